Context: an optimization exercise on an open-source flow, tuned for small area. The choices shown serve that exercise and are no tape-out recipe. Where RTL was checked, it was by simulation tests only, not by an equivalence proof against the original. Runs are listed by start time; runs that overlapped did not see each other's results, and the first one shown may already differ from the original design. Not every run is shown, and edits may drop behaviour that the tests do not exercise. No functional check of the RTL was part of runs 15, 16 and 23. Power and IR drop assume default switching activity.

`flow/design.v`:
```
module mtm_Alu_deserializer (
    input wire clk,
    input wire rst,
    input wire sin,
    output reg [31:0] A,
	output reg [31:0] B,
	output reg [7:0] CTL
) ;
	reg [3:0] CRC;
	reg [3:0]bit_counter;
	reg [10:0]data_a;
	reg [10:0]data_b;
	reg [10:0]data_ctl;
	reg [3:0] packet_counter;
	reg [1:0] error_data;
	reg [1:0] error;
	reg [1:0] stop;
	reg [31:0] A_nxt;
	reg [31:0] B_nxt;
	always @ (posedge clk) begin
		if (!rst) begin
			bit_counter = 11;
			packet_counter =0;
			error_data = 0;
			error = 0;
			stop = 0;
			data_a = 11'b11111111111;
			data_b = 11'b11111111111;
			data_ctl = 11'b11111111111;
			A_nxt= 32'b11111111111111111111111111111111;
			B_nxt = 32'b11111111111111111111111111111111;
			CTL <= 8'b11111111;
		end 
		else begin
		if((!sin) || (bit_counter < 11)) begin
			if(bit_counter == 11) begin
				bit_counter = 0;
			end
			if (error == 1) begin
				if(bit_counter >0) begin
					bit_counter = bit_counter -1;
				end
				else begin
          				CTL <= 8'b11111111;
					error = 0;
					bit_counter = 11;
					packet_counter = 0;
				end
			end
			else if(stop == 1) begin
				if(bit_counter >0) begin
					bit_counter = bit_counter -1;
				end
				else begin
					CTL <= 8'b11111111;
					stop = 0;
					bit_counter = 11;
					packet_counter = 0;
					data_a = 11'b11111111111;
					data_b = 11'b11111111111;
					data_ctl = 11'b11111111111;
					A_nxt= 32'b11111111111111111111111111111111;
					B_nxt = 32'b11111111111111111111111111111111;
					CTL <= 8'b11111111;
					A<= 32'b11111111111111111111111111111111;
					B <= 32'b11111111111111111111111111111111;
				end
			end
			else if(bit_counter == 0 && sin ==1) begin
				error_data=1;
			end
			else if(bit_counter ==1 && packet_counter <8 && sin == 1) begin
				error_data =1;
			end
			else if(bit_counter ==1 && packet_counter ==8 && sin == 0) begin
				error_data =1;
			end
			else if(bit_counter ==10 && sin != 1) begin
				error_data =1;
			end
			else if(packet_counter <4) begin
				data_a[11-1-bit_counter] = sin;			
				bit_counter = bit_counter + 1;
				if (bit_counter == 11) begin
					packet_counter = packet_counter+1;
					A_nxt= {A_nxt,data_a[8:1]};
				end
			end
			else if( packet_counter<8) begin
				data_b[11-1-bit_counter] = sin;			
				bit_counter = bit_counter + 1;
				if (bit_counter == 11) begin
					packet_counter = packet_counter+1;
					B_nxt= {B_nxt,data_b[8:1]};
				end
			end
			else if(packet_counter == 8) begin
				data_ctl[11-1-bit_counter] = sin;			
				bit_counter = bit_counter + 1;
				if (bit_counter == 11) begin
					CTL <= data_ctl[8:1];
					CRC = nextCRC4_D68({A_nxt[31:0],B_nxt[31:0],1'b1,data_ctl[7:5]}, 4'b0000);
					packet_counter = 0;
					if(CRC == data_ctl[4:1]) begin
						A <= A_nxt;
						B <= B_nxt;
						CTL <= data_ctl[8:1];
						stop = 1;
						bit_counter =1;
					end
					else begin
						CTL <= 8'b10100101;
						error =1;
						bit_counter = 9;
					end
				end
			end
			if ( error_data == 1) begin
				bit_counter =9;
				CTL <= 8'b11001001;
				error= 1;
				error_data =0;
			end
		end
		end
end
function [3:0] nextCRC4_D68;
    input [67:0] Data;
    input [3:0] crc;
    reg [67:0] d;
    reg [3:0] c;
    reg [3:0] newcrc;
  begin
    d = Data;
    c = crc;
    newcrc[0] = d[60] ^ d[56] ^ d[55] ^ d[54] ^ d[53] ^ d[51] ^ d[49] ^ d[48] ^ d[45] ^ d[41] ^ d[40] ^ d[39] ^ d[38] ^ d[36] ^ d[33] ^ d[32] ^ d[31] ^ d[30] ^ d[26] ^ d[25] ^ d[24] ^ d[23] ^ d[21] ^ d[19] ^ d[18] ^ d[15] ^ d[11] ^ d[10] ^ d[9] ^ d[8] ^ d[6] ^ d[4] ^ d[3] ^ d[0] ^ c[0] ^ c[2];
    newcrc[1] = d[60] ^ d[57] ^ d[53] ^ d[52] ^ d[51] ^ d[50] ^ d[48] ^ d[46] ^ d[45] ^ d[42] ^ d[38] ^ d[37] ^ d[36] ^ d[34] ^ d[30] ^ d[29] ^ d[27] ^ d[23] ^ d[22] ^ d[21] ^ d[20] ^ d[18] ^ d[16] ^ d[15] ^ d[12] ^ d[8] ^ d[7] ^ d[6] ^ d[5] ^ d[3] ^ d[1] ^ d[0] ^ c[1] ^ c[2] ^ c[3];
    newcrc[2] = d[58] ^ d[54] ^ d[53] ^ d[52] ^ d[51] ^ d[49] ^ d[47] ^ d[46] ^ d[43] ^ d[39] ^ d[38] ^ d[37] ^ d[36] ^ d[35] ^ d[31] ^ d[30] ^ d[29] ^ d[28] ^ d[24] ^ d[23] ^ d[22] ^ d[21] ^ d[19] ^ d[17] ^ d[16] ^ d[13] ^ d[9] ^ d[8] ^ d[7] ^ d[6] ^ d[4] ^ d[2] ^ d[1] ^ c[0] ^ c[2] ^ c[3];
    newcrc[3] = d[59] ^ d[55] ^ d[54] ^ d[53] ^ d[52] ^ d[50] ^ d[48] ^ d[47] ^ d[44] ^ d[40] ^ d[39] ^ d[38] ^ d[37] ^ d[32] ^ d[31] ^ d[30] ^ d[29] ^ d[25] ^ d[24] ^ d[23] ^ d[22] ^ d[20] ^ d[18] ^ d[17] ^ d[14] ^ d[10] ^ d[9] ^ d[8] ^ d[7] ^ d[5] ^ d[3] ^ d[2] ^ c[1] ^ c[3];
    nextCRC4_D68 = newcrc;
  end
  endfunction
endmodule
module mtm_Alu_core (
    input wire clk,
    input wire rst_n,
    input wire [31:0] A,
    input wire [31:0] B,
    input wire [7:0] CTL_in,
    output reg [31:0] C,
    output reg [7:0] CTL_out
) ;
wire [2:0] OP;
wire [3:0] CRC;
assign OP = CTL_in[6:4];
assign CRC = CTL_in[3:0];
reg [31:0] C_t;
reg [7:0] CTL_out_t;
reg Carry,
	Overflow, 
	Zero, 
	Negative;
localparam 	AND = 3'b000,
			OR = 3'b001,
			ADD = 3'b100,
			SUB = 3'b101;
always @(posedge clk) begin
	C_t = C;
	CTL_out_t = CTL_out;
	if (!rst_n) begin
		Carry = 0; 
		Overflow = 0; 
		Zero = 0; 
		Negative = 0;
		CTL_out_t = 8'b11111111;
		C_t = 0;
	end
	else begin
		if(CTL_in[7] == 0) begin
			case(OP)
				AND: begin						 
					C_t = A & B;					 
					Carry = 0; 
					Overflow = 0; 
					Zero = 0; 
					Negative = 0;
					CTL_out_t = {1'b0,Carry,Overflow,Zero,Negative,nextCRC3_D36({C_t,1'b0,Carry,Overflow,Zero,Negative}, 3'b000)};				 
				end							
				OR: begin
					C_t = A | B;
					Carry = 0; 
					Overflow = 0; 
					Zero = 0; 
					Negative = 0;
					CTL_out_t = {1'b0,Carry,Overflow,Zero,Negative,nextCRC3_D36({C_t,1'b0,Carry,Overflow,Zero,Negative}, 3'b000)};
				end
				ADD: begin
					{Carry,C_t} = A+B;
					Zero = ~(|C_t);
					Overflow = ({Carry,C_t[31]} == 2'b01);
					Negative = (C_t[31] == 1);
					CTL_out_t = {1'b0,Carry,Overflow,Zero,Negative,nextCRC3_D36({C_t,1'b0,Carry,Overflow,Zero,Negative}, 3'b000)};
				end
				SUB: begin
					{Carry,C_t} = A-B;
					Zero = ~(|C_t);
					Overflow = ({Carry,C_t[31]} == 2'b01);
					Negative = (A < B);
					CTL_out_t = {1'b0,Carry,Overflow,Zero,Negative,nextCRC3_D36({C_t,1'b0,Carry,Overflow,Zero,Negative}, 3'b000)};
				end
				default: begin
					CTL_out_t = 8'b10010011;
				end
			endcase
		end
		else if(CTL_in == 8'b10100101 || CTL_in == 8'b11001001) begin
			CTL_out_t = CTL_in;
		end
		else begin
			Carry = 0;
			Overflow =0;
			Zero = 0;
			Negative = 0;
			CTL_out_t = 8'b11111111;
		end
	end
	C <= C_t;
	CTL_out <= CTL_out_t;
end
    function [2:0] nextCRC3_D36;  
        input [35:0] Data;
        input [2:0] crc;
        reg [35:0] d;
        reg [2:0] c;
        reg [2:0] newcrc;
    begin
        d = Data;
        c = crc;
    newcrc[0] = d[35] ^ d[32] ^ d[31] ^ d[30] ^ d[28] ^ d[25] ^ d[24] ^ d[23] ^ d[21] ^ d[18] ^ d[17] ^ d[16] ^ d[14] ^ d[11] ^ d[10] ^ d[9] ^ d[7] ^ d[4] ^ d[3] ^ d[2] ^ d[0] ^ c[2];
    newcrc[1] = d[35] ^ d[33] ^ d[30] ^ d[29] ^ d[28] ^ d[26] ^ d[23] ^ d[22] ^ d[21] ^ d[19] ^ d[16] ^ d[15] ^ d[14] ^ d[12] ^ d[9] ^ d[8] ^ d[7] ^ d[5] ^ d[2] ^ d[1] ^ d[0] ^ c[0] ^ c[2];
    newcrc[2] = d[34] ^ d[31] ^ d[30] ^ d[29] ^ d[27] ^ d[24] ^ d[23] ^ d[22] ^ d[20] ^ d[17] ^ d[16] ^ d[15] ^ d[13] ^ d[10] ^ d[9] ^ d[8] ^ d[6] ^ d[3] ^ d[2] ^ d[1] ^ c[1];
    nextCRC3_D36 = newcrc;
  end
  endfunction
endmodule
module mtm_Alu_serializer(
  input  wire clk,   
  input  wire rst_n,
  input wire [31:0] C,
  input wire [7:0] CTL_out,
  output reg sout
  );
  localparam 	IDLE = 3'b000,  
  	 	TRANSFER_DATA = 3'b001,
	  	TRANSFER_CTL = 3'b010,
  		FIRST_BIT = 3'b011, 
		TRANSFER_OPT = 3'b100, 
  		END = 3'b101;   
  reg [7:0] bit_counter;
  reg [4:0] packet_counter;
  reg [2:0] state;
  reg [31:0] C_nxt;
  reg [7:0] CTL_nxt;
always @(posedge clk) begin
    if (!rst_n) begin
      state = IDLE;
      bit_counter = 0;
      packet_counter = 0;
      CTL_nxt = 0;
      C_nxt = 0;
      sout <= 1;
    end
    else begin
      case(state)
        IDLE: begin
	  if (CTL_out[7] == 0) begin
            C_nxt = C;
            CTL_nxt = CTL_out;
            packet_counter = 0;
            bit_counter = 31;
	    state = FIRST_BIT;
          end
          else if (CTL_out[7:0] == 8'b11001001 || CTL_out[7:0] == 8'b10010011 || CTL_out[7:0] == 8'b10100101) begin
            state = FIRST_BIT;
            C_nxt = C;
            CTL_nxt = CTL_out;
            packet_counter = 4;
          end
          else begin
            sout <= 1;
          end
        end
        FIRST_BIT: begin
          sout <= 0;
	  state = TRANSFER_OPT;
          end
	TRANSFER_OPT: begin  
		if (packet_counter < 4) begin
            sout <= 0;
            state = TRANSFER_DATA;
          end
          else begin
            sout <= 1;
            state = TRANSFER_CTL;
            bit_counter = 7;
          end
        end
        TRANSFER_DATA: begin
          if ((bit_counter+1)% 8 == 1) begin
            sout <= C_nxt[bit_counter];
            state = END;
            packet_counter = packet_counter + 1;
            bit_counter = bit_counter - 1;
          end
          else begin
            sout <= C_nxt[bit_counter];
            bit_counter = bit_counter - 1;
          end
        end
        TRANSFER_CTL: begin
          if (bit_counter == 0) begin
            sout <= CTL_nxt[bit_counter];
            packet_counter = packet_counter + 1;
	    state = END;
          end
          else begin
            sout <= CTL_nxt[bit_counter];
            bit_counter = bit_counter - 1;
          end
        end
        END: begin
          sout <= 1;
	  if (packet_counter == 5) begin
            	state = IDLE;
          end
          else
          	state = FIRST_BIT;
          end
      endcase
    end
  end
endmodule
module mtm_Alu (
    input  wire clk,    
    input  wire rst_n,  
    input  wire sin,    
    output wire sout    
);
wire [31:0] A;
wire [31:0] B;
wire [31:0]	C;
wire [7:0] CTL_in;
wire [7:0] CTL_out;
mtm_Alu_deserializer u_mtm_Alu_deserializer(
	.clk(clk),
	.rst(rst_n),
	.sin(sin),
	.A(A),
	.B(B),
	.CTL(CTL_in)
);
mtm_Alu_core u_mtm_Alu_core(
	.clk(clk),
	.rst_n(rst_n),
	.A(A),
	.B(B),
	.CTL_in(CTL_in),
	.C(C),
	.CTL_out(CTL_out)
);
mtm_Alu_serializer u_mtm_Alu_serializer(
	.clk(clk),
	.rst_n(rst_n),
	.C(C),
	.CTL_out(CTL_out),
	.sout(sout)
);
endmodule
```
`flow/run.sh`:
```
#!/bin/bash
# synth_recipe.tcl (not shown) runs the flow's synth.tcl, then flattens the netlist and writes it again
# the make line also repeats each setting of config.mk as NAME=value (left out here)
make -C /OpenROAD-flow-scripts/flow DESIGN_CONFIG=/design/flow/config.mk WORK_HOME=/design/flow/orfs CLKGATE_MAP_FILE= SYNTH_SCRIPT=/design/flow/synth_recipe.tcl finish
```
`flow/config.mk`:
```
export PLATFORM = sky130hd
export DESIGN_NAME = mtm_Alu
export DESIGN_NICKNAME = mtm_Alu
export VERILOG_FILES = /design/flow/design.v
export SDC_FILE = /design/flow/constraint.sdc
export NUM_CORES = 4
export LEC_CHECK = 0
export CAP_MARGIN = 20
export CORE_MARGIN = 2
export CORE_UTILIZATION = 40
export SLEW_MARGIN = 20
```
`flow/constraint.sdc`:
```
create_clock -name core_clock -period 8.0 [get_ports {clk}]
set_input_delay 1.6000 -clock core_clock [delete_from_list [all_inputs] [get_ports {clk}]]
set_output_delay 1.6000 -clock core_clock [all_outputs]
set_load 0.01 [all_outputs]
```
==> results of run 1 <==
==> worst max path at each step <==
stage,startpoint,end,slack [ns]
floorplan,u_mtm_Alu_deserializer.bit_counter[1]$_SDFFE_PN1N_,u_mtm_Alu_deserializer.A[0]$_SDFFCE_PP1P_,0.86
global placement,u_mtm_Alu_deserializer.bit_counter[0]$_SDFFE_PN1N_,u_mtm_Alu_deserializer.A[12]$_SDFFCE_PP1P_,1.95
detailed placement,u_mtm_Alu_deserializer.bit_counter[0]$_SDFFE_PN1N_,u_mtm_Alu_deserializer.B[9]$_SDFFCE_PP1P_,1.91
CTS,u_mtm_Alu_deserializer.bit_counter[0]$_SDFFE_PN1N_,u_mtm_Alu_deserializer.A[26]$_SDFFCE_PP1P_,1.86
global route,u_mtm_Alu_deserializer.bit_counter[0]$_SDFFE_PN1N_,u_mtm_Alu_deserializer.A[28]$_SDFFCE_PP1P_,1.36
finish,u_mtm_Alu_deserializer.bit_counter[0]$_SDFFE_PN1N_,u_mtm_Alu_deserializer.A[9]$_SDFFCE_PP1P_,1.80
==> synthesized netlist by cell type (4+ instances only) <==
| cell type | number |
|---|---|
| o21ai_1 | 6 |
| a22oi_1 | 6 |
| or3_1 | 12 |
| o22ai_1 | 15 |
| o31ai_1 | 21 |
| buf_2 | 19 |
| nor2b_1 | 15 |
| o21ai_0 | 93 |
| a21o_1 | 18 |
| o21a_1 | 11 |
| nand3_1 | 86 |
| nor4_1 | 10 |
| xor2_1 | 36 |
| nor2_1 | 157 |
| a21oi_1 | 188 |
| a221oi_1 | 8 |
| clkbuf_1 | 93 |
| dfxtp_1 | 205 |
| mux2_2 | 4 |
| inv_1 | 137 |
| and2_1 | 12 |
| nand3b_1 | 7 |
| a211oi_1 | 43 |
| nand4_1 | 24 |
| o211ai_1 | 17 |
| mux2i_1 | 11 |
| xnor2_1 | 208 |
| o2111ai_1 | 4 |
| nand2b_1 | 21 |
| edfxtp_1 | 64 |
| nor3b_1 | 7 |
| or2_2 | 73 |
| a2111oi_0 | 5 |
| ha_1 | 115 |
| mux4_2 | 33 |
| a211o_1 | 8 |
| buf_6 | 6 |
| buf_1 | 7 |
| o21bai_1 | 6 |
| xnor3_1 | 7 |
| nor3_1 | 38 |
| and3_1 | 15 |
| nand2_1 | 342 |
| nor4b_1 | 5 |
| a31oi_1 | 21 |
==> placed cells by master (no fill, tap or decap), types with 36 or more instances in the layout <==
| master | count |
|---|---|
| a211oi_1 | 42 |
| a21oi_1 | 187 |
| dfxtp_1 | 202 |
| edfxtp_1 | 64 |
| ha_1 | 115 |
| inv_1 | 136 |
| nand2_1 | 342 |
| nand3_1 | 86 |
| nor2_1 | 154 |
| nor3_1 | 38 |
| o21ai_0 | 92 |
| or2_2 | 73 |
| xnor2_1 | 208 |
| xor2_1 | 36 |
==> routing by layer <==
| metal | routed length (um) | track usage (%) |
|---|---|---|
| met5 | 0 | 0 |
| met2 | 27800 | 39.0 |
| met4 | 2430 | 8.49 |
| met3 | 3410 | 2.63 |
| met1 | 28400 | 34.1 |
==> metrics by stage <==
step | area [um2] | hold slack [ns]
global placement | 19600 | 0.435
floorplan | 19300 | 0.424
finish | 20700 | 0.445
global route | 20700 | 0.464
detailed placement | 19600 | 0.446
CTS | 20700 | 0.448
==> worst max-delay path: cells and delay by family, from the launching register on <==
kind,cells,cell delay (ns)
DFF,1,0.55
and+or+nand+nor,10,2.32
adders and majority gates,3,0.93
buffers and inverters,2,0.87
xor gates and xnor gates,2,0.25
AOI/OAI and AO/OA,4,0.85
==> cell families after synthesis <==
family / Yosys count / synth area share (%)
compound gates: 524 / 17.5
xor+xnor: 254 / 12.2
fa+ha+maj: 117 / 7.68
buf+inv: 267 / 5.60
flops: 269 / 31.3
mux: 49 / 4.74
simple gates: 849 / 20.9
==> power breakdown <==
group          switching, uW  internal [uW]  total (uW)
registers                109           1450        1560
logic                    775            468        1240
clock network            568            837        1410
==> flip-flops by register name (all words and copies together) (netlist names) <==
signal / flops
u_mtm_Alu_deserializer.stop: 1
u_mtm_Alu_serializer.packet_counter: 5
u_mtm_Alu_deserializer.CTL: 8
u_mtm_Alu_deserializer.error_data: 2
u_mtm_Alu_serializer.C_nxt: 32
u_mtm_Alu_deserializer.B_nxt: 32
u_mtm_Alu_deserializer.error: 1
u_mtm_Alu_serializer.bit_counter: 8
u_mtm_Alu_deserializer.data_ctl: 8
u_mtm_Alu_core.CTL_out: 8
u_mtm_Alu_deserializer.B: 32
u_mtm_Alu_serializer.CTL_nxt: 8
u_mtm_Alu_serializer.state: 3
u_mtm_Alu_serializer.sout: 1
u_mtm_Alu_deserializer.bit_counter: 4
u_mtm_Alu_deserializer.packet_counter: 4
u_mtm_Alu_deserializer.A_nxt: 32
u_mtm_Alu_deserializer.data_a: 8
u_mtm_Alu_deserializer.A: 32
u_mtm_Alu_deserializer.data_b: 8
u_mtm_Alu_core.C: 32
==> final cells by class <==
type / count / area (um2)
multi-input combinational: 1793 / 12200
antenna: 1 / 2.50
fill: 4725 / 27000
inverter: 140 / 526
timing repair buffer: 17 / 133
clock buffer: 43 / 891
tap: 615 / 769
clock inverter: 13 / 123
sequential: 269 / 6030
==> results_dict.tcl, run 1 <==
set metrics [dict create \
    final_max_slew_viol_count 0 \
    fin_skew_ns 0.0329 \
    netlist_top_cells_area "dfxtp_1 21%, edfxtp_1 10%, xnor2_1 9.5%" \
    placementRows 80 \
    io_pins 4 \
    synth.largest_area_cell "dfxtp_1" \
    crit_slowest_cell "buf_4" \
    syn_area_per_cell_um2 8.27 \
    numPlacedInstances 2834 \
    rr_startpoint "u_mtm_Alu_deserializer.bit_counter[0]$_SDFFE_PN1N_" \
    fin_util_pct 43.4 \
    cts_buffer_depth 3 \
    end_kind "flop" \
    min_to "u_mtm_Alu_serializer.C_nxt[13]$_SDFFE_PN0P_" \
    overflow 0 \
    worst_pin_slew_ns 1.02 \
    dpl.hpwl_um 47900 \
    cts_root_buffer "clkbuf_16" \
    total_power_uw 4210 \
    chipHeight_um 223 \
    nets 2371 \
    synth_cells 2329 \
    synthesis.nets 2449 \
    drive_gt1_share_pct 9.67 \
    drv_cap 0 \
    setup.worst_path.class "reg -> reg" \
    cts_max_level 1 \
    dieArea_um2 49900 \
    max_freq_mhz 161 \
    final_cell_count_no_fill 2891 \
    antenna_found_initial 0 \
    period_needed_ns 6.20 \
    p_leak_uw 0.00780 \
    drc 0 \
    crit_top_cell "ha_1" \
    synthFlopType "dfxtp_1" \
    synth_top_area_share_pct 21.3 \
    gp_congestion 0.993 \
    seq_area_frac_synth_pct 31.3 \
    p_per_area_nw_per_um2 204 \
    grt_start_max_net_pins 94 \
    synth_cell_type_count 100 \
    clk_latency_ns 0.57 \
    drt-total-wl_um 62100 \
    synthesis.area_um2 19300 \
    ant_nets 0 \
    fin_ws_ns 1.80 \
    grt.total_usage_pct 24.3 \
    yosys_warnings 3 \
    maxSlewHeadroom_pct 32.1 \
    synth_seq_cells 269 \
    fin_crit_sh_pct 77.5 \
    status "finished clean" \
    drtIter0Drc 1790 \
    rsz0062_at_grt "no" \
    hp-class "reg -> reg" \
    arrival_ns 6.40 \
    ys_async_sr_fraction_pct 0 \
    dr.pass1.iters 5 \
    grt_pass1_vias 15800 \
    max_stage_delay_ns 0.65 \
    r2r_setup_slack_ns 1.80 \
    grt_pass1_wl_um 94700 \
    post_drt_via_cell_ratio 5.78 \
    dp_slack_ns 1.91 \
    cts_made_buffers 30 \
    hold_viol_final 0 \
    wl_per_cell_um 21.5 \
    min_from "u_mtm_Alu_core.C[13]$_SDFFE_PN0P_" \
    start_util_pct 40.4 \
    crit_required_ns 8.20 \
    clkTransAtPathRegs_ns 0.06 \
    die_w_um 223 \
    setup_viol 0 \
    ir_drop_uv 145 \
    port_buffers 3 \
    cts-resized-gates 0 \
    critPathLaunchType "flop" \
    synthToLayoutAreaGrowth_pct 7.27 \
    synth_edf_count 64 \
    path_max_fanout 64 \
    worst_r2r_endpoint "u_mtm_Alu_deserializer.A[9]$_SDFFCE_PP1P_" \
    core_um2 47600 \
    cts_sinks 269 \
    tns_ns 0 \
    vias 16718 \
    cts_tree "done" \
    holdPathStages 2 \
    rr_worst_depth 21 \
    crit_chain "ha_1 > nand3b_1 > nand2_1 > inv_1 > ha_1 > or2_1 > o22ai_1 > and3_1 > nand2_1 > ha_1 > nand3b_1 > nor3_1 > and4_1 > a21o_1 > xnor2_1 > xnor2_1 > or3_1 > a22oi_4 > nand2_2 > a211oi_4 > buf_4" \
    postCtsSetupRepairBufs 0 \
    holdBufCountCts 0 \
]
==> run 2: changes to the inputs <==
==> flow/design.v (replaced) <==
module mtm_Alu (
    input  wire clk,    
    input  wire rst_n,  
    input  wire sin,    
    output reg  sout    
);
reg  [3:0]  bc;       
reg  [3:0]  pc;       
reg         err;      
reg         stp;      
reg         etype;    
reg         err_d, stp_d;
reg  [3:0]  lf;       
reg  [7:0]  cmd;      
reg  [31:0] X;
reg  [31:0] H;        
wire act     = !sin || (bc != 4'd11);
wire [3:0] b = (bc == 4'd11) ? 4'd0 : bc;
wire busy    = err || stp;
wire ferr    = (b == 4'd1 && pc != 4'd8 && sin) || (b == 4'd1 && pc == 4'd8 && !sin) ||
               (b == 4'd10 && !sin);
wire rx      = act && !busy && !ferr;            
wire pay     = rx && b >= 4'd2 && b <= 4'd9;    
wire last    = rx && b == 4'd10;                 
wire cmdstop = act && !busy && pc == 4'd8 && b == 4'd10;
wire        arith = cmd[6];
wire        sub   = cmd[4];
wire [32:0] sum   = {1'b0, X} + {1'b0, H ^ {32{sub}}} + {32'd0, sub};
wire [31:0] R     = arith ? sum[31:0] : (sub ? (X | H) : (X & H));
wire        cyr   = sum[32] ^ sub;
reg        sact;
reg  [2:0] spc;
reg  [3:0] sbc;
reg  [1:0] smode;     
reg  [2:0] oc;        
reg        z;
reg        fC, fR;
wire echoA5 = (cmd == 8'hA5);
wire echoC9 = (cmd == 8'hC9);
wire [2:0] code = err_d ? (etype ? 3'd6 : 3'd7) :
                  stp_d ? (!cmd[7] ? (cmd[5] ? 3'd5 : 3'd4) :
                           echoA5 ? 3'd6 : echoC9 ? 3'd7 : 3'd0) : 3'd0;
wire sdata = sact && spc != 3'd4 && sbc >= 4'd2 && sbc <= 4'd9;
reg  [7:0] cbyte;
always @* begin
    case (smode)
        2'd0: cbyte = {1'b0, fC, !fC && fR, z && arith, sub ? fC : fR, oc[2], oc[2], oc[2]};
        2'd1: cbyte = 8'h93;
        2'd2: cbyte = 8'hA5;
        default: cbyte = 8'hC9;
    endcase
end
wire cbit = cbyte[4'd9 - sbc];
reg  obit;
always @* begin
    if (sbc == 4'd0) obit = 1'b0;
    else if (sbc == 4'd1) obit = (spc == 3'd4);
    else if (sbc == 4'd10) obit = 1'b1;
    else if (spc != 3'd4) obit = H[31];
    else obit = cbit;
end
always @(posedge clk) begin
    if (!rst_n) begin
        bc <= 4'd11; pc <= 4'd0; err <= 1'b0; stp <= 1'b0;
        err_d <= 1'b0; stp_d <= 1'b0;
        sact <= 1'b0; sout <= 1'b1;
    end else begin
        err_d <= err;
        stp_d <= stp;
        if (act) begin
            if (busy) begin
                if (b != 4'd0) bc <= b - 4'd1;
                else begin
                    err <= 1'b0; stp <= 1'b0; bc <= 4'd11; pc <= 4'd0;
                end
            end else if (ferr) begin
                bc <= 4'd9; err <= 1'b1; etype <= 1'b0;
            end else if (b == 4'd10) begin
                bc <= 4'd11;
                if (pc != 4'd8) pc <= pc + 4'd1;
                else begin
                    pc <= 4'd0;
                    if (lf == 4'd0) begin stp <= 1'b1; bc <= 4'd1; end
                    else begin err <= 1'b1; bc <= 4'd9; etype <= 1'b1; end
                end
            end else bc <= b + 4'd1;
        end
        if (!sact) begin
            sout <= 1'b1;
            if (code != 3'd0) begin
                sact <= 1'b1;
                sbc <= 4'd0;
                spc <= (code == 3'd4) ? 3'd0 : 3'd4;
                smode <= code[1:0];
            end
        end else begin
            sout <= obit;
            if (sbc == 4'd10) begin
                sbc <= 4'd0;
                if (spc == 3'd4) sact <= 1'b0;
                else spc <= spc + 3'd1;
            end else sbc <= sbc + 4'd1;
        end
    end
end
always @(posedge clk) begin
    if (pc == 4'd0 && bc < 4'd9)
        lf <= 4'd0;
    else if (pay) begin
        lf <= {lf[2:0], 1'b0} ^ (lf[3] ? 4'b0011 : 4'b0000) ^
              (((pc == 4'd8 && b == 4'd2) || sin) ? ((pc == 4'd4 && b <= 4'd8) ? 4'b1111 : 4'b0011) : 4'b0000);
    end
    if (pay && pc == 4'd8) cmd <= {cmd[6:0], sin};
    if (pay && pc < 4'd4) X <= {X[30:0], sin};
    if (cmdstop) H <= R;
    else if ((pay && pc >= 4'd4 && pc < 4'd8) || sdata) H <= {H[30:0], sin};
    if (cmdstop) begin
        fC <= arith && cyr;
        fR <= arith && R[31];
    end
    if (!sact || (spc == 3'd0 && sbc <= 4'd2)) oc <= 3'd0;
    else if (sdata || (spc == 3'd4 && sbc >= 4'd2 && sbc <= 4'd6))
        oc <= {oc[1:0], 1'b0} ^ ((oc[2] ^ obit) ? 3'b011 : 3'b000);
    else if (spc == 3'd4 && sbc >= 4'd7 && sbc <= 4'd9)
        oc <= {oc[1:0], 1'b0};
    if (!sact) z <= 1'b1;
    else if (sdata) z <= z && !H[31];
end
endmodule
==> results_dict.tcl, run 2 <==
set metrics [dict create \
    status "finished clean" \
    path_max_fanout 32 \
    chipHeight_um 139 \
    drt-total-wl_um 14800 \
    cts_made_buffers 9 \
    setup.worst_path.class "in -> reg" \
    hp-class "reg -> reg" \
    netlist_top_cells_area "edfxtp_1 34%, ha_1 8.0%, a21oi_1 7.5%" \
    tns_ns 0 \
    min_from "cmd[0]$_DFFE_PP_" \
    synth_cell_type_count 71 \
    synthToLayoutAreaGrowth_pct 7.05 \
    holdPathStages 0 \
    start_util_pct 40.8 \
    drtIter0Drc 331 \
    rr_worst_depth 12 \
    antenna_found_initial 0 \
    dr.pass1.iters 5 \
    synth_top_area_share_pct 34.4 \
    synth_edf_count 84 \
    drive_gt1_share_pct 5.30 \
    period_needed_ns 4.10 \
    final_common_cell "a21oi_1" \
    port_buffers 3 \
    gp_congestion 0.840 \
    arrival_ns 4.10 \
    synthTopCellsByCount "110 x a21oi_1, 96 x nand2_1, 84 x edfxtp_1" \
    critPathLaunchType "input pin" \
    rsz0062_at_grt "no" \
    cts_tree "done" \
    core_um2 18000 \
    drv_cap 0 \
    overflow 0 \
    whs_ns 0.456 \
    final_cell_mix "110 x a21oi_1, 96 x nand2_1, 84 x edfxtp_1, 77 x o21ai_0, 64 x nor2_1" \
    maxSlewHeadroom_pct 46.2 \
    io_pins 4 \
    fin_ws_ns 3.90 \
    grt.total_usage_pct 15.6 \
    dp_slack_ns 3.55 \
    vias 5724 \
    fin_crit_sh_pct 51.3 \
    postCtsSetupRepairBufs 0 \
    p_per_area_nw_per_um2 314 \
    cts_max_level 3 \
    synth_cells 825 \
    met1_length_um 7560 \
    worst_pin_slew_ns 0.804 \
    synthesis.area_um2 7330 \
    ys_async_sr_fraction_pct 0 \
    drc 0 \
    end_kind "flop" \
    final_max_slew_viol_count 0 \
    syn_area_per_cell_um2 8.88 \
    synthFlopType "edfxtp_1" \
    crit_required_ns 8.00 \
    met2WireLength_um 6570 \
    post-synth-top-count-cell "a21oi_1" \
    numPlacedInstances 1025 \
    min_to "cmd[1]$_DFFE_PP_" \
    synthMuxAreaShare_pct 1.18 \
    fillers 1726 \
    final_cell_count_no_fill 1041 \
    seq_area_frac_synth_pct 40.4 \
    dieArea_um2 19400 \
    setup_viol 0 \
    dpl.hpwl_um 10100 \
    grt_pass1_wl_um 25400 \
    hold_viol_final 0 \
    worst_r2r_endpoint "H[27]$_DFFE_PP_" \
    seq_area_um2 2960 \
    cts_sinks 106 \
    r2r_setup_slack_ns 4.37 \
    grt_pass1_vias 5293 \
    die_w_um 139 \
    synthSimpleGateAreaFrac_pct 16.1 \
    max_freq_mhz 244 \
    reg_top3 "H x32, X x32, cmd x8" \
    cts_buffer_depth 2 \
    synth_compound_area_share_pct 22.3 \
    yosys_warnings 1 \
    cts-resized-gates 0 \
    grt_start_max_net_pins 70 \
    nets 858 \
    synth_seq_cells 106 \
    clk_latency_ns 0.35 \
    met3_length_um 452 \
    ant_nets 0 \
    clkTransAtPathRegs_ns 0.07 \
    post_drt_via_cell_ratio 5.50 \
    synth.largest_area_cell "edfxtp_1" \
    topRoutingLayerUsed "met4" \
    placementRows 49 \
    synth_top_family_by_area "compound AO/OA/AOI/OAI gates" \
    p_leak_uw 0.00304 \
    holdBufCountCts 0 \
    multiInputGateArea_um2 4120 \
    wl_per_cell_um 14.2 \
    rr_startpoint "cmd[4]$_DFFE_PP_" \
    synth-adder-area-share_pct 8.57 \
    n_antenna_cell 0 \
    synthesis.nets 876 \
    ir_drop_uv 191 \
    cts_root_buffer "clkbuf_16" \
    synth_xor_xnor_area_share_pct 7.89 \
    fin_skew_ns 0.00687 \
]
-- run 2: cell families after synthesis --
kind of cell             count (synthesis)
adder cells (fa/ha/maj)                 50
buffers and inverters                   67
AND/OR/NAND/NOR                        255
XOR/XNOR                                66
multiplexers                             8
flip-flops                             106
AO/OA/AOI/OAI                          273
-- run 2: layer usage --
layer	GRT usage (%)	vias to the layer above
li1	-	2961
met1	22.4	2653
met2	24.4	100
met3	2.48	10
met4	4.63	0
met5	0	-
-- run 2: how the worst max path moves through the flow --
stage                     cells past startpoint  slack [ns]  from               to
after floorplan                               6        1.07   sin   H[0]$_DFFE_PP_
after global placement                        7        3.61   sin  H[15]$_DFFE_PP_
after detailed placement                      7        3.55   sin  H[12]$_DFFE_PP_
after CTS                                     7        3.91   sin  H[16]$_DFFE_PP_
after global routing                          7        3.72   sin  H[22]$_DFFE_PP_
final                                         7        3.90   sin  H[15]$_DFFE_PP_
-- run 2: area by class of cell --
class / count / share of cell area, %
multi-input combinational: 652 / 52.5
sequential: 106 / 37.8
tap: 229 / 3.65
clock buffer: 11 / 3.22
inverter: 29 / 1.39
timing repair buffer: 9 / 0.957
clock inverter: 5 / 0.479
-- run 2: metrics by stage --
step / utilization, % / area, um2 / total power [uW]
after CTS: 43.7 / 7840 / 2480
after floorplan: - / 7330 / 1780
after detailed placement: 42.0 / 7550 / 2040
after global placement: 42.0 / 7550 / 2040
after global routing: 43.7 / 7840 / 2670
final: 43.7 / 7840 / 2470
-- run 2: worst max-delay path: stages --
cell	delay (ns)
clkdlybuf4s50_1	0.59
xnor2_1	0.22
and3_1	0.22
nor2_2	0.28
nand3_1	0.39
o311ai_2	0.33
buf_4	0.46
-- run 2: power by group --
group	internal [uW]	leakage [uW]	total [uW]	switching [uW]
logic	443	0.00192	1130	685
registers	788	0.000971	908	120
clock network	230	0.000146	429	200
==> run 3: changes to the inputs <==
==> flow/design.v (replaced) <==
module mtm_Alu (
    input  wire clk,    
    input  wire rst_n,  
    input  wire sin,    
    output reg  sout    
);
reg  [3:0]  bc;
reg  [3:0]  pc;
reg  [1:0]  cd;       
reg  [3:0]  lf;       
reg  [3:0]  M;        
reg         e;        
reg  [31:0] X;
reg  [31:0] H;        
wire busy  = pc[3] & pc[2];
wire pc8   = pc[3] & !pc[2];
wire bc10  = (bc == 4'd10);
wire ferr  = !busy && ((bc == 4'd1 && (pc8 ? !sin : sin)) || (bc10 && !sin));
wire pay   = !busy && bc >= 4'd2 && bc <= 4'd9;
wire ldr   = !busy && pc8 && bc10;               
wire        arith = M[2];
wire        sub   = M[0];
wire [31:0] yb    = H ^ {32{sub}};
wire [32:0] cc;
wire [31:0] sum;
assign cc[0] = sub;
genvar gi;
generate for (gi = 0; gi < 32; gi = gi + 1) begin : rca
    assign sum[gi]  = X[gi] ^ yb[gi] ^ cc[gi];
    assign cc[gi+1] = (X[gi] & yb[gi]) | (X[gi] & cc[gi]) | (yb[gi] & cc[gi]);
end endgenerate
wire [31:0] R     = arith ? sum : (sub ? (X | H) : (X & H));
wire        cyr   = cc[32] ^ sub;
reg  [2:0] spc;
reg  [3:0] sbc;
reg  [2:0] oc;        
reg        z;
reg        fC, fR;
wire sidle = spc[2] & (spc[1] | spc[0]);
wire spc4  = spc[2] & !spc[1] & !spc[0];
wire sdata = !sidle && !spc4 && sbc >= 4'd2 && sbc <= 4'd9;
wire go    = sidle && (cd[1] || (cd[0] && (!M[3] || e)));
reg cbit;
always @* begin
    if (!M[3]) begin
        case (sbc)
            4'd2: cbit = 1'b0;
            4'd3: cbit = fC;
            4'd4: cbit = !fC && fR;
            4'd5: cbit = z;
            4'd6: cbit = sub ? fC : fR;
            default: cbit = oc[2];
        endcase
    end else begin
        case (sbc)
            4'd2: cbit = M[3];
            4'd3: cbit = M[2];
            4'd4: cbit = M[1];
            4'd5: cbit = M[0];
            4'd6: cbit = M[2];
            4'd7: cbit = M[1];
            4'd8: cbit = M[0];
            default: cbit = 1'b1;
        endcase
    end
end
reg  obit;
always @* begin
    if (sbc == 4'd0) obit = 1'b0;
    else if (sbc == 4'd1) obit = spc4;
    else if (sbc == 4'd10) obit = 1'b1;
    else if (!spc4) obit = H[31];
    else obit = cbit;
end
always @(posedge clk) begin
    if (!rst_n) begin
        bc <= 4'd0; pc <= 4'd0; cd <= 2'd0;
        spc <= 3'd7; sout <= 1'b1;
    end else begin
        cd <= busy ? pc[1:0] : 2'd0;
        if (bc != 4'd0 || !sin) begin
            if (ferr) begin
                bc <= 4'd1; pc <= 4'd14;
            end else if (bc10) begin
                bc <= 4'd0;
                if (busy) pc <= 4'd0;
                else if (!pc8) pc <= pc + 4'd1;
                else if (lf == 4'd0) begin pc <= 4'd13; bc <= 4'd9; end
                else begin pc <= 4'd15; bc <= 4'd1; end
            end else bc <= bc + 4'd1;
        end
        if (sidle) begin
            sout <= 1'b1;
            if (go) begin
                sbc <= 4'd0;
                spc <= (cd[1] || M[3] || M[1]) ? 3'd4 : 3'd0;
            end
        end else begin
            sout <= obit;
            if (sbc == 4'd10) begin
                sbc <= 4'd0;
                spc <= spc + 3'd1;
            end else sbc <= sbc + 4'd1;
        end
    end
end
always @(posedge clk) begin
    if (pc == 4'd0 && bc < 4'd9)
        lf <= 4'd0;
    else if (pay) begin
        lf <= {lf[2:0], 1'b0} ^ (lf[3] ? 4'b0011 : 4'b0000) ^
              (((pc8 && bc == 4'd2) || sin) ? ((pc == 4'd4 && bc <= 4'd8) ? 4'b1111 : 4'b0011) : 4'b0000);
    end
    if (go && cd[1]) M <= {1'b1, !cd[0], cd[0], 1'b0};
    else if (go && !M[3] && M[1]) M <= 4'b1001;
    else if (pay && pc8 && bc <= 4'd5) M <= {M[2:0], sin};
    if (pay && pc8) begin
        if (bc == 4'd6) e <= M[3] && (M[2:0] == 3'b010 || M[2:0] == 3'b100) && (sin == M[2]);
        else if (bc == 4'd7) e <= e && (sin == M[1]);
        else if (bc == 4'd8) e <= e && !sin;
        else if (bc == 4'd9) e <= e && sin;
    end
    if (pay && pc[3:2] == 2'b00) X <= {X[30:0], sin};
    if (ldr) H <= R;
    else if ((pay && pc[3:2] == 2'b01) || sdata) H <= {H[30:0], sin};
    if (ldr) begin
        fC <= arith && cyr;
        fR <= arith && R[31];
    end
    if (spc == 3'd0 && sbc == 4'd2) begin
        oc <= 3'd0;
        z <= arith && !H[31];
    end else begin
        if (sdata || (spc4 && sbc >= 4'd2 && sbc <= 4'd6))
            oc <= {oc[1:0], 1'b0} ^ ((oc[2] ^ obit) ? 3'b011 : 3'b000);
        else if (spc4 && sbc >= 4'd7 && sbc <= 4'd9)
            oc <= {oc[1:0], 1'b0};
        if (sdata) z <= z && !H[31];
    end
end
endmodule
==> results_dict.tcl, run 3 <==
set metrics [dict create \
    final_cell_mix "82 x a21oi_1, 74 x edfxtp_1, 73 x inv_1, 64 x nor2_1, 56 x nand2_1" \
    drv_cap 0 \
    nets 713 \
    arrival_ns 11.98 \
    fin_crit_sh_pct 149 \
    grt.total_usage_pct 16.3 \
    drtIter0Drc 308 \
    holdPathStages 2 \
    synth_seq_cells 97 \
    critPathLaunchType "flop" \
    period_needed_ns 11.90 \
    synth_top_area_share_pct 36.1 \
    final_cell_count_no_fill 864 \
    synth_cells 661 \
    p_per_area_nw_per_um2 253 \
    maxSlewHeadroom_pct 53.7 \
    synthesis.nets 703 \
    grt_pass1_vias 4499 \
    clk_latency_ns 0.35 \
    placementRows 45 \
    fin_ws_ns -3.90 \
    min_to "oc[2]$_SDFFE_PP0P_" \
    dr.pass1.iters 4 \
    gp_congestion 0.851 \
    cts_root_buffer "clkbuf_16" \
    synthesis.area_um2 6150 \
    ir_drop_uv 129 \
    wl_per_cell_um 14.5 \
    synthToLayoutAreaGrowth_pct 12.2 \
    die_w_um 128 \
    antenna_found_initial 0 \
    ant_nets 0 \
    grt_pass1_wl_um 21500 \
    worst_r2r_endpoint "H[31]$_DFFE_PP_" \
    rsz0062_at_grt "yes" \
    synthTopCellsByCount "82 x a21oi_1, 74 x edfxtp_1, 74 x inv_1" \
    drive_gt1_share_pct 13.8 \
    rr_worst_depth 36 \
    crit_top_cell "fa_2" \
    end_kind "flop" \
    clkTransAtPathRegs_ns 0.07 \
    min_from "oc[2]$_SDFFE_PP0P_" \
    grt_start_max_net_pins 70 \
    ys_async_sr_fraction_pct 0 \
    setup_viol 14 \
    seq_area_frac_synth_pct 43.6 \
    cts_max_level 3 \
    overflow 0 \
    cts_sinks 97 \
    core_um2 15100 \
    vias 4552 \
    rr_startpoint "H[0]$_DFFE_PP_" \
    yosys_warnings 1 \
    holdBufCountCts 0 \
    path_max_fanout 4 \
    fin_skew_ns 0.00587 \
    chipHeight_um 128 \
    p_leak_uw 0.00265 \
    crit_required_ns 8.08 \
    post-synth-top-count-cell "a21oi_1" \
    final_common_cell "a21oi_1" \
    worst_pin_slew_ns 0.694 \
    reg_top3 "H x32, X x32" \
    r2r_setup_slack_ns -3.90 \
    hold_viol_final 0 \
    syn_area_per_cell_um2 9.31 \
    final_max_slew_viol_count 0 \
    violations "setup timing" \
    crit_slowest_cell "fa_2" \
    synthFlopType "edfxtp_1" \
    post_drt_via_cell_ratio 5.27 \
    max_freq_mhz 84.0 \
    cts_buffer_depth 2 \
    n_antenna_cell 0 \
    fillers 1379 \
    drc 0 \
    start_util_pct 40.6 \
    synth_cell_type_count 58 \
    numPlacedInstances 847 \
    status "finished with violations" \
    synth.largest_area_cell "edfxtp_1" \
    max_stage_delay_ns 0.53 \
    setup.worst_path.class "reg -> reg" \
    cts_made_buffers 9 \
    path_delay_family "adder cells" \
    synth_edf_count 74 \
    dpl.hpwl_um 8350 \
    io_pins 4 \
    fin_util_pct 45.6 \
    path_buf_inv 1 \
    netlist_top_cells_area "edfxtp_1 36%, fa_1 10%, dfxtp_1 7.5%" \
    cts_tree "done" \
    hp-class "reg -> reg" \
    dieArea_um2 16400 \
    port_buffers 3 \
    drt-total-wl_um 12500 \
    tns_ns -31.04 \
]
-- run 3: cell types whose count changed in the layout (fill, tap and decap cells not counted), moves of 10 or more --
cell and delta:
xnor2_1 +21, nor3_1 +25, fa_2 +31, o21ai_0 -35, ha_1 -39, inv_1 +44, nand2_1 -40, edfxtp_1 -10
a21o_1 -18, buf_4 +24, xor2_1 -45, nand3_1 -16, a21oi_1 -28
-- run 3: timing repair --
item	CTS	global route
resized for setup	7	0
setup buffers	1	0
hold endpoints to repair	0	0
setup endpoints to repair	14	14
pin swaps	3	1
-- run 3: worst max-delay path by stage --
stage                      startpoint               to  slack, ns  cells after the start
floorplan           M[0]$_SDFFE_PP0P_  H[31]$_DFFE_PP_      -3.75                     39
global placement       H[0]$_DFFE_PP_  H[31]$_DFFE_PP_      -3.78                     36
detailed placement     H[0]$_DFFE_PP_  H[31]$_DFFE_PP_      -3.99                     36
CTS                 M[0]$_SDFFE_PP0P_  H[31]$_DFFE_PP_      -3.92                     37
global route           H[0]$_DFFE_PP_  H[31]$_DFFE_PP_      -4.18                     36
finish                 H[0]$_DFFE_PP_  H[31]$_DFFE_PP_      -3.90                     36
-- run 3: report_power, final --
group / switching (uW) / total (uW) / internal, uW
logic: 391 / 717 / 326
clock network: 194 / 408 / 214
registers: 38.2 / 623 / 585
total: 624 / 1750 / 1120
-- run 3: routing by layer --
| metal | track usage [%] | part of all wire, % | up-vias |
|---|---|---|---|
| met5 | 0 | 0 | - |
| met4 | 6.46 | 1.8 | 0 |
| met3 | 2.55 | 2.4 | 19 |
| met2 | 26.8 | 48 | 48 |
| met1 | 21.8 | 48 | 2199 |
| li1 | - | - | 2286 |
-- run 3: area by class of cell --
| cell class | count | area, um2 | area share [%] |
|---|---|---|---|
| flip-flops and latches | 97 | 2680 | 38.9 |
| clock buffers | 11 | 233 | 3.37 |
| clock inverters | 5 | 41.3 | 0.598 |
| well taps | 188 | 235 | 3.41 |
| inverters | 75 | 282 | 4.08 |
| repair buffers | 34 | 267 | 3.86 |
| multi-input cells | 454 | 3160 | 45.8 |
-- run 3: tightest hold or removal path, cell delays in order (launching register included) --
cell and delay, ns:
dfxtp_1 0.32, nand2_1 0.05, a21oi_1 0.06
-- run 3: kinds of logic (layout without fill, tap and decap cells) --
family                   count (synthesis)  after routing  synth area share, %
AND/OR/NAND/NOR                        202            202                 15.1
AO/OA/AOI/OAI                          164            164                 15.7
buffers and inverters                  110            125                 6.85
flip-flops                              97             97                 43.6
XOR/XNOR                                44             44                 6.26
adder cells (fa/ha/maj)                 39             39                 11.7
multiplexers                             5              5                0.813
-- run 3: per-stage QoR --
stage                     hold slack, ns  setup WS [ns]  power (uW)  cell area (um2)
after floorplan                    0.436          -3.75        1200             6270
after global placement             0.450          -3.78        1310             6600
after detailed placement           0.460          -3.99        1340             6600
after CTS                          0.469          -3.92        1770             6900
after global routing               0.492          -4.18        1890             6900
final                              0.470          -3.90        1750             6900
==> run 4: changes to the inputs <==
--- a/flow/design.v
+++ b/flow/design.v
@@ -20,17 +20,20 @@
 wire ldr   = !busy && pc8 && bc10;               
 wire        arith = M[2];
 wire        sub   = M[0];
+reg         c16;
 wire [31:0] yb    = H ^ {32{sub}};
 wire [32:0] cc;
 wire [31:0] sum;
-assign cc[0] = sub;
+assign cc[0]  = sub;
 genvar gi;
 generate for (gi = 0; gi < 32; gi = gi + 1) begin : rca
-    assign sum[gi]  = X[gi] ^ yb[gi] ^ cc[gi];
-    assign cc[gi+1] = (X[gi] & yb[gi]) | (X[gi] & cc[gi]) | (yb[gi] & cc[gi]);
+    wire ci = (gi == 16) ? c16 : cc[gi];
+    assign sum[gi]  = X[gi] ^ yb[gi] ^ ci;
+    assign cc[gi+1] = (X[gi] & yb[gi]) | (X[gi] & ci) | (yb[gi] & ci);
 end endgenerate
 wire [31:0] R     = arith ? sum : (sub ? (X | H) : (X & H));
 wire        cyr   = cc[32] ^ sub;
+wire        ldh   = (pc == 4'd13) && bc[0];      
 reg  [2:0] spc;
 reg  [3:0] sbc;
 reg  [2:0] oc;        
@@ -121,9 +124,12 @@
         else if (bc == 4'd9) e <= e && sin;
     end
     if (pay && pc[3:2] == 2'b00) X <= {X[30:0], sin};
-    if (ldr) H <= R;
+    if (ldr) begin
+        H[15:0] <= R[15:0];
+        c16 <= cc[16];
+    end else if (ldh) H[31:16] <= R[31:16];
     else if ((pay && pc[3:2] == 2'b01) || sdata) H <= {H[30:0], sin};
-    if (ldr) begin
+    if (ldh) begin
         fC <= arith && cyr;
         fR <= arith && R[31];
     end
==> results_dict.tcl, run 4 <==
set metrics [dict create \
    status "finished clean" \
    fin_skew_ns 0.00935 \
    setup_viol 0 \
    gp_congestion 0.858 \
    synthesis.nets 653 \
    synthFlopType "edfxtp_1" \
    wl_per_cell_um 14.9 \
    grt_start_max_net_pins 59 \
    drtIter0Drc 242 \
    path_max_fanout 4 \
    nets 642 \
    p_sw_share_pct 33.1 \
    arrival_ns 7.51 \
    synth-adder-area-share_pct 16.4 \
    pwr-share-seq_pct 37.9 \
    yosys_warnings 1 \
    overflow 0 \
    cts_tree "done" \
    dpl.hpwl_um 7840 \
    port_buffers 3 \
    tns_ns 0 \
    synthToLayoutAreaGrowth_pct 7.88 \
    synthTopCellsByCount "75 x edfxtp_1, 63 x nor2_1, 56 x nand2_1" \
    drt-total-wl_um 11800 \
    drv_cap 0 \
    vias 4205 \
    synthSimpleGateAreaFrac_pct 13.2 \
    final_cell_mix "75 x edfxtp_1, 63 x nor2_1, 56 x nand2_1, 51 x a21oi_1, 45 x inv_1" \
    p_per_area_nw_per_um2 251 \
    final_common_cell "edfxtp_1" \
    dieArea_um2 16300 \
    synthesis.area_um2 6120 \
    drc 0 \
    rsz0062_at_grt "no" \
    chipHeight_um 128 \
    hold_viol_final 0 \
    core_um2 15100 \
    fin_util_pct 43.7 \
    cts_sinks 98 \
    reg_top3 "H x32, X x32" \
    rr_worst_depth 21 \
    total_power_uw 1660 \
    critPathLaunchType "flop" \
    synth_top_family_by_area "adder cells" \
    post-synth-top-count-cell "edfxtp_1" \
    combPwrFrac_pct 35.9 \
    synth_compound_area_share_pct 13.2 \
    placementRows 45 \
    max_freq_mhz 135 \
    n_antenna_cell 0 \
    post_drt_via_cell_ratio 5.31 \
    end_kind "flop" \
    postCtsSetupRepairBufs 0 \
    cts_max_level 3 \
    synthMuxAreaShare_pct 1.43 \
    setup.worst_path.class "reg -> reg" \
    seq_area_frac_synth_pct 44.4 \
    grt_pass1_vias 4218 \
    clk_latency_ns 0.35 \
    drive_gt1_share_pct 4.80 \
    clkTransAtPathRegs_ns 0.06 \
    crit_required_ns 8.08 \
    p_switching_uw 548 \
    fin_crit_sh_pct 92.9 \
    ant_nets 0 \
    synth_cell_type_count 58 \
    synth_cells 610 \
    ys_async_sr_fraction_pct 0 \
    antenna_found_initial 0 \
    holdBufCountCts 0 \
    period_needed_ns 7.43 \
    synth_edf_count 75 \
    grt_pass1_wl_um 20300 \
    netlist_top_cells_area "edfxtp_1 37%, fa_1 10%, dfxtp_1 7.5%" \
    p_int_uw 1110 \
    grt.total_usage_pct 15.6 \
    cts_buffer_depth 2 \
    die_w_um 128 \
    hp-class "reg -> reg" \
    worst_pin_slew_ns 0.646 \
    synth_xor_xnor_area_share_pct 6.30 \
    syn_area_per_cell_um2 10.0 \
    final_max_slew_viol_count 0 \
    cts_root_buffer "clkbuf_16" \
    p_leak_uw 0.00243 \
    cts-resized-gates 0 \
    synth_top_area_share_pct 36.8 \
    ir_drop_uv 129 \
    synth.largest_area_cell "edfxtp_1" \
    start_util_pct 40.5 \
    holdPathStages 1 \
    synth_seq_cells 98 \
    pwr-share-clk_pct 26.2 \
    io_pins 4 \
    dr.pass1.iters 5 \
    cts_made_buffers 9 \
    maxSlewHeadroom_pct 56.9 \
]
==> run 4: cell count changes after synthesis, moves of 3 or more <==
cell,before,now
nand3_1,4,10
a21boi_0,0,3
clkbuf_1,26,22
maj3_1,0,27
a21oi_1,82,51
inv_1,74,46
nor3_1,40,14
==> run 4: power by group through the flow <==
| stage | Clock (uW) | Sequential, uW | Combinational (uW) |
|---|---|---|---|
| final | 434 | 628 | 594 |
| after global routing | 463 | 633 | 697 |
| after CTS | 447 | 628 | 602 |
| after detailed placement | 0 | 638 | 594 |
| after global placement | 0 | 637 | 574 |
| after floorplan | 0 | 615 | 503 |
==> run 4: worst paths after layout <==
| check | start | end | slack (ns) |
|---|---|---|---|
| min reg2reg | oc[0]$_SDFFE_PP0P_ | oc[0]$_SDFFE_PP0P_ | 0.48 |
| max reg2reg | H[16]$_DFFE_PP_ | H[31]$_DFFE_PP_ | 0.57 |
| max | H[16]$_DFFE_PP_ | H[31]$_DFFE_PP_ | 0.57 |
| min | oc[0]$_SDFFE_PP0P_ | oc[0]$_SDFFE_PP0P_ | 0.48 |
==> run 4: through the flow <==
stage	instance area, um2	std cells	hold WS [ns]	worst slack (ns)
3_3_place_gp	6310	776	0.463	0.688
2_1_floorplan	6120	610	0.449	0.586
3_5_place_dp	6310	776	0.470	0.651
6_report	6600	792	0.483	0.568
4_1_cts	6600	792	0.486	0.587
5_1_grt	6600	792	0.504	0.226
==> run 4: layout make-up <==
type	instances	area, um2
Fill cell	1432	8490
Multi-Input combinational cell	433	3090
Sequential cell	98	2710
Clock buffer	14	254
Tap cell	188	235
Inverter	46	173
Timing Repair Buffer	11	90.1
Clock inverter	2	37.5
==> run 4: cells by family (layout without fill, tap and decap cells) <==
family / Yosys count / count (layout)
simple gates: 178 / 178
compound gates: 136 / 136
flops: 98 / 98
buf+inv: 79 / 73
fa+ha+maj: 67 / 67
xor+xnor: 44 / 44
mux: 8 / 8
==> run 4: worst max-delay path: stages, from the launching register on <==
cell      delay [ns]
edfxtp_1        0.43
xor2_1          0.20
fa_1            0.20
inv_1           0.05
fa_1            0.39
fa_1            0.39
fa_1            0.40
fa_1            0.41
fa_1            0.41
fa_1            0.41
fa_1            0.39
fa_1            0.40
fa_1            0.40
fa_1            0.39
fa_1            0.39
fa_1            0.39
fa_1            0.39
fa_1            0.38
fa_1            0.49
nor2_1          0.05
nor2_1          0.12
o21ai_0         0.09
==> run 4: layer usage <==
| layer | track usage [%] | up-vias | share of wire (%) |
|---|---|---|---|
| met2 | 24.6 | 57 | 46 |
| met3 | 2.55 | 14 | 2.4 |
| met1 | 21.4 | 2044 | 49 |
| met4 | 6.85 | 0 | 2.0 |
| met5 | 0 | - | 0 |
| li1 | - | 2090 | - |
==> run 5: changes to the inputs <==
--- a/flow/config.mk
+++ b/flow/config.mk
@@ -8,4 +8,5 @@
 export CAP_MARGIN = 20
 export CORE_MARGIN = 2
 export CORE_UTILIZATION = 40
+export CTS_BUF_LIST = sky130_fd_sc_hd__clkbuf_8
 export SLEW_MARGIN = 20
==> results_dict.tcl, run 5 <==
set metrics [dict create \
    status "finished clean" \
    p_int_uw 1010 \
    antenna_found_initial 0 \
    cts_root_buffer "clkbuf_8" \
    tns_ns 0 \
    drv_cap 0 \
    vias 4255 \
    n_antenna_cell 0 \
    max_stage_delay_ns 0.49 \
    fin_crit_sh_pct 92.9 \
    cts_buffer_depth 2 \
    p_leak_uw 0.00240 \
    nets 642 \
    min_from "oc[0]$_SDFFE_PP0P_" \
    clk_latency_ns 0.38 \
    io_pins 4 \
    final_cell_mix "75 x edfxtp_1, 63 x nor2_1, 56 x nand2_1, 51 x a21oi_1, 49 x inv_1" \
    cts-resized-gates 0 \
    ys_async_sr_fraction_pct 0 \
    setup_viol 0 \
    ant_nets 0 \
    gp_congestion 0.858 \
    cts_made_buffers 9 \
    rr_worst_depth 21 \
    p_sw_share_pct 34.9 \
    synth_edf_count 75 \
    fin_skew_ns 0.0128 \
    grt.total_usage_pct 15.6 \
    cts_tree "done" \
    grt_pass1_wl_um 20300 \
    path_max_fanout 4 \
    period_needed_ns 7.44 \
    netlist_top_cells_area "edfxtp_1 37%, fa_1 10%, dfxtp_1 7.5%" \
    syn_area_per_cell_um2 10.0 \
    rsz0062_at_grt "no" \
    drt-total-wl_um 11900 \
    rr_startpoint "H[16]$_DFFE_PP_" \
    critPathLaunchType "flop" \
    cts_sinks 98 \
    min_to "oc[0]$_SDFFE_PP0P_" \
    synth_cell_type_count 58 \
    core_um2 15100 \
    grt_start_max_net_pins 59 \
    synthesis.nets 653 \
    synthTopCellsByCount "75 x edfxtp_1, 63 x nor2_1, 56 x nand2_1" \
    post_drt_via_cell_ratio 5.37 \
    placementRows 45 \
    synth.largest_area_cell "edfxtp_1" \
    die_w_um 128 \
    ir_drop_uv 123 \
    drtIter0Drc 274 \
    chipHeight_um 128 \
    hp-class "reg -> reg" \
    dieArea_um2 16300 \
    synth_cells 610 \
    synth_top_area_share_pct 36.8 \
    synthesis.area_um2 6120 \
    postCtsSetupRepairBufs 0 \
    final_cell_count_no_fill 792 \
    grt_pass1_vias 4191 \
    post-synth-top-count-cell "edfxtp_1" \
    yosys_warnings 1 \
    crit_slowest_cell "fa_1" \
    seq_area_frac_synth_pct 44.4 \
    p_switching_uw 538 \
    final_common_cell "edfxtp_1" \
    p_per_area_nw_per_um2 238 \
    r2r_setup_slack_ns 0.56 \
    holdBufCountCts 0 \
    synth_seq_cells 98 \
    port_buffers 3 \
    pwr-share-seq_pct 40.6 \
    holdPathStages 1 \
    worst_pin_slew_ns 0.644 \
    numPlacedInstances 776 \
    combPwrFrac_pct 38.6 \
    arrival_ns 7.56 \
    setup.worst_path.class "reg -> reg" \
    maxSlewHeadroom_pct 57.1 \
    crit_required_ns 8.12 \
    fin_util_pct 43.1 \
    dpl.hpwl_um 7840 \
    synthToLayoutAreaGrowth_pct 6.22 \
    pwr-share-clk_pct 20.8 \
    worst_r2r_endpoint "H[31]$_DFFE_PP_" \
    cts_max_level 3 \
    crit_top_cell "fa_1" \
    max_freq_mhz 134 \
    fillers 1444 \
    clkTransAtPathRegs_ns 0.09 \
    reg_top3 "H x32, X x32" \
    end_kind "flop" \
    synthFlopType "edfxtp_1" \
    hold_viol_final 0 \
    start_util_pct 40.5 \
    crit_chain "xor2_1 > fa_1 > inv_1 > fa_1 > fa_1 > fa_1 > fa_1 > fa_1 > fa_1 > fa_1 > fa_1 > fa_1 > fa_1 > fa_1 > fa_1 > fa_1 > fa_1 > fa_1 > nor2_1 > nor2_1 > o21ai_0" \
    wl_per_cell_um 15.0 \
    final_max_slew_viol_count 0 \
    drive_gt1_share_pct 4.80 \
    drc 0 \
    overflow 0 \
    dr.pass1.iters 6 \
]
==> run 5: cell types whose count changed in the layout (fill, tap and decap cells not counted) <==
cell	change
clkbuf_8	+9
clkbuf_1	-4
inv_1	+4
clkbuf_16	-9
==> run 5: cell type report <==
class	count	area, um2	share of cell area [%]
Multi-Input combinational cell	433	3090	47.6
Timing Repair Buffer	11	90.1	1.39
Clock buffer	10	138	2.12
Tap cell	188	235	3.62
Inverter	46	173	2.66
Sequential cell	98	2710	41.8
Clock inverter	6	52.6	0.809
==> run 5: stage by stage <==
stage / total power, uW / instance area (um2) / worst slack (ns) / hold slack, ns
after detailed placement: 1230 / 6310 / 0.651 / 0.470
final: 1540 / 6500 / 0.565 / 0.489
after global routing: 1680 / 6500 / 0.224 / 0.511
after floorplan: 1120 / 6120 / 0.586 / 0.449
after global placement: 1210 / 6310 / 0.688 / 0.463
after CTS: 1570 / 6500 / 0.590 / 0.492
==> run 5: routing by layer <==
| layer | part of all wire, % | vias to the layer above | wire [um] | global-route usage, % |
|---|---|---|---|---|
| li1 | - | 2087 | - | - |
| met1 | 48 | 2077 | 5730 | 21.7 |
| met2 | 46 | 77 | 5510 | 24.3 |
| met3 | 3.4 | 14 | 403 | 3.17 |
| met4 | 1.7 | 0 | 204 | 5.88 |
| met5 | 0 | - | 0 | 0 |
==> run 5: worst max-delay path by stage <==
stage                       from               to
6_report         H[16]$_DFFE_PP_  H[31]$_DFFE_PP_
4_1_cts          H[16]$_DFFE_PP_  H[31]$_DFFE_PP_
3_5_place_dp     H[16]$_DFFE_PP_  H[31]$_DFFE_PP_
5_1_grt          H[16]$_DFFE_PP_  H[31]$_DFFE_PP_
2_1_floorplan  M[0]$_SDFFE_PP0P_  H[31]$_DFFE_PP_
3_3_place_gp     H[16]$_DFFE_PP_  H[31]$_DFFE_PP_
==> run 5: worst max-delay path, delay by kind of cell (launching register included) <==
family                     cells  cell delay [ns]
AOI/OAI and AO/OA              1             0.09
xor gates and xnor gates       1             0.20
adders and majority gates     16             6.25
buffers and inverters          1             0.05
DFF                            1             0.44
and+or+nand+nor                2             0.17
==> run 5: kinds of logic (layout without fill, tap and decap cells) <==
logic type,after synthesis,in the layout,share of synthesized area [%]
flops,98,98,44.4
xor+xnor,44,44,6.30
buf+inv,79,73,5.13
fa+ha+maj,67,67,16.4
mux,8,8,1.43
compound gates,136,136,13.2
simple gates,178,178,13.2
==> run 5: power by group through the flow <==
| stage | registers, uW | logic [uW] | clock network (uW) |
|---|---|---|---|
| 2_1_floorplan | 615 | 503 | 0 |
| 3_3_place_gp | 637 | 574 | 0 |
| 3_5_place_dp | 638 | 594 | 0 |
| 4_1_cts | 627 | 603 | 336 |
| 5_1_grt | 633 | 698 | 350 |
| 6_report | 627 | 596 | 320 |
==> run 6: changes to the inputs <==
--- a/flow/config.mk
+++ b/flow/config.mk
@@ -8,5 +8,5 @@
 export CAP_MARGIN = 20
 export CORE_MARGIN = 2
 export CORE_UTILIZATION = 40
-export CTS_BUF_LIST = sky130_fd_sc_hd__clkbuf_8
+export CTS_BUF_LIST = sky130_fd_sc_hd__clkbuf_8 sky130_fd_sc_hd__clkbuf_4
 export SLEW_MARGIN = 20
==> results_dict.tcl, run 6 <==
set metrics [dict create \
    ant_nets 0 \
    grt_start_max_net_pins 59 \
    setup_viol 0 \
    cts_sinks 98 \
    p_per_area_nw_per_um2 240 \
    dieArea_um2 16300 \
    tns_ns 0 \
    n_antenna_cell 0 \
    synthTopCellsByCount "75 x edfxtp_1, 63 x nor2_1, 56 x nand2_1" \
    cts-resized-gates 0 \
    cts_made_buffers 9 \
    dr.pass1.iters 5 \
    final_max_slew_viol_count 0 \
    post_drt_via_cell_ratio 5.34 \
    cts_buffer_depth 2 \
    synth.largest_area_cell "edfxtp_1" \
    period_needed_ns 7.44 \
    synth_cells 610 \
    dpl.hpwl_um 7840 \
    total_power_uw 1560 \
    status "finished clean" \
    yosys_warnings 1 \
    end_kind "flop" \
    fin_ws_ns 0.564 \
    maxSlewHeadroom_pct 57.8 \
    chipHeight_um 128 \
    syn_area_per_cell_um2 10.0 \
    die_w_um 128 \
    drv_cap 0 \
    synth_seq_cells 98 \
    fin_skew_ns 0.0160 \
    ys_async_sr_fraction_pct 0 \
    crit_top_cell "fa_1" \
    numPlacedInstances 776 \
    drtIter0Drc 252 \
    worst_pin_slew_ns 0.633 \
    grt.total_usage_pct 15.6 \
    final_cell_count_no_fill 792 \
    synth_edf_count 75 \
    gp_congestion 0.858 \
    synthesis.nets 653 \
    hold_viol_final 0 \
    dp_slack_ns 0.651 \
    max_stage_delay_ns 0.49 \
    synthToLayoutAreaGrowth_pct 6.46 \
    grt_pass1_wl_um 20300 \
    postCtsSetupRepairBufs 0 \
    netlist_top_cells_area "edfxtp_1 37%, fa_1 10%, dfxtp_1 7.5%" \
    cts_tree "done" \
    wl_per_cell_um 15.0 \
    fillers 1444 \
    clk_latency_ns 0.39 \
    max_freq_mhz 134 \
    post-synth-top-count-cell "edfxtp_1" \
    final_common_cell "edfxtp_1" \
    reg_top3 "H x32, X x32" \
    drt-total-wl_um 11900 \
    arrival_ns 7.56 \
    synthesis.area_um2 6120 \
    critPathLaunchType "flop" \
    fin_crit_sh_pct 92.9 \
    holdBufCountCts 0 \
    nets 642 \
    synthFlopType "edfxtp_1" \
    ir_drop_uv 123 \
    final_cell_mix "75 x edfxtp_1, 63 x nor2_1, 56 x nand2_1, 51 x a21oi_1, 45 x inv_1" \
    synth_top_area_share_pct 36.8 \
    crit_slowest_cell "fa_1" \
    cts_root_buffer "clkbuf_8" \
    clkTransAtPathRegs_ns 0.09 \
    port_buffers 3 \
    crit_chain "xor2_1 > fa_1 > inv_1 > fa_1 > fa_1 > fa_1 > fa_1 > fa_1 > fa_1 > fa_1 > fa_1 > fa_1 > fa_1 > fa_1 > fa_1 > fa_1 > fa_1 > fa_1 > nor2_1 > nor2_1 > o21ai_0" \
    grt_pass1_vias 4210 \
    hp-class "reg -> reg" \
    path_max_fanout 4 \
    seq_area_frac_synth_pct 44.4 \
    placementRows 45 \
    start_util_pct 40.5 \
    cts_max_level 3 \
    overflow 0 \
    setup.worst_path.class "reg -> reg" \
    synth_cell_type_count 58 \
    drc 0 \
    antenna_found_initial 0 \
    p_leak_uw 0.00240 \
    drive_gt1_share_pct 5.46 \
    io_pins 4 \
    vias 4232 \
    crit_required_ns 8.12 \
    rsz0062_at_grt "no" \
    core_um2 15100 \
]
run 6: stage by stage:
stage	utilization [%]	hold WS [ns]	cell area [um2]
after global routing	43.2	0.511	6510
final	43.2	0.489	6510
after floorplan	-	0.449	6120
after global placement	41.8	0.463	6310
after detailed placement	41.8	0.470	6310
after CTS	43.2	0.492	6510
run 6: where the power goes:
part	total (uW)	internal, uW	leakage (uW)	switching (uW)
clock	339	168	0.000105	172
combinational	595	268	0.00143	327
sequential	627	588	0.000869	39.1
total	1560	1020	0.00240	538
run 6: kinds of logic after synthesis:
family	Yosys count	synth area share (%)
AND/OR/NAND/NOR	178	13.2
AO/OA/AOI/OAI	136	13.2
flip-flops	98	44.4
buffers and inverters	79	5.13
adder cells (fa/ha/maj)	67	16.4
XOR/XNOR	44	6.30
multiplexers	8	1.43
run 6: critical path, delay by kind of cell, from the launching register on:
family	cells	cell delay (ns)
AOI/OAI and AO/OA	1	0.09
xor gates and xnor gates	1	0.20
adders and majority gates	16	6.25
buffers and inverters	1	0.05
DFF	1	0.44
and+or+nand+nor	2	0.18
run 6: cell type report:
type | instances | area, um2 | area share (%)
Clock buffer | 14 | 168 | 2.57
Clock inverter | 2 | 37.5 | 0.576
Inverter | 46 | 173 | 2.65
Multi-Input combinational cell | 433 | 3090 | 47.5
Sequential cell | 98 | 2710 | 41.7
Tap cell | 188 | 235 | 3.61
Timing Repair Buffer | 11 | 90.1 | 1.38
run 6: per-layer routing:
| layer | GRT usage (%) | up-vias | share of wire, % |
|---|---|---|---|
| met5 | 0 | - | 0 |
| met4 | 5.88 | 0 | 1.7 |
| met3 | 3.17 | 14 | 3.2 |
| met2 | 24.6 | 75 | 47 |
| met1 | 21.5 | 2054 | 48 |
| li1 | - | 2089 | - |
run 6: path summary, 6_finish.rpt:
kind                            from            endpoint  slack (ns)  cells after the start
setup reg to reg     H[16]$_DFFE_PP_     H[31]$_DFFE_PP_        0.56                     21
setup / recovery     H[16]$_DFFE_PP_     H[31]$_DFFE_PP_        0.56                     21
hold / removal    oc[0]$_SDFFE_PP0P_  oc[0]$_SDFFE_PP0P_        0.49                      1
hold reg to reg   oc[0]$_SDFFE_PP0P_  oc[0]$_SDFFE_PP0P_        0.49                      1
==> run 7: changes to the inputs <==
==> flow/design.v (replaced) <==
module mtm_Alu (
    input  wire clk,    
    input  wire rst_n,  
    input  wire sin,    
    output wire sout    
);
reg  [3:0]  bc;
reg  [3:0]  pc;
reg  [1:0]  cd;       
reg  [3:0]  lf;       
reg  [3:0]  M;
reg  [31:0] X;
reg  [31:0] H;        
wire busy  = pc[3] & pc[2];
wire pc8   = pc[3] & !pc[2];
wire bc10  = (bc == 4'd10);
wire ferr  = !busy && ((bc == 4'd1 && (pc8 ? !sin : sin)) || (bc10 && !sin));
wire pay   = !busy && bc >= 4'd2 && bc <= 4'd9;
wire ldr   = !busy && pc8 && bc10;               
wire ldh   = (pc == 4'd13) && bc[0];             
reg         c16;
wire        arith = M[2];
wire        sub   = M[0];
wire [31:0] yb    = H ^ {32{sub}};
wire [32:0] cc;
wire [31:0] sum;
assign cc[0]  = sub;
genvar gi;
generate for (gi = 0; gi < 32; gi = gi + 1) begin : rca
    wire ci = (gi == 16) ? c16 : cc[gi];
    assign sum[gi]  = X[gi] ^ yb[gi] ^ ci;
    assign cc[gi+1] = (X[gi] & yb[gi]) | (X[gi] & ci) | (yb[gi] & ci);
end endgenerate
wire [31:0] R     = arith ? sum : (sub ? (X | H) : (X & H));
reg  [2:0] spc;
reg  [3:0] sbc;
reg  [2:0] oc;        
reg        z;        
wire spc4  = spc[2];
wire sidle = spc4 && bc10s;
wire bc10s = (sbc == 4'd10);
wire spay  = sbc >= 4'd2 && sbc <= 4'd9;
wire sdata = !spc4 && spay;
wire go    = sidle && (cd[1] || (cd[0] && (!M[3] || M == 4'b1010 || M == 4'b1100)));
wire cy    = c16 ^ sub;
reg  obit;
always @* begin
    if (sbc == 4'd0) obit = 1'b0;
    else if (sbc == 4'd1) obit = spc4;
    else if (!spay) obit = 1'b1;
    else if (!spc4) obit = H[31];
    else if (sbc <= 4'd6) obit = M[3];
    else obit = oc[2];
end
assign sout = obit;
always @(posedge clk) begin
    if (!rst_n) begin
        bc <= 4'd0; pc <= 4'd0; cd <= 2'd0;
        spc <= 3'd4; sbc <= 4'd10;
    end else begin
        cd <= busy ? pc[1:0] : 2'd0;
        if (bc != 4'd0 || !sin) begin
            if (ferr) begin
                bc <= 4'd1; pc <= 4'd14;
            end else if (bc10) begin
                bc <= 4'd0;
                if (busy) pc <= 4'd0;
                else if (!pc8) pc <= pc + 4'd1;
                else if (lf == 4'd0) begin pc <= 4'd13; bc <= 4'd9; end
                else begin pc <= 4'd15; bc <= 4'd1; end
            end else bc <= bc + 4'd1;
        end
        if (go) begin
            sbc <= 4'd15;
            spc <= (cd[1] || M[3] || M[1]) ? 3'd4 : 3'd0;
        end else if (!sidle) begin
            if (bc10s) begin
                sbc <= 4'd0;
                spc <= spc + 3'd1;
            end else sbc <= sbc + 4'd1;
        end
    end
end
always @(posedge clk) begin
    if (pc == 4'd0 && bc < 4'd9)
        lf <= 4'd0;
    else if (pay) begin
        lf <= {lf[2:0], 1'b0} ^ (lf[3] ? 4'b0011 : 4'b0000) ^
              (((pc8 && bc == 4'd2) || sin) ? ((pc == 4'd4 && bc <= 4'd8) ? 4'b1111 : 4'b0011) : 4'b0000);
    end
    if (go) begin
        if (cd[1]) begin                                       
            M <= cd[0] ? 4'b1010 : 4'b1100;
            z <= !cd[0];
            oc <= cd[0] ? 3'b111 : 3'b101;
        end else if (M[3]) begin                               
            z <= M[2];
            oc <= M[2] ? 3'b101 : 3'b111;
        end else if (M[1]) begin                               
            M <= 4'b1001;
            z <= 1'b0;
            oc <= 3'b110;
        end else begin                                         
            M <= {1'b0, arith && cy, arith && !cy && H[31], arith};
            z <= arith && (sub ? cy : H[31]);
        end
    end else begin
        if (pay && pc8) begin
            if (bc <= 4'd5) M <= {M[2:0], sin};
            else if (M[3] && (sin != (bc == 4'd6 ? M[2] : bc == 4'd7 ? M[1] : bc == 4'd9)))
                M <= 4'b1000;
        end else if (spc4 && spay) M <= {M[2:0], z};
        else if (sdata) M[0] <= M[0] && !H[31];
        if (spc == 3'd0 && sbc == 4'd2) oc <= 3'd0;
        else if (spay) oc <= {oc[1:0], 1'b0} ^ ((oc[2] ^ obit) ? 3'b011 : 3'b000);
    end
    if (pay && pc[3:2] == 2'b00) X <= {X[30:0], sin};
    if (ldr) begin
        H[15:0] <= R[15:0];
        c16 <= cc[16];
    end else if (ldh) begin
        H[31:16] <= R[31:16];
        c16 <= cc[32];
    end else if ((pay && pc[3:2] == 2'b01) || sdata) H <= {H[30:0], sin};
end
endmodule
--- a/flow/config.mk
+++ b/flow/config.mk
@@ -8,5 +8,5 @@
 export CAP_MARGIN = 20
 export CORE_MARGIN = 2
 export CORE_UTILIZATION = 40
-export CTS_BUF_LIST = sky130_fd_sc_hd__clkbuf_8 sky130_fd_sc_hd__clkbuf_4
+export CTS_BUF_LIST = sky130_fd_sc_hd__clkbuf_8
 export SLEW_MARGIN = 20
==> results_dict.tcl, run 7 <==
set metrics [dict create \
    crit_slowest_cell "edfxtp_1" \
    drive_gt1_share_pct 5.82 \
    path_buf_inv 2 \
    tns_ns 0 \
    dr.pass1.iters 5 \
    syn_area_per_cell_um2 10.0 \
    p_per_area_nw_per_um2 253 \
    cts_root_buffer "clkbuf_8" \
    path_max_fanout 30 \
    path_delay_family "adder cells" \
    cts_max_level 3 \
    grt_pass1_wl_um 19300 \
    cts-resized-gates 0 \
    crit_chain "buf_4 > xnor2_1 > fa_1 > fa_1 > fa_1 > fa_1 > fa_1 > fa_1 > fa_1 > fa_1 > fa_1 > fa_1 > fa_1 > fa_1 > fa_1 > inv_1 > fa_1 > a21oi_1 > o21ai_0" \
    vias 4085 \
    setup_viol 0 \
    clkTransAtPathRegs_ns 0.10 \
    rsz0062_at_grt "no" \
    holdBufCountCts 0 \
    period_needed_ns 7.32 \
    yosys_warnings 1 \
    fin_skew_ns 0.0125 \
    synthToLayoutAreaGrowth_pct 6.47 \
    cts_sinks 94 \
    worst_pin_slew_ns 0.839 \
    met2WireLength_um 5190 \
    chipHeight_um 126 \
    ys_async_sr_fraction_pct 0 \
    seq_area_frac_synth_pct 44.0 \
    overflow 0 \
    n_antenna_cell 0 \
    met3_length_um 436 \
    cp.depth 19 \
    nets 619 \
    cts_buffer_depth 2 \
    grt.total_usage_pct 14.8 \
    synthesis.area_um2 5940 \
    ir_drop_uv 140 \
    worst_r2r_endpoint "H[15]$_DFFE_PP_" \
    synth_top_area_share_pct 36.9 \
    antenna_found_initial 0 \
    synth_edf_count 73 \
    r2r_setup_slack_ns 0.68 \
    dpl.hpwl_um 7530 \
    met1_length_um 5410 \
    seq_area_um2 2610 \
    maxSlewHeadroom_pct 44.0 \
    core_um2 14500 \
    reg_top3 "H x32, X x32" \
    final_common_cell "edfxtp_1" \
    ant_nets 0 \
    hp-class "reg -> reg" \
    final_max_slew_viol_count 0 \
    synthesis.nets 633 \
    synth_seq_cells 94 \
    crit_required_ns 8.10 \
    post_drt_via_cell_ratio 5.32 \
    max_freq_mhz 137 \
    dieArea_um2 15800 \
    postCtsSetupRepairBufs 0 \
    netlist_top_cells_area "edfxtp_1 37%, fa_1 10%, dfxtp_1 7.1%" \
    synth.largest_area_cell "edfxtp_1" \
    gp_congestion 0.811 \
    multiInputGateArea_um2 3010 \
    final_cell_mix "73 x edfxtp_1, 60 x nand2_1, 53 x nor2_1, 46 x inv_1" \
    crit_top_cell "fa_1" \
    synthFlopType "edfxtp_1" \
    start_util_pct 40.9 \
    cts_made_buffers 9 \
    placementRows 44 \
    drv_cap 0 \
    drt-total-wl_um 11200 \
    hold_viol_final 0 \
    port_buffers 3 \
    cts_tree "done" \
    rr_startpoint "M[0]$_DFFE_PP_" \
    fin_crit_sh_pct 91.5 \
    fillers 1411 \
    max_stage_delay_ns 0.52 \
    rr_worst_depth 19 \
    min_to "X[7]$_DFFE_PP_" \
    end_kind "flop" \
    total_power_uw 1600 \
    synth_cells 593 \
    min_from "X[6]$_DFFE_PP_" \
    critPathLaunchType "flop" \
    drtIter0Drc 298 \
    io_pins 4 \
    grt_start_max_net_pins 54 \
    post-synth-top-count-cell "edfxtp_1" \
    synth_cell_type_count 59 \
    clk_latency_ns 0.38 \
    topRoutingLayerUsed "met4" \
    grt_pass1_vias 4047 \
    wl_per_cell_um 14.6 \
    holdPathStages 0 \
    arrival_ns 7.42 \
    p_leak_uw 0.00239 \
    drc 0 \
    synthTopCellsByCount "73 x edfxtp_1, 61 x nand2_1, 53 x nor2_1" \
    die_w_um 126 \
    status "finished clean" \
    setup.worst_path.class "reg -> reg" \
]
run 7: changes by cell type after synthesis, sizes merged, moves of 4 or more:
cell,before,now
nor2,63,53
nand2b,8,3
nand2,56,61
a21oi,53,45
mux2i,5,9
nand3,10,6
a21o,1,5
run 7: kinds of logic after synthesis:
| group | count (synthesis) | share of synthesized area [%] |
|---|---|---|
| AND/OR/NAND/NOR | 168 | 13.0 |
| AO/OA/AOI/OAI | 135 | 13.6 |
| flip-flops | 94 | 44.0 |
| buffers and inverters | 81 | 5.43 |
| adder cells (fa/ha/maj) | 63 | 16.1 |
| XOR/XNOR | 41 | 6.04 |
| multiplexers | 11 | 1.90 |
run 7: how the worst max path moves through the flow:
stage                   startpoint              end  slack, ns
finish              M[0]$_DFFE_PP_  H[15]$_DFFE_PP_       0.68
global placement    M[0]$_DFFE_PP_  H[31]$_DFFE_PP_       0.84
floorplan           M[0]$_DFFE_PP_  H[31]$_DFFE_PP_       0.68
detailed placement  M[0]$_DFFE_PP_  H[15]$_DFFE_PP_       0.72
CTS                 M[0]$_DFFE_PP_  H[15]$_DFFE_PP_       0.69
global route        M[0]$_DFFE_PP_  H[31]$_DFFE_PP_       0.30
run 7: area by class of cell:
cell class / count / share of cell area (%)
inverters: 46 / 2.73
clock buffers: 9 / 1.96
flip-flops and latches: 94 / 41.3
multi-input cells: 418 / 47.6
well taps: 184 / 3.64
clock inverters: 7 / 1.42
repair buffers: 10 / 1.31
run 7: where the power goes:
part	total (uW)	switching, uW	internal (uW)
logic	593	331	262
clock network	345	171	174
registers	660	70.7	589
total	1600	573	1030
run 7: metrics by stage:
| stage | area (um2) | hold slack [ns] | worst slack, ns | util [%] | instances |
|---|---|---|---|---|---|
| finish | 6320 | 0.491 | 0.677 | 43.5 | 768 |
| global route | 6320 | 0.508 | 0.301 | 43.5 | 768 |
| CTS | 6320 | 0.496 | 0.687 | 43.5 | 768 |
| detailed placement | 6110 | 0.475 | 0.718 | 42.0 | 752 |
| global placement | 6110 | 0.476 | 0.840 | 42.0 | 752 |
| floorplan | 5940 | 0.457 | 0.682 | - | 593 |
run 7: routing by layer:
metal / vias to the layer above / GRT usage, %
met5: - / 0
met4: 0 / 4.40
met3: 13 / 4.08
met2: 89 / 23.7
met1: 1964 / 19.9
li1: 2019 / -
==> run 8: changes to the inputs <==
--- a/flow/design.v
+++ b/flow/design.v
@@ -16,22 +16,30 @@
 wire bc10  = (bc == 4'd10);
 wire ferr  = !busy && ((bc == 4'd1 && (pc8 ? !sin : sin)) || (bc10 && !sin));
 wire pay   = !busy && bc >= 4'd2 && bc <= 4'd9;
-wire ldr   = !busy && pc8 && bc10;               
-wire ldh   = (pc == 4'd13) && bc[0];             
-reg         c16;
+reg         c8;
 wire        arith = M[2];
 wire        sub   = M[0];
-wire [31:0] yb    = H ^ {32{sub}};
-wire [32:0] cc;
-wire [31:0] sum;
-assign cc[0]  = sub;
+wire [1:0]  ck    = {bc[3], bc[0]};                  
+wire        ldc   = pay && pc8 && bc >= 4'd6;
+reg  [7:0]  xa, ha;
+always @* begin
+    case (ck)
+        2'd0: begin xa = X[7:0];   ha = H[7:0];   end
+        2'd1: begin xa = X[15:8];  ha = H[15:8];  end
+        2'd2: begin xa = X[23:16]; ha = H[23:16]; end
+        default: begin xa = X[31:24]; ha = H[31:24]; end
+    endcase
+end
+wire [7:0]  yb    = ha ^ {8{sub}};
+wire [8:0]  cc;
+wire [7:0]  sum;
+assign cc[0] = (ck == 2'd0) ? sub : c8;
 genvar gi;
-generate for (gi = 0; gi < 32; gi = gi + 1) begin : rca
-    wire ci = (gi == 16) ? c16 : cc[gi];
-    assign sum[gi]  = X[gi] ^ yb[gi] ^ ci;
-    assign cc[gi+1] = (X[gi] & yb[gi]) | (X[gi] & ci) | (yb[gi] & ci);
+generate for (gi = 0; gi < 8; gi = gi + 1) begin : rca
+    assign sum[gi]  = xa[gi] ^ yb[gi] ^ cc[gi];
+    assign cc[gi+1] = (xa[gi] & yb[gi]) | (xa[gi] & cc[gi]) | (yb[gi] & cc[gi]);
 end endgenerate
-wire [31:0] R     = arith ? sum : (sub ? (X | H) : (X & H));
+wire [7:0]  R     = arith ? sum : (sub ? (xa | ha) : (xa & ha));
 reg  [2:0] spc;
 reg  [3:0] sbc;
 reg  [2:0] oc;        
@@ -42,7 +50,7 @@
 wire spay  = sbc >= 4'd2 && sbc <= 4'd9;
 wire sdata = !spc4 && spay;
 wire go    = sidle && (cd[1] || (cd[0] && (!M[3] || M == 4'b1010 || M == 4'b1100)));
-wire cy    = c16 ^ sub;
+wire cy    = c8 ^ sub;
 reg  obit;
 always @* begin
     if (sbc == 4'd0) obit = 1'b0;
@@ -115,12 +123,14 @@
         else if (spay) oc <= {oc[1:0], 1'b0} ^ ((oc[2] ^ obit) ? 3'b011 : 3'b000);
     end
     if (pay && pc[3:2] == 2'b00) X <= {X[30:0], sin};
-    if (ldr) begin
-        H[15:0] <= R[15:0];
-        c16 <= cc[16];
-    end else if (ldh) begin
-        H[31:16] <= R[31:16];
-        c16 <= cc[32];
+    if (ldc) begin
+        case (ck)
+            2'd0: H[7:0]   <= R;
+            2'd1: H[15:8]  <= R;
+            2'd2: H[23:16] <= R;
+            default: H[31:24] <= R;
+        endcase
+        c8 <= cc[8];
     end else if ((pay && pc[3:2] == 2'b01) || sdata) H <= {H[30:0], sin};
 end
 endmodule
==> results_dict.tcl, run 8 <==
set metrics [dict create \
    rr_startpoint "bc[0]$_SDFFE_PN0P_" \
    drt-total-wl_um 10500 \
    clk_latency_ns 0.38 \
    dr.pass1.iters 5 \
    hp-class "reg -> reg" \
    synth_cells 469 \
    drc 0 \
    worst_pin_slew_ns 1.02 \
    ir_drop_uv 80.6 \
    rsz0062_at_grt "no" \
    critPathLaunchType "flop" \
    hold_viol_final 0 \
    cts_buffer_depth 2 \
    crit_top_cell "fa_1" \
    antenna_found_initial 0 \
    seq_area_frac_synth_pct 50.4 \
    rr_worst_depth 14 \
    status "finished clean" \
    max_stage_delay_ns 0.94 \
    grt_start_max_net_pins 43 \
    clkTransAtPathRegs_ns 0.10 \
    p_per_area_nw_per_um2 220 \
    tns_ns 0 \
    ant_nets 0 \
    crit_slowest_cell "dfxtp_2" \
    synth_cell_type_count 69 \
    synth_seq_cells 94 \
    synth.largest_area_cell "edfxtp_1" \
    synth_top_area_share_pct 42.3 \
    grt.total_usage_pct 15.8 \
    port_buffers 3 \
    core_um2 12600 \
    synthFlopType "edfxtp_1" \
    period_needed_ns 5.68 \
    holdBufCountCts 0 \
    ys_async_sr_fraction_pct 0 \
    path_max_fanout 32 \
    worst_r2r_endpoint "H[15]$_DFFE_PP_" \
    final_max_slew_viol_count 0 \
    post_drt_via_cell_ratio 5.50 \
    cts_tree "done" \
    drive_gt1_share_pct 13.8 \
    gp_congestion 0.807 \
    final_common_cell "nand2_1" \
    drv_cap 0 \
    vias 3501 \
    yosys_warnings 1 \
    dpl.hpwl_um 7140 \
    crit_chain "mux4_1 > xnor2_1 > fa_1 > fa_1 > fa_1 > fa_1 > fa_1 > fa_1 > fa_1 > fa_1 > inv_1 > a21oi_1 > o21ai_2 > nand2_1" \
    p_leak_uw 0.00201 \
    netlist_top_cells_area "edfxtp_1 42%, dfxtp_1 8.1%, mux4_2 6.1%" \
    place_area_um2 5330 \
    startpoint "bc[0]$_SDFFE_PN0P_" \
    nets 475 \
    cts_made_buffers 9 \
    postCtsSetupRepairBufs 0 \
    whs_ns 0.454 \
    max_freq_mhz 176 \
    cts-resized-gates 0 \
    numPlacedInstances 621 \
    post-synth-top-count-cell "nand2_1" \
    fin_crit_sh_pct 71.0 \
    crit_required_ns 8.13 \
    n_antenna_cell 0 \
    final_cell_count_no_fill 637 \
    setup_viol 0 \
    start_util_pct 41.1 \
    r2r_setup_slack_ns 2.32 \
    cts_sinks 94 \
    synthTopCellsByCount "82 x nand2_1, 73 x edfxtp_1, 25 x nor2_1" \
    wl_per_cell_um 16.5 \
    crit_end "H[15]$_DFFE_PP_" \
    synthesis.area_um2 5190 \
    reg_top3 "H x32, X x32" \
    synth_edf_count 73 \
    die_w_um 118 \
    placementRows 41 \
    arrival_ns 5.81 \
    overflow 0 \
    final_cell_mix "82 x nand2_1, 73 x edfxtp_1, 25 x nor2_1, 24 x inv_1, 24 x a21oi_1" \
    fin_ws_ns 2.32 \
    cts_max_level 3 \
    stdcell_area_um2 5510 \
    dp_slack_ns 2.35 \
    synthToLayoutAreaGrowth_pct 6.13 \
    maxSlewHeadroom_pct 31.4 \
    dieArea_um2 13900 \
    chipHeight_um 118 \
    fin_skew_ns 0.0123 \
    grt_pass1_vias 3374 \
    drtIter0Drc 310 \
    io_pins 4 \
    grt_pass1_wl_um 17500 \
    cts_root_buffer "clkbuf_8" \
    synthesis.nets 484 \
    end_kind "flop" \
    setup.worst_path.class "reg -> reg" \
    syn_area_per_cell_um2 11.1 \
]
## run 8: worst min path at each step
stage	start	end	slack [ns]	cells after the start
after CTS	X[28]$_DFFE_PP_	X[29]$_DFFE_PP_	0.46	0
final	X[28]$_DFFE_PP_	X[29]$_DFFE_PP_	0.45	0
after global placement	X[29]$_DFFE_PP_	X[30]$_DFFE_PP_	0.43	0
after floorplan	X[11]$_DFFE_PP_	X[12]$_DFFE_PP_	0.42	0
after global routing	X[28]$_DFFE_PP_	X[29]$_DFFE_PP_	0.46	0
after detailed placement	X[28]$_DFFE_PP_	X[29]$_DFFE_PP_	0.43	0
## run 8: layer usage
layer	GRT usage, %	share of wire (%)	vias to the layer above
li1	-	-	1700
met1	22.8	49	1720
met2	23.5	46	63
met3	3.39	3.6	18
met4	5.50	2.0	0
met5	0	0	-
## run 8: kinds of logic (layout without fill, tap and decap cells)
kind of cell	after synthesis	after routing	share of synthesized area, %
multiplexers	22	22	8.30
XOR/XNOR	17	17	2.87
flip-flops	94	94	50.4
buffers and inverters	55	51	5.09
adder cells (fa/ha/maj)	20	20	5.76
AND/OR/NAND/NOR	162	162	14.6
AO/OA/AOI/OAI	99	99	13.0
## run 8: per-stage QoR
| stage | utilization, % | power, uW |
|---|---|---|
| 2_1_floorplan | - | 865 |
| 3_3_place_gp | 42.2 | 912 |
| 3_5_place_dp | 42.2 | 916 |
| 4_1_cts | 43.6 | 1220 |
| 5_1_grt | 43.6 | 1280 |
| 6_report | 43.6 | 1210 |
## run 8: cell type report
type	instances	area (um2)
fill	1189	7110
sequential	94	2610
multi-input combinational	320	2320
tap	172	215
clock buffer	9	124
inverter	26	97.6
timing repair buffer	9	75.1
clock inverter	7	56.3
## run 8: worst max-delay path, delay by kind of cell, from the launching register on
kind,cells,cell delay (ns)
AO/OA/AOI/OAI,2,0.21
XOR/XNOR,1,0.17
adder cells (fa/ha/maj),8,3.28
buffers and inverters,1,0.06
flip-flops,1,0.94
multiplexers,1,0.70
AND/OR/NAND/NOR,1,0.08
## run 8: where the power goes
group	leakage, uW	internal (uW)	switching [uW]
clock network	0.0000953	118	183
logic	0.00108	124	145
registers	0.000833	572	67.1
==> run 9: changes to the inputs <==
--- a/flow/design.v
+++ b/flow/design.v
@@ -111,6 +111,7 @@
         end else begin                                         
             M <= {1'b0, arith && cy, arith && !cy && H[31], arith};
             z <= arith && (sub ? cy : H[31]);
+            oc <= {H[31], 2'b00};
         end
     end else begin
         if (pay && pc8) begin
@@ -119,8 +120,7 @@
                 M <= 4'b1000;
         end else if (spc4 && spay) M <= {M[2:0], z};
         else if (sdata) M[0] <= M[0] && !H[31];
-        if (spc == 3'd0 && sbc == 4'd2) oc <= 3'd0;
-        else if (spay) oc <= {oc[1:0], 1'b0} ^ ((oc[2] ^ obit) ? 3'b011 : 3'b000);
+        if (spay) oc <= {oc[1:0], 1'b0} ^ ((oc[2] ^ obit) ? 3'b011 : 3'b000);
     end
     if (pay && pc[3:2] == 2'b00) X <= {X[30:0], sin};
     if (ldc) begin
==> flow/flow/run.sh (new file) <==
#!/bin/bash
set -euo pipefail
cd "$(dirname "$0")/.."
rm -rf scripts_area
cp -r "$FLOW_HOME/scripts" scripts_area
cp flow/abc_area.script scripts_area/abc_area.script
export SCRIPTS_DIR="$PWD/scripts_area"
bash standard.sh > standard_flow.log 2>&1
==> flow/flow/abc_area.script (new file) <==
strash
&get -n
&deepsyn -T 30
&put
dch -f
amap
==> flow/standard.sh (new file) <==
#!/bin/bash
# synth_recipe.tcl (not shown) runs the flow's synth.tcl, then flattens the netlist and writes it again
# the make line also repeats each setting of config.mk as NAME=value (left out here)
make -C /OpenROAD-flow-scripts/flow DESIGN_CONFIG=/design/flow/config.mk WORK_HOME=/design/flow/orfs CLKGATE_MAP_FILE= SYNTH_SCRIPT=/design/flow/synth_recipe.tcl "${@:-finish}"
--- a/flow/config.mk
+++ b/flow/config.mk
@@ -5,6 +5,7 @@
 export SDC_FILE = /design/flow/constraint.sdc
 export NUM_CORES = 4
 export LEC_CHECK = 0
+export ABC_AREA = 1
 export CAP_MARGIN = 20
 export CORE_MARGIN = 2
 export CORE_UTILIZATION = 40
removed: flow/run.sh
==> results_dict.tcl, run 9 <==
set metrics [dict create \
    grt.total_usage_pct 19.4 \
    setup_viol 0 \
    dieArea_um2 12100 \
    cts_root_buffer "clkbuf_8" \
    ir_drop_uv 105 \
    period_needed_ns 6.47 \
    io_pins 4 \
    cts_made_buffers 9 \
    post_drt_via_cell_ratio 5.81 \
    wl_per_cell_um 18.1 \
    max_freq_mhz 154 \
    syn_area_per_cell_um2 10.4 \
    path_max_fanout 13 \
    chipHeight_um 110 \
    antenna_found_initial 0 \
    cts-resized-gates 0 \
    post-synth-top-count-cell "edfxtp_1" \
    synthesis.area_um2 4490 \
    synth_cells 432 \
    end_kind "flop" \
    synthesis.nets 446 \
    topRoutingLayerUsed "met4" \
    drtIter0Drc 443 \
    final_cell_mix "73 x edfxtp_1, 69 x clkinv_1, 64 x nor2_1, 56 x o21ai_0, 27 x o22ai_1" \
    netlist_top_cells_area "edfxtp_1 49%, dfxtp_1 9.4%, o21ai_0 6.4%" \
    clkTransAtPathRegs_ns 0.11 \
    setup.worst_path.class "reg -> reg" \
    start_util_pct 41.2 \
    hp-class "reg -> reg" \
    p_per_area_nw_per_um2 224 \
    final_common_cell "edfxtp_1" \
    n_antenna_cell 0 \
    reg_top3 "H x32, X x32" \
    holdBufCountCts 0 \
    seq_area_um2 2610 \
    ant_nets 0 \
    multiInputGateArea_um2 1620 \
    clk_latency_ns 0.38 \
    synthFlopType "edfxtp_1" \
    maxSlewHeadroom_pct 34.0 \
    p_leak_uw 0.00158 \
    overflow 0 \
    rsz0062_at_grt "no" \
    synth.largest_area_cell "edfxtp_1" \
    placementRows 38 \
    seq_area_frac_synth_pct 58.2 \
    synth_edf_count 73 \
    cts_buffer_depth 2 \
    tns_ns 0 \
    core_um2 10900 \
    synthTopCellsByCount "73 x edfxtp_1, 69 x clkinv_1, 65 x nor2_1" \
    worst_pin_slew_ns 0.984 \
    met3_length_um 720 \
    crit_required_ns 8.11 \
    grt_pass1_wl_um 17300 \
    met2WireLength_um 4900 \
    ys_async_sr_fraction_pct 0 \
    total_power_uw 1110 \
    synthToLayoutAreaGrowth_pct 10.7 \
    die_w_um 110 \
    critPathLaunchType "flop" \
    vias 3474 \
    gp_congestion 0.925 \
    drv_cap 0 \
    met1_length_um 4940 \
    drt-total-wl_um 10800 \
    fin_skew_ns 0.0134 \
    grt_pass1_vias 3280 \
    drc 0 \
    yosys_warnings 1 \
    grt_start_max_net_pins 46 \
    postCtsSetupRepairBufs 0 \
    port_buffers 3 \
    synth_seq_cells 94 \
    final_max_slew_viol_count 0 \
    drive_gt1_share_pct 5.46 \
    fillers 1006 \
    fin_crit_sh_pct 80.9 \
    arrival_ns 6.59 \
    cts_sinks 94 \
    dpl.hpwl_um 7720 \
    hold_viol_final 0 \
    cts_max_level 3 \
    nets 467 \
    status "finished clean" \
    synth_cell_type_count 32 \
    synth_top_area_share_pct 48.9 \
    dr.pass1.iters 5 \
    cts_tree "done" \
]
run 9: changes by cell type in the layout (fill, tap and decap cells not counted), sizes merged, moves of 8 or more:
cell,delta
nand2,-68
maj3,-8
xnor2,-11
mux4,-16
a21oi,-14
o22ai,+26
clkinv,+71
o21ai,+31
nor2,+39
inv,-28
run 9: metrics by stage:
stage | cell area, um2 | hold WS, ns | worst slack (ns) | instances | util, %
floorplan | 4490 | 0.427 | 2.54 | 432 | -
global placement | 4750 | 0.441 | 1.97 | 582 | 43.6
detailed placement | 4750 | 0.440 | 1.68 | 582 | 43.6
CTS | 4970 | 0.468 | 1.65 | 598 | 45.6
global route | 4970 | 0.469 | 1.26 | 598 | 45.6
finish | 4970 | 0.465 | 1.53 | 598 | 45.6
run 9: cell type report:
| class | instances | area share [%] |
|---|---|---|
| Tap cell | 140 | 3.53 |
| Timing Repair Buffer | 10 | 1.66 |
| Clock inverter | 7 | 1.86 |
| Inverter | 69 | 5.21 |
| Clock buffer | 9 | 2.49 |
| Multi-Input combinational cell | 269 | 32.7 |
| Sequential cell | 94 | 52.6 |
run 9: critical path, cell delays in order (launching register included):
cell,delay (ns)
dfxtp_1,0.57
clkinv_1,0.19
nor2_1,0.66
clkinv_1,0.59
o22ai_1,0.32
nor2_1,0.12
fa_1,0.48
fa_1,0.40
fa_1,0.40
fa_1,0.40
fa_1,0.40
fa_1,0.42
fa_1,0.41
fa_1,0.45
a31oi_1,0.29
o21ai_0,0.14
run 9: final timing paths:
check	start	slack (ns)	cells past startpoint	to
worst max-delay path	bc[3]$_SDFFE_PN0P_	1.53	15	H[31]$_DFFE_PP_
worst min-delay path	X[27]$_DFFE_PP_	0.46	0	X[28]$_DFFE_PP_
worst max register to register	bc[3]$_SDFFE_PN0P_	1.53	15	H[31]$_DFFE_PP_
worst min register to register	X[27]$_DFFE_PP_	0.46	0	X[28]$_DFFE_PP_
run 9: cell families after synthesis:
kind of cell / count (synthesis) / synth area share, %
adder cells (fa/ha/maj): 11 / 4.41
buffers and inverters: 69 / 5.77
AND/OR/NAND/NOR: 110 / 10.4
flip-flops: 94 / 58.2
AO/OA/AOI/OAI: 148 / 21.2
run 9: power breakdown:
group          switching, uW  internal, uW
clock network            190           152
registers               28.3           572
logic                    109          60.6
total                    327           785
run 9: per-layer routing:
metal  vias up  GRT usage [%]
met2       154           28.7
met5         -              0
met1      1643           27.7
li1       1657              -
met3        20           3.14
met4         0           9.13
==> run 10: changes to the inputs <==
--- a/flow/flow/run.sh
+++ b/flow/flow/run.sh
@@ -5,4 +5,5 @@
 cp -r "$FLOW_HOME/scripts" scripts_area
 cp flow/abc_area.script scripts_area/abc_area.script
 export SCRIPTS_DIR="$PWD/scripts_area"
+export CTS_ARGS="-sink_clustering_enable -repair_clock_nets -buf_list sky130_fd_sc_hd__clkbuf_8 -dont_use_dummy_load"
 bash standard.sh > standard_flow.log 2>&1
==> results_dict.tcl, run 10 <==
set metrics [dict create \
    clkTransAtPathRegs_ns 0.11 \
    final_common_cell "edfxtp_1" \
    dpl.hpwl_um 7720 \
    p_leak_uw 0.00154 \
    crit_slowest_cell "nor2_1" \
    hp-class "reg -> reg" \
    final_max_slew_viol_count 0 \
    seq_area_frac_synth_pct 58.2 \
    synthToLayoutAreaGrowth_pct 8.67 \
    maxSlewHeadroom_pct 34.8 \
    crit_top_cell "fa_1" \
    hold_viol_final 0 \
    rr_startpoint "bc[3]$_SDFFE_PN0P_" \
    final_cell_mix "73 x edfxtp_1, 69 x clkinv_1, 64 x nor2_1, 56 x o21ai_0, 27 x o22ai_1" \
    synthesis.area_um2 4490 \
    placementRows 38 \
    holdPathStages 0 \
    crit_chain "clkinv_1 > nor2_1 > clkinv_1 > o22ai_1 > nor2_1 > fa_1 > fa_1 > fa_1 > fa_1 > fa_1 > fa_1 > fa_1 > fa_1 > a31oi_1 > o21ai_0" \
    antenna_found_initial 0 \
    synthesis.nets 446 \
    end_kind "flop" \
    fin_skew_ns 0.0453 \
    cts_tree "done" \
    cp.depth 15 \
    path_max_fanout 13 \
    wl_per_cell_um 18.3 \
    busiest_layer "met2" \
    synth_cells 432 \
    cts_made_buffers 9 \
    drv_cap 0 \
    dp_slack_ns 1.68 \
    synth.largest_area_cell "edfxtp_1" \
    path_buf_inv 2 \
    met2_usage_pct 28.7 \
    nets 467 \
    ir_drop_uv 90.4 \
    holdBufCountCts 0 \
    cts_max_level 3 \
    status "finished clean" \
    port_buffers 3 \
    critPathLaunchType "flop" \
    pwr-share-seq_pct 58.8 \
    synth_edf_count 73 \
    grt_pass1_wl_um 17200 \
    arrival_ns 6.58 \
    ys_async_sr_fraction_pct 0 \
    setup.worst_path.class "reg -> reg" \
    gp_congestion 0.925 \
    dieArea_um2 12100 \
    syn_area_per_cell_um2 10.4 \
    post-synth-top-count-cell "edfxtp_1" \
    cts_sinks 94 \
    p_per_area_nw_per_um2 210 \
    grt.total_usage_pct 19.4 \
    overflow 0 \
    use_met1_pct 27.7 \
    cts_buffer_depth 2 \
    setup_viol 0 \
    max_stage_delay_ns 0.69 \
    fin_ws_ns 1.50 \
    max_freq_mhz 154 \
    synth_top_area_share_pct 48.9 \
    vias 3468 \
    io_pins 4 \
    p_int_uw 734 \
    pwr-share-clk_pct 24.6 \
    fin_crit_sh_pct 81.3 \
    reg_top3 "H x32, X x32" \
    dr.pass1.iters 5 \
    chipHeight_um 110 \
    start_util_pct 41.2 \
    grtUsageMet3_pct 3.85 \
    drive_gt1_share_pct 3.99 \
    clk_latency_ns 0.38 \
    netlist_top_cells_area "edfxtp_1 49%, dfxtp_1 9.4%, o21ai_0 6.4%" \
    post_drt_via_cell_ratio 5.87 \
    grt_start_max_net_pins 46 \
    die_w_um 110 \
    synthFlopType "edfxtp_1" \
    rsz0062_at_grt "no" \
    path_delay_family "adder cells" \
    synthTopCellsByCount "73 x edfxtp_1, 69 x clkinv_1, 65 x nor2_1" \
    startpoint "bc[3]$_SDFFE_PN0P_" \
    postCtsSetupRepairBufs 0 \
    yosys_warnings 1 \
    drt-total-wl_um 10800 \
    drtIter0Drc 437 \
    drc 0 \
    synth_cell_type_count 32 \
    synth_seq_cells 94 \
    core_um2 10900 \
    ant_nets 0 \
    crit_required_ns 8.07 \
    cts-resized-gates 0 \
    grt_pass1_vias 3294 \
    p_sw_share_pct 28.2 \
    combPwrFrac_pct 16.6 \
    period_needed_ns 6.50 \
    cts_root_buffer "clkbuf_8" \
    n_antenna_cell 0 \
    worst_pin_slew_ns 0.971 \
    tns_ns 0 \
    min_from "X[27]$_DFFE_PP_" \
    p_switching_uw 289 \
    rr_worst_depth 15 \
]
==> run 10: cell count changes in the layout (fill, tap and decap cells not counted), sizes merged <==
cell,before,now
clkinv,73,69
inv,2,0
bufinv,1,0
==> run 10: worst paths after layout <==
check,endpoint,slack [ns]
max,H[31]$_DFFE_PP_,1.50
min,X[28]$_DFFE_PP_,0.44
max reg2reg,H[31]$_DFFE_PP_,1.50
min reg2reg,X[28]$_DFFE_PP_,0.44
==> run 10: through the flow <==
| step | instance area [um2] | util [%] | total power, uW | hold slack (ns) | cells |
|---|---|---|---|---|---|
| floorplan | 4490 | - | 721 | 0.427 | 432 |
| global placement | 4750 | 43.6 | 773 | 0.441 | 582 |
| detailed placement | 4750 | 43.6 | 779 | 0.440 | 582 |
| CTS | 4880 | 44.8 | 1030 | 0.447 | 591 |
| global route | 4880 | 44.8 | 1070 | 0.446 | 591 |
| finish | 4880 | 44.8 | 1020 | 0.439 | 591 |
==> run 10: logic make-up (layout without fill, tap and decap cells) <==
family                   after synthesis  after routing  synth area share, %
AND/OR/NAND/NOR                      110            110                 10.4
AO/OA/AOI/OAI                        148            148                 21.2
adder cells (fa/ha/maj)               11             11                 4.41
flip-flops                            94             94                 58.2
buffers and inverters                 69             88                 5.77
==> run 10: layout make-up <==
cell class / count / area [um2]
inverter: 69 / 259
clock buffer: 9 / 124
fill: 1019 / 6010
sequential: 94 / 2610
multi-input combinational: 269 / 1620
timing repair buffer: 10 / 82.6
tap: 140 / 175
==> run 10: per-layer routing <==
metal  wire [um]  up-vias
met5           0        -
met4         211        0
met3         858       14
met2        4850      155
met1        4910     1646
li1            -     1653
==> run 10: power groups by stage <==
stage	logic (uW)	clock network [uW]	registers, uW
after floorplan	120	0	601
after global placement	161	0	612
after detailed placement	168	0	611
after CTS	168	258	601
after global routing	190	276	606
final	170	252	601
==> run 11: changes to the inputs <==
==> flow/flow/run.sh (replaced) <==
#!/bin/bash
set -euo pipefail
cd "$(dirname "$0")/.."
rm -rf scripts_area
cp -r "$FLOW_HOME/scripts" scripts_area
cp flow/abc_area.script scripts_area/abc_area.script
export SCRIPTS_DIR="$PWD/scripts_area"
export CTS_ARGS="-sink_clustering_enable -repair_clock_nets -root_buf sky130_fd_sc_hd__clkbuf_8 -buf_list sky130_fd_sc_hd__clkbuf_4 -dont_use_dummy_load"
bash standard.sh > standard_flow.log 2>&1
==> results_dict.tcl, run 11 <==
set metrics [dict create \
    status "finished clean" \
    synth.largest_area_cell "edfxtp_1" \
    placementRows 38 \
    drive_gt1_share_pct 3.99 \
    end_kind "flop" \
    place_area_um2 4750 \
    crit_top_cell "fa_1" \
    nets 467 \
    drt-total-wl_um 10800 \
    arrival_ns 6.58 \
    max_freq_mhz 154 \
    cts_root_buffer "clkbuf_8" \
    antenna_found_initial 0 \
    critPathLaunchType "flop" \
    fillers 1019 \
    synthFlopType "edfxtp_1" \
    clk_latency_ns 0.38 \
    setup_viol 0 \
    fin_crit_sh_pct 81.3 \
    seq_area_frac_synth_pct 58.2 \
    synthesis.area_um2 4490 \
    final_cell_mix "73 x edfxtp_1, 69 x clkinv_1, 64 x nor2_1, 56 x o21ai_0, 27 x o22ai_1" \
    worst_pin_slew_ns 0.971 \
    grt_pass1_wl_um 17200 \
    cts_made_buffers 9 \
    overflow 0 \
    final_max_slew_viol_count 0 \
    n_antenna_cell 0 \
    cts_sinks 94 \
    hp-class "reg -> reg" \
    hold_viol_final 0 \
    vias 3468 \
    startpoint "bc[3]$_SDFFE_PN0P_" \
    tns_ns 0 \
    wl_per_cell_um 18.3 \
    die_w_um 110 \
    crit_required_ns 8.07 \
    post_drt_via_cell_ratio 5.87 \
    synth_seq_cells 94 \
    synthTopCellsByCount "73 x edfxtp_1, 69 x clkinv_1, 65 x nor2_1" \
    netlist_top_cells_area "edfxtp_1 49%, dfxtp_1 9.4%, o21ai_0 6.4%" \
    io_pins 4 \
    min_from "X[27]$_DFFE_PP_" \
    setup.worst_path.class "reg -> reg" \
    yosys_warnings 1 \
    period_needed_ns 6.50 \
    ir_drop_uv 90.4 \
    synth_cells 432 \
    p_leak_uw 0.00154 \
    max_stage_delay_ns 0.69 \
    crit_slowest_cell "nor2_1" \
    path_delay_family "adder cells" \
    start_util_pct 41.2 \
    gp_congestion 0.925 \
    ys_async_sr_fraction_pct 0 \
    post-synth-top-count-cell "edfxtp_1" \
    port_buffers 3 \
    cts_max_level 3 \
    synthesis.nets 446 \
    path_max_fanout 13 \
    seq_area_um2 2610 \
    clkTransAtPathRegs_ns 0.11 \
    cts_buffer_depth 2 \
    dieArea_um2 12100 \
    rr_startpoint "bc[3]$_SDFFE_PN0P_" \
    grt_start_max_net_pins 46 \
    synthToLayoutAreaGrowth_pct 8.67 \
    fin_skew_ns 0.0453 \
    path_buf_inv 2 \
    syn_area_per_cell_um2 10.4 \
    dpl.hpwl_um 7720 \
    synth_cell_type_count 32 \
    drc 0 \
    maxSlewHeadroom_pct 34.8 \
    grt.total_usage_pct 19.4 \
    holdBufCountCts 0 \
    drtIter0Drc 437 \
    ant_nets 0 \
    cts_tree "done" \
    core_um2 10900 \
    crit_chain "clkinv_1 > nor2_1 > clkinv_1 > o22ai_1 > nor2_1 > fa_1 > fa_1 > fa_1 > fa_1 > fa_1 > fa_1 > fa_1 > fa_1 > a31oi_1 > o21ai_0" \
    reg_top3 "H x32, X x32" \
    cts-resized-gates 0 \
    multiInputGateArea_um2 1620 \
    chipHeight_um 110 \
    synth_edf_count 73 \
    p_per_area_nw_per_um2 210 \
    final_common_cell "edfxtp_1" \
    grt_pass1_vias 3294 \
    stdcell_area_um2 4880 \
    drv_cap 0 \
    rsz0062_at_grt "no" \
    synth_top_area_share_pct 48.9 \
    postCtsSetupRepairBufs 0 \
    dr.pass1.iters 5 \
]
run 11: cell counts in the layout (fill, tap and decap cells not counted):
No cell type changed its count.
run 11: worst reg2reg max path, stage by stage (launching register included):
cell      delay (ns)
dfxtp_1         0.56
clkinv_1        0.19
nor2_1          0.69
clkinv_1        0.59
o22ai_1         0.33
nor2_1          0.12
fa_1            0.47
fa_1            0.40
fa_1            0.40
fa_1            0.40
fa_1            0.39
fa_1            0.42
fa_1            0.41
fa_1            0.44
a31oi_1         0.29
o21ai_0         0.14
run 11: layout make-up:
class	instances	area share [%]
clock buffer	9	2.54
timing repair buffer	10	1.69
tap	140	3.59
inverter	69	5.31
sequential	94	53.6
multi-input combinational	269	33.3
run 11: cell families after synthesis:
group / after synthesis / synth area share, %
fa+ha+maj: 11 / 4.41
simple gates: 110 / 10.4
flops: 94 / 58.2
compound gates: 148 / 21.2
buf+inv: 69 / 5.77
run 11: per-stage QoR:
step                utilization, %  setup slack, ns  hold WS (ns)  total power (uW)  std cells
floorplan                        -             2.54         0.427               721        432
global placement              43.6             1.97         0.441               773        582
finish                        44.8             1.50         0.439              1020        591
detailed placement            43.6             1.68         0.440               779        582
global route                  44.8             1.25         0.446              1070        591
CTS                           44.8             1.63         0.447              1030        591
run 11: worst paths after layout:
path / endpoint / slack (ns) / cells past startpoint
max: H[31]$_DFFE_PP_ / 1.50 / 15
max reg2reg: H[31]$_DFFE_PP_ / 1.50 / 15
min: X[28]$_DFFE_PP_ / 0.44 / 0
min reg2reg: X[28]$_DFFE_PP_ / 0.44 / 0
run 11: layer usage:
metal / vias up / GRT usage, % / wire (um)
met2: 155 / 28.7 / 4850
met3: 14 / 3.85 / 858
met1: 1646 / 27.7 / 4910
li1: 1653 / - / -
met4: 0 / 7.96 / 211
met5: - / 0 / 0
run 11: report_power, final:
group          leakage (uW)  switching [uW]  internal [uW]
Sequential         0.000838            28.5            572
Clock             0.0000647             151            101
Combinational      0.000638             110           60.5
==> run 12: changes to the inputs <==
==> flow/flow/run.sh (replaced) <==
#!/bin/bash
set -euo pipefail
cd "$(dirname "$0")/.."
rm -rf scripts_area
cp -r "$FLOW_HOME/scripts" scripts_area
cp flow/abc_area.script scripts_area/abc_area.script
export SCRIPTS_DIR="$PWD/scripts_area"
export CTS_ARGS="-sink_clustering_enable -repair_clock_nets -buf_list sky130_fd_sc_hd__clkbuf_8 -dont_use_dummy_load"
export BUFFER_PORTS_ARGS="-buffer_cell sky130_fd_sc_hd__buf_1"
bash standard.sh > standard_flow.log 2>&1
--- a/flow/config.mk
+++ b/flow/config.mk
@@ -6,8 +6,8 @@
 export NUM_CORES = 4
 export LEC_CHECK = 0
 export ABC_AREA = 1
-export CAP_MARGIN = 20
+export CAP_MARGIN = 0
 export CORE_MARGIN = 2
 export CORE_UTILIZATION = 40
 export CTS_BUF_LIST = sky130_fd_sc_hd__clkbuf_8
-export SLEW_MARGIN = 20
+export SLEW_MARGIN = 0
==> results_dict.tcl, run 12 <==
set metrics [dict create \
    gp_congestion 0.864 \
    setup_viol 0 \
    p_leak_uw 0.00153 \
    arrival_ns 6.61 \
    cts_made_buffers 9 \
    grt_start_max_net_pins 46 \
    port_buffers 3 \
    dieArea_um2 12100 \
    drt-total-wl_um 10700 \
    maxSlewHeadroom_pct 35.2 \
    grt_pass1_wl_um 17300 \
    cts_sinks 94 \
    clkTransAtPathRegs_ns 0.09 \
    rsz0062_at_grt "no" \
    postCtsSetupRepairBufs 0 \
    ys_async_sr_fraction_pct 0 \
    critPathLaunchType "flop" \
    reg_top3 "H x32, X x32" \
    final_cell_mix "73 x edfxtp_1, 69 x clkinv_1, 64 x nor2_1, 55 x o21ai_0, 27 x o22ai_1" \
    p_per_area_nw_per_um2 209 \
    vias 3462 \
    synth_seq_cells 94 \
    grtUsageMet3_pct 5.16 \
    drive_gt1_share_pct 3.78 \
    synthToLayoutAreaGrowth_pct 8.09 \
    holdBufCountCts 0 \
    max_stage_delay_ns 0.73 \
    synthesis.nets 446 \
    whs_ns 0.449 \
    ir_drop_uv 120 \
    end_kind "flop" \
    synthFlopType "edfxtp_1" \
    synth_cell_type_count 32 \
    crit_required_ns 8.10 \
    fin_skew_ns 0.0170 \
    post_drt_via_cell_ratio 5.87 \
    start_util_pct 41.2 \
    final_common_cell "edfxtp_1" \
    antenna_found_initial 0 \
    path_buf_inv 2 \
    drv_cap 0 \
    fin_crit_sh_pct 81.4 \
    syn_area_per_cell_um2 10.4 \
    cts_max_level 3 \
    path_delay_family "adder cells" \
    seq_area_frac_synth_pct 58.2 \
    core_um2 10900 \
    met2_usage_pct 28.4 \
    overflow 0 \
    n_antenna_cell 0 \
    crit_top_cell "fa_1" \
    fin_util_pct 44.5 \
    synth_edf_count 73 \
    r2r_setup_slack_ns 1.49 \
    worst_pin_slew_ns 0.966 \
    cts_root_buffer "clkbuf_8" \
    period_needed_ns 6.51 \
    crit_slowest_cell "nor2_1" \
    chipHeight_um 110 \
    synth_top_area_share_pct 48.9 \
    dr.pass1.iters 5 \
    max_freq_mhz 154 \
    synthTopCellsByCount "73 x edfxtp_1, 69 x clkinv_1, 65 x nor2_1" \
    worst_r2r_endpoint "H[31]$_DFFE_PP_" \
    wl_per_cell_um 18.2 \
    startpoint "bc[3]$_SDFFE_PN0P_" \
    nets 466 \
    placementRows 38 \
    rr_startpoint "bc[3]$_SDFFE_PN0P_" \
    clk_latency_ns 0.37 \
    synth_cells 432 \
    final_max_slew_viol_count 0 \
    dpl.hpwl_um 7760 \
    tns_ns 0 \
    cts_tree "done" \
    grt_pass1_vias 3298 \
    grt.total_usage_pct 19.4 \
    use_met1_pct 28.0 \
    ant_nets 0 \
    drc 0 \
    crit_chain "clkinv_1 > nor2_1 > clkinv_1 > o22ai_1 > nor2_1 > fa_1 > fa_1 > fa_1 > fa_1 > fa_1 > fa_1 > fa_1 > fa_1 > a31oi_1 > o21ai_0" \
    drtIter0Drc 307 \
    setup.worst_path.class "reg -> reg" \
    cts_buffer_depth 2 \
    status "finished clean" \
    yosys_warnings 1 \
    path_max_fanout 13 \
    io_pins 4 \
    synth.largest_area_cell "edfxtp_1" \
    crit_end "H[31]$_DFFE_PP_" \
    cts-resized-gates 0 \
    rr_worst_depth 15 \
    busiest_layer "met2" \
    synthesis.area_um2 4490 \
    die_w_um 110 \
    netlist_top_cells_area "edfxtp_1 49%, dfxtp_1 9.4%, o21ai_0 6.4%" \
    hold_viol_final 0 \
    cp.depth 15 \
    hp-class "reg -> reg" \
    post-synth-top-count-cell "edfxtp_1" \
]
-- run 12: cell counts after synthesis --
No cell type changed its count.
-- run 12: logic make-up (layout without fill, tap and decap cells) --
group / after synthesis / count (layout) / synth area share (%)
flops: 94 / 94 / 58.2
buf+inv: 69 / 87 / 5.77
simple gates: 110 / 110 / 10.4
fa+ha+maj: 11 / 11 / 4.41
compound gates: 148 / 148 / 21.2
-- run 12: layout make-up --
class | count | area [um2]
flip-flops and latches | 94 | 2610
repair buffers | 9 | 56.3
well taps | 140 | 175
inverters | 69 | 259
multi-input cells | 269 | 1620
clock buffers | 9 | 124
fillers | 1033 | 6040
-- run 12: worst min-delay path by stage --
stage	start	end	slack, ns	cells past startpoint
6_report	X[30]$_DFFE_PP_	X[31]$_DFFE_PP_	0.45	0
5_1_grt	X[30]$_DFFE_PP_	X[31]$_DFFE_PP_	0.46	0
4_1_cts	X[30]$_DFFE_PP_	X[31]$_DFFE_PP_	0.45	0
3_5_place_dp	X[26]$_DFFE_PP_	X[27]$_DFFE_PP_	0.44	0
3_3_place_gp	X[26]$_DFFE_PP_	X[27]$_DFFE_PP_	0.44	0
2_1_floorplan	X[0]$_DFFE_PP_	X[1]$_DFFE_PP_	0.43	0
-- run 12: worst reg2reg max path, cell delays in order, from the launching register on --
cell and delay, ns:
dfxtp_1 0.57, clkinv_1 0.18, nor2_1 0.73, clkinv_1 0.62
o22ai_1 0.32, nor2_1 0.12, fa_1 0.47, fa_1 0.40
fa_1 0.42, fa_1 0.40, fa_1 0.39, fa_1 0.39
fa_1 0.40, fa_1 0.44, a31oi_1 0.28, o21ai_0 0.14
-- run 12: per-stage QoR --
step / power, uW / instances / cell area [um2] / setup WS (ns)
2_1_floorplan: 721 / 432 / 4490 / 2.54
3_3_place_gp: 773 / 581 / 4730 / 1.84
3_5_place_dp: 776 / 581 / 4730 / 1.63
4_1_cts: 1020 / 590 / 4850 / 1.57
5_1_grt: 1070 / 590 / 4850 / 1.16
6_report: 1020 / 590 / 4850 / 1.49
-- run 12: power breakdown --
part	switching [uW]	leakage, uW	internal [uW]	total [uW]
Clock	149	0.0000647	101	250
Combinational	108	0.000623	58.1	166
Sequential	27.9	0.000838	572	600
-- run 12: layer usage --
layer | part of all wire, % | vias to the layer above
li1 | - | 1645
met1 | 48 | 1697
met2 | 45 | 109
met3 | 6.5 | 11
met4 | 1.1 | 0
met5 | 0 | -
==> run 13: changes to the inputs <==
--- a/flow/config.mk
+++ b/flow/config.mk
@@ -6,8 +6,8 @@
 export NUM_CORES = 4
 export LEC_CHECK = 0
 export ABC_AREA = 1
-export CAP_MARGIN = 0
+export CAP_MARGIN = 20
 export CORE_MARGIN = 2
 export CORE_UTILIZATION = 40
 export CTS_BUF_LIST = sky130_fd_sc_hd__clkbuf_8
-export SLEW_MARGIN = 0
+export SLEW_MARGIN = 20
==> results_dict.tcl, run 13 <==
set metrics [dict create \
    status "finished clean" \
    synth_cells 432 \
    cts_max_level 3 \
    rsz0062_at_grt "no" \
    synthToLayoutAreaGrowth_pct 8.09 \
    maxSlewHeadroom_pct 35.2 \
    fin_skew_ns 0.0170 \
    clk_latency_ns 0.37 \
    final_common_cell "edfxtp_1" \
    overflow 0 \
    cts_tree "done" \
    synth.largest_area_cell "edfxtp_1" \
    worst_r2r_endpoint "H[31]$_DFFE_PP_" \
    fillers 1033 \
    placementRows 38 \
    synthesis.area_um2 4490 \
    stdcell_area_um2 4850 \
    gp_congestion 0.864 \
    final_cell_mix "73 x edfxtp_1, 69 x clkinv_1, 64 x nor2_1, 55 x o21ai_0, 27 x o22ai_1" \
    arrival_ns 6.61 \
    vias 3462 \
    final_max_slew_viol_count 0 \
    ir_drop_uv 120 \
    path_max_fanout 13 \
    reg_top3 "H x32, X x32" \
    p_switching_uw 284 \
    post_drt_via_cell_ratio 5.87 \
    syn_area_per_cell_um2 10.4 \
    max_freq_mhz 154 \
    place_area_um2 4730 \
    n_antenna_cell 0 \
    max_stage_delay_ns 0.73 \
    total_power_uw 1020 \
    grt_start_max_net_pins 46 \
    numPlacedInstances 581 \
    start_util_pct 41.2 \
    fin_crit_sh_pct 81.4 \
    worst_pin_slew_ns 0.966 \
    final_cell_count_no_fill 590 \
    cts_made_buffers 9 \
    synthesis.nets 446 \
    setup.worst_path.class "reg -> reg" \
    drt-total-wl_um 10700 \
    ant_nets 0 \
    rr_worst_depth 15 \
    hp-class "reg -> reg" \
    crit_slowest_cell "nor2_1" \
    postCtsSetupRepairBufs 0 \
    nets 466 \
    synth_edf_count 73 \
    drc 0 \
    r2r_setup_slack_ns 1.49 \
    chipHeight_um 110 \
    grt.total_usage_pct 19.4 \
    synthTopCellsByCount "73 x edfxtp_1, 69 x clkinv_1, 65 x nor2_1" \
    synthFlopType "edfxtp_1" \
    cts-resized-gates 0 \
    holdBufCountCts 0 \
    critPathLaunchType "flop" \
    p_leak_uw 0.00153 \
    crit_required_ns 8.10 \
    die_w_um 110 \
    cts_buffer_depth 2 \
    combPwrFrac_pct 16.3 \
    period_needed_ns 6.51 \
    seq_area_frac_synth_pct 58.2 \
    end_kind "flop" \
    port_buffers 3 \
    holdPathStages 0 \
    yosys_warnings 1 \
    post-synth-top-count-cell "edfxtp_1" \
    dieArea_um2 12100 \
    pwr-share-clk_pct 24.6 \
    drv_cap 0 \
    tns_ns 0 \
    min_from "X[30]$_DFFE_PP_" \
    whs_ns 0.449 \
    drtIter0Drc 307 \
    grt_pass1_wl_um 17300 \
    io_pins 4 \
    pwr-share-seq_pct 59.1 \
    rr_startpoint "bc[3]$_SDFFE_PN0P_" \
    min_to "X[31]$_DFFE_PP_" \
    dpl.hpwl_um 7760 \
    crit_top_cell "fa_1" \
    wl_per_cell_um 18.2 \
    setup_viol 0 \
    ys_async_sr_fraction_pct 0 \
    grt_pass1_vias 3298 \
    dr.pass1.iters 5 \
    hold_viol_final 0 \
    cts_root_buffer "clkbuf_8" \
    p_int_uw 731 \
    synth_top_area_share_pct 48.9 \
    p_per_area_nw_per_um2 209 \
    cts_sinks 94 \
    clkTransAtPathRegs_ns 0.09 \
    synth_cell_type_count 32 \
    p_sw_share_pct 28.0 \
    core_um2 10900 \
    synth_seq_cells 94 \
    antenna_found_initial 0 \
    netlist_top_cells_area "edfxtp_1 49%, dfxtp_1 9.4%, o21ai_0 6.4%" \
    drive_gt1_share_pct 3.78 \
    crit_chain "clkinv_1 > nor2_1 > clkinv_1 > o22ai_1 > nor2_1 > fa_1 > fa_1 > fa_1 > fa_1 > fa_1 > fa_1 > fa_1 > fa_1 > a31oi_1 > o21ai_0" \
]
run 13: cell counts in the layout (fill, tap and decap cells not counted):
Identical to the previous run, type by type.
run 13: per-stage QoR:
stage | utilization (%) | setup WS, ns
final | 44.5 | 1.49
after global routing | 44.5 | 1.16
after CTS | 44.5 | 1.57
after detailed placement | 43.4 | 1.63
after global placement | 43.4 | 1.84
after floorplan | - | 2.54
run 13: critical path: cells and delay by family, from the launching register on:
kind | cells | cell delay, ns
adder cells (fa/ha/maj) | 8 | 3.30
AO/OA/AOI/OAI | 3 | 0.74
buffers and inverters | 2 | 0.80
flip-flops | 1 | 0.57
AND/OR/NAND/NOR | 2 | 0.85
run 13: worst max path at each step:
stage | from | to | depth (start not counted)
6_report | bc[3]$_SDFFE_PN0P_ | H[31]$_DFFE_PP_ | 15
5_1_grt | bc[3]$_SDFFE_PN0P_ | H[31]$_DFFE_PP_ | 15
2_1_floorplan | bc[0]$_SDFFE_PN0P_ | H[15]$_DFFE_PP_ | 17
3_5_place_dp | bc[3]$_SDFFE_PN0P_ | H[31]$_DFFE_PP_ | 15
3_3_place_gp | bc[3]$_SDFFE_PN0P_ | H[15]$_DFFE_PP_ | 15
4_1_cts | bc[3]$_SDFFE_PN0P_ | H[31]$_DFFE_PP_ | 15
run 13: per-layer routing:
| metal | up-vias | part of all wire, % | routed length [um] | GRT usage (%) |
|---|---|---|---|---|
| met4 | 0 | 1.1 | 116 | 5.79 |
| met2 | 109 | 45 | 4790 | 28.4 |
| li1 | 1645 | - | - | - |
| met1 | 1697 | 48 | 5110 | 28.0 |
| met5 | - | 0 | 0 | 0 |
| met3 | 11 | 6.5 | 699 | 5.16 |
run 13: power by group through the flow:
stage          registers [uW]  clock network [uW]  logic, uW
3_5_place_dp              611                   0        165
5_1_grt                   605                 273        189
4_1_cts                   601                 254        166
3_3_place_gp              611                   0        162
6_report                  600                 250        166
2_1_floorplan             601                   0        120
run 13: layout make-up:
class / count / area (um2) / share of cell area [%]
clock buffer: 9 / 124 / 2.55
multi-input combinational: 269 / 1620 / 33.5
inverter: 69 / 259 / 5.34
sequential: 94 / 2610 / 53.9
tap: 140 / 175 / 3.61
timing repair buffer: 9 / 56.3 / 1.16
run 13: cell families after synthesis:
| kind of cell | after synthesis | synth area share (%) |
|---|---|---|
| fa+ha+maj | 11 | 4.41 |
| compound gates | 148 | 21.2 |
| simple gates | 110 | 10.4 |
| flops | 94 | 58.2 |
| buf+inv | 69 | 5.77 |
==> run 14: changes to the inputs <==
--- a/flow/design.v
+++ b/flow/design.v
@@ -21,15 +21,16 @@
 wire        sub   = M[0];
 wire [1:0]  ck    = {bc[3], bc[0]};                  
 wire        ldc   = pay && pc8 && bc >= 4'd6;
-reg  [7:0]  xa, ha;
+reg  [7:0]  xa;
 always @* begin
     case (ck)
-        2'd0: begin xa = X[7:0];   ha = H[7:0];   end
-        2'd1: begin xa = X[15:8];  ha = H[15:8];  end
-        2'd2: begin xa = X[23:16]; ha = H[23:16]; end
-        default: begin xa = X[31:24]; ha = H[31:24]; end
+        2'd0: xa = X[7:0];
+        2'd1: xa = X[15:8];
+        2'd2: xa = X[23:16];
+        default: xa = X[31:24];
     endcase
 end
+wire [7:0]  ha    = H[7:0];
 wire [7:0]  yb    = ha ^ {8{sub}};
 wire [8:0]  cc;
 wire [7:0]  sum;
@@ -124,12 +125,7 @@
     end
     if (pay && pc[3:2] == 2'b00) X <= {X[30:0], sin};
     if (ldc) begin
-        case (ck)
-            2'd0: H[7:0]   <= R;
-            2'd1: H[15:8]  <= R;
-            2'd2: H[23:16] <= R;
-            default: H[31:24] <= R;
-        endcase
+        H <= {R, H[31:8]};
         c8 <= cc[8];
     end else if ((pay && pc[3:2] == 2'b01) || sdata) H <= {H[30:0], sin};
 end
--- a/flow/flow/run.sh
+++ b/flow/flow/run.sh
@@ -1,4 +1,7 @@
 #!/bin/bash
+# The standard layout (standard.sh), with these changes:
+#  - clock tree synthesis adds no dummy loads;
+#  - the ports are buffered with buf_1.
 set -euo pipefail
 cd "$(dirname "$0")/.."
 rm -rf scripts_area
==> results_dict.tcl, run 14 <==
set metrics [dict create \
    synth_top_area_share_pct 50.2 \
    p_per_area_nw_per_um2 210 \
    cts_sinks 94 \
    arrival_ns 5.58 \
    grt_start_max_net_pins 42 \
    die_w_um 108 \
    holdBufCountCts 0 \
    critPathLaunchType "flop" \
    max_stage_delay_ns 0.51 \
    wl_per_cell_um 16.3 \
    cts_buffer_depth 2 \
    grt_pass1_vias 2976 \
    cts_tree "done" \
    tns_ns 0 \
    rsz0062_at_grt "no" \
    ir_drop_uv 120 \
    stdcell_area_um2 4730 \
    synth_cell_type_count 32 \
    postCtsSetupRepairBufs 0 \
    max_freq_mhz 184 \
    overflow 0 \
    cts_max_level 3 \
    final_max_slew_viol_count 0 \
    hold_viol_final 0 \
    path_delay_family "adder cells" \
    clkTransAtPathRegs_ns 0.11 \
    cts-resized-gates 0 \
    period_needed_ns 5.43 \
    grt.total_usage_pct 17.5 \
    crit_slowest_cell "edfxtp_1" \
    grt_pass1_wl_um 15400 \
    synthToLayoutAreaGrowth_pct 8.35 \
    dpl.hpwl_um 6620 \
    cts_root_buffer "clkbuf_8" \
    drv_cap 0 \
    drtIter0Drc 248 \
    cts_made_buffers 9 \
    p_leak_uw 0.00151 \
    worst_pin_slew_ns 0.657 \
    crit_required_ns 8.16 \
    drt-total-wl_um 9290 \
    yosys_warnings 1 \
    setup_viol 0 \
    clk_latency_ns 0.38 \
    post-synth-top-count-cell "nor2_1" \
    crit_top_cell "fa_1" \
    setup.worst_path.class "reg -> reg" \
    synthesis.area_um2 4360 \
    ant_nets 0 \
    io_pins 4 \
    synth_seq_cells 94 \
    reg_top3 "H x32, X x32" \
    seq_area_frac_synth_pct 59.9 \
    netlist_top_cells_area "edfxtp_1 50%, dfxtp_1 9.6%, nor2_1 6.7%" \
    chipHeight_um 108 \
    post_drt_via_cell_ratio 5.57 \
    antenna_found_initial 0 \
    n_antenna_cell 0 \
    syn_area_per_cell_um2 10.6 \
    drive_gt1_share_pct 3.73 \
    synth_edf_count 73 \
    synthTopCellsByCount "78 x nor2_1, 73 x edfxtp_1, 53 x clkinv_1" \
    path_max_fanout 22 \
    hp-class "reg -> reg" \
    crit_chain "clkinv_1 > nor2_1 > a21oi_1 > nor2_1 > nor2_1 > a21oi_1 > and2_0 > nor2_1 > fa_1 > fa_1 > fa_1 > fa_1 > fa_1 > fa_1 > clkinv_1 > fa_1 > a222oi_1" \
    place_area_um2 4600 \
    dr.pass1.iters 5 \
    nets 444 \
    maxSlewHeadroom_pct 56.1 \
    start_util_pct 40.6 \
    placementRows 38 \
    final_common_cell "nor2_1" \
    synth.largest_area_cell "edfxtp_1" \
    final_cell_mix "78 x nor2_1, 73 x edfxtp_1, 52 x clkinv_1, 43 x a21oi_1, 23 x o22ai_1" \
    core_um2 10700 \
    dieArea_um2 11800 \
    synthesis.nets 426 \
    gp_congestion 0.910 \
    drc 0 \
    port_buffers 3 \
    synthFlopType "edfxtp_1" \
    vias 3171 \
    end_kind "flop" \
    fin_skew_ns 0.0336 \
    status "finished clean" \
    path_buf_inv 2 \
    fin_crit_sh_pct 67.8 \
    ys_async_sr_fraction_pct 0 \
    synth_cells 413 \
]
run 14: changes by cell type after synthesis, moves of 5 or more:
cell      before  now
o22a_1         0   15
a222oi_1       0    5
nor2_1        65   78
o21ai_0       57   15
a221o_1        5    0
nor2b_1        7    1
a221oi_1       8    2
a21oi_1       10   43
a32o_1         6    1
clkinv_1      69   53
run 14: path summary, 6_finish.rpt:
check                  startpoint               to  slack (ns)  cells past startpoint
setup reg to reg   M[0]$_DFFE_PP_  H[31]$_DFFE_PP_        2.57                     17
hold reg to reg   X[28]$_DFFE_PP_  X[29]$_DFFE_PP_        0.45                      0
hold / removal    X[28]$_DFFE_PP_  X[29]$_DFFE_PP_        0.45                      0
setup / recovery   M[0]$_DFFE_PP_  H[31]$_DFFE_PP_        2.57                     17
run 14: worst register-to-register path, cell delays in order, from the launching register on:
cell and delay [ns]:
edfxtp_1 0.51, clkinv_1 0.51, nor2_1 0.29, a21oi_1 0.10, nor2_1 0.18, nor2_1 0.05, a21oi_1 0.21, and2_0 0.19
nor2_1 0.06, fa_1 0.38, fa_1 0.40, fa_1 0.39, fa_1 0.39, fa_1 0.39, fa_1 0.37, clkinv_1 0.06
fa_1 0.40, a222oi_1 0.34
run 14: stage by stage:
stage               util, %  total power [uW]  hold WS, ns  setup slack (ns)  instances
CTS                    44.0              1010        0.459              2.54        569
floorplan                 -               709        0.421              3.07        413
finish                 44.0               994        0.451              2.57        569
global placement       42.8               751        0.433              2.74        560
detailed placement     42.8               755        0.437              2.54        560
global route           44.0              1050        0.469              2.19        569
run 14: report_power, final:
group / switching, uW / internal (uW) / leakage (uW)
Combinational: 97.0 / 51.6 / 0.000606
Clock: 149 / 101 / 0.0000647
Sequential: 26.2 / 569 / 0.000836
Total: 272 / 722 / 0.00151
run 14: area by class of cell:
cell class | instances | area, um2
timing repair buffer | 7 | 41.3
sequential | 94 | 2610
tap | 140 | 175
inverter | 53 | 199
clock buffer | 9 | 124
fill | 1059 | 6020
multi-input combinational | 266 | 1580
run 14: routing by layer:
| layer | global-route usage, % | vias up | wire, um |
|---|---|---|---|
| met1 | 24.3 | 1512 | 4280 |
| met4 | 5.77 | 0 | 206 |
| li1 | - | 1567 | - |
| met5 | 0 | - | 0 |
| met2 | 25.9 | 75 | 4310 |
| met3 | 5.61 | 17 | 496 |
run 14: logic make-up after synthesis:
group	count (synthesis)	share of synthesized area, %
AO/OA/AOI/OAI	133	19.8
adder cells (fa/ha/maj)	10	4.07
buffers and inverters	53	4.56
flip-flops	94	59.9
AND/OR/NAND/NOR	123	11.7
==> run 15: changes to the inputs <==
--- a/flow/design.v
+++ b/flow/design.v
@@ -75,7 +75,7 @@
                 bc <= 4'd0;
                 if (busy) pc <= 4'd0;
                 else if (!pc8) pc <= pc + 4'd1;
-                else if (lf == 4'd0) begin pc <= 4'd13; bc <= 4'd9; end
+                else if (lf == {{3{!M[3]}}, 1'b0}) begin pc <= 4'd13; bc <= 4'd9; end
                 else begin pc <= 4'd15; bc <= 4'd1; end
             end else bc <= bc + 4'd1;
         end
@@ -95,7 +95,7 @@
         lf <= 4'd0;
     else if (pay) begin
         lf <= {lf[2:0], 1'b0} ^ (lf[3] ? 4'b0011 : 4'b0000) ^
-              (((pc8 && bc == 4'd2) || sin) ? ((pc == 4'd4 && bc <= 4'd8) ? 4'b1111 : 4'b0011) : 4'b0000);
+              (sin ? ((pc == 4'd4 && bc <= 4'd8) ? 4'b1111 : 4'b0011) : 4'b0000);
     end
     if (go) begin
         if (cd[1]) begin                                       
--- a/flow/flow/run.sh
+++ b/flow/flow/run.sh
@@ -8,6 +8,6 @@
 cp -r "$FLOW_HOME/scripts" scripts_area
 cp flow/abc_area.script scripts_area/abc_area.script
 export SCRIPTS_DIR="$PWD/scripts_area"
-export CTS_ARGS="-sink_clustering_enable -repair_clock_nets -buf_list sky130_fd_sc_hd__clkbuf_8 -dont_use_dummy_load"
+export CTS_ARGS="-sink_clustering_enable -repair_clock_nets -buf_list sky130_fd_sc_hd__clkbuf_8 -dont_use_dummy_load -sink_clustering_size 24 -sink_clustering_max_diameter 80"
 export BUFFER_PORTS_ARGS="-buffer_cell sky130_fd_sc_hd__buf_1"
 bash standard.sh > standard_flow.log 2>&1
==> results_dict.tcl, run 15 <==
set metrics [dict create \
    status "finished clean" \
    fin_crit_sh_pct 61.4 \
    ant_nets 0 \
    core_um2 10700 \
    crit_top_cell "fa_1" \
    syn_area_per_cell_um2 11.0 \
    postCtsSetupRepairBufs 0 \
    synthFlopType "edfxtp_1" \
    stdcell_area_um2 4740 \
    clkTransAtPathRegs_ns 0.09 \
    arrival_ns 5.15 \
    ys_async_sr_fraction_pct 0 \
    drv_cap 0 \
    synthTopCellsByCount "73 x edfxtp_1, 60 x nor2_1, 54 x clkinv_1" \
    nets 426 \
    hold_viol_final 0 \
    path_max_fanout 7 \
    hp-class "reg -> reg" \
    place_area_um2 4590 \
    tns_ns 0 \
    synthToLayoutAreaGrowth_pct 8.88 \
    yosys_warnings 1 \
    antenna_found_initial 0 \
    wl_per_cell_um 16.9 \
    synth_seq_cells 94 \
    cts_buffer_depth 2 \
    cts_sinks 94 \
    cts_max_level 3 \
    path_buf_inv 3 \
    crit_chain "clkinv_1 > nor2_1 > clkinv_1 > o22ai_1 > nor2_1 > fa_1 > fa_1 > fa_1 > fa_1 > fa_1 > fa_1 > clkinv_1 > fa_1 > nor3_1 > a221o_1" \
    final_cell_count_no_fill 551 \
    p_per_area_nw_per_um2 220 \
    post-synth-top-count-cell "edfxtp_1" \
    dp_slack_ns 3.14 \
    max_stage_delay_ns 0.46 \
    maxSlewHeadroom_pct 48.6 \
    dr.pass1.iters 7 \
    rsz0062_at_grt "no" \
    final_common_cell "edfxtp_1" \
    synth.largest_area_cell "edfxtp_1" \
    path_delay_family "adder cells" \
    grt_start_max_net_pins 48 \
    reg_top3 "H x32, X x32" \
    setup_viol 0 \
    grt_pass1_wl_um 15500 \
    synthesis.nets 409 \
    cts_made_buffers 9 \
    clk_latency_ns 0.37 \
    critPathLaunchType "flop" \
    drive_gt1_share_pct 3.65 \
    netlist_top_cells_area "edfxtp_1 50%, dfxtp_1 9.7%, nor2_1 5.2%" \
    ir_drop_uv 129 \
    dieArea_um2 11700 \
    setup.worst_path.class "reg -> reg" \
    crit_slowest_cell "dfxtp_1" \
    grt_pass1_vias 3034 \
    synth-adder-area-share_pct 4.08 \
    synthesis.area_um2 4350 \
    start_util_pct 40.5 \
    worst_pin_slew_ns 0.768 \
    seq_area_frac_synth_pct 60.0 \
    synth_top_area_share_pct 50.3 \
    fin_util_pct 44.1 \
    drtIter0Drc 276 \
    synth_xor_xnor_area_share_pct 0 \
    port_buffers 3 \
    chipHeight_um 108 \
    holdBufCountCts 0 \
    cts-resized-gates 0 \
    synthMuxAreaShare_pct 0 \
    grt.total_usage_pct 17.5 \
    synth_top_family_by_area "compound AO/OA/AOI/OAI gates" \
    drt-total-wl_um 9320 \
    synth_compound_area_share_pct 21.1 \
    vias 3156 \
    synthSimpleGateAreaFrac_pct 10.2 \
    cts_tree "done" \
    numPlacedInstances 541 \
    final_cell_mix "73 x edfxtp_1, 60 x nor2_1, 54 x clkinv_1, 30 x a21oi_1, 23 x o21ai_0" \
    synth_edf_count 73 \
    n_antenna_cell 0 \
    p_leak_uw 0.00151 \
    period_needed_ns 4.91 \
    final_max_slew_viol_count 0 \
    cts_root_buffer "clkbuf_8" \
    max_freq_mhz 204 \
    fin_skew_ns 0.0240 \
    dpl.hpwl_um 6710 \
    io_pins 4 \
    drc 0 \
    end_kind "flop" \
    synth_cell_type_count 38 \
    synth_cells 396 \
    fin_ws_ns 3.09 \
    crit_required_ns 8.24 \
    gp_congestion 0.823 \
    die_w_um 108 \
    placementRows 38 \
    post_drt_via_cell_ratio 5.73 \
    overflow 0 \
]
-- run 15: cell count changes after synthesis, moves of 4 or more --
| cell | change |
|---|---|
| a21oi_1 | -13 |
| o21ai_0 | +9 |
| nor2_1 | -18 |
| o22ai_1 | -9 |
| a22o_1 | +5 |
| a222oi_1 | +4 |
| a31oi_1 | -6 |
| a221o_1 | +5 |
-- run 15: kinds of logic (layout without fill, tap and decap cells) --
group / Yosys count / in the layout
AO/OA/AOI/OAI: 132 / 132
AND/OR/NAND/NOR: 106 / 106
flip-flops: 94 / 94
buffers and inverters: 54 / 69
adder cells (fa/ha/maj): 10 / 10
-- run 15: worst reg2reg max path, cell delays in order (launching register included) --
cell,delay (ns)
dfxtp_1,0.46
clkinv_1,0.23
nor2_1,0.42
clkinv_1,0.28
o22ai_1,0.17
nor2_1,0.10
fa_1,0.46
fa_1,0.40
fa_1,0.39
fa_1,0.39
fa_1,0.38
fa_1,0.38
clkinv_1,0.07
fa_1,0.40
nor3_1,0.14
a221o_1,0.13
-- run 15: final timing paths --
check	slack [ns]	end	startpoint	cells after the start
max reg2reg	3.09	H[31]$_DFFE_PP_	bc[3]$_SDFFE_PN0P_	15
min	0.46	X[20]$_DFFE_PP_	X[19]$_DFFE_PP_	0
min reg2reg	0.46	X[20]$_DFFE_PP_	X[19]$_DFFE_PP_	0
max	3.09	H[31]$_DFFE_PP_	bc[3]$_SDFFE_PN0P_	15
-- run 15: layout make-up --
type,count,area (um2)
repair buffers,6,53.8
flip-flops and latches,94,2610
multi-input cells,248,1570
inverters,54,203
fillers,1038,6000
well taps,140,175
clock buffers,9,124
-- run 15: metal layers --
metal | vias to the layer above | global-route usage, % | wire length [um]
li1 | 1529 | - | -
met1 | 1530 | 24.1 | 4420
met2 | 84 | 27.3 | 4330
met3 | 13 | 4.10 | 415
met4 | 0 | 5.59 | 156
met5 | - | 0 | 0
-- run 15: per-stage QoR --
step / hold WS, ns / total power, uW
final: 0.461 / 1040
after global routing: 0.474 / 1100
after CTS: 0.462 / 1050
after detailed placement: 0.438 / 806
after global placement: 0.441 / 800
after floorplan: 0.425 / 751
-- run 15: report_power, final --
group	switching, uW	total [uW]	internal (uW)	leakage (uW)
combinational	114	182	68.2	0.000609
clock	145	246	101	0.0000647
sequential	33.9	616	582	0.000838
total	293	1040	751	0.00151
==> run 16: changes to the inputs <==
==> flow/flow/run.sh (replaced) <==
#!/bin/bash
# The standard layout (standard.sh), with these changes:
#  - clock tree synthesis adds no dummy loads;
#  - the ports are buffered with buf_1.
set -euo pipefail
cd "$(dirname "$0")/.."
rm -rf scripts_area
cp -r "$FLOW_HOME/scripts" scripts_area
cp flow/abc_area.script scripts_area/abc_area.script
export SCRIPTS_DIR="$PWD/scripts_area"
export CTS_ARGS="-sink_clustering_enable -repair_clock_nets -buf_list sky130_fd_sc_hd__clkbuf_8 -dont_use_dummy_load -sink_clustering_size 32 -sink_clustering_max_diameter 150"
export BUFFER_PORTS_ARGS="-buffer_cell sky130_fd_sc_hd__buf_1"
bash standard.sh > standard_flow.log 2>&1
==> results_dict.tcl, run 16 <==
set metrics [dict create \
    synthFlopType "edfxtp_1" \
    core_um2 10700 \
    rr_worst_depth 15 \
    holdBufCountCts 0 \
    crit_required_ns 8.24 \
    io_pins 4 \
    dpl.hpwl_um 6710 \
    synthesis.nets 409 \
    tns_ns 0 \
    grt.total_usage_pct 17.5 \
    fillers 1038 \
    grt_pass1_wl_um 15500 \
    ir_drop_uv 129 \
    synth-adder-area-share_pct 4.08 \
    cts_made_buffers 9 \
    critPathLaunchType "flop" \
    cts_tree "done" \
    path_max_fanout 7 \
    synth_xor_xnor_area_share_pct 0 \
    clk_latency_ns 0.37 \
    period_needed_ns 4.91 \
    post-synth-top-count-cell "edfxtp_1" \
    end_kind "flop" \
    status "finished clean" \
    n_antenna_cell 0 \
    fin_skew_ns 0.0240 \
    hp-class "reg -> reg" \
    max_freq_mhz 204 \
    maxSlewHeadroom_pct 48.6 \
    total_power_uw 1040 \
    drtIter0Drc 276 \
    start_util_pct 40.5 \
    cts_root_buffer "clkbuf_8" \
    ys_async_sr_fraction_pct 0 \
    grt_pass1_vias 3034 \
    final_cell_mix "73 x edfxtp_1, 60 x nor2_1, 54 x clkinv_1, 30 x a21oi_1, 23 x o21ai_0" \
    gp_congestion 0.823 \
    seq_area_frac_synth_pct 60.0 \
    cts_buffer_depth 2 \
    chipHeight_um 108 \
    yosys_warnings 1 \
    synth_top_family_by_area "compound AO/OA/AOI/OAI gates" \
    cts_max_level 3 \
    worst_r2r_endpoint "H[31]$_DFFE_PP_" \
    final_common_cell "edfxtp_1" \
    hold_viol_final 0 \
    dr.pass1.iters 7 \
    vias 3156 \
    clkTransAtPathRegs_ns 0.09 \
    synth_cells 396 \
    wl_per_cell_um 16.9 \
    synthToLayoutAreaGrowth_pct 8.88 \
    drive_gt1_share_pct 3.65 \
    ant_nets 0 \
    synth.largest_area_cell "edfxtp_1" \
    postCtsSetupRepairBufs 0 \
    rr_startpoint "bc[3]$_SDFFE_PN0P_" \
    fin_crit_sh_pct 61.4 \
    final_cell_count_no_fill 551 \
    placementRows 38 \
    drt-total-wl_um 9320 \
    cts-resized-gates 0 \
    setup_viol 0 \
    synthTopCellsByCount "73 x edfxtp_1, 60 x nor2_1, 54 x clkinv_1" \
    p_per_area_nw_per_um2 220 \
    numPlacedInstances 541 \
    antenna_found_initial 0 \
    reg_top3 "H x32, X x32" \
    die_w_um 108 \
    drc 0 \
    netlist_top_cells_area "edfxtp_1 50%, dfxtp_1 9.7%, nor2_1 5.2%" \
    synth_compound_area_share_pct 21.1 \
    arrival_ns 5.15 \
    dieArea_um2 11700 \
    cts_sinks 94 \
    synth_top_area_share_pct 50.3 \
    startpoint "bc[3]$_SDFFE_PN0P_" \
    r2r_setup_slack_ns 3.09 \
    synth_cell_type_count 38 \
    synth_edf_count 73 \
    setup.worst_path.class "reg -> reg" \
    fin_util_pct 44.1 \
    crit_end "H[31]$_DFFE_PP_" \
    drv_cap 0 \
    overflow 0 \
    grt_start_max_net_pins 48 \
    worst_pin_slew_ns 0.768 \
    final_max_slew_viol_count 0 \
    port_buffers 3 \
    post_drt_via_cell_ratio 5.73 \
    synthSimpleGateAreaFrac_pct 10.2 \
    synthMuxAreaShare_pct 0 \
    synth_seq_cells 94 \
    rsz0062_at_grt "no" \
    synthesis.area_um2 4350 \
    p_leak_uw 0.00151 \
    whs_ns 0.461 \
    nets 426 \
    syn_area_per_cell_um2 11.0 \
]
run 16: cell counts after synthesis:
Identical to the previous run, type by type.
run 16: worst min path at each step:
stage                          from              end  slack (ns)  cells past startpoint
floorplan            X[8]$_DFFE_PP_   X[9]$_DFFE_PP_        0.43                      0
global placement     X[5]$_DFFE_PP_   X[6]$_DFFE_PP_        0.44                      0
detailed placement   X[7]$_DFFE_PP_   X[8]$_DFFE_PP_        0.44                      0
CTS                  X[3]$_DFFE_PP_   X[4]$_DFFE_PP_        0.46                      0
global route         X[3]$_DFFE_PP_   X[4]$_DFFE_PP_        0.47                      0
finish              X[19]$_DFFE_PP_  X[20]$_DFFE_PP_        0.46                      0
run 16: kinds of logic after synthesis:
logic type / Yosys count
compound gates: 132
simple gates: 106
flops: 94
buf+inv: 54
fa+ha+maj: 10
run 16: where the power goes:
part           switching, uW  internal, uW
combinational            114          68.2
clock                    145           101
sequential              33.9           582
total                    293           751
run 16: per-layer routing:
| metal | global-route usage [%] | part of all wire [%] |
|---|---|---|
| met2 | 27.3 | 46 |
| met4 | 5.59 | 1.7 |
| met3 | 4.10 | 4.5 |
| met1 | 24.1 | 47 |
| met5 | 0 | 0 |
run 16: layout make-up:
| cell class | instances | area, um2 | area share, % |
|---|---|---|---|
| Clock buffer | 9 | 124 | 2.61 |
| Inverter | 54 | 203 | 4.28 |
| Multi-Input combinational cell | 248 | 1570 | 33.2 |
| Sequential cell | 94 | 2610 | 55.1 |
| Tap cell | 140 | 175 | 3.69 |
| Timing Repair Buffer | 6 | 53.8 | 1.13 |
run 16: critical path: stages (launching register included):
cell and delay (ns):
dfxtp_1 0.46, clkinv_1 0.23, nor2_1 0.42, clkinv_1 0.28, o22ai_1 0.17, nor2_1 0.10
fa_1 0.46, fa_1 0.40, fa_1 0.39, fa_1 0.39, fa_1 0.38, fa_1 0.38
clkinv_1 0.07, fa_1 0.40, nor3_1 0.14, a221o_1 0.13
run 16: per-stage QoR:
step	area [um2]	setup slack, ns
floorplan	4350	2.23
global placement	4590	3.29
detailed placement	4590	3.14
CTS	4710	3.13
global route	4740	2.75
finish	4740	3.09
==> run 17: changes to the inputs <==
--- a/flow/design.v
+++ b/flow/design.v
@@ -90,6 +90,9 @@
         end
     end
 end
+wire        hsh = !ldc && ((pay && pc[3:2] == 2'b01) || sdata);
+wire        hkp = !ldc && !hsh;
+wire [31:0] Hn  = ({32{ldc}} & {R, H[31:8]}) | ({32{hsh}} & {H[30:0], sin}) | ({32{hkp}} & H);
 always @(posedge clk) begin
     if (pc == 4'd0 && bc < 4'd9)
         lf <= 4'd0;
@@ -124,9 +127,7 @@
         if (spay) oc <= {oc[1:0], 1'b0} ^ ((oc[2] ^ obit) ? 3'b011 : 3'b000);
     end
     if (pay && pc[3:2] == 2'b00) X <= {X[30:0], sin};
-    if (ldc) begin
-        H <= {R, H[31:8]};
-        c8 <= cc[8];
-    end else if ((pay && pc[3:2] == 2'b01) || sdata) H <= {H[30:0], sin};
+    if (ldc) c8 <= cc[8];
+    H <= Hn;
 end
 endmodule
==> flow/flow/run.sh (replaced) <==
#!/bin/bash
# The standard layout (standard.sh), with these changes:
#  - clock tree synthesis adds no dummy loads;
#  - the ports are buffered with buf_1.
set -euo pipefail
cd "$(dirname "$0")/.."
rm -rf scripts_area
cp -r "$FLOW_HOME/scripts" scripts_area
cp flow/abc_area.script scripts_area/abc_area.script
export SCRIPTS_DIR="$PWD/scripts_area"
export CTS_ARGS="-sink_clustering_enable -repair_clock_nets -buf_list sky130_fd_sc_hd__clkbuf_8 -dont_use_dummy_load"
export BUFFER_PORTS_ARGS="-buffer_cell sky130_fd_sc_hd__buf_1"
bash standard.sh > standard_flow.log 2>&1
==> results_dict.tcl, run 17 <==
set metrics [dict create \
    status "finished clean" \
    tns_ns 0 \
    crit_slowest_cell "edfxtp_1" \
    combPwrFrac_pct 24.7 \
    p_switching_uw 414 \
    yosys_warnings 1 \
    synth_compound_area_share_pct 24.1 \
    synthMuxAreaShare_pct 0 \
    arrival_ns 5.18 \
    die_w_um 106 \
    p_sw_share_pct 32.7 \
    fin_crit_sh_pct 61.8 \
    chipHeight_um 106 \
    dr.pass1.iters 6 \
    synth_edf_count 41 \
    start_util_pct 40.7 \
    reg_top3 "H x32, X x32" \
    holdBufCountCts 0 \
    synth-adder-area-share_pct 4.57 \
    port_buffers 3 \
    crit_end "H[31]$_DFF_P_" \
    cts_tree "done" \
    synthesis.nets 434 \
    n_antenna_cell 0 \
    busiest_layer "met1" \
    max_stage_delay_ns 0.73 \
    setup.worst_path.class "reg -> reg" \
    vias 3305 \
    path_max_fanout 21 \
    ant_nets 0 \
    p_per_area_nw_per_um2 282 \
    overflow 0 \
    nets 451 \
    cp.depth 14 \
    grt_pass1_vias 3064 \
    worst_pin_slew_ns 0.879 \
    clkTransAtPathRegs_ns 0.08 \
    setup_viol 0 \
    drc 0 \
    post-synth-top-count-cell "clkinv_1" \
    antenna_found_initial 0 \
    path_delay_family "adder cells" \
    p_leak_uw 0.00149 \
    synth_seq_cells 94 \
    maxSlewHeadroom_pct 41.2 \
    cts_root_buffer "clkbuf_8" \
    cts_buffer_depth 2 \
    max_freq_mhz 202 \
    period_needed_ns 4.94 \
    dpl.hpwl_um 6800 \
    startpoint "M[0]$_DFFE_PP_" \
    synth_cells 420 \
    final_common_cell "clkinv_1" \
    synth_top_area_share_pct 29.6 \
    grt_start_max_net_pins 33 \
    synth.largest_area_cell "edfxtp_1" \
    grtUsageMet3_pct 3.43 \
    path_buf_inv 2 \
    drtIter0Drc 327 \
    end_kind "flop" \
    final_cell_mix "67 x clkinv_1, 59 x nor2_1, 53 x dfxtp_1, 41 x edfxtp_1, 41 x o22ai_1" \
    hold_viol_final 0 \
    ys_async_sr_fraction_pct 0 \
    pwr-share-clk_pct 19.7 \
    final_max_slew_viol_count 0 \
    pwr-share-seq_pct 55.7 \
    rr_worst_depth 14 \
    hp-class "reg -> reg" \
    r2r_setup_slack_ns 3.06 \
    seq_area_frac_synth_pct 55.1 \
    crit_chain "clkinv_1 > a21oi_1 > ha_1 > nor2_1 > fa_1 > fa_1 > fa_1 > fa_1 > fa_1 > fa_1 > clkinv_1 > fa_1 > o22ai_1 > a211oi_1" \
    clk_latency_ns 0.37 \
    use_met1_pct 26.7 \
    synthTopCellsByCount "67 x clkinv_1, 59 x nor2_1, 53 x dfxtp_1" \
    synthSimpleGateAreaFrac_pct 10.2 \
    cts_made_buffers 9 \
    fin_skew_ns 0.0208 \
    grt_pass1_wl_um 15900 \
    synthFlopType "dfxtp_1" \
    cts-resized-gates 0 \
    dieArea_um2 11200 \
    netlist_top_cells_area "edfxtp_1 30%, dfxtp_1 26%, o22ai_1 6.2%" \
    cts_sinks 94 \
    met2_usage_pct 26.4 \
    post_drt_via_cell_ratio 5.79 \
    crit_required_ns 8.24 \
    synth_xor_xnor_area_share_pct 0 \
    synth_top_family_by_area "compound AO/OA/AOI/OAI gates" \
    worst_r2r_endpoint "H[31]$_DFF_P_" \
    p_int_uw 852 \
    critPathLaunchType "flop" \
    drv_cap 0 \
    cts_max_level 3 \
    grt.total_usage_pct 18.1 \
    rsz0062_at_grt "no" \
    rr_startpoint "M[0]$_DFFE_PP_" \
    syn_area_per_cell_um2 9.90 \
    drt-total-wl_um 9490 \
    drive_gt1_share_pct 2.99 \
    io_pins 4 \
    crit_top_cell "fa_1" \
    placementRows 37 \
    ir_drop_uv 108 \
    fillers 998 \
    wl_per_cell_um 16.6 \
    whs_ns 0.458 \
    synth_cell_type_count 32 \
    synthToLayoutAreaGrowth_pct 8.00 \
    synthesis.area_um2 4160 \
    gp_congestion 0.876 \
    core_um2 10200 \
    postCtsSetupRepairBufs 0 \
]
## run 17: cell count changes after synthesis, sizes merged, moves of 5 or more
cell    delta
a211oi     +5
a21oi     -12
a221oi     +7
clkinv    +13
dfxtp     +32
edfxtp    -32
o221ai     +7
o22a      -16
o22ai     +27
## run 17: worst min path at each step
stage	start	end	cells past startpoint
after floorplan	X[19]$_DFFE_PP_	X[20]$_DFFE_PP_	0
after global placement	X[5]$_DFFE_PP_	X[6]$_DFFE_PP_	0
after detailed placement	X[30]$_DFFE_PP_	X[31]$_DFFE_PP_	0
after CTS	X[30]$_DFFE_PP_	X[31]$_DFFE_PP_	0
after global routing	X[28]$_DFFE_PP_	X[29]$_DFFE_PP_	0
final	X[13]$_DFFE_PP_	X[14]$_DFFE_PP_	0
## run 17: power groups by stage
stage | registers [uW] | logic [uW] | clock network, uW
6_report | 705 | 312 | 249
5_1_grt | 720 | 358 | 273
4_1_cts | 705 | 314 | 254
3_5_place_dp | 716 | 312 | 0
3_3_place_gp | 716 | 307 | 0
2_1_floorplan | 688 | 242 | 0
## run 17: stage by stage
stage               instances  total power, uW  utilization (%)  setup slack [ns]  instance area, um2
global placement          562             1020             42.7              3.22                4370
global route              571             1350             43.9              2.67                4490
detailed placement        562             1030             42.7              3.09                4370
floorplan                 420              930                -              3.48                4160
finish                    571             1270             43.9              3.06                4490
CTS                       571             1270             43.9              3.07                4490
## run 17: cell families (layout without fill, tap and decap cells)
group | count (synthesis) | in the layout
flip-flops | 94 | 94
AND/OR/NAND/NOR | 104 | 104
adder cells (fa/ha/maj) | 11 | 11
AO/OA/AOI/OAI | 144 | 144
buffers and inverters | 67 | 82
## run 17: metal layers
metal	vias up	part of all wire, %
met5	-	0
met4	0	2.0
met3	12	5.1
met2	88	45
met1	1588	48
li1	1617	-
## run 17: area by class of cell
cell class / count / area, um2 / area share (%)
flip-flops and latches: 94 / 2290 / 51.0
well taps: 136 / 170 / 3.79
multi-input cells: 259 / 1620 / 36.1
inverters: 67 / 251 / 5.60
clock buffers: 9 / 124 / 2.76
repair buffers: 6 / 33.8 / 0.752
==> run 18: changes to the inputs <==
--- a/flow/design.v
+++ b/flow/design.v
@@ -93,6 +93,40 @@
 wire        hsh = !ldc && ((pay && pc[3:2] == 2'b01) || sdata);
 wire        hkp = !ldc && !hsh;
 wire [31:0] Hn  = ({32{ldc}} & {R, H[31:8]}) | ({32{hsh}} & {H[30:0], sin}) | ({32{hkp}} & H);
+reg  [3:0] Mg;        
+reg        zg;
+reg  [2:0] ocg;
+always @* begin
+    if (cd[1]) begin                                       
+        Mg = cd[0] ? 4'b1010 : 4'b1100;
+        zg = !cd[0];
+        ocg = cd[0] ? 3'b111 : 3'b101;
+    end else if (M[3]) begin                               
+        Mg = M;
+        zg = M[2];
+        ocg = M[2] ? 3'b101 : 3'b111;
+    end else if (M[1]) begin                               
+        Mg = 4'b1001;
+        zg = 1'b0;
+        ocg = 3'b110;
+    end else begin                                         
+        Mg = {1'b0, arith && cy, arith && !cy && H[31], arith};
+        zg = arith && (sub ? cy : H[31]);
+        ocg = {H[31], 2'b00};
+    end
+end
+wire       mrx  = !go && pay && pc8;
+wire       mef  = mrx && !(!bc[3] && !(bc[2] && bc[1])) && M[3] &&
+                  (sin != (bc == 4'd6 ? M[2] : bc == 4'd7 ? M[1] : bc == 4'd9));
+wire       msh  = !go && ((mrx && bc <= 4'd5) || (!(pay && pc8) && spc4 && spay));
+wire       mza  = !go && !(pay && pc8) && !(spc4 && spay) && sdata;
+wire       mkp  = !go && !msh && !mef && !mza;
+wire [3:0] Mn   = ({4{go}} & Mg) | ({4{msh}} & {M[2:0], mrx ? sin : z}) | {mef, 3'b000} |
+                  ({4{mza}} & {M[3:1], M[0] && !H[31]}) | ({4{mkp}} & M);
+wire       zn   = go ? zg : z;
+wire       ocs  = !go && spay;
+wire [2:0] ocn  = ({3{go}} & ocg) | ({3{ocs}} & ({oc[1:0], 1'b0} ^ ((oc[2] ^ obit) ? 3'b011 : 3'b000))) |
+                  ({3{!go && !ocs}} & oc);
 always @(posedge clk) begin
     if (pc == 4'd0 && bc < 4'd9)
         lf <= 4'd0;
@@ -100,32 +134,9 @@
         lf <= {lf[2:0], 1'b0} ^ (lf[3] ? 4'b0011 : 4'b0000) ^
               (sin ? ((pc == 4'd4 && bc <= 4'd8) ? 4'b1111 : 4'b0011) : 4'b0000);
     end
-    if (go) begin
-        if (cd[1]) begin                                       
-            M <= cd[0] ? 4'b1010 : 4'b1100;
-            z <= !cd[0];
-            oc <= cd[0] ? 3'b111 : 3'b101;
-        end else if (M[3]) begin                               
-            z <= M[2];
-            oc <= M[2] ? 3'b101 : 3'b111;
-        end else if (M[1]) begin                               
-            M <= 4'b1001;
-            z <= 1'b0;
-            oc <= 3'b110;
-        end else begin                                         
-            M <= {1'b0, arith && cy, arith && !cy && H[31], arith};
-            z <= arith && (sub ? cy : H[31]);
-            oc <= {H[31], 2'b00};
-        end
-    end else begin
-        if (pay && pc8) begin
-            if (bc <= 4'd5) M <= {M[2:0], sin};
-            else if (M[3] && (sin != (bc == 4'd6 ? M[2] : bc == 4'd7 ? M[1] : bc == 4'd9)))
-                M <= 4'b1000;
-        end else if (spc4 && spay) M <= {M[2:0], z};
-        else if (sdata) M[0] <= M[0] && !H[31];
-        if (spay) oc <= {oc[1:0], 1'b0} ^ ((oc[2] ^ obit) ? 3'b011 : 3'b000);
-    end
+    M <= Mn;
+    z <= zn;
+    oc <= ocn;
     if (pay && pc[3:2] == 2'b00) X <= {X[30:0], sin};
     if (ldc) c8 <= cc[8];
     H <= Hn;
==> results_dict.tcl, run 18 <==
set metrics [dict create \
    status "finished clean" \
    synthesis.area_um2 4140 \
    nets 452 \
    p_per_area_nw_per_um2 315 \
    antenna_found_initial 0 \
    setup.worst_path.class "reg -> reg" \
    cts_tree "done" \
    fillers 1012 \
    synth_cells 421 \
    holdBufCountCts 0 \
    fin_crit_sh_pct 64.2 \
    grt_pass1_vias 3073 \
    ant_nets 0 \
    drc 0 \
    post-synth-top-count-cell "clkinv_1" \
    cts_sinks 94 \
    cts_made_buffers 9 \
    hold_viol_final 0 \
    drive_gt1_share_pct 2.98 \
    vias 3342 \
    clkTransAtPathRegs_ns 0.10 \
    reg_top3 "H x32, X x32" \
    fin_skew_ns 0.0343 \
    path_buf_inv 2 \
    chipHeight_um 106 \
    grt_pass1_wl_um 15500 \
    postCtsSetupRepairBufs 0 \
    io_pins 4 \
    seq_area_frac_synth_pct 53.7 \
    die_w_um 106 \
    drtIter0Drc 341 \
    whs_ns 0.435 \
    crit_top_cell "fa_1" \
    dr.pass1.iters 6 \
    wl_per_cell_um 16.5 \
    ir_drop_uv 98.0 \
    core_um2 10200 \
    overflow 0 \
    p_leak_uw 0.00147 \
    crit_slowest_cell "dfxtp_1" \
    rsz0062_at_grt "no" \
    drv_cap 0 \
    worst_pin_slew_ns 0.774 \
    synth_seq_cells 94 \
    grt.total_usage_pct 17.7 \
    max_stage_delay_ns 0.76 \
    path_delay_family "adder cells" \
    cts_buffer_depth 2 \
    synth_edf_count 34 \
    synthToLayoutAreaGrowth_pct 8.04 \
    ys_async_sr_fraction_pct 0 \
    synth_top_area_share_pct 29.0 \
    path_max_fanout 21 \
    rr_worst_depth 14 \
    period_needed_ns 5.14 \
    drt-total-wl_um 9420 \
    numPlacedInstances 563 \
    tns_ns 0 \
    synthesis.nets 435 \
    dieArea_um2 11200 \
    arrival_ns 5.38 \
    clk_latency_ns 0.38 \
    synthTopCellsByCount "83 x clkinv_1, 60 x dfxtp_1, 50 x nor2_1" \
    start_util_pct 40.6 \
    post_drt_via_cell_ratio 5.84 \
    synth_cell_type_count 34 \
    grt_start_max_net_pins 33 \
    end_kind "flop" \
    port_buffers 3 \
    cts_root_buffer "clkbuf_8" \
    setup_viol 0 \
    syn_area_per_cell_um2 9.83 \
    final_cell_mix "83 x clkinv_1, 60 x dfxtp_1, 50 x nor2_1, 40 x o22ai_1, 34 x edfxtp_1" \
    cts_max_level 3 \
    max_freq_mhz 195 \
    crit_chain "clkinv_1 > o22ai_1 > o21a_1 > nor2_1 > fa_1 > fa_1 > fa_1 > fa_1 > fa_1 > fa_1 > clkinv_1 > fa_1 > a31oi_1 > o221ai_1" \
    cts-resized-gates 0 \
    hp-class "reg -> reg" \
    n_antenna_cell 0 \
    yosys_warnings 1 \
    dpl.hpwl_um 6710 \
    critPathLaunchType "flop" \
    placementRows 37 \
    netlist_top_cells_area "dfxtp_1 29%, edfxtp_1 25%, clkinv_1 7.5%" \
    final_common_cell "clkinv_1" \
    synthFlopType "dfxtp_1" \
    maxSlewHeadroom_pct 48.1 \
    gp_congestion 0.835 \
    synth.largest_area_cell "dfxtp_1" \
    final_max_slew_viol_count 0 \
    holdPathStages 0 \
    crit_required_ns 8.24 \
    cp.depth 14 \
    final_cell_count_no_fill 572 \
]
==> run 18: kinds of logic (layout without fill, tap and decap cells) <==
logic type      count (synthesis)  count (layout)  synth area share (%)
flops                          94              94                  53.7
simple gates                   81              81                  8.19
compound gates                152             152                  26.0
fa+ha+maj                      11              11                  4.60
buf+inv                        83              98                  7.53
==> run 18: path summary, 6_finish.rpt <==
kind,startpoint,end,slack (ns)
worst max-delay path,M[0]$_DFF_P_,H[31]$_DFF_P_,2.86
worst min-delay path,X[13]$_DFFE_PP_,X[14]$_DFFE_PP_,0.43
worst max register to register,M[0]$_DFF_P_,H[31]$_DFF_P_,2.86
worst min register to register,X[13]$_DFFE_PP_,X[14]$_DFFE_PP_,0.43
==> run 18: routing by layer <==
| layer | up-vias | global-route usage, % | share of wire, % |
|---|---|---|---|
| met2 | 89 | 27.8 | 46 |
| met1 | 1597 | 23.6 | 47 |
| li1 | 1640 | - | - |
| met5 | - | 0 | 0 |
| met4 | 0 | 6.11 | 2.0 |
| met3 | 16 | 4.70 | 4.8 |
==> run 18: metrics by stage <==
stage	setup slack [ns]	total power [uW]	area, um2	utilization, %
2_1_floorplan	3.37	1040	4140	-
3_3_place_gp	2.97	1150	4350	42.7
3_5_place_dp	2.87	1160	4350	42.7
4_1_cts	2.88	1410	4470	43.9
5_1_grt	2.44	1520	4470	43.9
6_report	2.86	1410	4470	43.9
==> run 18: where the power goes <==
| part | switching (uW) | internal [uW] | total (uW) | leakage (uW) |
|---|---|---|---|---|
| Combinational | 269 | 175 | 445 | 0.000599 |
| Sequential | 91.4 | 622 | 714 | 0.000809 |
| Clock | 149 | 101 | 250 | 0.0000647 |
==> run 18: cell type report <==
| type | count | area [um2] | area share (%) |
|---|---|---|---|
| flip-flops and latches | 94 | 2220 | 49.7 |
| multi-input cells | 244 | 1610 | 36.0 |
| inverters | 83 | 312 | 6.97 |
| well taps | 136 | 170 | 3.81 |
| clock buffers | 9 | 124 | 2.77 |
| repair buffers | 6 | 33.8 | 0.756 |
==> run 19: changes to the inputs <==
--- a/flow/flow/run.sh
+++ b/flow/flow/run.sh
@@ -8,6 +8,6 @@
 cp -r "$FLOW_HOME/scripts" scripts_area
 cp flow/abc_area.script scripts_area/abc_area.script
 export SCRIPTS_DIR="$PWD/scripts_area"
-export CTS_ARGS="-sink_clustering_enable -repair_clock_nets -buf_list sky130_fd_sc_hd__clkbuf_8 -dont_use_dummy_load"
+export CTS_ARGS="-sink_clustering_enable -repair_clock_nets -buf_list sky130_fd_sc_hd__clkbuf_16 -dont_use_dummy_load"
 export BUFFER_PORTS_ARGS="-buffer_cell sky130_fd_sc_hd__buf_1"
 bash standard.sh > standard_flow.log 2>&1
--- a/flow/config.mk
+++ b/flow/config.mk
@@ -9,5 +9,5 @@
 export CAP_MARGIN = 20
 export CORE_MARGIN = 2
 export CORE_UTILIZATION = 40
-export CTS_BUF_LIST = sky130_fd_sc_hd__clkbuf_8
+export CTS_BUF_LIST = sky130_fd_sc_hd__clkbuf_16
 export SLEW_MARGIN = 20
==> results_dict.tcl, run 19 <==
set metrics [dict create \
    cts_tree "done" \
    port_buffers 3 \
    dpl.hpwl_um 6710 \
    dieArea_um2 11200 \
    cts-resized-gates 0 \
    min_from "X[9]$_DFFE_PP_" \
    grt_pass1_vias 3069 \
    arrival_ns 5.36 \
    synth_top_area_share_pct 29.0 \
    cts_max_level 3 \
    cts_made_buffers 9 \
    critPathLaunchType "flop" \
    post_drt_via_cell_ratio 5.84 \
    p_leak_uw 0.00152 \
    placementRows 37 \
    vias 3343 \
    pwr-share-seq_pct 47.1 \
    dr.pass1.iters 8 \
    post-synth-top-count-cell "clkinv_1" \
    cts_root_buffer "clkbuf_16" \
    rsz0062_at_grt "no" \
    seq_area_frac_synth_pct 53.7 \
    synth.largest_area_cell "dfxtp_1" \
    clk_latency_ns 0.34 \
    yosys_warnings 1 \
    maxSlewHeadroom_pct 47.1 \
    chipHeight_um 106 \
    p_int_uw 996 \
    synthTopCellsByCount "83 x clkinv_1, 60 x dfxtp_1, 50 x nor2_1" \
    setup.worst_path.class "reg -> reg" \
    hp-class "reg -> reg" \
    nets 452 \
    worst_pin_slew_ns 0.788 \
    ir_drop_uv 101 \
    drv_cap 0 \
    p_per_area_nw_per_um2 332 \
    startpoint "M[0]$_DFF_P_" \
    holdBufCountCts 0 \
    die_w_um 106 \
    final_cell_mix "83 x clkinv_1, 60 x dfxtp_1, 50 x nor2_1, 40 x o22ai_1, 34 x edfxtp_1" \
    n_antenna_cell 0 \
    hold_viol_final 0 \
    pwr-share-clk_pct 23.6 \
    clkTransAtPathRegs_ns 0.07 \
    drive_gt1_share_pct 2.98 \
    cts_buffer_depth 2 \
    cts_sinks 94 \
    wl_per_cell_um 16.4 \
    postCtsSetupRepairBufs 0 \
    grt_start_max_net_pins 33 \
    synth_edf_count 34 \
    end_kind "flop" \
    path_max_fanout 21 \
    fin_crit_sh_pct 64.5 \
    final_max_slew_viol_count 0 \
    tns_ns 0 \
    combPwrFrac_pct 29.3 \
    antenna_found_initial 0 \
    gp_congestion 0.835 \
    fillers 994 \
    ant_nets 0 \
    reg_top3 "H x32, X x32" \
    io_pins 4 \
    drtIter0Drc 357 \
    overflow 0 \
    period_needed_ns 5.16 \
    start_util_pct 40.6 \
    setup_viol 0 \
    whs_ns 0.443 \
    drt-total-wl_um 9410 \
    dp_slack_ns 2.87 \
    ys_async_sr_fraction_pct 0 \
    syn_area_per_cell_um2 9.83 \
    synth_seq_cells 94 \
    grt_pass1_wl_um 15500 \
    fin_skew_ns 0.0201 \
    p_switching_uw 520 \
    fin_ws_ns 2.84 \
    netlist_top_cells_area "dfxtp_1 29%, edfxtp_1 25%, clkinv_1 7.5%" \
    p_sw_share_pct 34.3 \
    crit_required_ns 8.20 \
    core_um2 10200 \
    synthesis.area_um2 4140 \
    max_freq_mhz 194 \
    synthToLayoutAreaGrowth_pct 10.5 \
    grt.total_usage_pct 17.6 \
    final_common_cell "clkinv_1" \
    status "finished clean" \
    synth_cell_type_count 34 \
    synth_cells 421 \
    rr_startpoint "M[0]$_DFF_P_" \
    synthesis.nets 435 \
    drc 0 \
    synthFlopType "dfxtp_1" \
]
## run 19: changes by cell type in the layout (fill, tap and decap cells not counted)
cell,before,now
clkbuf_16,0,9
clkbuf_8,9,0
## run 19: power groups by stage
| stage | registers [uW] | clock network (uW) | logic, uW |
|---|---|---|---|
| 3_3_place_gp | 721 | 0 | 431 |
| 5_1_grt | 732 | 384 | 512 |
| 2_1_floorplan | 697 | 0 | 345 |
| 3_5_place_dp | 722 | 0 | 442 |
| 4_1_cts | 714 | 365 | 444 |
| 6_report | 714 | 358 | 444 |
## run 19: cell type report
cell class	instances	area [um2]	area share, %
sequential	94	2220	48.6
multi-input combinational	244	1610	35.2
inverter	83	312	6.81
clock buffer	9	225	4.93
tap	136	170	3.72
timing repair buffer	6	33.8	0.739
## run 19: final timing paths
path / slack [ns] / cells after the start / endpoint
worst min register to register: 0.44 / 0 / X[10]$_DFFE_PP_
worst max-delay path: 2.84 / 14 / H[31]$_DFF_P_
worst min-delay path: 0.44 / 0 / X[10]$_DFFE_PP_
worst max register to register: 2.84 / 14 / H[31]$_DFF_P_
## run 19: layer usage
layer	up-vias	GRT usage [%]	wire, um
met1	1593	23.6	4390
met4	0	6.67	218
met3	17	3.77	420
met2	91	27.9	4380
met5	-	0	0
li1	1642	-	-
## run 19: cell families after synthesis
| family | synth area share [%] |
|---|---|
| AOI/OAI and AO/OA | 26.0 |
| DFF | 53.7 |
| buffers and inverters | 7.53 |
| adders and majority gates | 4.60 |
| and+or+nand+nor | 8.19 |
## run 19: stage by stage
stage	total power [uW]	util (%)	cell area [um2]	instances
global placement	1150	42.7	4350	563
detailed placement	1160	42.7	4350	563
floorplan	1040	-	4140	421
global route	1630	44.9	4570	572
finish	1520	44.9	4570	572
CTS	1520	44.9	4570	572
## run 19: critical path: stages, from the launching register on
cell	delay [ns]
dfxtp_1	0.76
clkinv_1	0.59
o22ai_1	0.39
o21a_1	0.16
nor2_1	0.04
fa_1	0.37
fa_1	0.38
fa_1	0.38
fa_1	0.39
fa_1	0.39
fa_1	0.38
clkinv_1	0.07
fa_1	0.39
a31oi_1	0.18
o221ai_1	0.14
==> run 20: changes to the inputs <==
--- a/flow/design.v
+++ b/flow/design.v
@@ -6,7 +6,6 @@
 );
 reg  [3:0]  bc;
 reg  [3:0]  pc;
-reg  [1:0]  cd;       
 reg  [3:0]  lf;       
 reg  [3:0]  M;
 reg  [31:0] X;
@@ -50,7 +49,9 @@
 wire bc10s = (sbc == 4'd10);
 wire spay  = sbc >= 4'd2 && sbc <= 4'd9;
 wire sdata = !spc4 && spay;
-wire go    = sidle && (cd[1] || (cd[0] && (!M[3] || M == 4'b1010 || M == 4'b1100)));
+wire [1:0] cd = busy ? pc[1:0] : 2'd0;                
+wire go    = spc4 && (bc10s || sbc == 4'd9) &&
+             (cd[1] || (cd[0] && (!M[3] || M == 4'b1010 || M == 4'b1100)));
 wire cy    = c8 ^ sub;
 reg  obit;
 always @* begin
@@ -64,10 +65,9 @@
 assign sout = obit;
 always @(posedge clk) begin
     if (!rst_n) begin
-        bc <= 4'd0; pc <= 4'd0; cd <= 2'd0;
+        bc <= 4'd0; pc <= 4'd0;
         spc <= 3'd4; sbc <= 4'd10;
     end else begin
-        cd <= busy ? pc[1:0] : 2'd0;
         if (bc != 4'd0 || !sin) begin
             if (ferr) begin
                 bc <= 4'd1; pc <= 4'd14;
@@ -80,7 +80,7 @@
             end else bc <= bc + 4'd1;
         end
         if (go) begin
-            sbc <= 4'd15;
+            sbc <= 4'd14;
             spc <= (cd[1] || M[3] || M[1]) ? 3'd4 : 3'd0;
         end else if (!sidle) begin
             if (bc10s) begin
--- a/flow/flow/run.sh
+++ b/flow/flow/run.sh
@@ -8,6 +8,6 @@
 cp -r "$FLOW_HOME/scripts" scripts_area
 cp flow/abc_area.script scripts_area/abc_area.script
 export SCRIPTS_DIR="$PWD/scripts_area"
-export CTS_ARGS="-sink_clustering_enable -repair_clock_nets -buf_list sky130_fd_sc_hd__clkbuf_16 -dont_use_dummy_load"
+export CTS_ARGS="-sink_clustering_enable -repair_clock_nets -buf_list sky130_fd_sc_hd__clkbuf_8 -dont_use_dummy_load"
 export BUFFER_PORTS_ARGS="-buffer_cell sky130_fd_sc_hd__buf_1"
 bash standard.sh > standard_flow.log 2>&1
--- a/flow/config.mk
+++ b/flow/config.mk
@@ -9,5 +9,5 @@
 export CAP_MARGIN = 20
 export CORE_MARGIN = 2
 export CORE_UTILIZATION = 40
-export CTS_BUF_LIST = sky130_fd_sc_hd__clkbuf_16
+export CTS_BUF_LIST = sky130_fd_sc_hd__clkbuf_8
 export SLEW_MARGIN = 20
==> results_dict.tcl, run 20 <==
set metrics [dict create \
    holdBufCountCts 0 \
    synth_seq_cells 92 \
    stdcell_area_um2 4450 \
    cts_root_buffer "clkbuf_8" \
    use_met1_pct 25.6 \
    period_needed_ns 5.16 \
    overflow 0 \
    rr_startpoint "M[0]$_DFF_P_" \
    cts_buffer_depth 2 \
    cts_made_buffers 9 \
    crit_required_ns 8.22 \
    critPathLaunchType "flop" \
    syn_area_per_cell_um2 9.57 \
    fillers 954 \
    post-synth-top-count-cell "clkinv_1" \
    path_max_fanout 20 \
    synthTopCellsByCount "69 x clkinv_1, 58 x dfxtp_1, 57 x nor2_1" \
    dr.pass1.iters 5 \
    wl_per_cell_um 16.1 \
    path_buf_inv 2 \
    ys_async_sr_fraction_pct 0 \
    worst_pin_slew_ns 0.741 \
    cp.depth 14 \
    cts_sinks 92 \
    drt-total-wl_um 9340 \
    final_cell_mix "69 x clkinv_1, 58 x dfxtp_1, 57 x nor2_1, 34 x edfxtp_1, 27 x nand2_1" \
    vias 3365 \
    nets 461 \
    busiest_layer "met2" \
    synthToLayoutAreaGrowth_pct 8.09 \
    cts_tree "done" \
    min_to "sbc[0]$_SDFFE_PP0N_" \
    seq_area_frac_synth_pct 53.0 \
    max_stage_delay_ns 0.74 \
    crit_slowest_cell "dfxtp_1" \
    tns_ns 0 \
    reg_top3 "H x32, X x32" \
    core_um2 10100 \
    r2r_setup_slack_ns 2.84 \
    die_w_um 105 \
    ant_nets 0 \
    n_antenna_cell 0 \
    synthesis.area_um2 4110 \
    drive_gt1_share_pct 2.92 \
    synth_top_area_share_pct 28.2 \
    maxSlewHeadroom_pct 50.4 \
    drv_cap 0 \
    arrival_ns 5.38 \
    placementRows 37 \
    netlist_top_cells_area "dfxtp_1 28%, edfxtp_1 25%, clkinv_1 6.3%" \
    p_per_area_nw_per_um2 307 \
    cts_max_level 3 \
    synth_cells 430 \
    hold_viol_final 0 \
    grt_pass1_wl_um 15600 \
    cts-resized-gates 0 \
    startpoint "M[0]$_DFF_P_" \
    port_buffers 3 \
    place_area_um2 4320 \
    grt_start_max_net_pins 33 \
    total_power_uw 1370 \
    crit_top_cell "fa_1" \
    drc 0 \
    synthFlopType "dfxtp_1" \
    postCtsSetupRepairBufs 0 \
    crit_chain "clkinv_1 > a21oi_1 > ha_1 > nor2_1 > fa_1 > fa_1 > fa_1 > fa_1 > fa_1 > fa_1 > clkinv_1 > fa_1 > a31oi_1 > o221ai_1" \
    grt_pass1_vias 3074 \
    io_pins 4 \
    final_max_slew_viol_count 0 \
    seq_area_um2 2180 \
    met2_usage_pct 26.0 \
    fin_crit_sh_pct 64.5 \
    post_drt_via_cell_ratio 5.79 \
    clk_latency_ns 0.35 \
    setup.worst_path.class "reg -> reg" \
    hp-class "reg -> reg" \
    status "finished clean" \
    grt.total_usage_pct 17.6 \
    min_from "sbc[0]$_SDFFE_PP0N_" \
    fin_skew_ns 0.0193 \
    max_freq_mhz 194 \
    gp_congestion 0.873 \
    ir_drop_uv 105 \
    synthesis.nets 444 \
    synth_edf_count 34 \
    worst_r2r_endpoint "H[31]$_DFF_P_" \
    rsz0062_at_grt "no" \
    clkTransAtPathRegs_ns 0.08 \
    grtUsageMet3_pct 3.83 \
    final_common_cell "clkinv_1" \
    start_util_pct 40.6 \
    multiInputGateArea_um2 1680 \
    fin_util_pct 43.9 \
    p_leak_uw 0.00149 \
    holdPathStages 1 \
    yosys_warnings 1 \
    end_kind "flop" \
    synth.largest_area_cell "dfxtp_1" \
    setup_viol 0 \
    antenna_found_initial 0 \
    dieArea_um2 11100 \
    dpl.hpwl_um 6840 \
    drtIter0Drc 320 \
    chipHeight_um 105 \
    rr_worst_depth 14 \
    path_delay_family "adder cells" \
    synth_cell_type_count 33 \
]
==> run 20: layout make-up <==
cell class	instances	area share [%]
clock buffer	9	2.79
inverter	69	5.82
multi-input combinational	269	37.7
sequential	92	49.1
tap	136	3.83
timing repair buffer	6	0.760
==> run 20: how the worst max path moves through the flow <==
| stage | to | slack, ns |
|---|---|---|
| final | H[31]$_DFF_P_ | 2.84 |
| after global routing | H[31]$_DFF_P_ | 2.52 |
| after CTS | H[31]$_DFF_P_ | 2.87 |
| after detailed placement | H[31]$_DFF_P_ | 2.88 |
| after global placement | H[31]$_DFF_P_ | 2.99 |
| after floorplan | H[31]$_DFF_P_ | 3.41 |
==> run 20: kinds of logic (layout without fill, tap and decap cells) <==
family                     after synthesis  in the layout  synth area share [%]
DFF                                     92             92                  53.0
buffers and inverters                   69             84                  6.30
adders and majority gates               11             11                  4.62
and+or+nand+nor                        113            113                  11.5
AOI/OAI and AO/OA                      145            145                  24.6
==> run 20: report_power, final <==
group / switching, uW / internal, uW
Clock: 141 / 101
Combinational: 244 / 170
Sequential: 100 / 609
==> run 20: stage by stage <==
| stage | instances | hold WS [ns] | setup WS, ns |
|---|---|---|---|
| 2_1_floorplan | 430 | 0.423 | 3.41 |
| 3_3_place_gp | 572 | 0.440 | 2.99 |
| 3_5_place_dp | 572 | 0.445 | 2.88 |
| 4_1_cts | 581 | 0.463 | 2.87 |
| 5_1_grt | 581 | 0.476 | 2.52 |
| 6_report | 581 | 0.457 | 2.84 |
==> run 20: layer usage <==
metal / up-vias / wire length [um]
met5: - / 0
met4: 0 / 154
met3: 15 / 708
met2: 126 / 4090
met1: 1574 / 4390
li1: 1650 / -
==> run 21: changes to the inputs <==
--- a/flow/config.mk
+++ b/flow/config.mk
@@ -8,6 +8,6 @@
 export ABC_AREA = 1
 export CAP_MARGIN = 20
 export CORE_MARGIN = 2
-export CORE_UTILIZATION = 40
+export CORE_UTILIZATION = 65
 export CTS_BUF_LIST = sky130_fd_sc_hd__clkbuf_8
 export SLEW_MARGIN = 20
==> results_dict.tcl, run 21 <==
set metrics [dict create \
    status "finished clean" \
    r2r_setup_slack_ns 2.88 \
    critPathLaunchType "flop" \
    fin_crit_sh_pct 64.0 \
    combPwrFrac_pct 30.5 \
    placementRows 28 \
    die_w_um 83.6 \
    final_common_cell "clkinv_1" \
    dp_slack_ns 2.97 \
    tns_ns 0 \
    rsz0062_at_grt "no" \
    n_antenna_cell 0 \
    postCtsSetupRepairBufs 0 \
    rr_worst_depth 15 \
    cts_sinks 92 \
    io_pins 4 \
    port_buffers 3 \
    hold_viol_final 0 \
    clkTransAtPathRegs_ns 0.08 \
    pwr-share-seq_pct 51.8 \
    synth_cells 430 \
    fin_ws_ns 2.88 \
    dieArea_um2 6980 \
    holdBufCountCts 0 \
    cts_max_level 3 \
    p_per_area_nw_per_um2 313 \
    ant_nets 0 \
    seq_area_frac_synth_pct 53.0 \
    drc 0 \
    gp_congestion 0.877 \
    reg_top3 "H x32, X x32" \
    path_delay_family "adder cells" \
    setup.worst_path.class "reg -> reg" \
    drive_gt1_share_pct 2.92 \
    cts_tree "done" \
    rr_startpoint "M[0]$_DFF_P_" \
    start_util_pct 68.3 \
    total_power_uw 1370 \
    maxSlewHeadroom_pct 50.2 \
    crit_top_cell "fa_1" \
    synth_seq_cells 92 \
    clk_latency_ns 0.37 \
    crit_slowest_cell "dfxtp_1" \
    syn_area_per_cell_um2 9.57 \
    cts_buffer_depth 2 \
    netlist_top_cells_area "dfxtp_1 28%, edfxtp_1 25%, clkinv_1 6.3%" \
    path_buf_inv 2 \
    synthFlopType "dfxtp_1" \
    hp-class "reg -> reg" \
    synth_top_area_share_pct 28.2 \
    drv_cap 0 \
    synthesis.nets 444 \
    cts-resized-gates 0 \
    path_max_fanout 20 \
    end_kind "flop" \
    max_stage_delay_ns 0.72 \
    setup_viol 0 \
    min_from "X[3]$_DFFE_PP_" \
    synth.largest_area_cell "dfxtp_1" \
    grt_pass1_vias 3118 \
    grt_start_max_net_pins 33 \
    chipHeight_um 83.6 \
    crit_chain "clkinv_1 > a21oi_1 > nor2_1 > nor2_1 > nor2_1 > fa_1 > fa_1 > fa_1 > fa_1 > fa_1 > fa_1 > clkinv_1 > fa_1 > a31oi_1 > o221ai_1" \
    startpoint "M[0]$_DFF_P_" \
    arrival_ns 5.34 \
    worst_pin_slew_ns 0.745 \
    post_drt_via_cell_ratio 6.58 \
    wl_per_cell_um 17.6 \
    p_sw_share_pct 35.5 \
    drtIter0Drc 452 \
    crit_required_ns 8.22 \
    drt-total-wl_um 9150 \
    synthTopCellsByCount "69 x clkinv_1, 58 x dfxtp_1, 57 x nor2_1" \
    holdPathStages 0 \
    min_to "X[4]$_DFFE_PP_" \
    grt.total_usage_pct 27.9 \
    p_switching_uw 486 \
    worst_r2r_endpoint "H[31]$_DFF_P_" \
    period_needed_ns 5.12 \
    synthToLayoutAreaGrowth_pct 6.23 \
    final_max_slew_viol_count 0 \
    yosys_warnings 1 \
    p_int_uw 882 \
    dr.pass1.iters 7 \
    final_cell_mix "69 x clkinv_1, 58 x dfxtp_1, 57 x nor2_1, 34 x edfxtp_1, 27 x nand2_1" \
    cts_root_buffer "clkbuf_8" \
    core_um2 6030 \
    p_leak_uw 0.00149 \
    dpl.hpwl_um 6530 \
    vias 3420 \
    fillers 446 \
    grt_pass1_wl_um 15500 \
    nets 461 \
    synth_edf_count 34 \
    overflow 0 \
    ir_drop_uv 171 \
    fin_skew_ns 0.0272 \
    cts_made_buffers 9 \
    ys_async_sr_fraction_pct 0 \
    max_freq_mhz 195 \
    synthesis.area_um2 4110 \
    synth_cell_type_count 33 \
    antenna_found_initial 0 \
    pwr-share-clk_pct 17.6 \
    post-synth-top-count-cell "clkinv_1" \
]
==> run 21: cell counts after synthesis <==
No cell type changed its count.
==> run 21: through the flow <==
step / utilization, % / area (um2) / hold slack (ns) / instances
floorplan: - / 4110 / 0.423 / 430
global placement: 70.5 / 4250 / 0.435 / 511
detailed placement: 70.5 / 4250 / 0.442 / 511
CTS: 72.5 / 4370 / 0.446 / 520
global route: 72.5 / 4370 / 0.460 / 520
finish: 72.5 / 4370 / 0.447 / 520
==> run 21: cell type report <==
cell class                 instances  area [um2]  area share (%)
timing repair buffer               6        33.8           0.773
multi-input combinational        269        1680            38.4
clock buffer                       9         124            2.83
sequential                        92        2180            49.9
inverter                          69         259            5.93
tap                               75        93.8            2.15
==> run 21: power groups by stage <==
| stage | clock, uW | combinational (uW) | sequential [uW] |
|---|---|---|---|
| after floorplan | 0 | 317 | 685 |
| after global placement | 0 | 400 | 715 |
| after detailed placement | 0 | 410 | 715 |
| after CTS | 245 | 412 | 707 |
| after global routing | 262 | 477 | 725 |
| final | 241 | 418 | 709 |
==> run 21: worst max-delay path by stage <==
stage,endpoint,slack [ns],depth (start not counted)
after floorplan,H[31]$_DFF_P_,3.41,14
after global placement,H[31]$_DFF_P_,3.08,14
after detailed placement,H[31]$_DFF_P_,2.97,15
after CTS,H[31]$_DFF_P_,2.95,15
after global routing,H[31]$_DFF_P_,2.46,15
final,H[31]$_DFF_P_,2.88,15
==> run 21: cells by family (layout without fill, tap and decap cells) <==
kind of cell / count (synthesis) / count (layout) / share of synthesized area [%]
compound gates: 145 / 145 / 24.6
simple gates: 113 / 113 / 11.5
buf+inv: 69 / 84 / 6.30
flops: 92 / 92 / 53.0
fa+ha+maj: 11 / 11 / 4.62
==> run 21: per-layer routing <==
metal  GRT usage, %  share of wire (%)
met3           5.14                7.2
met2           41.5                 45
met1           41.3                 46
met5              0                  0
met4           9.38                1.6
==> run 21: worst reg2reg max path, delay by kind of cell, from the launching register on <==
family	cells	cell delay (ns)
AO/OA/AOI/OAI	3	0.64
adder cells (fa/ha/maj)	7	2.74
buffers and inverters	2	0.64
flip-flops	1	0.72
AND/OR/NAND/NOR	3	0.24
==> run 22: changes to the inputs <==
--- a/flow/design.v
+++ b/flow/design.v
@@ -20,15 +20,7 @@
 wire        sub   = M[0];
 wire [1:0]  ck    = {bc[3], bc[0]};                  
 wire        ldc   = pay && pc8 && bc >= 4'd6;
-reg  [7:0]  xa;
-always @* begin
-    case (ck)
-        2'd0: xa = X[7:0];
-        2'd1: xa = X[15:8];
-        2'd2: xa = X[23:16];
-        default: xa = X[31:24];
-    endcase
-end
+wire [7:0]  xa    = X[7:0];
 wire [7:0]  ha    = H[7:0];
 wire [7:0]  yb    = ha ^ {8{sub}};
 wire [8:0]  cc;
@@ -90,6 +82,9 @@
         end
     end
 end
+wire        xsh = !ldc && pay && pc[3:2] == 2'b00;
+wire        xkp = !ldc && !xsh;
+wire [31:0] Xn  = ({32{ldc}} & {X[7:0], X[31:8]}) | ({32{xsh}} & {X[30:0], sin}) | ({32{xkp}} & X);
 wire        hsh = !ldc && ((pay && pc[3:2] == 2'b01) || sdata);
 wire        hkp = !ldc && !hsh;
 wire [31:0] Hn  = ({32{ldc}} & {R, H[31:8]}) | ({32{hsh}} & {H[30:0], sin}) | ({32{hkp}} & H);
@@ -137,7 +132,7 @@
     M <= Mn;
     z <= zn;
     oc <= ocn;
-    if (pay && pc[3:2] == 2'b00) X <= {X[30:0], sin};
+    X <= Xn;
     if (ldc) c8 <= cc[8];
     H <= Hn;
 end
--- a/flow/config.mk
+++ b/flow/config.mk
@@ -8,6 +8,6 @@
 export ABC_AREA = 1
 export CAP_MARGIN = 20
 export CORE_MARGIN = 2
-export CORE_UTILIZATION = 65
+export CORE_UTILIZATION = 40
 export CTS_BUF_LIST = sky130_fd_sc_hd__clkbuf_8
 export SLEW_MARGIN = 20
==> results_dict.tcl, run 22 <==
set metrics [dict create \
    syn_area_per_cell_um2 8.68 \
    post-synth-top-count-cell "clkinv_1" \
    numPlacedInstances 610 \
    maxSlewHeadroom_pct 55.1 \
    use_met1_pct 24.7 \
    synth_seq_cells 92 \
    chipHeight_um 105 \
    status "finished clean" \
    setup_viol 0 \
    io_pins 4 \
    pwr-share-clk_pct 14.8 \
    vias 3635 \
    wl_per_cell_um 15.8 \
    p_int_uw 990 \
    cts_root_buffer "clkbuf_8" \
    overflow 0 \
    period_needed_ns 5.08 \
    post_drt_via_cell_ratio 5.87 \
    min_from "H[11]$_DFF_P_" \
    combPwrFrac_pct 37.7 \
    path_max_fanout 21 \
    met2_usage_pct 29.3 \
    fin_skew_ns 0.0306 \
    drt-total-wl_um 9780 \
    rsz0062_at_grt "no" \
    startpoint "M[0]$_DFF_P_" \
    synth_top_area_share_pct 44.1 \
    grt_pass1_vias 3352 \
    total_power_uw 1630 \
    fin_crit_sh_pct 63.5 \
    worst_pin_slew_ns 0.669 \
    grtUsageMet3_pct 4.37 \
    synthesis.area_um2 4080 \
    placementRows 36 \
    ys_async_sr_fraction_pct 0 \
    port_buffers 3 \
    p_switching_uw 642 \
    synthFlopType "dfxtp_1" \
    grt_start_max_net_pins 39 \
    cts_buffer_depth 2 \
    p_leak_uw 0.00153 \
    setup.worst_path.class "reg -> reg" \
    arrival_ns 5.38 \
    hold_viol_final 0 \
    crit_chain "clkinv_1 > o22ai_1 > fa_1 > clkinv_1 > fa_1 > fa_1 > fa_1 > fa_1 > fa_1 > fa_1 > clkinv_1 > fa_1 > nand3_1 > o21ai_0 > a211oi_1" \
    critPathLaunchType "flop" \
    grt.total_usage_pct 18.6 \
    ir_drop_uv 183 \
    drtIter0Drc 353 \
    clk_latency_ns 0.37 \
    nets 502 \
    dr.pass1.iters 7 \
    dpl.hpwl_um 6800 \
    max_stage_delay_ns 0.74 \
    tns_ns 0 \
    grt_pass1_wl_um 16500 \
    final_max_slew_viol_count 0 \
    die_w_um 105 \
    holdBufCountCts 0 \
    start_util_pct 41.6 \
    seq_area_frac_synth_pct 45.6 \
    reg_top3 "H x32, X x32" \
    yosys_warnings 1 \
    cts_made_buffers 9 \
    p_sw_share_pct 39.3 \
    netlist_top_cells_area "dfxtp_1 44%, a222oi_1 13%, clkinv_1 9.9%" \
    cts_max_level 3 \
    ant_nets 0 \
    core_um2 9820 \
    pwr-share-seq_pct 47.5 \
    end_kind "flop" \
    rr_startpoint "M[0]$_DFF_P_" \
    cts_tree "done" \
    drc 0 \
    final_common_cell "clkinv_1" \
    final_cell_count_no_fill 619 \
    cts_sinks 92 \
    busiest_layer "met2" \
    drv_cap 0 \
    synth_cell_type_count 30 \
    crit_required_ns 8.30 \
    synthToLayoutAreaGrowth_pct 8.43 \
    p_per_area_nw_per_um2 369 \
    n_antenna_cell 0 \
    synthesis.nets 484 \
    drive_gt1_share_pct 3.09 \
    synth.largest_area_cell "dfxtp_1" \
    hp-class "reg -> reg" \
    crit_slowest_cell "dfxtp_1" \
    synth_cells 470 \
    cts-resized-gates 0 \
    crit_top_cell "fa_1" \
    postCtsSetupRepairBufs 0 \
    final_cell_mix "108 x clkinv_1, 90 x dfxtp_1, 52 x a222oi_1, 43 x nor2_1, 30 x o22ai_1" \
    synthTopCellsByCount "108 x clkinv_1, 90 x dfxtp_1, 52 x a222oi_1" \
    gp_congestion 0.915 \
    synth_edf_count 2 \
    dieArea_um2 11000 \
    antenna_found_initial 0 \
    clkTransAtPathRegs_ns 0.09 \
    max_freq_mhz 197 \
]
[run 22: critical path, delay by kind of cell, from the launching register on]
kind            cells  cell delay [ns]
buf+inv             3             0.65
simple gates        1             0.08
fa+ha+maj           8             2.94
flops               1             0.74
compound gates      3             0.60
[run 22: path summary, 6_finish.rpt]
check / cells after the start / endpoint / slack (ns)
setup / recovery: 15 / H[31]$_DFF_P_ / 2.92
hold / removal: 2 / H[3]$_DFF_P_ / 0.46
setup reg to reg: 15 / H[31]$_DFF_P_ / 2.92
hold reg to reg: 2 / H[3]$_DFF_P_ / 0.46
[run 22: final cells by class]
class | count | area, um2
tap | 133 | 166
inverter | 108 | 405
sequential | 92 | 1860
timing repair buffer | 7 | 41.3
clock buffer | 9 | 124
multi-input combinational | 270 | 1830
fill | 1005 | 5390
[run 22: per-stage QoR]
step / hold slack (ns) / cell area [um2] / setup slack (ns) / utilization (%)
3_5_place_dp: 0.444 / 4300 / 2.89 / 43.8
5_1_grt: 0.481 / 4430 / 2.62 / 45.1
6_report: 0.460 / 4430 / 2.92 / 45.1
2_1_floorplan: 0.422 / 4080 / 3.35 / -
4_1_cts: 0.463 / 4420 / 2.91 / 45.0
3_3_place_gp: 0.443 / 4300 / 3.06 / 43.8
[run 22: logic make-up (layout without fill, tap and decap cells)]
group	Yosys count	count (layout)	share of synthesized area (%)
compound gates	157	157	28.8
fa+ha+maj	11	11	4.84
buf+inv	108	124	9.93
flops	92	92	45.6
simple gates	102	102	10.8
[run 22: layer usage]
metal | wire [um] | share of wire, % | vias to the layer above
li1 | - | - | 1788
met1 | 4440 | 45 | 1703
met2 | 4560 | 47 | 127
met3 | 651 | 6.7 | 17
met4 | 130 | 1.3 | 0
met5 | 0 | 0 | -
[run 22: power by group through the flow]
stage | Combinational [uW] | Clock [uW] | Sequential, uW
after floorplan | 480 | 0 | 737
after detailed placement | 606 | 0 | 784
after CTS | 614 | 252 | 775
final | 615 | 242 | 776
after global placement | 602 | 0 | 783
after global routing | 703 | 271 | 799
==> run 23: changes to the inputs <==
--- a/flow/design.v
+++ b/flow/design.v
@@ -35,7 +35,6 @@
 reg  [2:0] spc;
 reg  [3:0] sbc;
 reg  [2:0] oc;        
-reg        z;        
 wire spc4  = spc[2];
 wire sidle = spc4 && bc10s;
 wire bc10s = (sbc == 4'd10);
@@ -116,9 +115,10 @@
 wire       msh  = !go && ((mrx && bc <= 4'd5) || (!(pay && pc8) && spc4 && spay));
 wire       mza  = !go && !(pay && pc8) && !(spc4 && spay) && sdata;
 wire       mkp  = !go && !msh && !mef && !mza;
-wire [3:0] Mn   = ({4{go}} & Mg) | ({4{msh}} & {M[2:0], mrx ? sin : z}) | {mef, 3'b000} |
+wire [3:0] Mn   = ({4{go}} & Mg) | ({4{msh}} & {M[2:0], mrx ? sin : c8}) | {mef, 3'b000} |
                   ({4{mza}} & {M[3:1], M[0] && !H[31]}) | ({4{mkp}} & M);
-wire       zn   = go ? zg : z;
+wire       c8k  = !go && !ldc;
+wire       c8n  = (go && zg) || (ldc && cc[8]) || (c8k && c8);
 wire       ocs  = !go && spay;
 wire [2:0] ocn  = ({3{go}} & ocg) | ({3{ocs}} & ({oc[1:0], 1'b0} ^ ((oc[2] ^ obit) ? 3'b011 : 3'b000))) |
                   ({3{!go && !ocs}} & oc);
@@ -130,10 +130,9 @@
               (sin ? ((pc == 4'd4 && bc <= 4'd8) ? 4'b1111 : 4'b0011) : 4'b0000);
     end
     M <= Mn;
-    z <= zn;
+    c8 <= c8n;
     oc <= ocn;
     X <= Xn;
-    if (ldc) c8 <= cc[8];
     H <= Hn;
 end
 endmodule
--- a/flow/flow/run.sh
+++ b/flow/flow/run.sh
@@ -8,6 +8,6 @@
 cp -r "$FLOW_HOME/scripts" scripts_area
 cp flow/abc_area.script scripts_area/abc_area.script
 export SCRIPTS_DIR="$PWD/scripts_area"
-export CTS_ARGS="-sink_clustering_enable -repair_clock_nets -buf_list sky130_fd_sc_hd__clkbuf_8 -dont_use_dummy_load"
+export CTS_ARGS="-repair_clock_nets -buf_list sky130_fd_sc_hd__clkbuf_8 -dont_use_dummy_load"
 export BUFFER_PORTS_ARGS="-buffer_cell sky130_fd_sc_hd__buf_1"
 bash standard.sh > standard_flow.log 2>&1
==> results_dict.tcl, run 23 <==
set metrics [dict create \
    end_kind "flop" \
    io_pins 4 \
    antenna_found_initial 0 \
    synth-adder-area-share_pct 4.94 \
    vias 3591 \
    post-synth-top-count-cell "clkinv_1" \
    gp_congestion 0.912 \
    critPathLaunchType "flop" \
    fin_ws_ns 2.89 \
    worst_pin_slew_ns 0.726 \
    path_delay_family "adder cells" \
    reg_top3 "H x32, X x32" \
    post_drt_via_cell_ratio 5.92 \
    grt.total_usage_pct 18.1 \
    n_antenna_cell 0 \
    tns_ns 0 \
    synthFlopType "dfxtp_1" \
    cts_tree "done" \
    setup.worst_path.class "reg -> reg" \
    dieArea_um2 10800 \
    pwr-share-clk_pct 16.0 \
    path_buf_inv 2 \
    period_needed_ns 5.11 \
    hp-class "reg -> reg" \
    port_buffers 3 \
    placementRows 36 \
    fin_util_pct 44.7 \
    fin_skew_ns 0.0298 \
    cts_sinks 91 \
    total_power_uw 1490 \
    ys_async_sr_fraction_pct 0 \
    synthTopCellsByCount "104 x clkinv_1, 91 x dfxtp_1, 57 x nor2_1" \
    postCtsSetupRepairBufs 0 \
    crit_chain "clkinv_1 > o22ai_1 > fa_1 > clkinv_1 > fa_1 > fa_1 > fa_1 > fa_1 > fa_1 > fa_1 > fa_1 > a32oi_1 > o211ai_1" \
    synthMuxAreaShare_pct 0 \
    grt_start_max_net_pins 65 \
    overflow 0 \
    cts_made_buffers 9 \
    synth.largest_area_cell "dfxtp_1" \
    setup_viol 0 \
    pwr-share-seq_pct 50.0 \
    synth_xor_xnor_area_share_pct 0 \
    synthesis.area_um2 4010 \
    ant_nets 0 \
    final_cell_mix "104 x clkinv_1, 91 x dfxtp_1, 55 x a222oi_1, 54 x nor2_1, 23 x o21ai_0" \
    max_freq_mhz 196 \
    p_leak_uw 0.00154 \
    arrival_ns 5.32 \
    chipHeight_um 104 \
    clkTransAtPathRegs_ns 0.07 \
    clk_latency_ns 0.36 \
    core_um2 9730 \
    hold_viol_final 0 \
    cts_buffer_depth 2 \
    synthSimpleGateAreaFrac_pct 10.2 \
    synth_top_area_share_pct 45.5 \
    fin_crit_sh_pct 63.8 \
    drt-total-wl_um 9620 \
    cts_root_buffer "clkbuf_8" \
    synth_compound_area_share_pct 29.7 \
    p_switching_uw 566 \
    path_max_fanout 18 \
    netlist_top_cells_area "dfxtp_1 45%, a222oi_1 14%, clkinv_1 9.7%" \
    combPwrFrac_pct 34.1 \
    dpl.hpwl_um 6740 \
    status "finished clean" \
    drc 0 \
    crit_top_cell "fa_1" \
    nets 490 \
    drv_cap 0 \
    start_util_pct 41.2 \
    ir_drop_uv 166 \
    syn_area_per_cell_um2 8.74 \
    crit_slowest_cell "dfxtp_1" \
    dr.pass1.iters 6 \
    synth_seq_cells 91 \
    p_per_area_nw_per_um2 343 \
    holdBufCountCts 0 \
    maxSlewHeadroom_pct 51.1 \
    synth_cells 458 \
    yosys_warnings 1 \
    drive_gt1_share_pct 3.38 \
    synth_top_family_by_area "compound AO/OA/AOI/OAI gates" \
    max_stage_delay_ns 0.70 \
    synth_edf_count 0 \
    final_max_slew_viol_count 0 \
    synthesis.nets 472 \
    grt_pass1_wl_um 16200 \
    final_common_cell "clkinv_1" \
    dp_slack_ns 2.96 \
    fillers 970 \
    cts_max_level 3 \
    p_int_uw 924 \
    whs_ns 0.462 \
    crit_required_ns 8.22 \
    die_w_um 104 \
    rsz0062_at_grt "no" \
    cts-resized-gates 0 \
    p_sw_share_pct 38.0 \
    grt_pass1_vias 3292 \
    drtIter0Drc 428 \
    seq_area_frac_synth_pct 45.5 \
    synthToLayoutAreaGrowth_pct 8.59 \
    synth_cell_type_count 30 \
    wl_per_cell_um 15.9 \
]
run 23: logic make-up after synthesis:
| family | count (synthesis) |
|---|---|
| buf+inv | 104 |
| fa+ha+maj | 11 |
| simple gates | 99 |
| flops | 91 |
| compound gates | 153 |
run 23: final timing paths:
path,end,startpoint,cells past startpoint,slack [ns]
hold reg to reg,oc[2]$_DFF_P_,oc[1]$_DFF_P_,2,0.46
setup reg to reg,H[31]$_DFF_P_,M[0]$_DFF_P_,13,2.89
setup / recovery,H[31]$_DFF_P_,M[0]$_DFF_P_,13,2.89
hold / removal,oc[2]$_DFF_P_,oc[1]$_DFF_P_,2,0.46
run 23: layer usage:
metal	vias up	part of all wire (%)	global-route usage (%)	wire length, um
li1	1752	-	-	-
met5	-	0	0	0
met1	1701	46	24.6	4420
met3	16	5.2	4.45	497
met4	0	2.0	6.66	197
met2	122	47	28.1	4510
run 23: cell type report:
| class | count | area (um2) | share of cell area (%) |
|---|---|---|---|
| clock buffers | 9 | 124 | 2.85 |
| flip-flops and latches | 91 | 1820 | 41.9 |
| inverters | 104 | 390 | 8.98 |
| repair buffers | 7 | 41.3 | 0.949 |
| multi-input cells | 263 | 1810 | 41.5 |
| well taps | 133 | 166 | 3.83 |
run 23: worst min-delay path: stages (launching register included):
cell and delay, ns:
dfxtp_1 0.30, clkinv_1 0.05, a221oi_1 0.07
run 23: power groups by stage:
| stage | sequential, uW | clock, uW | combinational [uW] |
|---|---|---|---|
| 2_1_floorplan | 707 | 0 | 398 |
| 3_3_place_gp | 752 | 0 | 489 |
| 3_5_place_dp | 754 | 0 | 503 |
| 4_1_cts | 744 | 248 | 506 |
| 5_1_grt | 768 | 264 | 575 |
| 6_report | 745 | 238 | 508 |
run 23: metrics by stage:
step / instances / area (um2)
finish: 607 / 4350
global route: 607 / 4350
CTS: 607 / 4340
detailed placement: 598 / 4220
global placement: 598 / 4220
floorplan: 458 / 4010
==> run 24: changes to the inputs <==
--- a/flow/design.v
+++ b/flow/design.v
@@ -114,8 +114,8 @@
                   (sin != (bc == 4'd6 ? M[2] : bc == 4'd7 ? M[1] : bc == 4'd9));
 wire       msh  = !go && ((mrx && bc <= 4'd5) || (!(pay && pc8) && spc4 && spay));
 wire       mza  = !go && !(pay && pc8) && !(spc4 && spay) && sdata;
-wire       mkp  = !go && !msh && !mef && !mza;
-wire [3:0] Mn   = ({4{go}} & Mg) | ({4{msh}} & {M[2:0], mrx ? sin : c8}) | {mef, 3'b000} |
+wire       mkp  = !go && !msh && !mza;
+wire [3:0] Mn   = ({4{go}} & Mg) | ({4{msh}} & {M[2:0], mrx ? sin : c8}) | {3'b000, mef} |
                   ({4{mza}} & {M[3:1], M[0] && !H[31]}) | ({4{mkp}} & M);
 wire       c8k  = !go && !ldc;
 wire       c8n  = (go && zg) || (ldc && cc[8]) || (c8k && c8);
--- a/flow/flow/run.sh
+++ b/flow/flow/run.sh
@@ -8,6 +8,6 @@
 cp -r "$FLOW_HOME/scripts" scripts_area
 cp flow/abc_area.script scripts_area/abc_area.script
 export SCRIPTS_DIR="$PWD/scripts_area"
-export CTS_ARGS="-repair_clock_nets -buf_list sky130_fd_sc_hd__clkbuf_8 -dont_use_dummy_load"
+export CTS_ARGS="-sink_clustering_enable -repair_clock_nets -buf_list sky130_fd_sc_hd__clkbuf_8 -dont_use_dummy_load"
 export BUFFER_PORTS_ARGS="-buffer_cell sky130_fd_sc_hd__buf_1"
 bash standard.sh > standard_flow.log 2>&1
==> flow/flow/abc_area.script (replaced) <==
strash
&get -n
&deepsyn -J 500
&put
dch -f
amap
==> results_dict.tcl, run 24 <==
set metrics [dict create \
    status "finished clean" \
    post_drt_via_cell_ratio 5.87 \
    place_area_um2 4230 \
    chipHeight_um 104 \
    synth_edf_count 0 \
    arrival_ns 5.23 \
    cts_made_buffers 9 \
    io_pins 4 \
    ys_async_sr_fraction_pct 0 \
    synth_seq_cells 91 \
    synth_cells 459 \
    fillers 987 \
    port_buffers 3 \
    die_w_um 104 \
    synthFlopType "dfxtp_1" \
    setup_viol 0 \
    fin_skew_ns 0.0286 \
    final_common_cell "clkinv_1" \
    start_util_pct 41.1 \
    end_kind "flop" \
    tns_ns 0 \
    drc 0 \
    multiInputGateArea_um2 1830 \
    p_leak_uw 0.00153 \
    dr.pass1.iters 6 \
    reg_top3 "H x32, X x32" \
    fin_crit_sh_pct 62.3 \
    clk_latency_ns 0.36 \
    combPwrFrac_pct 31.4 \
    synthToLayoutAreaGrowth_pct 8.57 \
    ir_drop_uv 125 \
    post-synth-top-count-cell "clkinv_1" \
    netlist_top_cells_area "dfxtp_1 45%, a222oi_1 12%, clkinv_1 9.3%" \
    p_per_area_nw_per_um2 316 \
    cts-resized-gates 0 \
    vias 3566 \
    maxSlewHeadroom_pct 55.9 \
    grt_pass1_vias 3243 \
    cts_buffer_depth 2 \
    clkTransAtPathRegs_ns 0.08 \
    synthesis.nets 473 \
    p_int_uw 854 \
    p_sw_share_pct 38.1 \
    overflow 0 \
    setup.worst_path.class "reg -> reg" \
    synth.largest_area_cell "dfxtp_1" \
    seq_area_um2 1820 \
    seq_area_frac_synth_pct 45.4 \
    hold_viol_final 0 \
    gp_congestion 0.824 \
    period_needed_ns 4.98 \
    yosys_warnings 1 \
    final_max_slew_viol_count 0 \
    hp-class "reg -> reg" \
    cts_tree "done" \
    crit_required_ns 8.24 \
    stdcell_area_um2 4360 \
    path_max_fanout 19 \
    critPathLaunchType "flop" \
    pwr-share-clk_pct 17.5 \
    drv_cap 0 \
    final_cell_mix "99 x clkinv_1, 91 x dfxtp_1, 48 x nor2_1, 48 x a222oi_1, 27 x o21ai_0" \
    p_switching_uw 526 \
    drtIter0Drc 344 \
    grt_pass1_wl_um 15900 \
    cts_max_level 3 \
    max_freq_mhz 201 \
    cts_root_buffer "clkbuf_8" \
    worst_pin_slew_ns 0.660 \
    fin_ws_ns 3.02 \
    drt-total-wl_um 9570 \
    antenna_found_initial 0 \
    holdBufCountCts 0 \
    nets 491 \
    synth_cell_type_count 32 \
    rsz0062_at_grt "no" \
    n_antenna_cell 0 \
    dp_slack_ns 3.03 \
    grt.total_usage_pct 17.9 \
    wl_per_cell_um 15.7 \
    cts_sinks 91 \
    synthesis.area_um2 4010 \
    synthTopCellsByCount "99 x clkinv_1, 91 x dfxtp_1, 49 x nor2_1" \
    postCtsSetupRepairBufs 0 \
    syn_area_per_cell_um2 8.74 \
    pwr-share-seq_pct 51.1 \
    drive_gt1_share_pct 3.16 \
    grt_start_max_net_pins 44 \
    ant_nets 0 \
    dieArea_um2 10900 \
    synth_top_area_share_pct 45.4 \
    placementRows 36 \
    core_um2 9770 \
    dpl.hpwl_um 6650 \
]
## run 24: cell count changes in the layout (fill, tap and decap cells not counted), sizes merged, moves of 5 or more
cell,before,now
nor2,57,49
o32ai,1,6
clkinv,104,99
o22ai,18,24
a22oi,4,9
o221ai,12,4
a222oi,55,48
## run 24: power by group through the flow
stage | logic [uW] | clock network (uW) | registers (uW)
after global routing | 496 | 265 | 724
after CTS | 431 | 248 | 703
after floorplan | 352 | 0 | 665
after detailed placement | 429 | 0 | 713
final | 433 | 242 | 705
after global placement | 422 | 0 | 711
## run 24: metrics by stage
stage                     hold WS, ns  power [uW]  instances  util [%]
after floorplan                 0.436        1020        459         -
after global placement          0.454        1130        599      43.3
after detailed placement        0.464        1140        599      43.3
after CTS                       0.470        1380        608      44.5
after global routing            0.517        1490        608      44.6
final                           0.464        1380        608      44.6
## run 24: path summary, 6_finish.rpt
kind | startpoint | end | slack [ns] | depth (start not counted)
worst min register to register | oc[1]$_DFF_P_ | oc[2]$_DFF_P_ | 0.46 | 2
worst max-delay path | M[0]$_DFF_P_ | H[31]$_DFF_P_ | 3.02 | 13
worst min-delay path | oc[1]$_DFF_P_ | oc[2]$_DFF_P_ | 0.46 | 2
worst max register to register | M[0]$_DFF_P_ | H[31]$_DFF_P_ | 3.02 | 13
## run 24: logic make-up (layout without fill, tap and decap cells)
family / after synthesis / after routing / share of synthesized area [%]
AO/OA/AOI/OAI: 158 / 158 / 29.8
adder cells (fa/ha/maj): 11 / 11 / 4.93
buffers and inverters: 99 / 115 / 9.26
flip-flops: 91 / 91 / 45.4
AND/OR/NAND/NOR: 100 / 100 / 10.7
## run 24: critical path: stages, from the launching register on
cell      delay [ns]
dfxtp_1         0.70
clkinv_1        0.51
o22ai_1         0.34
fa_1            0.21
clkinv_1        0.07
fa_1            0.38
fa_1            0.39
fa_1            0.40
fa_1            0.39
fa_1            0.40
fa_1            0.39
fa_1            0.45
o22ai_1         0.19
nor2_1          0.05
## run 24: cell type report
class | instances | share of cell area, %
Clock buffer | 9 | 2.84
Inverter | 99 | 8.53
Multi-Input combinational cell | 269 | 42.1
Sequential cell | 91 | 41.8
Tap cell | 133 | 3.82
Timing Repair Buffer | 7 | 0.947
## run 24: routing by layer
metal | up-vias | GRT usage [%] | wire length (um)
li1 | 1767 | - | -
met2 | 115 | 26.9 | 4180
met5 | - | 0 | 0
met4 | 0 | 5.98 | 110
met1 | 1675 | 26.5 | 4700
met3 | 9 | 2.44 | 584
==> run 25: changes to the inputs <==
==> flow/flow/abc_area.script (replaced) <==
strash
&get -n
&deepsyn -J 500
&put
dch -f
amap -F 6 -A 16
==> results_dict.tcl, run 25 <==
set metrics [dict create \
    yosys_warnings 1 \
    whs_ns 0.471 \
    synthTopCellsByCount "99 x clkinv_1, 91 x dfxtp_1, 48 x nor2_1" \
    path_max_fanout 21 \
    max_freq_mhz 187 \
    gp_congestion 0.805 \
    rr_worst_depth 13 \
    reg_top3 "H x32, X x32" \
    critPathLaunchType "flop" \
    p_per_area_nw_per_um2 331 \
    ir_drop_uv 107 \
    cts_buffer_depth 2 \
    worst_pin_slew_ns 0.670 \
    grt.total_usage_pct 18.0 \
    drv_cap 0 \
    cts_made_buffers 9 \
    dp_slack_ns 2.70 \
    fillers 992 \
    pwr-share-clk_pct 16.5 \
    synthMuxAreaShare_pct 0 \
    combPwrFrac_pct 34.8 \
    pwr-share-seq_pct 48.7 \
    synth_xor_xnor_area_share_pct 0 \
    cts_max_level 3 \
    antenna_found_initial 0 \
    clkTransAtPathRegs_ns 0.08 \
    cts_sinks 91 \
    arrival_ns 5.59 \
    crit_slowest_cell "dfxtp_1" \
    synthFlopType "dfxtp_1" \
    fin_crit_sh_pct 66.9 \
    setup_viol 0 \
    drtIter0Drc 344 \
    maxSlewHeadroom_pct 55.3 \
    cts-resized-gates 0 \
    overflow 0 \
    grt_pass1_vias 3305 \
    status "finished clean" \
    p_switching_uw 554 \
    chipHeight_um 104 \
    dieArea_um2 10900 \
    synthesis.area_um2 4030 \
    hold_viol_final 0 \
    synth_top_area_share_pct 45.2 \
    placementRows 36 \
    seq_area_frac_synth_pct 45.2 \
    synthToLayoutAreaGrowth_pct 8.54 \
    post_drt_via_cell_ratio 5.91 \
    post-synth-top-count-cell "clkinv_1" \
    drc 0 \
    core_um2 9770 \
    synth-adder-area-share_pct 4.91 \
    synth_compound_area_share_pct 31.0 \
    cts_tree "done" \
    crit_chain "clkinv_1 > o22ai_1 > fa_1 > clkinv_1 > fa_1 > fa_1 > fa_1 > fa_1 > fa_1 > fa_1 > fa_1 > o22ai_1 > a221oi_1" \
    synth_cell_type_count 27 \
    drive_gt1_share_pct 3.13 \
    netlist_top_cells_area "dfxtp_1 45%, a222oi_1 11%, clkinv_1 9.2%" \
    crit_top_cell "fa_1" \
    final_cell_count_no_fill 612 \
    holdPathStages 2 \
    grt_pass1_wl_um 16200 \
    die_w_um 104 \
    fin_ws_ns 2.64 \
    synthesis.nets 477 \
    rsz0062_at_grt "no" \
    use_met1_pct 26.7 \
    port_buffers 3 \
    dpl.hpwl_um 6620 \
    holdBufCountCts 0 \
    p_int_uw 892 \
    n_antenna_cell 0 \
    end_kind "flop" \
    p_sw_share_pct 38.3 \
    wl_per_cell_um 15.7 \
    tns_ns 0 \
    clk_latency_ns 0.35 \
    dr.pass1.iters 6 \
    fin_skew_ns 0.0236 \
    postCtsSetupRepairBufs 0 \
    period_needed_ns 5.36 \
    io_pins 4 \
    max_stage_delay_ns 0.72 \
    nets 495 \
    synth_cells 463 \
    stdcell_area_um2 4370 \
    numPlacedInstances 603 \
    final_common_cell "clkinv_1" \
    drt-total-wl_um 9590 \
    crit_required_ns 8.24 \
    ys_async_sr_fraction_pct 0 \
    start_util_pct 41.2 \
    synth_seq_cells 91 \
    synthSimpleGateAreaFrac_pct 9.66 \
    hp-class "reg -> reg" \
    grt_start_max_net_pins 55 \
    busiest_layer "met2" \
    final_max_slew_viol_count 0 \
    final_cell_mix "99 x clkinv_1, 91 x dfxtp_1, 47 x nor2_1, 45 x a222oi_1, 39 x o21ai_0" \
    ant_nets 0 \
    synth.largest_area_cell "dfxtp_1" \
    synth_edf_count 0 \
    place_area_um2 4240 \
    met2_usage_pct 26.8 \
    syn_area_per_cell_um2 8.70 \
    synth_top_family_by_area "compound AO/OA/AOI/OAI gates" \
    grtUsageMet3_pct 2.44 \
    p_leak_uw 0.00152 \
    cts_root_buffer "clkbuf_8" \
    setup.worst_path.class "reg -> reg" \
    vias 3615 \
]
==> run 25: per-stage QoR <==
step | utilization (%) | power, uW
floorplan | - | 1070
global placement | 43.4 | 1200
detailed placement | 43.4 | 1210
CTS | 44.7 | 1460
global route | 44.7 | 1570
finish | 44.7 | 1450
==> run 25: worst paths after layout <==
kind                  from            end  slack [ns]
max           M[0]$_DFF_P_  H[31]$_DFF_P_        2.64
min          oc[1]$_DFF_P_  oc[2]$_DFF_P_        0.47
max reg2reg   M[0]$_DFF_P_  H[31]$_DFF_P_        2.64
min reg2reg  oc[1]$_DFF_P_  oc[2]$_DFF_P_        0.47
==> run 25: worst max-delay path, delay by kind of cell, from the launching register on <==
family,cells,cell delay (ns)
DFF,1,0.72
adders and majority gates,8,3.11
AOI/OAI and AO/OA,3,0.70
buffers and inverters,2,0.72
==> run 25: routing by layer <==
layer | vias up | wire length (um)
met1 | 1750 | 4840
li1 | 1772 | -
met2 | 84 | 4310
met5 | - | 0
met4 | 0 | 96
met3 | 9 | 342
==> run 25: layout make-up <==
cell class / instances / area (um2) / share of cell area, %
Clock buffer: 9 / 124 / 2.83
Inverter: 99 / 372 / 8.50
Multi-Input combinational cell: 273 / 1850 / 42.2
Sequential cell: 91 / 1820 / 41.7
Tap cell: 133 / 166 / 3.81
Timing Repair Buffer: 7 / 41.3 / 0.944
==> run 25: kinds of logic (layout without fill, tap and decap cells) <==
family | Yosys count | count (layout)
AO/OA/AOI/OAI | 168 | 168
adder cells (fa/ha/maj) | 11 | 11
buffers and inverters | 99 | 115
flip-flops | 91 | 91
AND/OR/NAND/NOR | 94 | 94
==> run 25: power by group through the flow <==
stage	clock network (uW)	registers, uW	logic (uW)
after floorplan	0	668	399
after global placement	0	711	490
after detailed placement	0	714	499
after CTS	250	704	501
after global routing	264	726	577
final	239	704	503
==> run 26: changes to the inputs <==
--- a/flow/design.v
+++ b/flow/design.v
@@ -83,7 +83,7 @@
 end
 wire        xsh = !ldc && pay && pc[3:2] == 2'b00;
 wire        xkp = !ldc && !xsh;
-wire [31:0] Xn  = ({32{ldc}} & {X[7:0], X[31:8]}) | ({32{xsh}} & {X[30:0], sin}) | ({32{xkp}} & X);
+wire [23:0] Xl  = ({24{ldc}} & X[31:8]) | ({24{xsh}} & {X[22:0], sin}) | ({24{xkp}} & X[23:0]);
 wire        hsh = !ldc && ((pay && pc[3:2] == 2'b01) || sdata);
 wire        hkp = !ldc && !hsh;
 wire [31:0] Hn  = ({32{ldc}} & {R, H[31:8]}) | ({32{hsh}} & {H[30:0], sin}) | ({32{hkp}} & H);
@@ -132,7 +132,8 @@
     M <= Mn;
     c8 <= c8n;
     oc <= ocn;
-    X <= Xn;
+    X[23:0] <= Xl;
+    if (xsh) X[31:24] <= X[30:23];
     H <= Hn;
 end
 endmodule
==> results_dict.tcl, run 26 <==
set metrics [dict create \
    synth_xor_xnor_area_share_pct 0 \
    vias 3415 \
    crit_required_ns 8.23 \
    cts_made_buffers 9 \
    chipHeight_um 103 \
    gp_congestion 0.855 \
    grt_pass1_wl_um 15700 \
    p_per_area_nw_per_um2 352 \
    synth_top_family_by_area "compound AO/OA/AOI/OAI gates" \
    synth-adder-area-share_pct 5.00 \
    clkTransAtPathRegs_ns 0.08 \
    cts_sinks 91 \
    r2r_setup_slack_ns 2.68 \
    status "finished clean" \
    post_drt_via_cell_ratio 5.88 \
    crit_chain "clkinv_1 > o22ai_1 > fa_1 > clkinv_1 > fa_1 > fa_1 > fa_1 > fa_1 > fa_1 > fa_1 > fa_1 > a222oi_1 > o21ai_0" \
    synthesis.nets 446 \
    grt_pass1_vias 3149 \
    hold_viol_final 0 \
    end_kind "flop" \
    postCtsSetupRepairBufs 0 \
    drt-total-wl_um 9270 \
    drv_cap 0 \
    cts_root_buffer "clkbuf_8" \
    final_max_slew_viol_count 0 \
    wl_per_cell_um 15.9 \
    synthFlopType "dfxtp_1" \
    cts_tree "done" \
    dieArea_um2 10700 \
    period_needed_ns 5.32 \
    max_stage_delay_ns 0.79 \
    fin_crit_sh_pct 66.5 \
    maxSlewHeadroom_pct 51.8 \
    setup.worst_path.class "reg -> reg" \
    synthSimpleGateAreaFrac_pct 7.50 \
    final_cell_mix "100 x clkinv_1, 83 x dfxtp_1, 53 x a222oi_1, 48 x o21ai_0, 32 x nor2_1" \
    cts_buffer_depth 2 \
    ant_nets 0 \
    drtIter0Drc 310 \
    clk_latency_ns 0.35 \
    drive_gt1_share_pct 3.57 \
    cts-resized-gates 0 \
    start_util_pct 40.8 \
    rsz0062_at_grt "no" \
    worst_pin_slew_ns 0.722 \
    final_common_cell "clkinv_1" \
    p_leak_uw 0.00148 \
    drc 0 \
    fillers 960 \
    ir_drop_uv 151 \
    synthesis.area_um2 3960 \
    crit_slowest_cell "dfxtp_1" \
    synth_edf_count 8 \
    path_buf_inv 2 \
    syn_area_per_cell_um2 9.16 \
    die_w_um 103 \
    fin_skew_ns 0.0183 \
    n_antenna_cell 0 \
    synth_top_area_share_pct 42.0 \
    seq_area_frac_synth_pct 48.1 \
    reg_top3 "H x32, X x32" \
    dr.pass1.iters 6 \
    grt.total_usage_pct 18.8 \
    arrival_ns 5.55 \
    antenna_found_initial 0 \
    total_power_uw 1520 \
    nets 464 \
    ys_async_sr_fraction_pct 0 \
    overflow 0 \
    post-synth-top-count-cell "clkinv_1" \
    placementRows 36 \
    synthMuxAreaShare_pct 0 \
    synth_compound_area_share_pct 29.9 \
    synthToLayoutAreaGrowth_pct 8.76 \
    dpl.hpwl_um 6490 \
    yosys_warnings 1 \
    synth_cell_type_count 30 \
    path_max_fanout 24 \
    port_buffers 3 \
    io_pins 4 \
    synth_seq_cells 91 \
    core_um2 9680 \
    grt_start_max_net_pins 49 \
    tns_ns 0 \
    setup_viol 0 \
    max_freq_mhz 188 \
    synth.largest_area_cell "dfxtp_1" \
    cts_max_level 3 \
    holdBufCountCts 0 \
    hp-class "reg -> reg" \
    critPathLaunchType "flop" \
    path_delay_family "adder cells" \
    crit_top_cell "fa_1" \
    synthTopCellsByCount "100 x clkinv_1, 83 x dfxtp_1, 53 x a222oi_1" \
    synth_cells 432 \
    netlist_top_cells_area "dfxtp_1 42%, a222oi_1 13%, clkinv_1 9.5%" \
]
==> run 26: cell count changes after synthesis, moves of 7 or more <==
cell | previous run | this run
o21ai_0 | 39 | 48
dfxtp_1 | 91 | 83
edfxtp_1 | 0 | 8
a22oi_1 | 16 | 9
nand2_1 | 23 | 14
a222oi_1 | 45 | 53
o221ai_1 | 12 | 4
nor2_1 | 48 | 34
==> run 26: area by class of cell <==
cell class	instances	area [um2]	area share, %
Inverter	100	375	8.73
Sequential cell	91	1900	44.2
Tap cell	133	166	3.87
Timing Repair Buffer	7	41.3	0.960
Multi-Input combinational cell	241	1690	39.4
Clock buffer	9	124	2.88
==> run 26: final timing paths <==
path         cells past startpoint           from            end
max                             13   M[0]$_DFF_P_  H[31]$_DFF_P_
min                              2  H[23]$_DFF_P_  H[15]$_DFF_P_
max reg2reg                     13   M[0]$_DFF_P_  H[31]$_DFF_P_
min reg2reg                      2  H[23]$_DFF_P_  H[15]$_DFF_P_
==> run 26: stage by stage <==
step           hold slack (ns)  instance area, um2  cells  utilization [%]  setup WS (ns)
2_1_floorplan            0.423                3960    432                -           3.28
3_3_place_gp             0.439                4180    572             43.1           2.90
3_5_place_dp             0.446                4180    572             43.1           2.77
4_1_cts                  0.465                4300    581             44.4           2.74
5_1_grt                  0.487                4300    581             44.4           2.35
6_report                 0.458                4300    581             44.4           2.68
==> run 26: metal layers <==
| layer | wire (um) | part of all wire [%] | GRT usage (%) | up-vias |
|---|---|---|---|---|
| met5 | 0 | 0 | 0 | - |
| met4 | 150 | 1.6 | 8.40 | 0 |
| met1 | 4350 | 47 | 26.5 | 1628 |
| li1 | - | - | - | 1672 |
| met2 | 4210 | 45 | 28.8 | 103 |
| met3 | 555 | 6.0 | 2.76 | 12 |
==> run 26: cell families (layout without fill, tap and decap cells) <==
logic type / count (synthesis) / count (layout)
AO/OA/AOI/OAI: 161 / 161
adder cells (fa/ha/maj): 11 / 11
buffers and inverters: 100 / 116
flip-flops: 91 / 91
AND/OR/NAND/NOR: 69 / 69
==> run 26: power by group <==
part	leakage [uW]	switching [uW]	total [uW]	internal [uW]
Clock	0.0000647	137	238	101
Sequential	0.000758	144	759	615
Combinational	0.000661	286	518	232
Total	0.00148	568	1520	948
==> run 26: worst reg2reg max path, cell delays in order (launching register included) <==
cell	delay [ns]
dfxtp_1	0.79
clkinv_1	0.57
o22ai_1	0.36
fa_1	0.21
clkinv_1	0.08
fa_1	0.41
fa_1	0.40
fa_1	0.40
fa_1	0.41
fa_1	0.40
fa_1	0.40
fa_1	0.44
a222oi_1	0.22
o21ai_0	0.12
==> run 27: changes to the inputs <==
--- a/flow/config.mk
+++ b/flow/config.mk
@@ -10,4 +10,6 @@
 export CORE_MARGIN = 2
 export CORE_UTILIZATION = 40
 export CTS_BUF_LIST = sky130_fd_sc_hd__clkbuf_8
+export GPL_ROUTABILITY_DRIVEN = 0
+export GPL_TIMING_DRIVEN = 0
 export SLEW_MARGIN = 20
==> results_dict.tcl, run 27 <==
set metrics [dict create \
    status "finished clean" \
    synthesis.area_um2 3960 \
    synth_top_family_by_area "compound AO/OA/AOI/OAI gates" \
    post-synth-top-count-cell "clkinv_1" \
    drt-total-wl_um 9280 \
    holdPathStages 0 \
    synthSimpleGateAreaFrac_pct 7.50 \
    drtIter0Drc 337 \
    yosys_warnings 1 \
    dr.pass1.iters 7 \
    cts_sinks 91 \
    clk_latency_ns 0.37 \
    start_util_pct 40.8 \
    die_w_um 103 \
    hp-class "reg -> reg" \
    chipHeight_um 103 \
    fin_util_pct 44.7 \
    end_kind "flop" \
    maxSlewHeadroom_pct 40.6 \
    synthToLayoutAreaGrowth_pct 9.36 \
    ys_async_sr_fraction_pct 0 \
    cts_max_level 3 \
    clkTransAtPathRegs_ns 0.11 \
    crit_required_ns 8.22 \
    placementRows 36 \
    min_from "X[28]$_DFFE_PP_" \
    syn_area_per_cell_um2 9.16 \
    overflow 0 \
    seq_area_frac_synth_pct 48.1 \
    fin_skew_ns 0.0373 \
    setup.worst_path.class "reg -> reg" \
    tns_ns 0 \
    vias 3412 \
    setup_viol 0 \
    synth_seq_cells 91 \
    synth_cell_type_count 30 \
    dieArea_um2 10700 \
    netlist_top_cells_area "dfxtp_1 42%, a222oi_1 13%, clkinv_1 9.5%" \
    arrival_ns 5.69 \
    critPathLaunchType "flop" \
    min_to "X[29]$_DFFE_PP_" \
    synth_top_area_share_pct 42.0 \
    synth_compound_area_share_pct 29.9 \
    synth_xor_xnor_area_share_pct 0 \
    dpl.hpwl_um 6490 \
    synthFlopType "dfxtp_1" \
    max_freq_mhz 183 \
    synthTopCellsByCount "100 x clkinv_1, 83 x dfxtp_1, 53 x a222oi_1" \
    p_leak_uw 0.00149 \
    grt.total_usage_pct 18.5 \
    n_antenna_cell 0 \
    synth_cells 432 \
    postCtsSetupRepairBufs 0 \
    synth.largest_area_cell "dfxtp_1" \
    ir_drop_uv 154 \
    cts-resized-gates 0 \
    whs_ns 0.453 \
    synth-adder-area-share_pct 5.00 \
    antenna_found_initial 0 \
    post_drt_via_cell_ratio 5.88 \
    rr_startpoint "M[0]$_DFF_P_" \
    grt_start_max_net_pins 33 \
    cts_made_buffers 9 \
    wl_per_cell_um 16.0 \
    fin_crit_sh_pct 68.4 \
    r2r_setup_slack_ns 2.53 \
    holdBufCountCts 0 \
    final_max_slew_viol_count 0 \
    synthesis.nets 446 \
    nets 463 \
    worst_pin_slew_ns 0.890 \
    ant_nets 0 \
    rr_worst_depth 13 \
    drc 0 \
    cts_tree "done" \
    rsz0062_at_grt "no" \
    grt_pass1_vias 3110 \
    hold_viol_final 0 \
    drv_cap 0 \
    final_common_cell "clkinv_1" \
    cts_buffer_depth 2 \
    grt_pass1_wl_um 15600 \
    final_cell_mix "100 x clkinv_1, 83 x dfxtp_1, 53 x a222oi_1, 48 x o21ai_0, 31 x nor2_1" \
    synth_edf_count 8 \
    core_um2 9680 \
    period_needed_ns 5.47 \
    p_per_area_nw_per_um2 347 \
    synthMuxAreaShare_pct 0 \
    cts_root_buffer "clkbuf_8" \
    reg_top3 "H x32, X x32" \
    path_max_fanout 24 \
    drive_gt1_share_pct 3.58 \
    worst_r2r_endpoint "H[31]$_DFF_P_" \
    io_pins 4 \
    port_buffers 3 \
]
==> run 27: layer usage <==
| layer | vias to the layer above | track usage, % | part of all wire [%] |
|---|---|---|---|
| met2 | 103 | 27.2 | 46 |
| li1 | 1671 | - | - |
| met3 | 9 | 2.82 | 5.5 |
| met5 | - | 0 | 0 |
| met4 | 0 | 6.68 | 0.89 |
| met1 | 1629 | 27.5 | 48 |
==> run 27: cell families (layout without fill, tap and decap cells) <==
kind of cell / Yosys count / count (layout)
and+or+nand+nor: 69 / 69
AOI/OAI and AO/OA: 161 / 161
DFF: 91 / 91
adders and majority gates: 11 / 11
buffers and inverters: 100 / 115
==> run 27: layout make-up <==
cell class                 count  area [um2]
fill                         945        5360
sequential                    91        1900
multi-input combinational    241        1700
inverter                     100         375
tap                          133         166
clock buffer                   9         124
timing repair buffer           6        57.6
==> run 27: worst max-delay path, stage by stage (launching register included) <==
cell and delay (ns):
dfxtp_1 0.82, clkinv_1 0.63, o22ai_1 0.37, fa_1 0.22, clkinv_1 0.08, fa_1 0.39
fa_1 0.41, fa_1 0.42, fa_1 0.41, fa_1 0.41, fa_1 0.41, fa_1 0.43
a222oi_1 0.22, o21ai_0 0.12
==> run 27: through the flow <==
stage | area, um2 | setup WS (ns) | instances | power, uW
after floorplan | 3960 | 3.28 | 432 | 1120
after global placement | 4130 | 1.17 | 568 | 1250
after detailed placement | 4200 | 2.55 | 571 | 1270
after CTS | 4330 | 2.56 | 580 | 1510
after global routing | 4330 | 2.19 | 580 | 1620
final | 4330 | 2.53 | 580 | 1500
==> run 27: where the power goes <==
part | switching [uW] | internal (uW)
Clock | 140 | 101
Sequential | 143 | 615
Combinational | 275 | 226
Total | 558 | 942
==> run 27: worst max-delay path by stage <==
stage                  startpoint       endpoint  slack [ns]  cells after the start
2_1_floorplan        M[0]$_DFF_P_  H[31]$_DFF_P_        3.28                     13
3_5_place_dp         M[0]$_DFF_P_  H[31]$_DFF_P_        2.55                     13
3_3_place_gp   pc[3]$_SDFFE_PN0P_  H[30]$_DFF_P_        1.17                     11
4_1_cts              M[0]$_DFF_P_  H[31]$_DFF_P_        2.56                     13
6_report             M[0]$_DFF_P_  H[31]$_DFF_P_        2.53                     13
5_1_grt              M[0]$_DFF_P_  H[31]$_DFF_P_        2.19                     13
==> run 28: changes to the inputs <==
--- a/flow/config.mk
+++ b/flow/config.mk
@@ -10,6 +10,5 @@
 export CORE_MARGIN = 2
 export CORE_UTILIZATION = 40
 export CTS_BUF_LIST = sky130_fd_sc_hd__clkbuf_8
-export GPL_ROUTABILITY_DRIVEN = 0
 export GPL_TIMING_DRIVEN = 0
 export SLEW_MARGIN = 20
==> results_dict.tcl, run 28 <==
set metrics [dict create \
    status "finished clean" \
    antenna_found_initial 0 \
    fin_skew_ns 0.0373 \
    reg_top3 "H x32, X x32" \
    yosys_warnings 1 \
    post-synth-top-count-cell "clkinv_1" \
    end_kind "flop" \
    critPathLaunchType "flop" \
    fin_crit_sh_pct 68.4 \
    netlist_top_cells_area "dfxtp_1 42%, a222oi_1 13%, clkinv_1 9.5%" \
    hold_viol_final 0 \
    final_max_slew_viol_count 0 \
    synthesis.nets 446 \
    synth_seq_cells 91 \
    clkTransAtPathRegs_ns 0.11 \
    chipHeight_um 103 \
    synth_cell_type_count 30 \
    ant_nets 0 \
    cts_tree "done" \
    vias 3412 \
    path_max_fanout 24 \
    fin_ws_ns 2.53 \
    cts_max_level 3 \
    crit_top_cell "fa_1" \
    max_stage_delay_ns 0.82 \
    synth_edf_count 8 \
    ir_drop_uv 154 \
    final_cell_mix "100 x clkinv_1, 83 x dfxtp_1, 53 x a222oi_1, 48 x o21ai_0, 31 x nor2_1" \
    whs_ns 0.453 \
    r2r_setup_slack_ns 2.53 \
    dieArea_um2 10700 \
    synthFlopType "dfxtp_1" \
    dp_slack_ns 2.55 \
    fin_util_pct 44.7 \
    synthesis.area_um2 3960 \
    setup_viol 0 \
    grt_pass1_vias 3110 \
    tns_ns 0 \
    seq_area_frac_synth_pct 48.1 \
    holdBufCountCts 0 \
    wl_per_cell_um 16.0 \
    maxSlewHeadroom_pct 40.6 \
    worst_pin_slew_ns 0.890 \
    clk_latency_ns 0.37 \
    synth.largest_area_cell "dfxtp_1" \
    cts_buffer_depth 2 \
    drtIter0Drc 337 \
    port_buffers 3 \
    cts_sinks 91 \
    cts-resized-gates 0 \
    die_w_um 103 \
    n_antenna_cell 0 \
    postCtsSetupRepairBufs 0 \
    max_freq_mhz 183 \
    placementRows 36 \
    post_drt_via_cell_ratio 5.88 \
    synthToLayoutAreaGrowth_pct 9.36 \
    final_common_cell "clkinv_1" \
    core_um2 9680 \
    cts_made_buffers 9 \
    gp_congestion 0.874 \
    dr.pass1.iters 7 \
    synth_cells 432 \
    drive_gt1_share_pct 3.58 \
    synthTopCellsByCount "100 x clkinv_1, 83 x dfxtp_1, 53 x a222oi_1" \
    synth_top_area_share_pct 42.0 \
    grt_pass1_wl_um 15600 \
    grt_start_max_net_pins 33 \
    arrival_ns 5.69 \
    dpl.hpwl_um 6490 \
    grt.total_usage_pct 18.5 \
    setup.worst_path.class "reg -> reg" \
    path_buf_inv 2 \
    io_pins 4 \
    syn_area_per_cell_um2 9.16 \
    period_needed_ns 5.47 \
    hp-class "reg -> reg" \
    start_util_pct 40.8 \
    drt-total-wl_um 9280 \
    drc 0 \
    crit_slowest_cell "dfxtp_1" \
    rsz0062_at_grt "no" \
    overflow 0 \
    crit_chain "clkinv_1 > o22ai_1 > fa_1 > clkinv_1 > fa_1 > fa_1 > fa_1 > fa_1 > fa_1 > fa_1 > fa_1 > a222oi_1 > o21ai_0" \
    p_leak_uw 0.00149 \
    p_per_area_nw_per_um2 347 \
    path_delay_family "adder cells" \
    crit_required_ns 8.22 \
    cts_root_buffer "clkbuf_8" \
    ys_async_sr_fraction_pct 0 \
    nets 463 \
    drv_cap 0 \
]
[run 28: cell counts after synthesis]
Identical to the previous run, type by type.
[run 28: logic make-up after synthesis]
group	synth area share (%)
DFF	48.1
and+or+nand+nor	7.50
adders and majority gates	5.00
buffers and inverters	9.49
AOI/OAI and AO/OA	29.9
[run 28: where the power goes]
| group | switching [uW] | internal, uW | total (uW) |
|---|---|---|---|
| Sequential | 143 | 615 | 758 |
| Clock | 140 | 101 | 241 |
| Combinational | 275 | 226 | 501 |
| Total | 558 | 942 | 1500 |
[run 28: layout make-up]
class / instances / area, um2
fill: 945 / 5360
sequential: 91 / 1900
multi-input combinational: 241 / 1700
inverter: 100 / 375
tap: 133 / 166
clock buffer: 9 / 124
timing repair buffer: 6 / 57.6
[run 28: per-layer routing]
layer,track usage (%),vias to the layer above,share of wire (%)
met3,2.82,9,5.5
met1,27.5,1629,48
met2,27.2,103,46
li1,-,1671,-
met4,6.68,0,0.89
met5,0,-,0
[run 28: worst paths after layout]
| kind | startpoint | depth (start not counted) | endpoint |
|---|---|---|---|
| setup / recovery | M[0]$_DFF_P_ | 13 | H[31]$_DFF_P_ |
| hold / removal | X[28]$_DFFE_PP_ | 0 | X[29]$_DFFE_PP_ |
| setup reg to reg | M[0]$_DFF_P_ | 13 | H[31]$_DFF_P_ |
| hold reg to reg | X[28]$_DFFE_PP_ | 0 | X[29]$_DFFE_PP_ |
[run 28: stage by stage]
stage	instances	area (um2)	total power, uW
2_1_floorplan	432	3960	1120
3_3_place_gp	568	4130	1250
3_5_place_dp	571	4200	1270
4_1_cts	580	4330	1510
5_1_grt	580	4330	1620
6_report	580	4330	1500
==> run 29: changes to the inputs <==
--- a/flow/flow/run.sh
+++ b/flow/flow/run.sh
@@ -8,6 +8,6 @@
 cp -r "$FLOW_HOME/scripts" scripts_area
 cp flow/abc_area.script scripts_area/abc_area.script
 export SCRIPTS_DIR="$PWD/scripts_area"
-export CTS_ARGS="-sink_clustering_enable -repair_clock_nets -buf_list sky130_fd_sc_hd__clkbuf_8 -dont_use_dummy_load"
+export CTS_ARGS="-sink_clustering_enable -repair_clock_nets -buf_list sky130_fd_sc_hd__clkbuf_8 -dont_use_dummy_load -sink_clustering_size 30 -sink_clustering_max_diameter 300 -sink_clustering_levels 1"
 export BUFFER_PORTS_ARGS="-buffer_cell sky130_fd_sc_hd__buf_1"
 bash standard.sh > standard_flow.log 2>&1
--- a/flow/config.mk
+++ b/flow/config.mk
@@ -10,5 +10,4 @@
 export CORE_MARGIN = 2
 export CORE_UTILIZATION = 40
 export CTS_BUF_LIST = sky130_fd_sc_hd__clkbuf_8
-export GPL_TIMING_DRIVEN = 0
 export SLEW_MARGIN = 20
==> results_dict.tcl, run 29 <==
set metrics [dict create \
    status "finished clean" \
    synth_cells 432 \
    hold_viol_final 0 \
    fillers 960 \
    ant_nets 0 \
    synthTopCellsByCount "100 x clkinv_1, 83 x dfxtp_1, 53 x a222oi_1" \
    setup_viol 0 \
    drtIter0Drc 310 \
    rr_worst_depth 13 \
    tns_ns 0 \
    rr_startpoint "M[0]$_DFF_P_" \
    drc 0 \
    whs_ns 0.458 \
    maxSlewHeadroom_pct 51.8 \
    port_buffers 3 \
    seq_area_frac_synth_pct 48.1 \
    postCtsSetupRepairBufs 0 \
    final_cell_mix "100 x clkinv_1, 83 x dfxtp_1, 53 x a222oi_1, 48 x o21ai_0, 32 x nor2_1" \
    r2r_setup_slack_ns 2.68 \
    grt_pass1_wl_um 15700 \
    die_w_um 103 \
    ir_drop_uv 151 \
    nets 464 \
    cts_tree "done" \
    crit_required_ns 8.23 \
    hp-class "reg -> reg" \
    arrival_ns 5.55 \
    grt.total_usage_pct 18.8 \
    chipHeight_um 103 \
    startpoint "M[0]$_DFF_P_" \
    fin_crit_sh_pct 66.5 \
    dr.pass1.iters 6 \
    cts_sinks 91 \
    seq_area_um2 1900 \
    cts_made_buffers 9 \
    drt-total-wl_um 9270 \
    drv_cap 0 \
    clk_latency_ns 0.35 \
    gp_congestion 0.855 \
    synth_edf_count 8 \
    end_kind "flop" \
    dieArea_um2 10700 \
    netlist_top_cells_area "dfxtp_1 42%, a222oi_1 13%, clkinv_1 9.5%" \
    vias 3415 \
    crit_slowest_cell "dfxtp_1" \
    grt_pass1_vias 3149 \
    crit_chain "clkinv_1 > o22ai_1 > fa_1 > clkinv_1 > fa_1 > fa_1 > fa_1 > fa_1 > fa_1 > fa_1 > fa_1 > a222oi_1 > o21ai_0" \
    synth_seq_cells 91 \
    cts_buffer_depth 2 \
    final_max_slew_viol_count 0 \
    worst_pin_slew_ns 0.722 \
    crit_top_cell "fa_1" \
    setup.worst_path.class "reg -> reg" \
    synth.largest_area_cell "dfxtp_1" \
    synthesis.nets 446 \
    holdBufCountCts 0 \
    fin_skew_ns 0.0183 \
    synth_top_area_share_pct 42.0 \
    antenna_found_initial 0 \
    p_leak_uw 0.00148 \
    synthFlopType "dfxtp_1" \
    crit_end "H[31]$_DFF_P_" \
    cts-resized-gates 0 \
    start_util_pct 40.8 \
    ys_async_sr_fraction_pct 0 \
    post_drt_via_cell_ratio 5.88 \
    overflow 0 \
    clkTransAtPathRegs_ns 0.08 \
    placementRows 36 \
    max_stage_delay_ns 0.79 \
    multiInputGateArea_um2 1690 \
    p_per_area_nw_per_um2 352 \
    yosys_warnings 1 \
    cts_root_buffer "clkbuf_8" \
    synthesis.area_um2 3960 \
    n_antenna_cell 0 \
    max_freq_mhz 188 \
    synth_cell_type_count 30 \
    synthToLayoutAreaGrowth_pct 8.76 \
    syn_area_per_cell_um2 9.16 \
    reg_top3 "H x32, X x32" \
    worst_r2r_endpoint "H[31]$_DFF_P_" \
    grt_start_max_net_pins 49 \
    io_pins 4 \
    dpl.hpwl_um 6490 \
    cts_max_level 3 \
    wl_per_cell_um 15.9 \
    period_needed_ns 5.32 \
    final_common_cell "clkinv_1" \
    path_max_fanout 24 \
    critPathLaunchType "flop" \
    drive_gt1_share_pct 3.57 \
    post-synth-top-count-cell "clkinv_1" \
    rsz0062_at_grt "no" \
    core_um2 9680 \
]
-- run 29: kinds of logic (layout without fill, tap and decap cells) --
kind of cell             count (synthesis)  count (layout)  synth area share, %
AO/OA/AOI/OAI                          161             161                 29.9
buffers and inverters                  100             116                 9.49
flip-flops                              91              91                 48.1
AND/OR/NAND/NOR                         69              69                 7.50
adder cells (fa/ha/maj)                 11              11                 5.00
-- run 29: power by group --
| part | internal, uW | leakage (uW) | total (uW) | switching, uW |
|---|---|---|---|---|
| Clock | 101 | 0.0000647 | 238 | 137 |
| Combinational | 232 | 0.000661 | 518 | 286 |
| Sequential | 615 | 0.000758 | 759 | 144 |
-- run 29: layout make-up --
| class | instances | area share, % |
|---|---|---|
| flip-flops and latches | 91 | 44.2 |
| multi-input cells | 241 | 39.4 |
| inverters | 100 | 8.73 |
| well taps | 133 | 3.87 |
| clock buffers | 9 | 2.88 |
| repair buffers | 7 | 0.960 |
-- run 29: per-layer routing --
metal	routed length [um]	GRT usage (%)	vias up	share of wire (%)
met4	150	8.40	0	1.6
met3	555	2.76	12	6.0
met1	4350	26.5	1628	47
li1	-	-	1672	-
met5	0	0	-	0
met2	4210	28.8	103	45
-- run 29: worst min path at each step --
| stage | startpoint | end | cells after the start | slack [ns] |
|---|---|---|---|---|
| 4_1_cts | H[23]$_DFF_P_ | H[15]$_DFF_P_ | 2 | 0.46 |
| 2_1_floorplan | sbc[0]$_SDFFE_PP0N_ | sbc[0]$_SDFFE_PP0N_ | 1 | 0.42 |
| 3_3_place_gp | sbc[0]$_SDFFE_PP0N_ | sbc[0]$_SDFFE_PP0N_ | 1 | 0.44 |
| 3_5_place_dp | X[31]$_DFFE_PP_ | X[23]$_DFF_P_ | 2 | 0.45 |
| 5_1_grt | X[31]$_DFFE_PP_ | X[23]$_DFF_P_ | 2 | 0.49 |
| 6_report | H[23]$_DFF_P_ | H[15]$_DFF_P_ | 2 | 0.46 |
-- run 29: worst max-delay path: cells and delay by family (launching register included) --
kind / cells / cell delay, ns
AOI/OAI and AO/OA: 3 / 0.70
adders and majority gates: 8 / 3.07
buffers and inverters: 2 / 0.65
DFF: 1 / 0.79
-- run 29: metrics by stage --
stage	cells	total power [uW]	cell area, um2	util [%]	setup WS (ns)
2_1_floorplan	432	1120	3960	-	3.28
3_3_place_gp	572	1260	4180	43.1	2.90
3_5_place_dp	572	1280	4180	43.1	2.77
4_1_cts	581	1520	4300	44.4	2.74
5_1_grt	581	1640	4300	44.4	2.35
6_report	581	1520	4300	44.4	2.68
==> run 30: changes to the inputs <==
==> flow/flow/run.sh (replaced) <==
#!/bin/bash
# The standard layout (standard.sh), with these changes:
#  - clock tree synthesis adds no dummy loads;
#  - the ports are buffered with buf_1.
set -euo pipefail
cd "$(dirname "$0")/.."
rm -rf scripts_area
cp -r "$FLOW_HOME/scripts" scripts_area
cp flow/abc_area.script scripts_area/abc_area.script
export SCRIPTS_DIR="$PWD/scripts_area"
export CTS_ARGS="-sink_clustering_enable -repair_clock_nets -root_buf sky130_fd_sc_hd__clkbuf_16 -buf_list sky130_fd_sc_hd__clkbuf_4 -dont_use_dummy_load -sink_clustering_size 8"
export BUFFER_PORTS_ARGS="-buffer_cell sky130_fd_sc_hd__buf_1"
bash standard.sh > standard_flow.log 2>&1
==> results_dict.tcl, run 30 <==
set metrics [dict create \
    status "finished clean" \
    synth_top_family_by_area "compound AO/OA/AOI/OAI gates" \
    final_max_slew_viol_count 0 \
    p_switching_uw 582 \
    p_per_area_nw_per_um2 370 \
    port_buffers 3 \
    cts_buffer_depth 2 \
    fin_skew_ns 0.0126 \
    hold_viol_final 0 \
    clkTransAtPathRegs_ns 0.06 \
    dpl.hpwl_um 6490 \
    max_freq_mhz 188 \
    drive_gt1_share_pct 3.57 \
    start_util_pct 40.8 \
    synth_xor_xnor_area_share_pct 0 \
    period_needed_ns 5.31 \
    p_int_uw 1050 \
    path_max_fanout 24 \
    cts_max_level 3 \
    drv_cap 0 \
    synth-adder-area-share_pct 5.00 \
    numPlacedInstances 572 \
    placementRows 36 \
    chipHeight_um 103 \
    synthToLayoutAreaGrowth_pct 11.3 \
    yosys_warnings 1 \
    wl_per_cell_um 16.0 \
    final_cell_mix "100 x clkinv_1, 83 x dfxtp_1, 53 x a222oi_1, 48 x o21ai_0, 32 x nor2_1" \
    drtIter0Drc 390 \
    drc 0 \
    ir_drop_uv 170 \
    fin_crit_sh_pct 66.4 \
    p_leak_uw 0.00153 \
    grt_pass1_wl_um 15800 \
    synth_compound_area_share_pct 29.9 \
    pwr-share-clk_pct 21.5 \
    synthFlopType "dfxtp_1" \
    clk_latency_ns 0.34 \
    final_common_cell "clkinv_1" \
    die_w_um 103 \
    p_sw_share_pct 35.7 \
    drt-total-wl_um 9310 \
    maxSlewHeadroom_pct 52.2 \
    cts_tree "done" \
    n_antenna_cell 0 \
    hp-class "reg -> reg" \
    setup.worst_path.class "reg -> reg" \
    holdBufCountCts 0 \
    reg_top3 "H x32, X x32" \
    cts_made_buffers 9 \
    synth_edf_count 8 \
    cts-resized-gates 0 \
    synth_cells 432 \
    combPwrFrac_pct 31.9 \
    gp_congestion 0.855 \
    postCtsSetupRepairBufs 0 \
    rsz0062_at_grt "no" \
    post_drt_via_cell_ratio 5.93 \
    ys_async_sr_fraction_pct 0 \
    arrival_ns 5.52 \
    post-synth-top-count-cell "clkinv_1" \
    pwr-share-seq_pct 46.6 \
    io_pins 4 \
    dr.pass1.iters 8 \
    fillers 945 \
    ant_nets 0 \
    final_cell_count_no_fill 581 \
    core_um2 9680 \
    dieArea_um2 10700 \
    overflow 0 \
    worst_pin_slew_ns 0.711 \
    met2WireLength_um 4200 \
    synth_cell_type_count 30 \
    crit_required_ns 8.21 \
    critPathLaunchType "flop" \
    synthMuxAreaShare_pct 0 \
    synth_seq_cells 91 \
    vias 3445 \
    met3_length_um 553 \
    grt_pass1_vias 3164 \
    synthesis.nets 446 \
    syn_area_per_cell_um2 9.16 \
    end_kind "flop" \
    synth.largest_area_cell "dfxtp_1" \
    synthesis.area_um2 3960 \
    synthSimpleGateAreaFrac_pct 7.50 \
    netlist_top_cells_area "dfxtp_1 42%, a222oi_1 13%, clkinv_1 9.5%" \
    cts_sinks 91 \
    setup_viol 0 \
    seq_area_frac_synth_pct 48.1 \
    topRoutingLayerUsed "met4" \
    antenna_found_initial 0 \
    met1_length_um 4420 \
    synthTopCellsByCount "100 x clkinv_1, 83 x dfxtp_1, 53 x a222oi_1" \
    tns_ns 0 \
    synth_top_area_share_pct 42.0 \
    grt.total_usage_pct 19.1 \
    cts_root_buffer "clkbuf_16" \
    grt_start_max_net_pins 49 \
    nets 464 \
]
-- run 30: cell counts after synthesis --
Identical to the previous run, type by type.
-- run 30: cells by family (layout without fill, tap and decap cells) --
group | count (synthesis) | in the layout
buf+inv | 100 | 116
simple gates | 69 | 69
flops | 91 | 91
fa+ha+maj | 11 | 11
compound gates | 161 | 161
-- run 30: cell type report --
| class | instances | area, um2 | area share (%) |
|---|---|---|---|
| clock buffer | 9 | 225 | 5.12 |
| inverter | 100 | 375 | 8.53 |
| multi-input combinational | 241 | 1690 | 38.4 |
| sequential | 91 | 1900 | 43.2 |
| tap | 133 | 166 | 3.78 |
| timing repair buffer | 7 | 41.3 | 0.938 |
-- run 30: worst paths after layout --
| check | startpoint | to | slack [ns] | depth (start not counted) |
|---|---|---|---|---|
| hold / removal | X[31]$_DFFE_PP_ | X[23]$_DFF_P_ | 0.45 | 2 |
| hold reg to reg | X[31]$_DFFE_PP_ | X[23]$_DFF_P_ | 0.45 | 2 |
| setup / recovery | M[0]$_DFF_P_ | H[31]$_DFF_P_ | 2.69 | 13 |
| setup reg to reg | M[0]$_DFF_P_ | H[31]$_DFF_P_ | 2.69 | 13 |
-- run 30: power groups by stage --
stage / Sequential, uW / Combinational [uW] / Clock [uW]
6_report: 759 / 520 / 350
5_1_grt: 784 / 597 / 375
4_1_cts: 758 / 517 / 361
3_5_place_dp: 766 / 515 / 0
3_3_place_gp: 763 / 495 / 0
2_1_floorplan: 720 / 403 / 0
-- run 30: routing by layer --
| layer | up-vias | track usage, % |
|---|---|---|
| met4 | 0 | 6.58 |
| li1 | 1669 | - |
| met5 | - | 0 |
| met2 | 107 | 29.0 |
| met1 | 1660 | 26.7 |
| met3 | 9 | 4.57 |
-- run 30: metrics by stage --
stage	cell area [um2]	power [uW]	hold slack (ns)	util [%]	worst slack (ns)
2_1_floorplan	3960	1120	0.423	-	3.28
3_3_place_gp	4180	1260	0.439	43.1	2.90
3_5_place_dp	4180	1280	0.446	43.1	2.77
4_1_cts	4400	1640	0.460	45.5	2.73
5_1_grt	4400	1760	0.481	45.5	2.34
6_report	4400	1630	0.455	45.5	2.69
-- run 30: worst max-delay path: stages (launching register included) --
cell,delay (ns)
dfxtp_1,0.77
clkinv_1,0.57
o22ai_1,0.36
fa_1,0.21
clkinv_1,0.08
fa_1,0.40
fa_1,0.40
fa_1,0.40
fa_1,0.41
fa_1,0.40
fa_1,0.41
fa_1,0.44
a222oi_1,0.22
o21ai_0,0.12

static timing again, ports no longer ideal:
No port has a modelled driver above. Below, the same layouts with a new extraction and two added sets of constraints.
Step 1 assumes that a clkbuf_16 drives the clock port and a buf_2 every other input.
Step 2 moves the port delays by t, midway between the first and last clock arrival at a register: inputs arrive t later, outputs are due t later. That takes back most of the time a late clock gives input paths.
Slacks: ideal ports / drivers / drivers and shift; pairs: ideal ports / drivers.
run	t, ns	slack for setup (ns)	worst setup path after step 2	latest minus earliest clock arrival (ns)	cell pins on the clock port's net
run 1	0.619	1.799 / 1.799 / 1.799	register to register	0.033 / 0.034	1
run 2	0.392	3.899 / 3.923 / 3.532	input to register	0.007 / 0.007	1
run 3	0.385	-3.898 / -3.898 / -3.898	register to register	0.006 / 0.006	1
run 4	0.387	0.568 / 0.568 / 0.568	register to register	0.009 / 0.009	1
run 5	0.414	0.565 / 0.565 / 0.565	register to register	0.012 / 0.012	1
run 6	0.413	0.564 / 0.564 / 0.564	register to register	0.017 / 0.017	1
run 7	0.407	0.677 / 0.677 / 0.677	register to register	0.013 / 0.013	1
run 8	0.404	2.320 / 2.320 / 2.320	register to register	0.013 / 0.012	1
run 9	0.411	1.526 / 1.526 / 1.526	register to register	0.014 / 0.013	1
run 10	0.398	1.499 / 1.499 / 1.499	register to register	0.045 / 0.045	1
run 11	0.398	1.499 / 1.499 / 1.499	register to register	0.045 / 0.045	1
run 12	0.400	1.491 / 1.491 / 1.491	register to register	0.017 / 0.017	1
run 13	0.400	1.491 / 1.491 / 1.491	register to register	0.017 / 0.017	1
run 14	0.396	2.575 / 2.575 / 2.575	register to register	0.034 / 0.035	1
run 15	0.396	3.087 / 3.087 / 3.087	register to register	0.025 / 0.024	1
run 16	0.396	3.087 / 3.087 / 3.087	register to register	0.025 / 0.024	1
run 17	0.390	3.056 / 3.056 / 3.056	register to register	0.021 / 0.021	1
run 18	0.397	2.861 / 2.861 / 2.861	register to register	0.034 / 0.034	1
run 19	0.372	2.839 / 2.839 / 2.839	register to register	0.021 / 0.020	1
run 20	0.374	2.839 / 2.839 / 2.839	register to register	0.021 / 0.021	1
run 21	0.386	2.879 / 2.879 / 2.879	register to register	0.028 / 0.027	1
run 22	0.390	2.917 / 2.917 / 2.917	register to register	0.031 / 0.031	1
run 23	0.375	2.893 / 2.893 / 2.893	register to register	0.029 / 0.030	1
run 24	0.382	3.019 / 3.019 / 3.019	register to register	0.028 / 0.029	1
run 25	0.374	2.644 / 2.644 / 2.644	register to register	0.024 / 0.025	1
run 26	0.375	2.683 / 2.683 / 2.683	register to register	0.021 / 0.020	1
run 27	0.378	2.529 / 2.529 / 2.529	register to register	0.041 / 0.041	1
run 28	0.378	2.529 / 2.529 / 2.529	register to register	0.041 / 0.041	1
run 29	0.375	2.683 / 2.683 / 2.683	register to register	0.021 / 0.020	1
run 30	0.366	2.688 / 2.688 / 2.688	register to register	0.014 / 0.014	1
The setup slack of run 2, which loses most, moves by +0.024 ns with the drivers and by -0.367 ns with both steps.
